What follows belongs to an exercise in optimizing a design on an open flow for small area and a short achievable clock period; a production flow would make more cautious choices. RTL that was checked went through simulation tests only; none was proved equivalent to the original. Order is by start time. A run may have started before the one above it ended, and the first run may already hold edits. Not every run is shown, and edits may drop behaviour that the tests do not exercise. For runs 3 to 5, 7 and 8, only the layout was checked, not whether the RTL still works. No activity file was given, so power comes from the tool's default toggle rates.

==> design/flow/run.sh <==
#!/bin/bash
# synth_recipe.tcl (not shown) runs the flow's synth.tcl, then flattens the netlist and writes it again
# the make line also repeats each setting of config.mk as NAME=value (left out here)
make -C /OpenROAD-flow-scripts/flow DESIGN_CONFIG=/design/flow/config.mk WORK_HOME=/design/flow/orfs CLKGATE_MAP_FILE= SYNTH_SCRIPT=/design/flow/synth_recipe.tcl finish
==> design/flow/config.mk <==
export PLATFORM = sky130hd
export DESIGN_NAME = sata_link
export DESIGN_NICKNAME = sata_link
export VERILOG_FILES = /design/flow/design.v
export SDC_FILE = /design/flow/constraint.sdc
export NUM_CORES = 4
export LEC_CHECK = 0
export CAP_MARGIN = 20
export CORE_MARGIN = 2
export CORE_UTILIZATION = 45
export PLACE_DENSITY = 0.6
export SLEW_MARGIN = 20
==> design/flow/constraint.sdc <==
create_clock -name core_clock -period 6.5 [get_ports {phyclk}]
set_input_delay 1.3000 -clock core_clock [delete_from_list [all_inputs] [get_ports {phyclk}]]
set_output_delay 1.3000 -clock core_clock [all_outputs]
set_load 0.01 [all_outputs]
==> design/flow/design.v <==
localparam [31:0]
  P_ALIGN              = 32'h7B4A_4ABC, 
  P_CONT               = 32'h9999_AA7C,
  P_DMAT               = 32'h3636_B57C,
  P_EOF                = 32'hD5D5_B57C,
  P_HOLD               = 32'hD5D5_AA7C,
  P_HOLDA              = 32'h9595_AA7C,
  P_PMNAK              = 32'hF5F5_957C,
  P_PMREQ_P            = 32'h1717_B57C,
  P_PMREQ_S            = 32'h7575_957C,
  P_R_ERR              = 32'h5656_B57C,
  P_R_IP               = 32'h5555_B57C,
  P_R_OK               = 32'h3535_B57C,
  P_R_RDY              = 32'h4A4A_957C,
  P_SOF                = 32'h3737_B57C,
  P_SYNC               = 32'hB5B5_957C,
  P_WTRM               = 32'h5858_B57C,
  P_X_RDY              = 32'h5757_B57C;
localparam [3:0]
  C_R_OK  = 4'h1,
  C_R_ERR = 4'h2,
  C_SYNC  = 4'h3,
  C_GOOD  = 4'h4,
  C_BAD   = 4'h5,
  C_SRCV  = 4'h6;
function [4:0] encode_prim;
   input [31:0] prim;
   begin
      case (prim)
	P_ALIGN   : encode_prim = 5'h01;
	P_SYNC    : encode_prim = 5'h02;
	P_CONT    : encode_prim = 5'h03;
	P_SOF     : encode_prim = 5'h04;
	P_EOF     : encode_prim = 5'h05;
	P_HOLD    : encode_prim = 5'h06;
	P_WTRM    : encode_prim = 5'h07;
	P_HOLDA   : encode_prim = 5'h10;
	P_R_ERR   : encode_prim = 5'h11;
	P_R_IP    : encode_prim = 5'h12;
	P_R_OK    : encode_prim = 5'h13;
	P_R_RDY   : encode_prim = 5'h14;
	P_X_RDY   : encode_prim = 5'h15;
	P_DMAT    : encode_prim = 5'h1c;
	P_PMNAK   : encode_prim = 5'h1d;
	P_PMREQ_P : encode_prim = 5'h1e;
	P_PMREQ_S : encode_prim = 5'h1f;
	default   : encode_prim = 5'h00;
      endcase
   end
endfunction
function [64:0] prim2ascii;
   input [31:0] prim;
   begin
      case (prim)
	P_ALIGN   : prim2ascii = "ALIGN";
	P_SYNC    : prim2ascii = "SYNC";
	P_CONT    : prim2ascii = "CONT ";
	P_SOF     : prim2ascii = "SOF";
	P_EOF     : prim2ascii = "EOF  ";
	P_HOLD    : prim2ascii = "HOLD ";
	P_WTRM    : prim2ascii = "WTRM";
	P_HOLDA   : prim2ascii = "HOLDA";
	P_R_ERR   : prim2ascii = "R_ERR";
	P_R_IP    : prim2ascii = "R_IP";
	P_R_OK    : prim2ascii = "R_OK";
	P_R_RDY   : prim2ascii = "R_RDY";
	P_X_RDY   : prim2ascii = "X_RDY";
	P_DMAT    : prim2ascii = "DMAT ";
	P_PMNAK   : prim2ascii = "PMNAK";
	P_PMREQ_P : prim2ascii = "PMREQ_P";
	P_PMREQ_S : prim2ascii = "PMREQ_S";
	default   : prim2ascii = "       ";
      endcase
   end
endfunction 
function [7:0] Swap_inv;
   input [7:0] Byte;
   begin
      Swap_inv[7]  = ~Byte[0];
      Swap_inv[6]  = ~Byte[1];
      Swap_inv[5]  = ~Byte[2];
      Swap_inv[4]  = ~Byte[3];
      Swap_inv[3]  = ~Byte[4];
      Swap_inv[2]  = ~Byte[5];
      Swap_inv[1]  = ~Byte[6];
      Swap_inv[0]  = ~Byte[7];
   end
endfunction  
function [7:0] Swap;
   input [7:0] Byte;
   begin
      Swap[7]  = Byte[0];
      Swap[6]  = Byte[1];
      Swap[5]  = Byte[2];
      Swap[4]  = Byte[3];
      Swap[3]  = Byte[4];
      Swap[2]  = Byte[5];
      Swap[1]  = Byte[6];
      Swap[0]  = Byte[7];
   end
endfunction  
module crc ( 
   crc_out,
   clk_75m, crc_rst, data_in, data_valid
   );
   input clk_75m;
   input crc_rst;
   input [31:0] data_in;
   input data_valid;
   output [31:0] crc_out;
   reg 		crc_valid;
   wire [31:0] 	new_bit;
   wire [31:0] 	crc_bit;
   reg  [31:0]	crc_out;
   always @(posedge clk_75m)
     begin
	if(crc_rst) 
          crc_out <= 32'h52325032;
	else if(data_valid)
          begin
             crc_out <= new_bit;
          end
     end   
   assign crc_bit = data_in ^ crc_out ; 
   assign new_bit[31] = crc_bit[31] ^ crc_bit[30] ^ crc_bit[29] ^
			crc_bit[28] ^ crc_bit[27] ^ crc_bit[25] ^
			crc_bit[24] ^ crc_bit[23] ^ crc_bit[15] ^
			crc_bit[11] ^ crc_bit[9]  ^ crc_bit[8]  ^ crc_bit[5];
   assign new_bit[30] = crc_bit[30] ^ crc_bit[29] ^ crc_bit[28] ^
			crc_bit[27] ^ crc_bit[26] ^ crc_bit[24] ^
			crc_bit[23] ^ crc_bit[22] ^ crc_bit[14] ^
			crc_bit[10] ^ crc_bit[8]  ^ crc_bit[7]  ^ crc_bit[4];
   assign new_bit[29] = crc_bit[31] ^ crc_bit[29] ^ crc_bit[28] ^
			crc_bit[27] ^ crc_bit[26] ^ crc_bit[25] ^
			crc_bit[23] ^ crc_bit[22] ^ crc_bit[21] ^
			crc_bit[13] ^ crc_bit[9]  ^ crc_bit[7]  ^
			crc_bit[6]  ^ crc_bit[3];
   assign new_bit[28] = crc_bit[30] ^ crc_bit[28] ^ crc_bit[27] ^
			crc_bit[26] ^ crc_bit[25] ^ crc_bit[24] ^
			crc_bit[22] ^ crc_bit[21] ^ crc_bit[20] ^
			crc_bit[12] ^ crc_bit[8]  ^ crc_bit[6]  ^
			crc_bit[5]  ^ crc_bit[2];
   assign new_bit[27] = crc_bit[29] ^ crc_bit[27] ^ crc_bit[26] ^
			crc_bit[25] ^ crc_bit[24] ^ crc_bit[23] ^
			crc_bit[21] ^ crc_bit[20] ^ crc_bit[19] ^
			crc_bit[11] ^ crc_bit[7]  ^ crc_bit[5]  ^
			crc_bit[4]  ^ crc_bit[1];
   assign new_bit[26] = crc_bit[31] ^ crc_bit[28] ^ crc_bit[26] ^
			crc_bit[25] ^ crc_bit[24] ^ crc_bit[23] ^
			crc_bit[22] ^ crc_bit[20] ^ crc_bit[19] ^
			crc_bit[18] ^ crc_bit[10] ^ crc_bit[6]  ^
			crc_bit[4]  ^ crc_bit[3]  ^ crc_bit[0];
   assign new_bit[25] = crc_bit[31] ^ crc_bit[29] ^ crc_bit[28] ^
			crc_bit[22] ^ crc_bit[21] ^ crc_bit[19] ^
			crc_bit[18] ^ crc_bit[17] ^ crc_bit[15] ^
			crc_bit[11] ^ crc_bit[8]  ^ crc_bit[3]  ^ crc_bit[2];
   assign new_bit[24] = crc_bit[30] ^ crc_bit[28] ^ crc_bit[27] ^
			crc_bit[21] ^ crc_bit[20] ^ crc_bit[18] ^
			crc_bit[17] ^ crc_bit[16] ^ crc_bit[14] ^
			crc_bit[10] ^ crc_bit[7]  ^ crc_bit[2]  ^ crc_bit[1];
   assign new_bit[23] = crc_bit[31] ^ crc_bit[29] ^ crc_bit[27] ^
			crc_bit[26] ^ crc_bit[20] ^ crc_bit[19] ^
			crc_bit[17] ^ crc_bit[16] ^ crc_bit[15] ^
			crc_bit[13] ^ crc_bit[9]  ^ crc_bit[6]  ^
			crc_bit[1]  ^ crc_bit[0];
   assign new_bit[22] = crc_bit[31] ^ crc_bit[29] ^ crc_bit[27] ^
			crc_bit[26] ^ crc_bit[24] ^ crc_bit[23] ^
			crc_bit[19] ^ crc_bit[18] ^ crc_bit[16] ^
			crc_bit[14] ^ crc_bit[12] ^ crc_bit[11] ^
			crc_bit[9]  ^ crc_bit[0];
   assign new_bit[21] = crc_bit[31] ^ crc_bit[29] ^ crc_bit[27] ^
			crc_bit[26] ^ crc_bit[24] ^ crc_bit[22] ^
			crc_bit[18] ^ crc_bit[17] ^ crc_bit[13] ^
			crc_bit[10] ^ crc_bit[9]  ^ crc_bit[5];
   assign new_bit[20] = crc_bit[30] ^ crc_bit[28] ^ crc_bit[26] ^
			crc_bit[25] ^ crc_bit[23] ^ crc_bit[21] ^
			crc_bit[17] ^ crc_bit[16] ^ crc_bit[12] ^
			crc_bit[9]  ^ crc_bit[8]  ^ crc_bit[4];
   assign new_bit[19] = crc_bit[29] ^ crc_bit[27] ^ crc_bit[25] ^
			crc_bit[24] ^ crc_bit[22] ^ crc_bit[20] ^
			crc_bit[16] ^ crc_bit[15] ^ crc_bit[11] ^
			crc_bit[8]  ^ crc_bit[7]  ^ crc_bit[3];
   assign new_bit[18] = crc_bit[31] ^ crc_bit[28] ^ crc_bit[26] ^
			crc_bit[24] ^ crc_bit[23] ^ crc_bit[21] ^
			crc_bit[19] ^ crc_bit[15] ^ crc_bit[14] ^
			crc_bit[10] ^ crc_bit[7]  ^ crc_bit[6]  ^ crc_bit[2];
   assign new_bit[17] = crc_bit[31] ^ crc_bit[30] ^ crc_bit[27] ^
			crc_bit[25] ^ crc_bit[23] ^ crc_bit[22] ^
			crc_bit[20] ^ crc_bit[18] ^ crc_bit[14] ^
			crc_bit[13] ^ crc_bit[9]  ^ crc_bit[6]  ^
			crc_bit[5]  ^ crc_bit[1];
   assign new_bit[16] = crc_bit[30] ^ crc_bit[29] ^ crc_bit[26] ^
			crc_bit[24] ^ crc_bit[22] ^ crc_bit[21] ^
			crc_bit[19] ^ crc_bit[17] ^ crc_bit[13] ^
			crc_bit[12] ^ crc_bit[8]  ^ crc_bit[5]  ^
			crc_bit[4]  ^ crc_bit[0];
   assign new_bit[15] = crc_bit[30] ^ crc_bit[27] ^ crc_bit[24] ^
			crc_bit[21] ^ crc_bit[20] ^ crc_bit[18] ^
			crc_bit[16] ^ crc_bit[15] ^ crc_bit[12] ^
			crc_bit[9]  ^ crc_bit[8]  ^ crc_bit[7]  ^
			crc_bit[5]  ^ crc_bit[4]  ^ crc_bit[3];
   assign new_bit[14] = crc_bit[29] ^ crc_bit[26] ^ crc_bit[23] ^
			crc_bit[20] ^ crc_bit[19] ^ crc_bit[17] ^
			crc_bit[15] ^ crc_bit[14] ^ crc_bit[11] ^
			crc_bit[8]  ^ crc_bit[7]  ^ crc_bit[6]  ^
			crc_bit[4]  ^ crc_bit[3]  ^ crc_bit[2];
   assign new_bit[13] = crc_bit[31] ^ crc_bit[28] ^ crc_bit[25] ^
			crc_bit[22] ^ crc_bit[19] ^ crc_bit[18] ^
			crc_bit[16] ^ crc_bit[14] ^ crc_bit[13] ^
			crc_bit[10] ^ crc_bit[7]  ^ crc_bit[6]  ^
			crc_bit[5]  ^ crc_bit[3]  ^ crc_bit[2]  ^ crc_bit[1];
   assign new_bit[12] = crc_bit[31] ^ crc_bit[30] ^ crc_bit[27] ^
			crc_bit[24] ^ crc_bit[21] ^ crc_bit[18] ^
			crc_bit[17] ^ crc_bit[15] ^ crc_bit[13] ^
			crc_bit[12] ^ crc_bit[9]  ^ crc_bit[6]  ^
			crc_bit[5]  ^ crc_bit[4]  ^ crc_bit[2]  ^
			crc_bit[1]  ^ crc_bit[0];
   assign new_bit[11] = crc_bit[31] ^ crc_bit[28] ^ crc_bit[27] ^
			crc_bit[26] ^ crc_bit[25] ^ crc_bit[24] ^
			crc_bit[20] ^ crc_bit[17] ^ crc_bit[16] ^
			crc_bit[15] ^ crc_bit[14] ^ crc_bit[12] ^
			crc_bit[9]  ^ crc_bit[4]  ^ crc_bit[3]  ^
			crc_bit[1]  ^ crc_bit[0];
   assign new_bit[10] = crc_bit[31] ^ crc_bit[29] ^ crc_bit[28] ^
			crc_bit[26] ^ crc_bit[19] ^ crc_bit[16] ^
			crc_bit[14] ^ crc_bit[13] ^ crc_bit[9] ^
			crc_bit[5]  ^ crc_bit[3]  ^ crc_bit[2] ^ crc_bit[0];
   assign new_bit[9] = crc_bit[29] ^ crc_bit[24] ^ crc_bit[23] ^
		       crc_bit[18] ^ crc_bit[13] ^ crc_bit[12] ^
		       crc_bit[11] ^ crc_bit[9]  ^ crc_bit[5]  ^
		       crc_bit[4]  ^ crc_bit[2]  ^ crc_bit[1];
   assign new_bit[8] = crc_bit[31] ^ crc_bit[28] ^ crc_bit[23] ^
		       crc_bit[22] ^ crc_bit[17] ^ crc_bit[12] ^
		       crc_bit[11] ^ crc_bit[10] ^ crc_bit[8]  ^
		       crc_bit[4]  ^ crc_bit[3]  ^ crc_bit[1]  ^ crc_bit[0];
   assign new_bit[7] = crc_bit[29] ^ crc_bit[28] ^ crc_bit[25] ^
		       crc_bit[24] ^ crc_bit[23] ^ crc_bit[22] ^
		       crc_bit[21] ^ crc_bit[16] ^ crc_bit[15] ^
		       crc_bit[10] ^ crc_bit[8]  ^ crc_bit[7]  ^
		       crc_bit[5]  ^ crc_bit[3]  ^ crc_bit[2]  ^ crc_bit[0];
   assign new_bit[6] = crc_bit[30] ^ crc_bit[29] ^ crc_bit[25] ^
		       crc_bit[22] ^ crc_bit[21] ^ crc_bit[20] ^
		       crc_bit[14] ^ crc_bit[11] ^ crc_bit[8]  ^
		       crc_bit[7]  ^ crc_bit[6]  ^ crc_bit[5]  ^
		       crc_bit[4]  ^ crc_bit[2]  ^ crc_bit[1];
   assign new_bit[5] = crc_bit[29] ^ crc_bit[28] ^ crc_bit[24] ^
		       crc_bit[21] ^ crc_bit[20] ^ crc_bit[19] ^
		       crc_bit[13] ^ crc_bit[10] ^ crc_bit[7]  ^
		       crc_bit[6]  ^ crc_bit[5]  ^ crc_bit[4]  ^
		       crc_bit[3]  ^ crc_bit[1]  ^ crc_bit[0];
   assign new_bit[4] = crc_bit[31] ^ crc_bit[30] ^ crc_bit[29] ^
		       crc_bit[25] ^ crc_bit[24] ^ crc_bit[20] ^
		       crc_bit[19] ^ crc_bit[18] ^ crc_bit[15] ^
		       crc_bit[12] ^ crc_bit[11] ^ crc_bit[8]  ^
		       crc_bit[6]  ^ crc_bit[4]  ^ crc_bit[3]  ^
		       crc_bit[2]  ^ crc_bit[0];
   assign new_bit[3] = crc_bit[31] ^ crc_bit[27] ^ crc_bit[25] ^
		       crc_bit[19] ^ crc_bit[18] ^ crc_bit[17] ^
		       crc_bit[15] ^ crc_bit[14] ^ crc_bit[10] ^
		       crc_bit[9]  ^ crc_bit[8]  ^ crc_bit[7]  ^
		       crc_bit[3]  ^ crc_bit[2]  ^ crc_bit[1];
   assign new_bit[2] = crc_bit[31] ^ crc_bit[30] ^ crc_bit[26] ^
		       crc_bit[24] ^ crc_bit[18] ^ crc_bit[17] ^
		       crc_bit[16] ^ crc_bit[14] ^ crc_bit[13] ^
		       crc_bit[9]  ^ crc_bit[8]  ^ crc_bit[7]  ^
		       crc_bit[6]  ^ crc_bit[2]  ^ crc_bit[1]  ^ crc_bit[0];
   assign new_bit[1] = crc_bit[28] ^ crc_bit[27] ^ crc_bit[24] ^
		       crc_bit[17] ^ crc_bit[16] ^ crc_bit[13] ^
		       crc_bit[12] ^ crc_bit[11] ^ crc_bit[9]  ^
		       crc_bit[7]  ^ crc_bit[6]  ^ crc_bit[1]  ^ crc_bit[0];
   assign new_bit[0] = crc_bit[31] ^ crc_bit[30] ^ crc_bit[29] ^
		       crc_bit[28] ^ crc_bit[26] ^ crc_bit[25] ^
		       crc_bit[24] ^ crc_bit[16] ^ crc_bit[12] ^
		       crc_bit[10] ^ crc_bit[9]  ^ crc_bit[6]  ^ crc_bit[0];
endmodule
module scrambler( 
   scrambler,
   clk_75m, crc_rst, data_valid
   );
   input         clk_75m;
   input         crc_rst;
   input         data_valid;
   output [31:0] scrambler;
   reg [15:0]scr_context;
   wire scrambler_rst;
   assign scrambler_rst = crc_rst;
   always @(posedge clk_75m)
     if(scrambler_rst)
       scr_context <= 16'hF0F6;
     else if(data_valid)
       scr_context <= scrambler[31:16];
   wire [15:0] now;
   wire  [31:0] next;
   assign now = scr_context[15:0];
   assign scrambler = next[31:0];
   assign        next[31] = now[12] ^ now[10] ^ now[7] ^ now[3] ^ now[1] ^ now[0];
   assign        next[30] = now[15] ^ now[14] ^ now[12] ^ now[11] ^ now[9] ^ now[6]    ^  now[3]  ^ now[2]  ^ now[0];
   assign        next[29] = now[15] ^ now[13] ^ now[12] ^ now[11] ^ now[10] ^ now[8]   ^  now[5]  ^ now[3]  ^ now[2]  ^ now[1];
   assign        next[28] = now[14] ^ now[12] ^ now[11] ^ now[10] ^ now[9] ^ now[7]    ^  now[4]  ^ now[2]  ^ now[1]  ^ now[0];
   assign        next[27] = now[15] ^ now[14] ^ now[13] ^ now[12] ^ now[11] ^ now[10]  ^  now[9]  ^ now[8]  ^ now[6]  ^ now[1] ^ now[0];
   assign        next[26] = now[15] ^ now[13] ^ now[11] ^ now[10] ^ now[9] ^ now[8]    ^  now[7]  ^ now[5]  ^ now[3]  ^ now[0];
   assign        next[25] = now[15] ^ now[10] ^ now[9] ^ now[8] ^ now[7] ^ now[6]      ^  now[4]  ^ now[3]  ^ now[2];
   assign        next[24] = now[14] ^ now[9] ^ now[8] ^ now[7] ^ now[6] ^ now[5]       ^  now[3]  ^ now[2]  ^ now[1];
   assign        next[23] = now[13] ^ now[8] ^ now[7] ^ now[6] ^ now[5] ^ now[4]       ^  now[2]  ^ now[1]  ^ now[0];
   assign        next[22] = now[15] ^ now[14] ^ now[7] ^ now[6] ^ now[5] ^ now[4]      ^  now[1]  ^ now[0];
   assign        next[21] = now[15] ^ now[13] ^ now[12] ^ now[6] ^ now[5] ^ now[4]     ^  now[0];
   assign        next[20] = now[15] ^ now[11] ^ now[5] ^ now[4];
   assign        next[19] = now[14] ^ now[10] ^ now[4] ^ now[3];
   assign        next[18] = now[13] ^ now[9] ^ now[3] ^ now[2];
   assign        next[17] = now[12] ^ now[8] ^ now[2] ^ now[1];
   assign        next[16] = now[11] ^ now[7] ^ now[1] ^ now[0];
   assign        next[15] = now[15] ^ now[14] ^ now[12] ^ now[10] ^ now[6] ^ now[3]    ^ now[0];
   assign        next[14] = now[15] ^ now[13] ^ now[12] ^ now[11] ^ now[9] ^ now[5]    ^ now[3]   ^ now[2];
   assign        next[13] = now[14] ^ now[12] ^ now[11] ^ now[10] ^ now[8] ^ now[4]    ^ now[2]   ^ now[1];
   assign        next[12] = now[13] ^ now[11] ^ now[10] ^ now[9] ^ now[7] ^ now[3]     ^ now[1]   ^ now[0];
   assign        next[11] = now[15] ^ now[14] ^ now[10] ^ now[9] ^ now[8] ^ now[6]     ^ now[3]   ^ now[2]  ^ now[0];
   assign        next[10] = now[15] ^ now[13] ^ now[12] ^ now[9] ^ now[8] ^ now[7]     ^ now[5]   ^ now[3]  ^ now[2]  ^ now[1];
   assign        next[9] = now[14] ^ now[12] ^ now[11] ^ now[8] ^ now[7] ^ now[6]      ^ now[4]   ^ now[2]  ^ now[1]  ^ now[0];
   assign        next[8] = now[15] ^ now[14] ^ now[13] ^ now[12] ^ now[11] ^ now[10]   ^ now[7]   ^ now[6]  ^ now[5]  ^ now[1] ^ now[0];
   assign        next[7] = now[15] ^ now[13] ^ now[11] ^ now[10] ^ now[9] ^ now[6]     ^ now[5]   ^ now[4]  ^ now[3]  ^ now[0];
   assign        next[6] = now[15] ^ now[10] ^ now[9] ^ now[8] ^ now[5] ^ now[4]       ^ now[2];
   assign        next[5] = now[14] ^ now[9] ^ now[8] ^ now[7] ^ now[4] ^ now[3]        ^ now[1];
   assign        next[4] = now[13] ^ now[8] ^ now[7] ^ now[6] ^ now[3] ^ now[2]        ^ now[0];
   assign        next[3] = now[15] ^ now[14] ^ now[7] ^ now[6] ^ now[5] ^ now[3]       ^ now[2]   ^ now[1];
   assign        next[2] = now[14] ^ now[13] ^ now[6] ^ now[5] ^ now[4] ^ now[2]       ^ now[1]   ^ now[0];
   assign        next[1] = now[15] ^ now[14] ^ now[13] ^ now[5] ^ now[4] ^ now[1]      ^ now[0];
   assign        next[0] = now[15] ^ now[13] ^ now[4] ^ now[0];
endmodule  
module srl16e_fifo_protect
 #(parameter
    c_width  = 8,
    c_awidth = 4,
    c_depth  = 16
  )
  (
    input                Clk,        
    input                Rst,      
    input                WR_EN,      
    input                RD_EN,      
    input  [c_width-1:0] DIN,        
    output [c_width-1:0] DOUT,       
    output               ALMOST_FULL,
    output               FULL,       
    output               ALMOST_EMPTY,
    output               EMPTY       
  );
localparam [c_awidth-1:0] c_empty     = ~(0);
localparam [c_awidth-1:0] c_empty_pre =  (0);
localparam [c_awidth-1:0] c_empty_pre1=  (1);
localparam [c_awidth-1:0] c_full      = c_empty-1;
localparam [c_awidth-1:0] c_full_pre  = c_full-1;
localparam [c_awidth-1:0] c_full_pre1 = c_full-2;
reg  [c_width-1:0] memory [c_depth-1:0];
reg [c_awidth-1:0] cnt_read;
always @(posedge Clk) begin : blkSRL
integer i;
  if (WR_EN) begin
    for (i = 0; i < c_depth-1; i = i + 1) begin
      memory[i+1] <= memory[i];
    end
    memory[0] <= DIN;
  end
end
always @(posedge Clk) begin
  if (Rst) cnt_read <= c_empty;
  else if ( WR_EN & !RD_EN & !FULL)  cnt_read <= cnt_read + 1;
  else if (!WR_EN &  RD_EN & !EMPTY) cnt_read <= cnt_read - 1;
end
assign FULL  = (cnt_read == c_full);
assign EMPTY = (cnt_read == c_empty);
assign ALMOST_FULL  = (cnt_read == c_full_pre  || c_full_pre1  == cnt_read);
assign ALMOST_EMPTY = (cnt_read == c_empty_pre || c_empty_pre1 == cnt_read);
assign DOUT  = (c_depth == 1) ? memory[0] : memory[cnt_read];
endmodule  
module link_fsm( 
   link2cs_char, link2cs_chark, trn_tfifo_rst, ll2cs_sof, ll2cs_eof,
   ll2cs_datav, trn_csrc_rdy_n, trn_csrc_dsc_n, trn_cd, trn_csof_n,
   trn_ceof_n, trn_tdst_dsc_n, state_idle, lfsm_state, link_fsm2dbg,
   tx_sync,
   clk_75m, host_rst, link_up, rxdata, rxdatak, txdata, txdatak,
   txdatak_pop, cs2link_crc_ok, cs2link_crc_rdy, cs2link_char,
   cs2link_kchar, rd_sof, rd_eof, rd_empty, rd_almost_empty,
   trn_cdst_rdy_n, trn_cdst_dsc_n, trn_rsof_n, trn_reof_n, trn_rd,
   trn_rsrc_rdy_n, trn_rsrc_dsc_n, trn_rdst_rdy_n, trn_rdst_dsc_n,
   trn_tsof_n, trn_teof_n, trn_td, trn_tsrc_rdy_n, trn_tsrc_dsc_n,
   trn_tdst_rdy_n
   );
localparam [31:0]
  P_ALIGN              = 32'h7B4A_4ABC, 
  P_CONT               = 32'h9999_AA7C,
  P_DMAT               = 32'h3636_B57C,
  P_EOF                = 32'hD5D5_B57C,
  P_HOLD               = 32'hD5D5_AA7C,
  P_HOLDA              = 32'h9595_AA7C,
  P_PMNAK              = 32'hF5F5_957C,
  P_PMREQ_P            = 32'h1717_B57C,
  P_PMREQ_S            = 32'h7575_957C,
  P_R_ERR              = 32'h5656_B57C,
  P_R_IP               = 32'h5555_B57C,
  P_R_OK               = 32'h3535_B57C,
  P_R_RDY              = 32'h4A4A_957C,
  P_SOF                = 32'h3737_B57C,
  P_SYNC               = 32'hB5B5_957C,
  P_WTRM               = 32'h5858_B57C,
  P_X_RDY              = 32'h5757_B57C;
localparam [3:0]
  C_R_OK  = 4'h1,
  C_R_ERR = 4'h2,
  C_SYNC  = 4'h3,
  C_GOOD  = 4'h4,
  C_BAD   = 4'h5,
  C_SRCV  = 4'h6;
function [4:0] encode_prim;
   input [31:0] prim;
   begin
      case (prim)
	P_ALIGN   : encode_prim = 5'h01;
	P_SYNC    : encode_prim = 5'h02;
	P_CONT    : encode_prim = 5'h03;
	P_SOF     : encode_prim = 5'h04;
	P_EOF     : encode_prim = 5'h05;
	P_HOLD    : encode_prim = 5'h06;
	P_WTRM    : encode_prim = 5'h07;
	P_HOLDA   : encode_prim = 5'h10;
	P_R_ERR   : encode_prim = 5'h11;
	P_R_IP    : encode_prim = 5'h12;
	P_R_OK    : encode_prim = 5'h13;
	P_R_RDY   : encode_prim = 5'h14;
	P_X_RDY   : encode_prim = 5'h15;
	P_DMAT    : encode_prim = 5'h1c;
	P_PMNAK   : encode_prim = 5'h1d;
	P_PMREQ_P : encode_prim = 5'h1e;
	P_PMREQ_S : encode_prim = 5'h1f;
	default   : encode_prim = 5'h00;
      endcase
   end
endfunction
function [64:0] prim2ascii;
   input [31:0] prim;
   begin
      case (prim)
	P_ALIGN   : prim2ascii = "ALIGN";
	P_SYNC    : prim2ascii = "SYNC";
	P_CONT    : prim2ascii = "CONT ";
	P_SOF     : prim2ascii = "SOF";
	P_EOF     : prim2ascii = "EOF  ";
	P_HOLD    : prim2ascii = "HOLD ";
	P_WTRM    : prim2ascii = "WTRM";
	P_HOLDA   : prim2ascii = "HOLDA";
	P_R_ERR   : prim2ascii = "R_ERR";
	P_R_IP    : prim2ascii = "R_IP";
	P_R_OK    : prim2ascii = "R_OK";
	P_R_RDY   : prim2ascii = "R_RDY";
	P_X_RDY   : prim2ascii = "X_RDY";
	P_DMAT    : prim2ascii = "DMAT ";
	P_PMNAK   : prim2ascii = "PMNAK";
	P_PMREQ_P : prim2ascii = "PMREQ_P";
	P_PMREQ_S : prim2ascii = "PMREQ_S";
	default   : prim2ascii = "       ";
      endcase
   end
endfunction 
function [7:0] Swap_inv;
   input [7:0] Byte;
   begin
      Swap_inv[7]  = ~Byte[0];
      Swap_inv[6]  = ~Byte[1];
      Swap_inv[5]  = ~Byte[2];
      Swap_inv[4]  = ~Byte[3];
      Swap_inv[3]  = ~Byte[4];
      Swap_inv[2]  = ~Byte[5];
      Swap_inv[1]  = ~Byte[6];
      Swap_inv[0]  = ~Byte[7];
   end
endfunction  
function [7:0] Swap;
   input [7:0] Byte;
   begin
      Swap[7]  = Byte[0];
      Swap[6]  = Byte[1];
      Swap[5]  = Byte[2];
      Swap[4]  = Byte[3];
      Swap[3]  = Byte[4];
      Swap[2]  = Byte[5];
      Swap[1]  = Byte[6];
      Swap[0]  = Byte[7];
   end
endfunction  
   input         clk_75m;
   input         host_rst;
   input         link_up;
   input [31:0]  rxdata;
   input         rxdatak;
   input [31:0]  txdata;
   input         txdatak;
   input 	 txdatak_pop;
   input 	 cs2link_crc_ok;
   input 	 cs2link_crc_rdy;
   input [31:0]  cs2link_char;
   input         cs2link_kchar;
   output [31:0] link2cs_char;
   output        link2cs_chark;
   output        trn_tfifo_rst;
   wire          phy2link_rdy;
   assign        phy2link_rdy = 1'b1;  
   output 	 ll2cs_sof;
   output 	 ll2cs_eof;
   output 	 ll2cs_datav;
   input 	 rd_sof;
   input 	 rd_eof;
   input 	 rd_empty;
   input 	 rd_almost_empty;
   input         trn_cdst_rdy_n;
   input         trn_cdst_dsc_n;
   output        trn_csrc_rdy_n;
   output        trn_csrc_dsc_n;
   output [31:0] trn_cd;
   output        trn_csof_n;
   output        trn_ceof_n;
   input         trn_rsof_n;
   input         trn_reof_n;
   input [31:0]  trn_rd;
   input 	 trn_rsrc_rdy_n;
   input 	 trn_rsrc_dsc_n;
   input 	 trn_rdst_rdy_n;
   input 	 trn_rdst_dsc_n;
   input 	 trn_tsof_n;
   input 	 trn_teof_n;
   input [31:0]  trn_td;
   input 	 trn_tsrc_rdy_n;
   input 	 trn_tsrc_dsc_n;
   input 	 trn_tdst_rdy_n;   
   output 	 trn_tdst_dsc_n;   
   output        state_idle;
   output [7:0]  lfsm_state;
   output        tx_sync;
   reg [31:0]		link2cs_char;
   reg			link2cs_chark;
   reg [31:0]		trn_cd;
   reg			trn_ceof_n;
   reg			trn_csof_n;
   reg			trn_csrc_dsc_n;
   reg			trn_csrc_rdy_n;
   reg			trn_tdst_dsc_n;
   reg			trn_tfifo_rst;
   wire          trn_rd_rdy;
   wire          trn_rd_rdy1;
   wire          trn_rd_rdy2;
   assign        trn_rd_rdy1= (rd_empty | rd_almost_empty) && rd_eof;
   assign        trn_rd_rdy2= ~(rd_empty | rd_almost_empty) && ~rd_eof;
   assign        trn_rd_rdy = trn_rd_rdy1 || trn_rd_rdy2;
   localparam [4:0]        
     S_IDLE               = 5'h00,
     S_H_SENDCHKRDY       = 5'h01,
     S_L_SENDSOF          = 5'h02,
     S_L_SENDDATA         = 5'h03, 
     S_L_RCVRHOLD         = 5'h04, 
     S_L_SENDHOLD         = 5'h05,
     S_L_SENDCRC          = 5'h06,
     S_L_SENDEOF          = 5'h07,
     S_L_WAIT             = 5'h08,
     S_L_SYNCESCAPE       = 5'h09,
     S_L_RCVWAITFIFO      = 5'h0a,
     S_L_RCVCHKRDY        = 5'h0b,
     S_L_RCVDATA          = 5'h0c,
     S_L_HOLD             = 5'h0d,
     S_L_RCVHOLD          = 5'h0e,
     S_L_RCVEOF           = 5'h0f,
     S_L_GOODCRC          = 5'h10,
     S_L_GOODEND          = 5'h11,
     S_L_BADEND           = 5'h12,
     S_PM_DENY            = 5'h13,
     S_L_NoCommErr        = 5'h14,
     S_L_NoComm           = 5'h15,
     S_L_SendAlign        = 5'h16,
     S_L_SEND_RCV         = 5'h18,  
     S_L_SEND_SYNC        = 5'h19,  
     S_L_SEND_RERR        = 5'h1a,  
     S_L_SEND_ROK         = 5'h1b,  
     S_L_RCV_SYNC         = 5'h1c,  
     S_L_RCV_GOOD         = 5'h1d,  
     S_L_RCV_BAD          = 5'h1e,  
     S_L_RCV_ABORT        = 5'h1f;  
   reg [4:0]              
			 state, next_state;
   always @(posedge clk_75m)
     begin
	if (host_rst || ~link_up)
	  begin
	     state <= S_IDLE;
	  end
	else
	  begin
	     state <= next_state; 
	  end
     end
   always @(*)
     begin
	next_state  = state;
	case (state)
          S_IDLE: 
            begin
               if (rd_sof && ~rd_empty &&  
		   phy2link_rdy)
		 begin
                    next_state = S_H_SENDCHKRDY;
		 end
	       else if (cs2link_kchar && cs2link_char == P_X_RDY && 
			phy2link_rdy)
		 begin		 
		    next_state = S_L_RCVWAITFIFO;
		 end	
               else if ((cs2link_char == P_PMREQ_P && cs2link_kchar) |  
			(cs2link_char == P_PMREQ_S && cs2link_kchar))
		 begin
		    next_state = S_PM_DENY;
		 end
	       else if (~phy2link_rdy)  
		 begin
		    next_state = S_L_NoCommErr;
		 end
            end  
          S_L_SYNCESCAPE:
            begin
	       if (cs2link_kchar &&
		   (cs2link_char == P_SYNC |
		    cs2link_char == P_X_RDY))
		 begin		 
                    next_state = S_IDLE;
                 end
	       else if (~phy2link_rdy)
		 begin		 
		    next_state = S_L_NoCommErr;
		 end
	    end
	  S_L_NoCommErr:
	    begin
	       next_state = S_L_NoComm;
	    end
	  S_L_NoComm:
	    begin
	       if (~phy2link_rdy)
		 begin
		    next_state = S_L_NoComm;
		 end
	       else
		 begin
		    next_state = S_L_SendAlign;
		 end
	    end  
	  S_L_SendAlign:
	    begin
	       if (~phy2link_rdy)
		 begin
		    next_state = S_L_NoCommErr;
		 end
	       else
		 begin
		    next_state = S_IDLE;
		 end
	    end
          S_PM_DENY:
            begin
               if (cs2link_kchar && 
		   (cs2link_char != P_PMREQ_P ||
		    cs2link_char != P_PMREQ_S))
		 begin
                    next_state = S_IDLE;
		 end	
            end
          S_H_SENDCHKRDY:
            begin
               if (cs2link_kchar && cs2link_char == P_R_RDY &&
		   phy2link_rdy && 
		   ~rd_empty &&
	           rd_sof)
		 begin		 
                    next_state = S_L_SENDSOF;
		 end	
               else if (cs2link_kchar && cs2link_char == P_X_RDY &&
			phy2link_rdy)
		 begin		 
		    next_state = S_L_SEND_RCV;
		 end
	       else if (~phy2link_rdy)
		 begin		 
		    next_state = S_L_NoCommErr;
		 end
            end  
	  S_L_SEND_RCV:
	    begin
	       if (trn_cdst_rdy_n == 1'b0)
		 begin
	            next_state = S_L_RCVWAITFIFO;
		 end
	    end
          S_L_SENDSOF:
            begin
	       if (~phy2link_rdy)
		 begin		 
		    next_state = S_L_NoCommErr;
		 end
               else if (cs2link_kchar && cs2link_char == P_SYNC)
		 begin		 
                    next_state = S_L_SEND_SYNC;
                 end
	       else if (phy2link_rdy && 
			~rd_empty &&
			rd_sof &&
			txdatak_pop)
		 begin		 
		    next_state = S_L_SENDDATA;
		 end
	    end  
          S_L_SENDDATA:
            begin
               if (trn_rd_rdy2 &&
		   cs2link_kchar && cs2link_char == P_HOLD)
		 begin		 
                    next_state = S_L_RCVRHOLD;
                 end
	       else if ((rd_empty | rd_almost_empty) &&
		        ~rd_eof &&
			cs2link_kchar && cs2link_char != P_SYNC)
		 begin		 
		    next_state = S_L_SENDHOLD;
		 end
	       else if (~rd_empty &&
			rd_eof &&
			cs2link_kchar && cs2link_char != P_SYNC)
		 begin
		    next_state = S_L_SENDCRC;
		 end
               else if (cs2link_kchar && cs2link_char == P_SYNC)
		 begin		 
                    next_state = S_L_SEND_SYNC;
                 end
	       else if (~phy2link_rdy)
		 begin		 
		    next_state = S_L_NoCommErr;
		 end
               else if (trn_tsrc_dsc_n == 1'b0)
		 begin		 
                    next_state = S_L_SYNCESCAPE;
                 end
            end
          S_L_RCVRHOLD:
            begin
	       if (trn_rd_rdy &&
		   (cs2link_kchar &&
		    ~(cs2link_char == P_HOLD ||
		      cs2link_char == P_SYNC)) &&
		   phy2link_rdy)
		 begin		 
		    next_state = S_L_SENDDATA;
		 end
	       else if (~rd_empty &&
			cs2link_kchar && cs2link_char == P_HOLD)
		 begin		 
                    next_state = S_L_RCVRHOLD;
                 end
               else if (~rd_empty &&
			cs2link_kchar && cs2link_char == P_SYNC)
		 begin		 
                    next_state = S_L_SEND_SYNC;
                 end
	       else if (~phy2link_rdy)
		 begin		 
		    next_state = S_L_NoCommErr;
		 end
               else if (trn_tsrc_dsc_n == 1'b0)
		 begin		 
                    next_state = S_L_SYNCESCAPE;
                 end
	       else if (cs2link_kchar && cs2link_char == P_SYNC)
		 begin		 
		    next_state = S_L_SEND_SYNC;
		 end
            end  
	  S_L_SEND_SYNC:
	    begin
	       if (trn_cdst_rdy_n == 1'b0) 
		 begin
	            next_state = S_IDLE;
		 end
	    end
          S_L_SENDHOLD:
            begin
	       if (trn_rd_rdy &&
		   cs2link_kchar &&
		   ~(cs2link_char == P_HOLD ||
		     cs2link_char == P_SYNC) &&
		   txdatak_pop)
		 begin		 
		    next_state = S_L_SENDDATA;
		 end
               else if (~rd_empty &&
			cs2link_kchar && cs2link_char == P_HOLD)
		 begin		 
                    next_state = S_L_RCVRHOLD;
                 end
               else if (cs2link_kchar && cs2link_char == P_SYNC)
		 begin		 
                    next_state = S_L_SEND_SYNC;
                 end
	       else if (~phy2link_rdy)
		 begin		 
		    next_state = S_L_NoCommErr;
		 end
               else if (trn_tsrc_dsc_n == 1'b0)
		 begin		 
                    next_state = S_L_SYNCESCAPE;
                 end
            end
          S_L_SENDCRC:
            begin
               if (phy2link_rdy &&
		   cs2link_kchar && cs2link_char != P_SYNC &&
		   txdatak_pop)
		 begin		 
		    next_state = S_L_SENDEOF;
		 end
	       else if (~phy2link_rdy)
		 begin		 
		    next_state = S_L_NoCommErr;
		 end
	       else if (phy2link_rdy &&
			cs2link_kchar && cs2link_char == P_SYNC)
		 begin		 
                    next_state = S_L_SEND_SYNC;
                 end
            end
          S_L_SENDEOF:
            begin
	       if (phy2link_rdy &&
		   cs2link_kchar && cs2link_char != P_SYNC &&
		   txdatak_pop)
		 begin		 
		    next_state = S_L_WAIT;
		 end		
	       else if (~phy2link_rdy)
		 begin		 
		    next_state = S_L_NoCommErr;
		 end
	       else if (phy2link_rdy &&
			cs2link_kchar & cs2link_char == P_SYNC)
		 begin		 
                    next_state = S_L_SEND_SYNC;
                 end
            end
          S_L_WAIT:
            begin
               if (cs2link_kchar && cs2link_char == P_R_OK)
		 begin		 
                    next_state = S_L_SEND_ROK;
                 end
               else if (cs2link_kchar && cs2link_char == P_R_ERR)
		 begin		 
                    next_state = S_L_SEND_RERR;
                 end
               else if (cs2link_kchar && cs2link_char == P_SYNC)
		 begin		 
                    next_state = S_L_SEND_SYNC;
                 end
	       else if (~phy2link_rdy)
		 begin		 
		    next_state = S_L_NoCommErr;
		 end
            end  
	  S_L_SEND_RERR:
	    begin
	       if (trn_cdst_rdy_n == 1'b0)
		 begin
		    next_state = S_IDLE;
		 end
	    end
	  S_L_SEND_ROK:
	    begin
	       if (trn_cdst_rdy_n == 1'b0)
		 begin
		    next_state = S_IDLE;
		 end
	    end
          S_L_RCVWAITFIFO:
            begin
               if (cs2link_kchar && cs2link_char == P_X_RDY &&
		   trn_rdst_rdy_n == 1'b0)
		 begin		 
                    next_state = S_L_RCVCHKRDY;
                 end
	       else if (cs2link_kchar && cs2link_char == P_X_RDY &&
			trn_rdst_rdy_n == 1'b1)
		 begin		 
                    next_state = S_L_RCVWAITFIFO;
                 end
               else if (cs2link_kchar && cs2link_char != P_X_RDY)
		 begin		 
                    next_state = S_IDLE;
                 end
	       else if (~phy2link_rdy)
		 begin		 
		    next_state = S_L_NoCommErr;
		 end
            end
          S_L_RCVCHKRDY:
            begin
	       if (cs2link_char == P_X_RDY && cs2link_kchar) 
		 begin		 
                    next_state = S_L_RCVCHKRDY;
                 end
	       else if (cs2link_char == P_SOF && cs2link_kchar)
		 begin		 
		    next_state = S_L_RCVDATA;
		 end
	       else if (cs2link_kchar && 
			(cs2link_char != P_SOF ||
			 cs2link_char != P_X_RDY))
		 begin		 
                    next_state = S_IDLE;
                 end
	       else if (~phy2link_rdy)
		 begin		 
		    next_state = S_L_NoCommErr;
		 end
            end  
          S_L_RCVDATA:
            begin
	       if (cs2link_char == P_HOLDA && cs2link_kchar)
		 begin		 
		    next_state = S_L_RCVDATA;
		 end
               else if (cs2link_char == P_EOF && cs2link_kchar)
		 begin		 
                    next_state = S_L_RCVEOF;
                 end
               else if (trn_rdst_rdy_n == 1'b1)
		 begin		 
                    next_state = S_L_HOLD;
                 end
               else if (cs2link_char == P_HOLD && cs2link_kchar)
		 begin		 
                    next_state = S_L_RCVHOLD;
                 end
               else if (cs2link_char == P_WTRM && cs2link_kchar)
		 begin		 
                    next_state = S_L_BADEND;
                 end
               else if (cs2link_char == P_SYNC && cs2link_kchar)
		 begin		 
                    next_state = S_L_RCV_SYNC; 
                 end
	       else if (~phy2link_rdy)
		 begin		 
		    next_state = S_L_NoCommErr;
		 end
               else if (trn_rdst_dsc_n == 1'b0)
		 begin		 
                    next_state = S_L_RCV_ABORT;
                 end
            end  
          S_L_HOLD:
            begin
               if (trn_rdst_rdy_n == 1'b0 &&
		   cs2link_char == P_HOLD && cs2link_kchar)
		 begin		 
                    next_state = S_L_RCVHOLD;
                 end
	       else if (cs2link_char == P_EOF && cs2link_kchar)
		 begin		 
                    next_state = S_L_RCVEOF;
                 end
	       else if (~phy2link_rdy)
		 begin		 
		    next_state = S_L_NoCommErr;
		 end
               else if (cs2link_char == P_SYNC && cs2link_kchar)
		 begin		 
                    next_state = S_L_RCV_SYNC;
                 end
               else if (trn_rdst_dsc_n == 1'b0)
		 begin		 
                    next_state = S_L_RCV_ABORT;
                 end
               else if (trn_rdst_rdy_n == 1'b0)
		 begin		 
                    next_state = S_L_RCVDATA;
                 end
            end
          S_L_RCVHOLD:
            begin
	       if (cs2link_char == P_HOLD && cs2link_kchar)
		 begin		 
		    next_state = S_L_RCVHOLD;
		 end
	       else if (cs2link_char == P_EOF && cs2link_kchar)
		 begin		 
                    next_state = S_L_RCVEOF;
                 end
               else if (cs2link_char == P_SYNC && cs2link_kchar)
		 begin		 
                    next_state = S_L_RCV_SYNC;
                 end
	       else if (~phy2link_rdy)
		 begin		 
		    next_state = S_L_NoCommErr;
		 end
               else if (trn_rdst_dsc_n == 1'b0)
		 begin		 
                    next_state = S_IDLE;
                 end
	       else              
		 begin
		    next_state = S_L_RCVDATA;
		 end
            end  
          S_L_RCVEOF:
            begin
               if (cs2link_crc_ok && cs2link_crc_rdy)
		 begin
                    next_state = S_L_GOODCRC;
                 end
               else if (~cs2link_crc_ok && cs2link_crc_rdy)
		 begin
                    next_state = S_L_BADEND;
                 end
            end  
          S_L_GOODCRC:
            begin
	       begin		 
		  if (cs2link_char == P_SYNC && cs2link_kchar)
		    begin
		       next_state = S_L_RCV_SYNC;
		    end
		  else
		    begin
                       next_state = S_L_RCV_GOOD;
		    end
	       end
            end  
	  S_L_RCV_GOOD:
	    begin
	       if (cs2link_char == P_SYNC && cs2link_kchar)
		 begin
		    next_state = S_L_RCV_SYNC;
		 end
	       else if (trn_cdst_rdy_n == 1'b0 && trn_cdst_dsc_n == 1'b1)
		 begin
		    next_state = S_L_GOODEND;
		 end
	       else if (trn_cdst_rdy_n == 1'b0 && trn_cdst_dsc_n == 1'b0)
		 begin
		    next_state = S_L_RCV_ABORT;		    
		 end
	    end  
          S_L_GOODEND:
            begin
               if (cs2link_char == P_SYNC && cs2link_kchar)
		 begin		 
                    next_state = S_IDLE;
                 end
	       else if (~phy2link_rdy)
		 begin		 
		    next_state = S_L_NoCommErr;
		 end
            end
          S_L_BADEND:
            begin
	       if (cs2link_char == P_SYNC && cs2link_kchar)
		 begin		 
                    next_state = S_L_RCV_BAD;
                 end
	       else if (~phy2link_rdy)
		 begin		 
		    next_state = S_L_NoCommErr;
		 end
            end  
	  S_L_RCV_ABORT:
	    begin
	       if (trn_cdst_dsc_n == 1'b1)
		 begin
		    next_state = S_IDLE;
		 end
	    end
	  S_L_RCV_SYNC:
	    begin
	       if (trn_cdst_rdy_n == 1'b0)
		 begin
		    next_state = S_IDLE;
		 end
	    end
	  S_L_RCV_BAD:
	    begin
	       if (trn_cdst_rdy_n == 1'b0)
		 begin
		    next_state = S_IDLE;
		 end
	    end
        endcase
     end  
   always @(posedge clk_75m)
     begin
	if (state == S_L_SEND_RCV)
	  begin
	     trn_csrc_rdy_n <= 1'b0;
	     trn_csrc_dsc_n <= 1'b1;
	     trn_csof_n     <= 1'b0;
	     trn_ceof_n     <= 1'b0;
	     trn_cd         <= C_SRCV;	     
	     trn_tfifo_rst  <= 1'b1;
	  end
	else if (state == S_L_SEND_SYNC)
	  begin
	     trn_csrc_rdy_n <= 1'b0;
	     trn_csrc_dsc_n <= 1'b1;
	     trn_csof_n     <= 1'b0;
	     trn_ceof_n     <= 1'b0;
	     trn_cd         <= C_SYNC;
	     trn_tfifo_rst  <= 1'b1;
	  end
	else if (state == S_L_SEND_ROK)
	  begin
	     trn_csrc_rdy_n <= 1'b0;
	     trn_csrc_dsc_n <= 1'b1;
	     trn_csof_n     <= 1'b0;
	     trn_ceof_n     <= 1'b0;
	     trn_cd         <= C_R_OK;
	     trn_tfifo_rst  <= 1'b1;
	  end
	else if (state == S_L_SEND_RERR)
	  begin
	     trn_csrc_rdy_n <= 1'b0;
	     trn_csrc_dsc_n <= 1'b1;
	     trn_csof_n     <= 1'b0;
	     trn_ceof_n     <= 1'b0;
	     trn_cd         <= C_R_ERR;
	     trn_tfifo_rst  <= 1'b1;
	  end
	else if (state == S_L_RCV_SYNC)
	  begin
	     trn_csrc_rdy_n <= 1'b0;
	     trn_csrc_dsc_n <= 1'b1;
	     trn_csof_n     <= 1'b0;
	     trn_ceof_n     <= 1'b0;
	     trn_cd         <= C_SYNC;
	     trn_tfifo_rst  <= 1'b1;
	  end
	else if (state == S_L_RCV_GOOD)
	  begin
	     trn_csrc_rdy_n <= 1'b0;
	     trn_csrc_dsc_n <= 1'b1;	     
	     trn_csof_n     <= 1'b0;
	     trn_ceof_n     <= 1'b0;
	     trn_cd         <= C_GOOD;
	     trn_tfifo_rst  <= 1'b1;
	  end
	else if (state == S_L_RCV_BAD)
	  begin
	     trn_csrc_rdy_n <= 1'b0;
	     trn_csrc_dsc_n <= 1'b1;
	     trn_csof_n     <= 1'b0;
	     trn_ceof_n     <= 1'b0;
	     trn_cd         <= C_BAD;	     	     	     
	     trn_tfifo_rst  <= 1'b1;
	  end
	else
	  begin
	     trn_csrc_rdy_n <= 1'b1;
	     trn_csrc_dsc_n <= 1'b1;
	     trn_csof_n     <= 1'b1;
	     trn_ceof_n     <= 1'b1;
	     trn_cd         <= 8'h0;
	     trn_tfifo_rst  <= ~link_up;
	  end
     end  
   always @(posedge clk_75m)
     begin
	if (state == S_L_RCVWAITFIFO ||
	    state == S_L_RCVCHKRDY ||
	    state == S_L_RCVDATA ||
	    state == S_L_HOLD    ||
	    state == S_L_RCVHOLD ||
	    state == S_L_RCVEOF  ||
	    state == S_L_GOODCRC ||
	    state == S_L_GOODEND ||
	    state == S_L_BADEND  ||
	    state == S_L_RCV_ABORT ||
	    state == S_L_RCV_SYNC  ||
	    state == S_L_RCV_GOOD  ||
	    state == S_L_RCV_BAD)
	  begin
	     trn_tdst_dsc_n <= 1'b0;	     
	  end
	else
	  begin
	     trn_tdst_dsc_n <= 1'b1;	     
	  end
     end  
   always @(posedge clk_75m)
     begin
        case (next_state)
          S_IDLE: 
            begin
               link2cs_char      <= P_SYNC;
               link2cs_chark     <= 1'b1;
            end
          S_L_SYNCESCAPE:
            begin
               link2cs_char      <= P_SYNC;
               link2cs_chark     <= 1'b1;
            end 
	  S_L_NoCommErr:
            begin
            end 
	  S_L_NoComm, S_L_SendAlign:
            begin
               link2cs_char      <= P_ALIGN;
               link2cs_chark     <= 1'b1;
            end 
          S_PM_DENY:
            begin
               link2cs_char      <= P_PMNAK;
               link2cs_chark     <= 1'b1;
            end
          S_H_SENDCHKRDY:
            begin
               link2cs_char      <= P_X_RDY;
               link2cs_chark     <= 1'b1;
            end
	  S_L_SENDSOF:
	    begin
               link2cs_char      <= P_SOF;
               link2cs_chark     <= 1'b1;
	    end
	  S_L_SENDDATA:
	    begin
	       link2cs_char      <= 32'h0;
               link2cs_chark     <= 1'b0;	       	       	       
	    end
	  S_L_SENDCRC:
	    begin
	       link2cs_char      <= 32'h0;
               link2cs_chark     <= 1'b0;
	    end
	  S_L_SENDEOF:
	    begin
	       link2cs_char      <= P_EOF;
               link2cs_chark     <= 1'b1;
	    end
          S_L_RCVRHOLD:
            begin
               link2cs_char      <= P_HOLDA;
               link2cs_chark     <= 1'b1;                 
            end
          S_L_SENDHOLD:
            begin
               link2cs_char      <= P_HOLD;
               link2cs_chark     <= 1'b1;
            end           
          S_L_WAIT:
            begin
               link2cs_char      <= P_WTRM;
               link2cs_chark     <= 1'b1;  
            end
          S_L_RCVWAITFIFO:
            begin
               link2cs_char      <= P_SYNC;
               link2cs_chark     <= 1'b1;
            end
          S_L_RCVCHKRDY:
            begin
               link2cs_char      <= P_R_RDY;
               link2cs_chark     <= 1'b1;
            end
          S_L_RCVDATA:
            begin
               link2cs_char      <= P_R_IP;
               link2cs_chark     <= 1'b1;
            end
          S_L_HOLD:
            begin
               link2cs_char      <= P_HOLD;
               link2cs_chark     <= 1'b1;
            end        
          S_L_RCVHOLD:
            begin
               link2cs_char      <= P_HOLDA;
               link2cs_chark     <= 1'b1;
            end 
          S_L_RCVEOF:
            begin
               link2cs_char      <= P_R_IP;
               link2cs_chark     <= 1'b1;
            end          
          S_L_GOODCRC:
            begin
               link2cs_char      <= P_R_IP;
               link2cs_chark     <= 1'b1;
            end            
          S_L_GOODEND:
            begin
               link2cs_char      <= P_R_OK;
               link2cs_chark     <= 1'b1;
            end
          S_L_RCV_GOOD:
            begin
               link2cs_char      <= P_R_IP;
               link2cs_chark     <= 1'b1;
            end	  
          S_L_BADEND:
            begin
               link2cs_char      <= P_R_ERR;
               link2cs_chark     <= 1'b1;
            end
          S_L_SEND_RCV, S_L_SEND_SYNC, S_L_SEND_RERR, S_L_SEND_ROK:
	    begin
               link2cs_char      <= P_SYNC;
               link2cs_chark     <= 1'b1;	       
	    end
	  S_L_RCV_SYNC, S_L_RCV_BAD, S_L_RCV_ABORT:
	    begin
               link2cs_char      <= P_SYNC;
               link2cs_chark     <= 1'b1;	       	       
	    end
        endcase
     end  
   assign ll2cs_sof = state == S_L_RCVCHKRDY && 
		      cs2link_char == P_SOF && cs2link_kchar;
   assign ll2cs_eof = (state == S_L_RCVDATA  ||
		       state == S_L_HOLD     ||
		       state == S_L_RCVHOLD) && 
		      cs2link_char == P_EOF && cs2link_kchar;
   assign ll2cs_datav=(state == S_L_RCVDATA && ~cs2link_kchar) |
		      (state == S_L_RCVHOLD && ~cs2link_kchar) |
		      (state == S_L_HOLD    && ~cs2link_kchar);
   assign state_idle = state == S_IDLE;
   assign lfsm_state = state;
   wire dead_lock;
   reg [8:0] dead_cnt;
   always @(posedge clk_75m)
     begin
	if (state == S_L_RCVRHOLD ||
		 state == S_L_SENDHOLD ||
		 state == S_L_RCVRHOLD ||
		 state == S_L_HOLD ||
		 state == S_L_WAIT)
	  begin
	     dead_cnt <= dead_cnt + 1'b1;
	  end
	else
	  begin
	     dead_cnt <= 0;
	  end
     end  
   assign dead_lock = &dead_cnt;
   reg tx_sync;
   always @(posedge clk_75m)
     begin
        if (next_state == S_L_SEND_SYNC && state != S_L_SEND_SYNC)
	  tx_sync <= 1;
	else 
	  tx_sync <= 0;
     end
   output [127:0] link_fsm2dbg;
   assign link_fsm2dbg[7:0]  = state;
   assign link_fsm2dbg[15:8] = encode_prim(cs2link_char);
   assign link_fsm2dbg[23:16]= encode_prim(link2cs_char);
   assign link_fsm2dbg[24]   = cs2link_crc_ok;
   assign link_fsm2dbg[25]   = cs2link_crc_rdy;
   assign link_fsm2dbg[26]   = trn_rsof_n;
   assign link_fsm2dbg[27]   = trn_reof_n;
   assign link_fsm2dbg[28]   = trn_rsrc_rdy_n;
   assign link_fsm2dbg[29]   = trn_rdst_rdy_n;
   assign link_fsm2dbg[30]   = trn_rsrc_dsc_n;
   assign link_fsm2dbg[31]   = trn_rdst_dsc_n;
   assign link_fsm2dbg[63:32]= trn_rd;
   assign link_fsm2dbg[95:64]= trn_td;
   assign link_fsm2dbg[96]   = txdatak;
   assign link_fsm2dbg[97]   = trn_tsof_n;
   assign link_fsm2dbg[98]   = trn_teof_n;
   assign link_fsm2dbg[99]   = trn_tsrc_rdy_n;
   assign link_fsm2dbg[100]  = trn_tsrc_dsc_n;
   assign link_fsm2dbg[101]  = trn_tdst_rdy_n;
   assign link_fsm2dbg[102]  = trn_tdst_dsc_n;
   assign link_fsm2dbg[103]  = trn_cdst_rdy_n;
   assign link_fsm2dbg[104]  = trn_cdst_dsc_n;
   assign link_fsm2dbg[105]  = trn_csrc_rdy_n;
   assign link_fsm2dbg[106]  = dead_lock;
   assign link_fsm2dbg[107]  = trn_csof_n;
   assign link_fsm2dbg[108]  = trn_ceof_n;
   assign link_fsm2dbg[112:109]=trn_cd;
   assign link_fsm2dbg[113]  = 1'b0;
   reg [63:0] cs2link_char_ascii;
   reg [63:0] link2cs_char_ascii;
   always @(*)
     begin
	cs2link_char_ascii = prim2ascii(cs2link_char);
	link2cs_char_ascii = prim2ascii(link2cs_char);
     end
   reg [103:0]		state_ascii;		 
   always @(state) begin
      case ({state})
	S_IDLE:          state_ascii = "idle         ";
	S_H_SENDCHKRDY:  state_ascii = "h_sendchkrdy ";
	S_L_SENDSOF:     state_ascii = "l_sendsof    ";
	S_L_SENDDATA:    state_ascii = "l_senddata   ";
	S_L_RCVRHOLD:    state_ascii = "l_rcvrhold   ";
	S_L_SENDHOLD:    state_ascii = "l_sendhold   ";
	S_L_SENDCRC:     state_ascii = "l_sendcrc    ";
	S_L_SENDEOF:     state_ascii = "l_sendeof    ";
	S_L_WAIT:        state_ascii = "l_wait       ";
	S_L_SYNCESCAPE:  state_ascii = "l_syncescape ";
	S_L_RCVWAITFIFO: state_ascii = "l_rcvwaitfifo";
	S_L_RCVCHKRDY:   state_ascii = "l_rcvchkrdy  ";
	S_L_RCVDATA:     state_ascii = "l_rcvdata    ";
	S_L_HOLD:        state_ascii = "l_hold       ";
	S_L_RCVHOLD:     state_ascii = "l_rcvhold    ";
	S_L_RCVEOF:      state_ascii = "l_rcveof     ";
	S_L_GOODCRC:     state_ascii = "l_goodcrc    ";
	S_L_GOODEND:     state_ascii = "l_goodend    ";
	S_L_BADEND:      state_ascii = "l_badend     ";
	S_PM_DENY:       state_ascii = "pm_deny      ";
	S_L_NoCommErr:   state_ascii = "l_nocommerr  ";
	S_L_NoComm:      state_ascii = "l_nocomm     ";
	S_L_SendAlign:   state_ascii = "l_sendalign  ";
	S_L_SEND_RCV:    state_ascii = "l_send_rcv   ";
	S_L_SEND_SYNC:   state_ascii = "l_send_sync  ";
	S_L_SEND_RERR:   state_ascii = "l_send_rerr  ";
	S_L_SEND_ROK:    state_ascii = "l_send_rok   ";
	S_L_RCV_SYNC:    state_ascii = "l_rcv_sync   ";
	S_L_RCV_GOOD:    state_ascii = "l_rcv_good   ";
	S_L_RCV_BAD:     state_ascii = "l_rcv_bad    ";
	S_L_RCV_ABORT:   state_ascii = "l_rcv_abort  ";
	default:         state_ascii = "%Error       ";
      endcase
   end
endmodule
module rx_cs ( 
   cs2link_char, cs2link_kchar, cs2link_crc_ok, cs2link_crc_rdy,
   trn_rsof_n, trn_reof_n, trn_rd, trn_rsrc_rdy_n, trn_rsrc_dsc_n,
   cs2dcr_prim, cs2dcr_cnt, err_ack_dfis, err_ack_ndfis, rx_cs2dbg,
   clk_75m, host_rst, phy2cs_k, phy2cs_data, trn_rdst_rdy_n,
   trn_rdst_dsc_n, ll2cs_sof, ll2cs_eof, ll2cs_datav, dcr2cs_pop,
   dcr2cs_clk, txdatak, txdata, state_idle, lfsm_state, port_state,
   gtx_txdata, gtx_txdatak, gtx_rxdata, gtx_rxdatak, err_req
   );
   parameter C_LINKFSM_DEBUG = 0;
   parameter C_HW_CRC = 0;
   parameter C_HW_FAKE_ERROR = 0;
localparam [31:0]
  P_ALIGN              = 32'h7B4A_4ABC, 
  P_CONT               = 32'h9999_AA7C,
  P_DMAT               = 32'h3636_B57C,
  P_EOF                = 32'hD5D5_B57C,
  P_HOLD               = 32'hD5D5_AA7C,
  P_HOLDA              = 32'h9595_AA7C,
  P_PMNAK              = 32'hF5F5_957C,
  P_PMREQ_P            = 32'h1717_B57C,
  P_PMREQ_S            = 32'h7575_957C,
  P_R_ERR              = 32'h5656_B57C,
  P_R_IP               = 32'h5555_B57C,
  P_R_OK               = 32'h3535_B57C,
  P_R_RDY              = 32'h4A4A_957C,
  P_SOF                = 32'h3737_B57C,
  P_SYNC               = 32'hB5B5_957C,
  P_WTRM               = 32'h5858_B57C,
  P_X_RDY              = 32'h5757_B57C;
localparam [3:0]
  C_R_OK  = 4'h1,
  C_R_ERR = 4'h2,
  C_SYNC  = 4'h3,
  C_GOOD  = 4'h4,
  C_BAD   = 4'h5,
  C_SRCV  = 4'h6;
function [4:0] encode_prim;
   input [31:0] prim;
   begin
      case (prim)
	P_ALIGN   : encode_prim = 5'h01;
	P_SYNC    : encode_prim = 5'h02;
	P_CONT    : encode_prim = 5'h03;
	P_SOF     : encode_prim = 5'h04;
	P_EOF     : encode_prim = 5'h05;
	P_HOLD    : encode_prim = 5'h06;
	P_WTRM    : encode_prim = 5'h07;
	P_HOLDA   : encode_prim = 5'h10;
	P_R_ERR   : encode_prim = 5'h11;
	P_R_IP    : encode_prim = 5'h12;
	P_R_OK    : encode_prim = 5'h13;
	P_R_RDY   : encode_prim = 5'h14;
	P_X_RDY   : encode_prim = 5'h15;
	P_DMAT    : encode_prim = 5'h1c;
	P_PMNAK   : encode_prim = 5'h1d;
	P_PMREQ_P : encode_prim = 5'h1e;
	P_PMREQ_S : encode_prim = 5'h1f;
	default   : encode_prim = 5'h00;
      endcase
   end
endfunction
function [64:0] prim2ascii;
   input [31:0] prim;
   begin
      case (prim)
	P_ALIGN   : prim2ascii = "ALIGN";
	P_SYNC    : prim2ascii = "SYNC";
	P_CONT    : prim2ascii = "CONT ";
	P_SOF     : prim2ascii = "SOF";
	P_EOF     : prim2ascii = "EOF  ";
	P_HOLD    : prim2ascii = "HOLD ";
	P_WTRM    : prim2ascii = "WTRM";
	P_HOLDA   : prim2ascii = "HOLDA";
	P_R_ERR   : prim2ascii = "R_ERR";
	P_R_IP    : prim2ascii = "R_IP";
	P_R_OK    : prim2ascii = "R_OK";
	P_R_RDY   : prim2ascii = "R_RDY";
	P_X_RDY   : prim2ascii = "X_RDY";
	P_DMAT    : prim2ascii = "DMAT ";
	P_PMNAK   : prim2ascii = "PMNAK";
	P_PMREQ_P : prim2ascii = "PMREQ_P";
	P_PMREQ_S : prim2ascii = "PMREQ_S";
	default   : prim2ascii = "       ";
      endcase
   end
endfunction 
function [7:0] Swap_inv;
   input [7:0] Byte;
   begin
      Swap_inv[7]  = ~Byte[0];
      Swap_inv[6]  = ~Byte[1];
      Swap_inv[5]  = ~Byte[2];
      Swap_inv[4]  = ~Byte[3];
      Swap_inv[3]  = ~Byte[4];
      Swap_inv[2]  = ~Byte[5];
      Swap_inv[1]  = ~Byte[6];
      Swap_inv[0]  = ~Byte[7];
   end
endfunction  
function [7:0] Swap;
   input [7:0] Byte;
   begin
      Swap[7]  = Byte[0];
      Swap[6]  = Byte[1];
      Swap[5]  = Byte[2];
      Swap[4]  = Byte[3];
      Swap[3]  = Byte[4];
      Swap[2]  = Byte[5];
      Swap[1]  = Byte[6];
      Swap[0]  = Byte[7];
   end
endfunction  
   input clk_75m;
   input host_rst;
   input phy2cs_k;
   input [31:0] phy2cs_data;
   output [31:0] cs2link_char;
   output        cs2link_kchar;
   output 	 cs2link_crc_ok;
   output 	 cs2link_crc_rdy;
   output 	 trn_rsof_n;
   output 	 trn_reof_n;
   output [31:0] trn_rd;
   output 	 trn_rsrc_rdy_n;
   output        trn_rsrc_dsc_n;
   input 	 trn_rdst_rdy_n;
   input 	 trn_rdst_dsc_n;
   input         ll2cs_sof;
   input         ll2cs_eof;
   input         ll2cs_datav;
   output [35:0] cs2dcr_prim;
   output [8:0]  cs2dcr_cnt;
   input         dcr2cs_pop;
   input         dcr2cs_clk;
   input 	 txdatak;
   input [31:0]  txdata;
   input 	 state_idle;
   input [7:0]   lfsm_state;
   input [7:0]   port_state;
   input [31:0]  gtx_txdata;
   input [3:0] 	 gtx_txdatak;
   input [31:0]  gtx_rxdata;
   input [3:0] 	 gtx_rxdatak;
   input [7:0] 	 err_req;
   output 	 err_ack_dfis;
   output 	 err_ack_ndfis;
   reg			cs2link_crc_ok;
   reg			cs2link_crc_rdy;
   reg			err_ack_dfis;
   reg			err_ack_ndfis;
   reg [31:0]		trn_rd;
   reg			trn_reof_n;
   reg			trn_rsof_n;
   reg			trn_rsrc_dsc_n;
   reg			trn_rsrc_rdy_n;
   wire cs_sof;
   wire cs_eof;
   wire cs_datav;
   assign cs_sof = ll2cs_sof;
   assign cs_eof = ll2cs_eof;
   assign cs_datav=ll2cs_datav;
   reg  cs_kvalid;
   reg  cs_kvalid1;
   reg  cs_kvalid2;
   reg 	cs_kchar;
   reg [31:0] cs_char;
   reg 	cs_kchar_d1;
   reg [31:0] cs_char_d1;
   reg 	      cs_cont_mask;
   always @(posedge clk_75m)
     begin
	if (host_rst)
	  begin
	     cs_cont_mask<= 1'b0;
	     cs_kchar    <= 1'b0;
	     cs_kvalid   <= 1'b0;
	  end
	else if (phy2cs_k && phy2cs_data == P_CONT)
	  begin
	     cs_cont_mask<= 1'b1;
	     cs_kvalid   <= 1'b1;
	  end
	else if (phy2cs_k && phy2cs_data == P_ALIGN)
	  begin  
	     cs_kvalid   <= 1'b0;
	  end
	else if ((phy2cs_k && phy2cs_data != P_CONT) ||
		 (~cs_cont_mask))
	  begin
	     cs_cont_mask<= 1'b0;
	     cs_kvalid   <= 1'b1;
	     cs_kchar    <= phy2cs_k;
	     cs_kchar_d1 <= cs_kchar;
	     cs_char     <= phy2cs_data;
	     cs_char_d1  <= cs_char;
	  end
     end  
   assign cs2link_char = cs_char;
   assign cs2link_kchar= cs_kchar;
   wire [31:0] scrambler_out;
   wire [31:0] crc_out;
   wire        crc_rdy;
   scrambler
     rx_scrambler (.scrambler(scrambler_out),
		   .clk_75m(clk_75m),
		   .crc_rst(cs_sof),
		   .data_valid(cs_datav && cs_kvalid));
   wire [31:0] rd_do;
   wire        rd_sof;
   wire        rd_eof;
   wire        rd_en;
   wire        rd_empty;
   reg [31:0]  wr_di;
   reg 	       wr_sof;
   reg 	       wr_eof;
   reg 	       wr_en;
   wire        wr_almost_full;
   srl16e_fifo_protect
     rx_fifo (
	      .DOUT			({rd_sof, rd_eof, rd_do}),
	      .ALMOST_FULL		(wr_almost_full),
	      .FULL			(),
	      .ALMOST_EMPTY		(),
	      .EMPTY			(rd_empty),
	      .Clk			(clk_75m),
	      .Rst			(host_rst),
	      .WR_EN			(wr_en),
	      .RD_EN			(rd_en),
	      .DIN			({wr_sof, wr_eof, wr_di}));
   defparam rx_fifo.c_width = 34;
   defparam rx_fifo.c_depth = 16;
   defparam rx_fifo.c_awidth= 4;
   always @(posedge clk_75m)
     begin
	if (cs_sof)
	  begin
	     wr_en  <= 1'b1;
	     wr_sof <= 1'b1;
	     wr_eof <= 1'b0;
	     wr_di  <= 32'h0;
	  end
	else if (cs_datav && cs_kvalid)
	  begin
	     wr_en  <= 1'b1;
	     wr_sof <= 1'b0;
	     wr_eof <= 1'b0;
	     wr_di  <= scrambler_out ^ cs_char;
	  end
	else if (cs_eof)
	  begin
	     wr_en  <= 1'b1;
	     wr_sof <= 1'b0;
	     wr_eof <= 1'b1;
	  end
	else
	  begin
	     wr_en  <= 1'b0;	     
	  end
     end  
   assign rd_en = wr_almost_full | (wr_eof && ~rd_empty);
   reg rd_sof1;
   reg rd_sof2;
   reg rd_sof3;   
   reg rd_eof1;
   reg rd_eof2;
   reg rd_eof3;
   reg [31:0] rd_do1;
   reg [31:0] rd_do2;
   reg [31:0] rd_do3;
   reg 	      rd_rdy1;
   reg 	      rd_rdy2;
   reg 	      rd_rdy3;
   always @(posedge clk_75m)
     begin
	rd_sof1 <= rd_sof;
	rd_eof1 <= rd_eof;
	rd_do1  <= rd_do;
	rd_rdy1 <= rd_en;
	rd_sof2 <= rd_sof1;
	rd_eof2 <= rd_eof1;
	rd_do2  <= rd_do1;
	rd_rdy2 <= rd_rdy1;
	rd_sof3 <= rd_sof2;
	rd_eof3 <= rd_eof2;
	rd_do3  <= rd_do2;
	rd_rdy3 <= rd_rdy2;
     end  
   reg eof_sent;
   wire rdy_case;
   wire eof_case;
   assign rdy_case = rd_rdy3 && ~eof_sent;
   assign eof_case = rd_eof;
   always @(posedge clk_75m)
     begin
	if (cs_sof)
	  begin
	     eof_sent <= 1'b0;
	  end
	else if (rdy_case && eof_case)
	  begin
	     eof_sent <= 1'b1;
	  end
     end  
   always @(posedge clk_75m)
     begin
	trn_rd         <= rd_do2;
	trn_rsrc_rdy_n <= ~rdy_case;
	trn_rsof_n     <= ~(rdy_case && rd_sof3);
	trn_reof_n     <= ~(rdy_case && eof_case);
     end
   wire crc_valid;
   assign crc_valid = wr_en && wr_sof == 1'b0 && wr_eof == 1'b0;
   wire [31:0] crc_out_hw;
   wire [31:0] crc_out_lut;
   reg [31:0]  crc_out_inv;
   reg [31:0]  wr_di_swap;
generate if (C_HW_CRC == 0)
begin
   crc
     rx_crc (.crc_out(crc_out_lut),
	     .clk_75m(clk_75m),
	     .crc_rst(cs_sof),
	     .data_in(wr_di),
	     .data_valid(crc_valid));
   assign crc_out = crc_out_lut;
   assign crc_rdy = cs_eof;
end
endgenerate
   reg fake_crc_err_dfis;
   reg fake_crc_err_ndfis;
generate if (C_HW_FAKE_ERROR == 1)
  begin
   always @(posedge clk_75m)
     begin
	if (host_rst || crc_rdy)
	  begin
	     fake_crc_err_dfis  <= 1'b0;
	     fake_crc_err_ndfis <= 1'b0;
	  end
	else if (trn_rsof_n == 1'b0)
	  begin
	     fake_crc_err_dfis  <= err_req[0] && trn_rd[7:0] == 8'h46;
	     fake_crc_err_ndfis <= err_req[1] && trn_rd[7:0] != 8'h46;
	  end
     end  
  end  
endgenerate
generate if (C_HW_FAKE_ERROR == 0)
  begin
     always @(posedge clk_75m)
     begin
	fake_crc_err_dfis  <= 1'b0;	
	fake_crc_err_ndfis <= 1'b0;
     end
  end
endgenerate   
   reg fake_crc_err_dfis_d0;
   reg fake_crc_err_ndfis_d0;
   always @(posedge clk_75m)
     begin
	fake_crc_err_dfis_d0  <= fake_crc_err_dfis;
	fake_crc_err_ndfis_d0 <= fake_crc_err_ndfis;
	err_ack_dfis  <= fake_crc_err_dfis_d0 ^ fake_crc_err_dfis;
	err_ack_ndfis <= fake_crc_err_ndfis_d0 ^ fake_crc_err_ndfis;
     end
   always @(posedge clk_75m)
     begin
	if (crc_rdy)
	  begin
	     cs2link_crc_ok <= crc_out == wr_di && ~(fake_crc_err_dfis | fake_crc_err_ndfis);
	     cs2link_crc_rdy<= 1'b1;
	  end
	else if (cs_sof)
	  begin
	     cs2link_crc_rdy<= 1'b0;
	     cs2link_crc_ok <= 1'b0;
	  end
     end  
   reg [7:0]  rx_wi;
   reg 	      rx_we;
   reg [7:0]  tx_wi;
   reg 	      tx_we;
   reg [31:0] phy2cs_data_d1;
   reg [31:0] txdata_d1;
   always @(posedge clk_75m)
     begin
	if (state_idle)
	  begin
	     txdata_d1 <= 32'h0;
	  end
	else if (txdatak)
	  begin
	     txdata_d1 <= txdata;
	  end
     end
   always @(posedge clk_75m)
     begin
	if (state_idle)
	  begin
	     phy2cs_data_d1<= 32'h0;
	  end
	else if (phy2cs_k && phy2cs_data != P_CONT)
	  begin
	     phy2cs_data_d1 <= phy2cs_data;
	  end
     end  
   always @(posedge clk_75m)
     begin
	if (phy2cs_k &&
	    phy2cs_data_d1 != phy2cs_data &&
	    phy2cs_data != P_ALIGN &&
            ~state_idle)
	  begin
	     rx_wi[6:0] <= encode_prim(phy2cs_data);
	     rx_wi[7]   <= 1'b1;
	     rx_we      <= 1'b1;
	  end
	else
	  begin
	     rx_wi[6:0] <= encode_prim(phy2cs_data);
	     rx_wi[7]   <= 1'b0;
	     rx_we      <= 1'b0;
	  end
     end  
   always @(posedge clk_75m)
     begin
	if (txdatak &&
	    txdata_d1 != txdata &&
	    ~state_idle)
	  begin
	     tx_wi[6:0] <= encode_prim(txdata);
	     tx_wi[7]   <= 1'b1;
	     tx_we      <= 1'b1;
	  end
	else
	  begin
	     tx_wi[6:0] <= encode_prim(txdata);
	     tx_wi[7]   <= 1'b0;
	     tx_we      <= 1'b0;
	  end
     end  
   wire cs2dcr_we;
   wire [35:0] cs2dcr_wi;
   assign cs2dcr_wi[7:0] = rx_wi;
   assign cs2dcr_wi[15:8]= tx_wi;
   assign cs2dcr_wi[23:16]=lfsm_state;
   assign cs2dcr_wi[31:24]=port_state;
   assign cs2dcr_wi[35:32]=4'h0;
   assign cs2dcr_we = rx_we | tx_we;
   wire [8:0]		cs2dcr_cnt;
   wire [35:0]		cs2dcr_prim;
   assign cs2dcr_prim = 36'h0;
   assign cs2dcr_cnt = 9'h0;
   reg [63:0] phy2cs_ascii;
   always @(*)
   begin
	phy2cs_ascii = prim2ascii(phy2cs_data);
   end
   output [127:0] rx_cs2dbg;
   assign rx_cs2dbg[31:0] = phy2cs_data;
   assign rx_cs2dbg[32]   = phy2cs_k;
   assign rx_cs2dbg[64:33]= trn_rd;
   assign rx_cs2dbg[65]   = trn_rsrc_rdy_n;
   assign rx_cs2dbg[66]   = trn_rdst_rdy_n;
   assign rx_cs2dbg[67]   = trn_rdst_dsc_n;
   assign rx_cs2dbg[68]   = trn_rsof_n;
   assign rx_cs2dbg[69]   = trn_reof_n;
endmodule  
module tx_cs ( 
   trn_tdst_rdy_n, txdata, txdatak, rd_sof, rd_eof, rd_empty,
   rd_almost_empty, tx_cs2dbg, err_ack_dfis_tx, err_ack_ndfis_tx,
   clk_75m, host_rst, link2cs_char, link2cs_chark, trn_tsof_n,
   trn_teof_n, trn_td, trn_tsrc_rdy_n, trn_tsrc_dsc_n, trn_tdst_dsc_n,
   trn_tfifo_rst, txdatak_pop, gtx_tune, err_req, link_up, tx_sync
   );
   parameter C_HW_CRC = 0;
   parameter C_HW_FAKE_ERROR = 1;
localparam [31:0]
  P_ALIGN              = 32'h7B4A_4ABC, 
  P_CONT               = 32'h9999_AA7C,
  P_DMAT               = 32'h3636_B57C,
  P_EOF                = 32'hD5D5_B57C,
  P_HOLD               = 32'hD5D5_AA7C,
  P_HOLDA              = 32'h9595_AA7C,
  P_PMNAK              = 32'hF5F5_957C,
  P_PMREQ_P            = 32'h1717_B57C,
  P_PMREQ_S            = 32'h7575_957C,
  P_R_ERR              = 32'h5656_B57C,
  P_R_IP               = 32'h5555_B57C,
  P_R_OK               = 32'h3535_B57C,
  P_R_RDY              = 32'h4A4A_957C,
  P_SOF                = 32'h3737_B57C,
  P_SYNC               = 32'hB5B5_957C,
  P_WTRM               = 32'h5858_B57C,
  P_X_RDY              = 32'h5757_B57C;
localparam [3:0]
  C_R_OK  = 4'h1,
  C_R_ERR = 4'h2,
  C_SYNC  = 4'h3,
  C_GOOD  = 4'h4,
  C_BAD   = 4'h5,
  C_SRCV  = 4'h6;
function [4:0] encode_prim;
   input [31:0] prim;
   begin
      case (prim)
	P_ALIGN   : encode_prim = 5'h01;
	P_SYNC    : encode_prim = 5'h02;
	P_CONT    : encode_prim = 5'h03;
	P_SOF     : encode_prim = 5'h04;
	P_EOF     : encode_prim = 5'h05;
	P_HOLD    : encode_prim = 5'h06;
	P_WTRM    : encode_prim = 5'h07;
	P_HOLDA   : encode_prim = 5'h10;
	P_R_ERR   : encode_prim = 5'h11;
	P_R_IP    : encode_prim = 5'h12;
	P_R_OK    : encode_prim = 5'h13;
	P_R_RDY   : encode_prim = 5'h14;
	P_X_RDY   : encode_prim = 5'h15;
	P_DMAT    : encode_prim = 5'h1c;
	P_PMNAK   : encode_prim = 5'h1d;
	P_PMREQ_P : encode_prim = 5'h1e;
	P_PMREQ_S : encode_prim = 5'h1f;
	default   : encode_prim = 5'h00;
      endcase
   end
endfunction
function [64:0] prim2ascii;
   input [31:0] prim;
   begin
      case (prim)
	P_ALIGN   : prim2ascii = "ALIGN";
	P_SYNC    : prim2ascii = "SYNC";
	P_CONT    : prim2ascii = "CONT ";
	P_SOF     : prim2ascii = "SOF";
	P_EOF     : prim2ascii = "EOF  ";
	P_HOLD    : prim2ascii = "HOLD ";
	P_WTRM    : prim2ascii = "WTRM";
	P_HOLDA   : prim2ascii = "HOLDA";
	P_R_ERR   : prim2ascii = "R_ERR";
	P_R_IP    : prim2ascii = "R_IP";
	P_R_OK    : prim2ascii = "R_OK";
	P_R_RDY   : prim2ascii = "R_RDY";
	P_X_RDY   : prim2ascii = "X_RDY";
	P_DMAT    : prim2ascii = "DMAT ";
	P_PMNAK   : prim2ascii = "PMNAK";
	P_PMREQ_P : prim2ascii = "PMREQ_P";
	P_PMREQ_S : prim2ascii = "PMREQ_S";
	default   : prim2ascii = "       ";
      endcase
   end
endfunction 
function [7:0] Swap_inv;
   input [7:0] Byte;
   begin
      Swap_inv[7]  = ~Byte[0];
      Swap_inv[6]  = ~Byte[1];
      Swap_inv[5]  = ~Byte[2];
      Swap_inv[4]  = ~Byte[3];
      Swap_inv[3]  = ~Byte[4];
      Swap_inv[2]  = ~Byte[5];
      Swap_inv[1]  = ~Byte[6];
      Swap_inv[0]  = ~Byte[7];
   end
endfunction  
function [7:0] Swap;
   input [7:0] Byte;
   begin
      Swap[7]  = Byte[0];
      Swap[6]  = Byte[1];
      Swap[5]  = Byte[2];
      Swap[4]  = Byte[3];
      Swap[3]  = Byte[4];
      Swap[2]  = Byte[5];
      Swap[1]  = Byte[6];
      Swap[0]  = Byte[7];
   end
endfunction  
   input clk_75m;
   input host_rst;
   input link_up;
   input tx_sync;
   input [31:0] link2cs_char;
   input 	link2cs_chark;
   input        trn_tsof_n;
   input        trn_teof_n;
   input [31:0] trn_td;
   input        trn_tsrc_rdy_n;
   output 	trn_tdst_rdy_n;
   input 	trn_tsrc_dsc_n;
   input 	trn_tdst_dsc_n;
   input        trn_tfifo_rst;
   output [31:0] txdata;
   output 	 txdatak;
   input 	 txdatak_pop;
   output 	 rd_sof;
   output 	 rd_eof;
   output 	 rd_empty;
   output 	 rd_almost_empty;
   input [31:0]  gtx_tune;
   input [7:0] 	 err_req;
   output 	 err_ack_dfis_tx;
   output 	 err_ack_ndfis_tx;
   reg  	 err_ack_dfis_tx;
   reg  	 err_ack_ndfis_tx;
   reg           txcs_rst;
   wire [31:0] rd_do;
   wire        rd_sof;
   wire        rd_eof;
   wire        rd_en;
   wire        rd_empty;
   wire        rd_almost_empty;
   wire        wr_almost_full;
   wire        wr_full;
   wire        align_send;
   reg [31:0]  wr_di;
   reg 	       wr_sof;
   reg 	       wr_eof;
   reg 	       wr_en;
   reg [31:0] link2cs_char_d;
   reg        prim_insert;
   srl16e_fifo_protect
     cs_fifo (
	      .DOUT			({rd_eof, rd_sof, rd_do}),
	      .ALMOST_FULL		(wr_almost_full),
	      .FULL			(wr_full),
	      .ALMOST_EMPTY		(rd_almost_empty),
	      .EMPTY			(rd_empty),
	      .Clk			(clk_75m),
	      .Rst			(host_rst | trn_tfifo_rst),
	      .WR_EN			(wr_en),
	      .RD_EN			(rd_en),
	      .DIN			({wr_eof, wr_sof, wr_di}));
   defparam cs_fifo.c_width = 34;
   defparam cs_fifo.c_awidth= 4;
   defparam cs_fifo.c_depth = 16;
   assign trn_tdst_rdy_n = ~(~(wr_almost_full|wr_full) && trn_tsrc_rdy_n == 1'b0);
   wire [31:0] trn_scrambler;
   wire [31:0] trn_crc_lut;
   wire [31:0] trn_crc_int;
   wire        trn_rst;
   wire        trn_xfer;
   assign trn_rst  = trn_tsrc_rdy_n == 1'b1 && trn_tsof_n == 1'b0;
   assign trn_xfer = trn_tdst_rdy_n == 1'b0 && trn_tsrc_rdy_n == 1'b0;
   scrambler
     cs_scrambler (.scrambler (trn_scrambler),
		   .clk_75m   (clk_75m),
		   .crc_rst   (txcs_rst || tx_sync),
		   .data_valid(trn_xfer));
   reg [31:0]  trn_td_swap;
   wire [31:0] trn_crc_hw;
   reg [31:0]  trn_crc_inv;
generate if (C_HW_CRC == 0)
begin
   crc
     cs_crc       (.crc_out   (trn_crc_lut),
		   .clk_75m   (clk_75m),
		   .crc_rst   (txcs_rst || tx_sync),
		   .data_valid(trn_xfer),
		   .data_in   (trn_td));
   assign trn_crc_int = trn_crc_lut;
end
endgenerate
   reg 	       eof_reg, eof_reg_d;
   always @(posedge clk_75m)
     begin
	eof_reg <= trn_xfer && trn_teof_n == 1'b0;
	eof_reg_d <= eof_reg;
     end
   reg fake_crc_err_dfis_tx;
   reg fake_crc_err_ndfis_tx;
   wire fake_crc_en;
   wire [31:0] crc_xor;
   assign fake_crc_en = fake_crc_err_dfis_tx | fake_crc_err_ndfis_tx;
   assign crc_xor = trn_scrambler ^ trn_crc_int;
   always @(posedge clk_75m)
     begin
        if (host_rst)
          begin
             wr_en <= 1'b0;
             txcs_rst <= 1'b1;
          end
        else if (trn_xfer)
          begin
             wr_en  <= 1'b1;
             wr_di  <= trn_scrambler ^ trn_td;
             wr_sof <= ~trn_tsof_n;
             wr_eof <= ~trn_teof_n;
             txcs_rst <= 1'b0;
          end
        else if (eof_reg_d)
          begin
             wr_di  <= fake_crc_en ? ~crc_xor : crc_xor;
             wr_en  <= 1'b1;
             txcs_rst <= 1'b1;
          end
        else
          begin
             wr_en <= 1'b0;
             txcs_rst <= 1'b0;
          end
     end  
   reg trn_eof_reg;
   always @(posedge clk_75m)
     begin
	if (rd_eof && rd_en)
	  begin
	     trn_eof_reg <= 1'b1;
	  end
	else if (rd_sof)
	  begin
	     trn_eof_reg <= 1'b0;
	  end
     end  
   reg link2cs_chark_d1, link2cs_chark_d2;
   wire data_insert0;
   wire data_insert1;
   assign rd_en  =(~link2cs_chark && ~align_send && ~prim_insert) | data_insert0 | data_insert1 ;
   assign txdatak= (link2cs_chark | align_send | prim_insert) && ~data_insert0 && ~data_insert1; 
   assign txdata = align_send ? P_ALIGN : 
		   (~align_send && ~data_insert0 && ~data_insert1 && prim_insert)? link2cs_char_d :
		   ((data_insert0|data_insert1) && ~trn_eof_reg) ? rd_do :
		   ((data_insert0|data_insert1) && trn_eof_reg) ? wr_di :
		   link2cs_chark ? link2cs_char :
		   trn_eof_reg? wr_di  :  rd_do;
generate if (C_HW_FAKE_ERROR == 1)
  begin
   always @(posedge clk_75m)
     begin
	if (host_rst || trn_eof_reg)
	  begin
	     fake_crc_err_dfis_tx  <= 1'b0;
	     fake_crc_err_ndfis_tx <= 1'b0;
	  end
	else if (trn_xfer && (trn_tsof_n == 1'b0))
	  begin
	     fake_crc_err_dfis_tx  <= err_req[4] && trn_td[7:0] == 8'h46;
	     fake_crc_err_ndfis_tx <= err_req[5] && trn_td[7:0] != 8'h46;
	  end
     end  
  end  
endgenerate
generate if (C_HW_FAKE_ERROR == 0)
  begin
     always @(posedge clk_75m)
     begin
	fake_crc_err_dfis_tx  <= 1'b0;	
	fake_crc_err_ndfis_tx <= 1'b0;
     end
  end
endgenerate   
   reg fake_crc_err_dfis_d1;
   reg fake_crc_err_ndfis_d1;
   always @(posedge clk_75m)
     begin
	fake_crc_err_dfis_d1  <= fake_crc_err_dfis_tx;
	fake_crc_err_ndfis_d1 <= fake_crc_err_ndfis_tx;
	err_ack_dfis_tx  <= fake_crc_err_dfis_d1 ^ fake_crc_err_dfis_tx;
	err_ack_ndfis_tx <= fake_crc_err_ndfis_d1 ^ fake_crc_err_ndfis_tx;
     end
   always @(posedge clk_75m)
     begin
	link2cs_chark_d1 <= link2cs_chark;
        link2cs_chark_d2 <= link2cs_chark_d1;
     end
   always @(posedge clk_75m)
     begin
	if ((align_send | data_insert0 | data_insert1) && link2cs_chark && (link2cs_char == P_SOF | 
		link2cs_char == P_EOF))
	   begin
	     link2cs_char_d <= link2cs_char;
	     prim_insert <= 1;
	   end
	else if (~align_send && (data_insert0|data_insert1) && prim_insert)
	   begin
	     prim_insert <= 1;
           end
	else if (~align_send | host_rst)
	   begin
	     prim_insert <= 0;
	   end
     end
   reg [7:0] align_cnt;
   assign data_insert0 = align_cnt == 1 && ~link2cs_chark_d2;
   assign data_insert1 = align_cnt == 2 && ~link2cs_chark_d2;
   assign align_send = align_cnt == 0 | &align_cnt;
   always @(posedge clk_75m)
     begin
	if (host_rst | ~link_up)
	   begin
	     align_cnt <= 1;
	   end 
	else
	   begin
	     align_cnt <= align_cnt + 1;
	   end
     end
   output [127:0] tx_cs2dbg;
endmodule
module sata_link( 
   trn_rsof_n, trn_reof_n, trn_rd, trn_rsrc_rdy_n,
   trn_tdst_rdy_n, trn_tdst_dsc_n, trn_csof_n, trn_ceof_n, trn_cd,
   trn_csrc_rdy_n, trn_csrc_dsc_n, txdata, txdatak,
   phyclk, host_rst, trn_rdst_rdy_n, trn_rdst_dsc_n, trn_tsof_n,
   trn_teof_n, trn_td, trn_tsrc_rdy_n, trn_tsrc_dsc_n, trn_cdst_rdy_n,
   trn_cdst_dsc_n, txdatak_pop, rxdata, rxdatak, linkup
   );
   parameter C_LINKFSM_DEBUG = 0;
   parameter C_HW_CRC = 0;
   parameter C_HW_FAKE_ERROR = 0;
localparam [31:0]
  P_ALIGN              = 32'h7B4A_4ABC, 
  P_CONT               = 32'h9999_AA7C,
  P_DMAT               = 32'h3636_B57C,
  P_EOF                = 32'hD5D5_B57C,
  P_HOLD               = 32'hD5D5_AA7C,
  P_HOLDA              = 32'h9595_AA7C,
  P_PMNAK              = 32'hF5F5_957C,
  P_PMREQ_P            = 32'h1717_B57C,
  P_PMREQ_S            = 32'h7575_957C,
  P_R_ERR              = 32'h5656_B57C,
  P_R_IP               = 32'h5555_B57C,
  P_R_OK               = 32'h3535_B57C,
  P_R_RDY              = 32'h4A4A_957C,
  P_SOF                = 32'h3737_B57C,
  P_SYNC               = 32'hB5B5_957C,
  P_WTRM               = 32'h5858_B57C,
  P_X_RDY              = 32'h5757_B57C;
localparam [3:0]
  C_R_OK  = 4'h1,
  C_R_ERR = 4'h2,
  C_SYNC  = 4'h3,
  C_GOOD  = 4'h4,
  C_BAD   = 4'h5,
  C_SRCV  = 4'h6;
function [4:0] encode_prim;
   input [31:0] prim;
   begin
      case (prim)
	P_ALIGN   : encode_prim = 5'h01;
	P_SYNC    : encode_prim = 5'h02;
	P_CONT    : encode_prim = 5'h03;
	P_SOF     : encode_prim = 5'h04;
	P_EOF     : encode_prim = 5'h05;
	P_HOLD    : encode_prim = 5'h06;
	P_WTRM    : encode_prim = 5'h07;
	P_HOLDA   : encode_prim = 5'h10;
	P_R_ERR   : encode_prim = 5'h11;
	P_R_IP    : encode_prim = 5'h12;
	P_R_OK    : encode_prim = 5'h13;
	P_R_RDY   : encode_prim = 5'h14;
	P_X_RDY   : encode_prim = 5'h15;
	P_DMAT    : encode_prim = 5'h1c;
	P_PMNAK   : encode_prim = 5'h1d;
	P_PMREQ_P : encode_prim = 5'h1e;
	P_PMREQ_S : encode_prim = 5'h1f;
	default   : encode_prim = 5'h00;
      endcase
   end
endfunction
function [64:0] prim2ascii;
   input [31:0] prim;
   begin
      case (prim)
	P_ALIGN   : prim2ascii = "ALIGN";
	P_SYNC    : prim2ascii = "SYNC";
	P_CONT    : prim2ascii = "CONT ";
	P_SOF     : prim2ascii = "SOF";
	P_EOF     : prim2ascii = "EOF  ";
	P_HOLD    : prim2ascii = "HOLD ";
	P_WTRM    : prim2ascii = "WTRM";
	P_HOLDA   : prim2ascii = "HOLDA";
	P_R_ERR   : prim2ascii = "R_ERR";
	P_R_IP    : prim2ascii = "R_IP";
	P_R_OK    : prim2ascii = "R_OK";
	P_R_RDY   : prim2ascii = "R_RDY";
	P_X_RDY   : prim2ascii = "X_RDY";
	P_DMAT    : prim2ascii = "DMAT ";
	P_PMNAK   : prim2ascii = "PMNAK";
	P_PMREQ_P : prim2ascii = "PMREQ_P";
	P_PMREQ_S : prim2ascii = "PMREQ_S";
	default   : prim2ascii = "       ";
      endcase
   end
endfunction 
function [7:0] Swap_inv;
   input [7:0] Byte;
   begin
      Swap_inv[7]  = ~Byte[0];
      Swap_inv[6]  = ~Byte[1];
      Swap_inv[5]  = ~Byte[2];
      Swap_inv[4]  = ~Byte[3];
      Swap_inv[3]  = ~Byte[4];
      Swap_inv[2]  = ~Byte[5];
      Swap_inv[1]  = ~Byte[6];
      Swap_inv[0]  = ~Byte[7];
   end
endfunction  
function [7:0] Swap;
   input [7:0] Byte;
   begin
      Swap[7]  = Byte[0];
      Swap[6]  = Byte[1];
      Swap[5]  = Byte[2];
      Swap[4]  = Byte[3];
      Swap[3]  = Byte[4];
      Swap[2]  = Byte[5];
      Swap[1]  = Byte[6];
      Swap[0]  = Byte[7];
   end
endfunction  
   input         phyclk;
   input         host_rst;
   output 	 trn_rsof_n;
   output 	 trn_reof_n;
   output [31:0] trn_rd;
   output 	 trn_rsrc_rdy_n;
   input 	 trn_rdst_rdy_n;
   input 	 trn_rdst_dsc_n;
   input 	 trn_tsof_n;
   input 	 trn_teof_n;
   input [31:0]  trn_td;
   input 	 trn_tsrc_rdy_n;
   output 	 trn_tdst_rdy_n;
   input 	 trn_tsrc_dsc_n;
   output 	 trn_tdst_dsc_n;
   output 	 trn_csof_n;
   output 	 trn_ceof_n;
   output [31:0] trn_cd;
   output 	 trn_csrc_rdy_n;
   input 	 trn_cdst_rdy_n;
   output	 trn_csrc_dsc_n;
   input 	 trn_cdst_dsc_n;
   output [31:0] txdata;
   output        txdatak;
   input         txdatak_pop;
   input [31:0]  rxdata;
   input    	 rxdatak;
   input 	 linkup;
   wire           plllock = 1'b1;
   wire [127:0]   rx_cs2dbg;
   wire [127:0]   tx_cs2dbg;
   wire [127:0]   link_fsm2dbg;
   wire [35:0]    cs2dcr_prim;
   wire [8:0]     cs2dcr_cnt;
   wire           dcr2cs_pop = 1'b0;
   wire           dcr2cs_clk = 1'b0;
   wire [7:0]     port_state = 8'h0;
   wire [31:0]    gtx_txdata = 32'h0;
   wire [3:0]     gtx_txdatak = 4'h0;
   wire [31:0]    gtx_rxdata = 32'h0;
   wire [3:0]     gtx_rxdatak = 4'h0;
   wire [31:0]    gtx_tune = 32'h0;
   wire [7:0]     err_req = 8'h0;
   wire [7:0]     err_ack;
   wire           trn_rsrc_dsc_n;
   wire           link_up;
   wire [31:0]		cs2link_char;		 
   wire			cs2link_crc_ok;		 
   wire			cs2link_crc_rdy;	 
   wire			cs2link_kchar;		 
   wire			err_ack_dfis;		 
   wire			err_ack_ndfis;		 
   wire			err_ack_dfis_tx;	 
   wire			err_ack_ndfis_tx;	 
   wire [7:0]		lfsm_state;		 
   wire [31:0]		link2cs_char;		 
   wire			link2cs_chark;		 
   wire			ll2cs_datav;		 
   wire			ll2cs_eof;		 
   wire			ll2cs_sof;		 
   wire			rd_almost_empty;	 
   wire			rd_empty;		 
   wire			rd_eof;			 
   wire			rd_sof;			 
   wire			state_idle;		 
   wire			trn_tfifo_rst;		 
   wire [31:0] 	  phy2cs_data;
   wire           tx_sync;		
   assign               phy2cs_data 	   = rxdata;
   assign               phy2cs_k    	   = rxdatak;
   assign               link_up     	   = linkup;
   assign err_ack[0]   = err_ack_dfis;
   assign err_ack[1]   = err_ack_ndfis;
   assign err_ack[4]   = err_ack_dfis_tx;
   assign err_ack[5]   = err_ack_ndfis_tx;
   assign err_ack[3:2] = 0;
   assign err_ack[7:6] = 0;
   link_fsm 
     link_fsm(.clk_75m(phyclk),
	      .link2cs_char		(link2cs_char[31:0]),
	      .link2cs_chark		(link2cs_chark),
	      .trn_tfifo_rst		(trn_tfifo_rst),
	      .ll2cs_sof		(ll2cs_sof),
	      .ll2cs_eof		(ll2cs_eof),
	      .ll2cs_datav		(ll2cs_datav),
	      .trn_csrc_rdy_n		(trn_csrc_rdy_n),
	      .trn_csrc_dsc_n		(trn_csrc_dsc_n),
	      .trn_cd			(trn_cd[31:0]),
	      .trn_csof_n		(trn_csof_n),
	      .trn_ceof_n		(trn_ceof_n),
	      .trn_tdst_dsc_n		(trn_tdst_dsc_n),
	      .state_idle		(state_idle),
	      .lfsm_state		(lfsm_state[7:0]),
	      .link_fsm2dbg		(link_fsm2dbg[127:0]),
	      .tx_sync                  (tx_sync),
	      .host_rst			(host_rst),
	      .link_up			(link_up),
	      .rxdata			(rxdata[31:0]),
	      .rxdatak			(rxdatak),
	      .txdata			(txdata[31:0]),
	      .txdatak			(txdatak),
	      .txdatak_pop		(txdatak_pop),
	      .cs2link_crc_ok		(cs2link_crc_ok),
	      .cs2link_crc_rdy		(cs2link_crc_rdy),
	      .cs2link_char		(cs2link_char[31:0]),
	      .cs2link_kchar		(cs2link_kchar),
	      .rd_sof			(rd_sof),
	      .rd_eof			(rd_eof),
	      .rd_empty			(rd_empty),
	      .rd_almost_empty		(rd_almost_empty),
	      .trn_cdst_rdy_n		(trn_cdst_rdy_n),
	      .trn_cdst_dsc_n		(trn_cdst_dsc_n),
	      .trn_rsof_n		(trn_rsof_n),
	      .trn_reof_n		(trn_reof_n),
	      .trn_rd			(trn_rd[31:0]),
	      .trn_rsrc_rdy_n		(trn_rsrc_rdy_n),
	      .trn_rsrc_dsc_n		(trn_rsrc_dsc_n),
	      .trn_rdst_rdy_n		(trn_rdst_rdy_n),
	      .trn_rdst_dsc_n		(trn_rdst_dsc_n),
	      .trn_tsof_n		(trn_tsof_n),
	      .trn_teof_n		(trn_teof_n),
	      .trn_td			(trn_td[31:0]),
	      .trn_tsrc_rdy_n		(trn_tsrc_rdy_n),
	      .trn_tsrc_dsc_n		(trn_tsrc_dsc_n),
	      .trn_tdst_rdy_n		(trn_tdst_rdy_n));
   rx_cs #( 
	   .C_LINKFSM_DEBUG		(C_LINKFSM_DEBUG),
	   .C_HW_CRC			(C_HW_CRC),
	   .C_HW_FAKE_ERROR		(C_HW_FAKE_ERROR))
   rx_cs (
	  .clk_75m			(phyclk),
	  .cs2link_char			(cs2link_char[31:0]),
	  .cs2link_kchar		(cs2link_kchar),
	  .cs2link_crc_ok		(cs2link_crc_ok),
	  .cs2link_crc_rdy		(cs2link_crc_rdy),
	  .trn_rsof_n			(trn_rsof_n),
	  .trn_reof_n			(trn_reof_n),
	  .trn_rd			(trn_rd[31:0]),
	  .trn_rsrc_rdy_n		(trn_rsrc_rdy_n),
	  .trn_rsrc_dsc_n		(trn_rsrc_dsc_n),
	  .cs2dcr_prim			(cs2dcr_prim[35:0]),
	  .cs2dcr_cnt			(cs2dcr_cnt[8:0]),
	  .err_ack_dfis			(err_ack_dfis),
	  .err_ack_ndfis		(err_ack_ndfis),
	  .rx_cs2dbg			(rx_cs2dbg[127:0]),
	  .host_rst			(host_rst),
	  .phy2cs_k			(phy2cs_k),
	  .phy2cs_data			(phy2cs_data[31:0]),
	  .trn_rdst_rdy_n		(trn_rdst_rdy_n),
	  .trn_rdst_dsc_n		(trn_rdst_dsc_n),
	  .ll2cs_sof			(ll2cs_sof),
	  .ll2cs_eof			(ll2cs_eof),
	  .ll2cs_datav			(ll2cs_datav),
	  .dcr2cs_pop			(dcr2cs_pop),
	  .dcr2cs_clk			(dcr2cs_clk),
	  .txdatak			(txdatak),
	  .txdata			(txdata[31:0]),
	  .state_idle			(state_idle),
	  .lfsm_state			(lfsm_state[7:0]),
	  .port_state			(port_state[7:0]),
	  .gtx_txdata			(gtx_txdata[31:0]),
	  .gtx_txdatak			(gtx_txdatak[3:0]),
	  .gtx_rxdata			(gtx_rxdata[31:0]),
	  .gtx_rxdatak			(gtx_rxdatak[3:0]),
	  .err_req			(err_req[7:0]));
   tx_cs #( 
	   .C_HW_CRC			(C_HW_CRC),
	   .C_HW_FAKE_ERROR		(C_HW_FAKE_ERROR))
   tx_cs (
	  .clk_75m			(phyclk),
	  .trn_tdst_rdy_n		(trn_tdst_rdy_n),
	  .txdata			(txdata[31:0]),
	  .txdatak			(txdatak),
	  .rd_sof			(rd_sof),
	  .rd_eof			(rd_eof),
	  .rd_empty			(rd_empty),
	  .rd_almost_empty		(rd_almost_empty),
	  .err_ack_dfis_tx		(err_ack_dfis_tx),
	  .err_ack_ndfis_tx		(err_ack_ndfis_tx),
	  .tx_cs2dbg			(tx_cs2dbg[127:0]),
	  .host_rst			(host_rst),
	  .link_up			(link_up),
	  .link2cs_char			(link2cs_char[31:0]),
	  .link2cs_chark		(link2cs_chark),
	  .tx_sync                      (tx_sync),
	  .trn_tsof_n			(trn_tsof_n),
	  .trn_teof_n			(trn_teof_n),
	  .trn_td			(trn_td[31:0]),
	  .trn_tsrc_rdy_n		(trn_tsrc_rdy_n),
	  .trn_tsrc_dsc_n		(trn_tsrc_dsc_n),
	  .trn_tdst_dsc_n		(trn_tdst_dsc_n),
	  .trn_tfifo_rst		(trn_tfifo_rst),
	  .txdatak_pop			(txdatak_pop),
	  .gtx_tune			(gtx_tune[31:0]),
          .err_req			(err_req[7:0]));
endmodule
==> results.yml, run 1 <==
detailed_routing:
  postRouteWirelength_um: 165000
  via_per_inst: 5.90
  firstDrtPassIters: 6
  num_vias: 38000
  antenna_left: 0
  drc: 0
  routedWlPerCell_um: 25.6
  drtIter0Drc: 4970
placement:
  place_hpwl_um: 106000
  gp_congestion: 0.903
  dp.cells: 6167
  postPlaceCellArea_um2: 64700
  portBuffers: 152
die:
  die_x_um: 373
  dieArea_um2: 139000
  coreArea_um2: 135000
  rows: 135
  ios: 183
  start_util: 0.453
  die_h_um: 373
clock_network:
  cts_buffers: 152
  ctsResizeCount: 0
  cts_setup_buffers: 0
  h-tree-depth: 4
  cts.clk_slew.worst_paths_ps: 60
  hold_buffers: 0
  cts_tree: "done"
  cts_root_buffer: "clkbuf_16"
  cts_sinks: 1467
  clk_latency_ps: 800
  clk_path_buf_depth: 3
setup_path:
  r2r_slack_ps: 1130
  crit_chain: "or4_1 -> nor3_1 -> nor3b_1 -> nand2b_1 -> buf_4 -> o221ai_1 -> nor2b_1 -> o21ai_0 -> buf_4 -> clkdlybuf4s50_1"
  cp.required_ps: 5200
  crit_path_top_delay_cell: "nor3b_1"
  cpMostUsedCell: "buf_4"
  worst-endpoint-arrival_ps: 5020
  crit_fanout: 12
  crit_path_end_kind: "output port"
  slowest_delay_ps: 710
  criticalPathCategory: "register to output port"
  worst_setup_path_start_kind: "register"
layout:
  area_delta_synth_final_pct: 13.4
  final_core_util: 0.514
  stdcell_area_um2: 69600
  drive_gt1_frac: 0.0803
  finalNonFillerCells: 6452
  largestRegisters: "rx_cs.rx_fifo.memory x544, tx_cs.cs_fifo.memory x544"
  regArea_um2: 41300
  multi_input_area_um2: 18900
  finalNetCount: 4636
  fillers: 11500
sta:
  finClkSkew_ps: 34.1
  report.final.setup_viol: 0
  fin_crit_ps: 6320
  hold_viol_final: 0
  max-slew-margin-rel: 0.214
  maxSlewViolCount: 0
  tightest_slew_ps: 1170
  fin_tns_setup_ps: 0
  fin_crit_sh: 0.972
  clock.fmax_mhz: 158
  rsz0062_at_grt: "false"
synth:
  syn_area_um2: 61400
  ys_async_sr_fraction: 0
  yosys.area.top_type_share: 0.582
  ys_types: 100
  synth_common_cells: "edfxtp_1 (1190), xnor2_1 (632), dfxtp_1 (277)"
  yosysSeqAreaShare: 0.673
  synthCells: 4413
  synth_top_flop_cell: "edfxtp_1"
  yosys.cell_count.top_type: "edfxtp_1"
  synth.top_cells.by_area: "edfxtp_1 (58%), dfxtp_1 (9.0%), xnor2_1 (9.0%)"
  yosys_warnings: 8
  synth_top_area_cell: "edfxtp_1"
  synth-edff-count: 1190
  postSynthAreaPerCell_um2: 13.9
  ys_ff_latch: 1467
global_routing:
  grt_pass1_vias: 37100
  grt_pass1_wl_um: 245000
  grt_max_degree: 215
  grt_overflow_total: 0
  gr-usage-all-layers: 0.232
  antenna_found_initial: 2
pwr:
  power_mw: 26.7
  powerDensity_nw_per_um2: 384
  power_leakage_nw: 23.0
  peakVddDrop_mv: 0.429
outcome:
  status: "finished clean"
flow_run:
  drv_cap: 0
hold_path:
  min_path_type: "register to register"
[layer usage]
layer	global-route usage	share of wire	up-vias
met4	0.0589	0.020	0
met5	0	0	-
met1	0.346	0.45	19100
met3	0.0454	0.082	218
li1	-	-	16900
met2	0.349	0.44	1794
[worst max-delay path: cells and delay by family (launching register included)]
kind,cells,cell delay [ps]
flip-flops,1,350
buffers and inverters,3,1060
AO/OA/AOI/OAI,2,480
AND/OR/NAND/NOR,5,2340
[report_power, final]
part | internal, mW | total [mW] | switching, mW
Clock | 4.70 | 8.44 | 3.74
Sequential | 10.9 | 11.5 | 0.553
Combinational | 3.06 | 6.78 | 3.72
[placed cells by master (no fill, tap or decap), drive strengths merged, types with 89 or more instances in the layout]
cell type / count
edfxtp: 1190
xnor2: 632
dfxtp: 277
nand2: 273
a22oi: 219
clkbuf: 206
nor2: 196
xor2: 174
clkdlybuf4s50: 152
a21oi: 137
a221oi: 100
nand3: 99
a22o: 97
o21ai: 89
[final timing paths]
kind                             startpoint                        end  cells after the start
setup / recovery         tx_cs.align_cnt[3]                  txdata[3]                     10
hold / removal             rx_cs.rd_do1[12]           rx_cs.rd_do2[12]                      0
setup reg to reg  tx_cs.cs_fifo.cnt_read[2]  link_fsm.link2cs_char[24]                     13
hold reg to reg            rx_cs.rd_do1[12]           rx_cs.rd_do2[12]                      0
[area by class of cell]
class	instances	area share
flip-flops and latches	1467	0.593
multi-input cells	2650	0.271
clock buffers	206	0.0596
well taps	1781	0.0320
repair buffers	233	0.0316
clock inverters	77	0.0100
inverters	37	0.00200
diodes	1	0.0000360
[metrics by stage]
stage                     setup WS (ps)  hold WS, ps
after detailed placement           1130          312
final                               182          318
after floorplan                    1030          310
after global placement             1190          311
after CTS                           237          325
after global routing               8.06          331
[logic make-up after synthesis]
kind of cell    Yosys count  share of synthesized area
compound gates          888                      0.108
buf+inv                 324                     0.0227
other cells               2                   0.000122
fa+ha+maj                18                    0.00367
xor+xnor                807                      0.115
flops                  1467                      0.673
simple gates            869                     0.0706
mux                      38                    0.00667
==> run 2: changes to the inputs <==
==> design/flow/design.v (replaced) <==
localparam [31:0]
  P_ALIGN              = 32'h7B4A_4ABC,
  P_CONT               = 32'h9999_AA7C,
  P_DMAT               = 32'h3636_B57C,
  P_EOF                = 32'hD5D5_B57C,
  P_HOLD               = 32'hD5D5_AA7C,
  P_HOLDA              = 32'h9595_AA7C,
  P_PMNAK              = 32'hF5F5_957C,
  P_PMREQ_P            = 32'h1717_B57C,
  P_PMREQ_S            = 32'h7575_957C,
  P_R_ERR              = 32'h5656_B57C,
  P_R_IP               = 32'h5555_B57C,
  P_R_OK               = 32'h3535_B57C,
  P_R_RDY              = 32'h4A4A_957C,
  P_SOF                = 32'h3737_B57C,
  P_SYNC               = 32'hB5B5_957C,
  P_WTRM               = 32'h5858_B57C,
  P_X_RDY              = 32'h5757_B57C;
localparam [3:0]
  C_R_OK  = 4'h1,
  C_R_ERR = 4'h2,
  C_SYNC  = 4'h3,
  C_GOOD  = 4'h4,
  C_BAD   = 4'h5,
  C_SRCV  = 4'h6;
localparam [3:0]
  K_OTHER   = 4'd0,
  K_X_RDY   = 4'd1,
  K_PMREQ_P = 4'd2,
  K_PMREQ_S = 4'd3,
  K_SYNC    = 4'd4,
  K_R_RDY   = 4'd5,
  K_HOLD    = 4'd6,
  K_R_OK    = 4'd7,
  K_R_ERR   = 4'd8,
  K_SOF     = 4'd9,
  K_HOLDA   = 4'd10,
  K_EOF     = 4'd11,
  K_WTRM    = 4'd12;
module crc_next (
   input  [31:0] crc,
   input  [31:0] data_in,
   output [31:0] new_bit
   );
   wire [31:0] crc_bit = data_in ^ crc;
   assign new_bit[31] = crc_bit[31] ^ crc_bit[30] ^ crc_bit[29] ^
			crc_bit[28] ^ crc_bit[27] ^ crc_bit[25] ^
			crc_bit[24] ^ crc_bit[23] ^ crc_bit[15] ^
			crc_bit[11] ^ crc_bit[9]  ^ crc_bit[8]  ^ crc_bit[5];
   assign new_bit[30] = crc_bit[30] ^ crc_bit[29] ^ crc_bit[28] ^
			crc_bit[27] ^ crc_bit[26] ^ crc_bit[24] ^
			crc_bit[23] ^ crc_bit[22] ^ crc_bit[14] ^
			crc_bit[10] ^ crc_bit[8]  ^ crc_bit[7]  ^ crc_bit[4];
   assign new_bit[29] = crc_bit[31] ^ crc_bit[29] ^ crc_bit[28] ^
			crc_bit[27] ^ crc_bit[26] ^ crc_bit[25] ^
			crc_bit[23] ^ crc_bit[22] ^ crc_bit[21] ^
			crc_bit[13] ^ crc_bit[9]  ^ crc_bit[7]  ^
			crc_bit[6]  ^ crc_bit[3];
   assign new_bit[28] = crc_bit[30] ^ crc_bit[28] ^ crc_bit[27] ^
			crc_bit[26] ^ crc_bit[25] ^ crc_bit[24] ^
			crc_bit[22] ^ crc_bit[21] ^ crc_bit[20] ^
			crc_bit[12] ^ crc_bit[8]  ^ crc_bit[6]  ^
			crc_bit[5]  ^ crc_bit[2];
   assign new_bit[27] = crc_bit[29] ^ crc_bit[27] ^ crc_bit[26] ^
			crc_bit[25] ^ crc_bit[24] ^ crc_bit[23] ^
			crc_bit[21] ^ crc_bit[20] ^ crc_bit[19] ^
			crc_bit[11] ^ crc_bit[7]  ^ crc_bit[5]  ^
			crc_bit[4]  ^ crc_bit[1];
   assign new_bit[26] = crc_bit[31] ^ crc_bit[28] ^ crc_bit[26] ^
			crc_bit[25] ^ crc_bit[24] ^ crc_bit[23] ^
			crc_bit[22] ^ crc_bit[20] ^ crc_bit[19] ^
			crc_bit[18] ^ crc_bit[10] ^ crc_bit[6]  ^
			crc_bit[4]  ^ crc_bit[3]  ^ crc_bit[0];
   assign new_bit[25] = crc_bit[31] ^ crc_bit[29] ^ crc_bit[28] ^
			crc_bit[22] ^ crc_bit[21] ^ crc_bit[19] ^
			crc_bit[18] ^ crc_bit[17] ^ crc_bit[15] ^
			crc_bit[11] ^ crc_bit[8]  ^ crc_bit[3]  ^ crc_bit[2];
   assign new_bit[24] = crc_bit[30] ^ crc_bit[28] ^ crc_bit[27] ^
			crc_bit[21] ^ crc_bit[20] ^ crc_bit[18] ^
			crc_bit[17] ^ crc_bit[16] ^ crc_bit[14] ^
			crc_bit[10] ^ crc_bit[7]  ^ crc_bit[2]  ^ crc_bit[1];
   assign new_bit[23] = crc_bit[31] ^ crc_bit[29] ^ crc_bit[27] ^
			crc_bit[26] ^ crc_bit[20] ^ crc_bit[19] ^
			crc_bit[17] ^ crc_bit[16] ^ crc_bit[15] ^
			crc_bit[13] ^ crc_bit[9]  ^ crc_bit[6]  ^
			crc_bit[1]  ^ crc_bit[0];
   assign new_bit[22] = crc_bit[31] ^ crc_bit[29] ^ crc_bit[27] ^
			crc_bit[26] ^ crc_bit[24] ^ crc_bit[23] ^
			crc_bit[19] ^ crc_bit[18] ^ crc_bit[16] ^
			crc_bit[14] ^ crc_bit[12] ^ crc_bit[11] ^
			crc_bit[9]  ^ crc_bit[0];
   assign new_bit[21] = crc_bit[31] ^ crc_bit[29] ^ crc_bit[27] ^
			crc_bit[26] ^ crc_bit[24] ^ crc_bit[22] ^
			crc_bit[18] ^ crc_bit[17] ^ crc_bit[13] ^
			crc_bit[10] ^ crc_bit[9]  ^ crc_bit[5];
   assign new_bit[20] = crc_bit[30] ^ crc_bit[28] ^ crc_bit[26] ^
			crc_bit[25] ^ crc_bit[23] ^ crc_bit[21] ^
			crc_bit[17] ^ crc_bit[16] ^ crc_bit[12] ^
			crc_bit[9]  ^ crc_bit[8]  ^ crc_bit[4];
   assign new_bit[19] = crc_bit[29] ^ crc_bit[27] ^ crc_bit[25] ^
			crc_bit[24] ^ crc_bit[22] ^ crc_bit[20] ^
			crc_bit[16] ^ crc_bit[15] ^ crc_bit[11] ^
			crc_bit[8]  ^ crc_bit[7]  ^ crc_bit[3];
   assign new_bit[18] = crc_bit[31] ^ crc_bit[28] ^ crc_bit[26] ^
			crc_bit[24] ^ crc_bit[23] ^ crc_bit[21] ^
			crc_bit[19] ^ crc_bit[15] ^ crc_bit[14] ^
			crc_bit[10] ^ crc_bit[7]  ^ crc_bit[6]  ^ crc_bit[2];
   assign new_bit[17] = crc_bit[31] ^ crc_bit[30] ^ crc_bit[27] ^
			crc_bit[25] ^ crc_bit[23] ^ crc_bit[22] ^
			crc_bit[20] ^ crc_bit[18] ^ crc_bit[14] ^
			crc_bit[13] ^ crc_bit[9]  ^ crc_bit[6]  ^
			crc_bit[5]  ^ crc_bit[1];
   assign new_bit[16] = crc_bit[30] ^ crc_bit[29] ^ crc_bit[26] ^
			crc_bit[24] ^ crc_bit[22] ^ crc_bit[21] ^
			crc_bit[19] ^ crc_bit[17] ^ crc_bit[13] ^
			crc_bit[12] ^ crc_bit[8]  ^ crc_bit[5]  ^
			crc_bit[4]  ^ crc_bit[0];
   assign new_bit[15] = crc_bit[30] ^ crc_bit[27] ^ crc_bit[24] ^
			crc_bit[21] ^ crc_bit[20] ^ crc_bit[18] ^
			crc_bit[16] ^ crc_bit[15] ^ crc_bit[12] ^
			crc_bit[9]  ^ crc_bit[8]  ^ crc_bit[7]  ^
			crc_bit[5]  ^ crc_bit[4]  ^ crc_bit[3];
   assign new_bit[14] = crc_bit[29] ^ crc_bit[26] ^ crc_bit[23] ^
			crc_bit[20] ^ crc_bit[19] ^ crc_bit[17] ^
			crc_bit[15] ^ crc_bit[14] ^ crc_bit[11] ^
			crc_bit[8]  ^ crc_bit[7]  ^ crc_bit[6]  ^
			crc_bit[4]  ^ crc_bit[3]  ^ crc_bit[2];
   assign new_bit[13] = crc_bit[31] ^ crc_bit[28] ^ crc_bit[25] ^
			crc_bit[22] ^ crc_bit[19] ^ crc_bit[18] ^
			crc_bit[16] ^ crc_bit[14] ^ crc_bit[13] ^
			crc_bit[10] ^ crc_bit[7]  ^ crc_bit[6]  ^
			crc_bit[5]  ^ crc_bit[3]  ^ crc_bit[2]  ^ crc_bit[1];
   assign new_bit[12] = crc_bit[31] ^ crc_bit[30] ^ crc_bit[27] ^
			crc_bit[24] ^ crc_bit[21] ^ crc_bit[18] ^
			crc_bit[17] ^ crc_bit[15] ^ crc_bit[13] ^
			crc_bit[12] ^ crc_bit[9]  ^ crc_bit[6]  ^
			crc_bit[5]  ^ crc_bit[4]  ^ crc_bit[2]  ^
			crc_bit[1]  ^ crc_bit[0];
   assign new_bit[11] = crc_bit[31] ^ crc_bit[28] ^ crc_bit[27] ^
			crc_bit[26] ^ crc_bit[25] ^ crc_bit[24] ^
			crc_bit[20] ^ crc_bit[17] ^ crc_bit[16] ^
			crc_bit[15] ^ crc_bit[14] ^ crc_bit[12] ^
			crc_bit[9]  ^ crc_bit[4]  ^ crc_bit[3]  ^
			crc_bit[1]  ^ crc_bit[0];
   assign new_bit[10] = crc_bit[31] ^ crc_bit[29] ^ crc_bit[28] ^
			crc_bit[26] ^ crc_bit[19] ^ crc_bit[16] ^
			crc_bit[14] ^ crc_bit[13] ^ crc_bit[9] ^
			crc_bit[5]  ^ crc_bit[3]  ^ crc_bit[2] ^ crc_bit[0];
   assign new_bit[9] = crc_bit[29] ^ crc_bit[24] ^ crc_bit[23] ^
		       crc_bit[18] ^ crc_bit[13] ^ crc_bit[12] ^
		       crc_bit[11] ^ crc_bit[9]  ^ crc_bit[5]  ^
		       crc_bit[4]  ^ crc_bit[2]  ^ crc_bit[1];
   assign new_bit[8] = crc_bit[31] ^ crc_bit[28] ^ crc_bit[23] ^
		       crc_bit[22] ^ crc_bit[17] ^ crc_bit[12] ^
		       crc_bit[11] ^ crc_bit[10] ^ crc_bit[8]  ^
		       crc_bit[4]  ^ crc_bit[3]  ^ crc_bit[1]  ^ crc_bit[0];
   assign new_bit[7] = crc_bit[29] ^ crc_bit[28] ^ crc_bit[25] ^
		       crc_bit[24] ^ crc_bit[23] ^ crc_bit[22] ^
		       crc_bit[21] ^ crc_bit[16] ^ crc_bit[15] ^
		       crc_bit[10] ^ crc_bit[8]  ^ crc_bit[7]  ^
		       crc_bit[5]  ^ crc_bit[3]  ^ crc_bit[2]  ^ crc_bit[0];
   assign new_bit[6] = crc_bit[30] ^ crc_bit[29] ^ crc_bit[25] ^
		       crc_bit[22] ^ crc_bit[21] ^ crc_bit[20] ^
		       crc_bit[14] ^ crc_bit[11] ^ crc_bit[8]  ^
		       crc_bit[7]  ^ crc_bit[6]  ^ crc_bit[5]  ^
		       crc_bit[4]  ^ crc_bit[2]  ^ crc_bit[1];
   assign new_bit[5] = crc_bit[29] ^ crc_bit[28] ^ crc_bit[24] ^
		       crc_bit[21] ^ crc_bit[20] ^ crc_bit[19] ^
		       crc_bit[13] ^ crc_bit[10] ^ crc_bit[7]  ^
		       crc_bit[6]  ^ crc_bit[5]  ^ crc_bit[4]  ^
		       crc_bit[3]  ^ crc_bit[1]  ^ crc_bit[0];
   assign new_bit[4] = crc_bit[31] ^ crc_bit[30] ^ crc_bit[29] ^
		       crc_bit[25] ^ crc_bit[24] ^ crc_bit[20] ^
		       crc_bit[19] ^ crc_bit[18] ^ crc_bit[15] ^
		       crc_bit[12] ^ crc_bit[11] ^ crc_bit[8]  ^
		       crc_bit[6]  ^ crc_bit[4]  ^ crc_bit[3]  ^
		       crc_bit[2]  ^ crc_bit[0];
   assign new_bit[3] = crc_bit[31] ^ crc_bit[27] ^ crc_bit[25] ^
		       crc_bit[19] ^ crc_bit[18] ^ crc_bit[17] ^
		       crc_bit[15] ^ crc_bit[14] ^ crc_bit[10] ^
		       crc_bit[9]  ^ crc_bit[8]  ^ crc_bit[7]  ^
		       crc_bit[3]  ^ crc_bit[2]  ^ crc_bit[1];
   assign new_bit[2] = crc_bit[31] ^ crc_bit[30] ^ crc_bit[26] ^
		       crc_bit[24] ^ crc_bit[18] ^ crc_bit[17] ^
		       crc_bit[16] ^ crc_bit[14] ^ crc_bit[13] ^
		       crc_bit[9]  ^ crc_bit[8]  ^ crc_bit[7]  ^
		       crc_bit[6]  ^ crc_bit[2]  ^ crc_bit[1]  ^ crc_bit[0];
   assign new_bit[1] = crc_bit[28] ^ crc_bit[27] ^ crc_bit[24] ^
		       crc_bit[17] ^ crc_bit[16] ^ crc_bit[13] ^
		       crc_bit[12] ^ crc_bit[11] ^ crc_bit[9]  ^
		       crc_bit[7]  ^ crc_bit[6]  ^ crc_bit[1]  ^ crc_bit[0];
   assign new_bit[0] = crc_bit[31] ^ crc_bit[30] ^ crc_bit[29] ^
		       crc_bit[28] ^ crc_bit[26] ^ crc_bit[25] ^
		       crc_bit[24] ^ crc_bit[16] ^ crc_bit[12] ^
		       crc_bit[10] ^ crc_bit[9]  ^ crc_bit[6]  ^ crc_bit[0];
endmodule
module scrambler_next (
   input  [15:0] now,
   output [31:0] next
   );
   assign        next[31] = now[12] ^ now[10] ^ now[7] ^ now[3] ^ now[1] ^ now[0];
   assign        next[30] = now[15] ^ now[14] ^ now[12] ^ now[11] ^ now[9] ^ now[6]    ^  now[3]  ^ now[2]  ^ now[0];
   assign        next[29] = now[15] ^ now[13] ^ now[12] ^ now[11] ^ now[10] ^ now[8]   ^  now[5]  ^ now[3]  ^ now[2]  ^ now[1];
   assign        next[28] = now[14] ^ now[12] ^ now[11] ^ now[10] ^ now[9] ^ now[7]    ^  now[4]  ^ now[2]  ^ now[1]  ^ now[0];
   assign        next[27] = now[15] ^ now[14] ^ now[13] ^ now[12] ^ now[11] ^ now[10]  ^  now[9]  ^ now[8]  ^ now[6]  ^ now[1] ^ now[0];
   assign        next[26] = now[15] ^ now[13] ^ now[11] ^ now[10] ^ now[9] ^ now[8]    ^  now[7]  ^ now[5]  ^ now[3]  ^ now[0];
   assign        next[25] = now[15] ^ now[10] ^ now[9] ^ now[8] ^ now[7] ^ now[6]      ^  now[4]  ^ now[3]  ^ now[2];
   assign        next[24] = now[14] ^ now[9] ^ now[8] ^ now[7] ^ now[6] ^ now[5]       ^  now[3]  ^ now[2]  ^ now[1];
   assign        next[23] = now[13] ^ now[8] ^ now[7] ^ now[6] ^ now[5] ^ now[4]       ^  now[2]  ^ now[1]  ^ now[0];
   assign        next[22] = now[15] ^ now[14] ^ now[7] ^ now[6] ^ now[5] ^ now[4]      ^  now[1]  ^ now[0];
   assign        next[21] = now[15] ^ now[13] ^ now[12] ^ now[6] ^ now[5] ^ now[4]     ^  now[0];
   assign        next[20] = now[15] ^ now[11] ^ now[5] ^ now[4];
   assign        next[19] = now[14] ^ now[10] ^ now[4] ^ now[3];
   assign        next[18] = now[13] ^ now[9] ^ now[3] ^ now[2];
   assign        next[17] = now[12] ^ now[8] ^ now[2] ^ now[1];
   assign        next[16] = now[11] ^ now[7] ^ now[1] ^ now[0];
   assign        next[15] = now[15] ^ now[14] ^ now[12] ^ now[10] ^ now[6] ^ now[3]    ^ now[0];
   assign        next[14] = now[15] ^ now[13] ^ now[12] ^ now[11] ^ now[9] ^ now[5]    ^ now[3]   ^ now[2];
   assign        next[13] = now[14] ^ now[12] ^ now[11] ^ now[10] ^ now[8] ^ now[4]    ^ now[2]   ^ now[1];
   assign        next[12] = now[13] ^ now[11] ^ now[10] ^ now[9] ^ now[7] ^ now[3]     ^ now[1]   ^ now[0];
   assign        next[11] = now[15] ^ now[14] ^ now[10] ^ now[9] ^ now[8] ^ now[6]     ^ now[3]   ^ now[2]  ^ now[0];
   assign        next[10] = now[15] ^ now[13] ^ now[12] ^ now[9] ^ now[8] ^ now[7]     ^ now[5]   ^ now[3]  ^ now[2]  ^ now[1];
   assign        next[9] = now[14] ^ now[12] ^ now[11] ^ now[8] ^ now[7] ^ now[6]      ^ now[4]   ^ now[2]  ^ now[1]  ^ now[0];
   assign        next[8] = now[15] ^ now[14] ^ now[13] ^ now[12] ^ now[11] ^ now[10]   ^ now[7]   ^ now[6]  ^ now[5]  ^ now[1] ^ now[0];
   assign        next[7] = now[15] ^ now[13] ^ now[11] ^ now[10] ^ now[9] ^ now[6]     ^ now[5]   ^ now[4]  ^ now[3]  ^ now[0];
   assign        next[6] = now[15] ^ now[10] ^ now[9] ^ now[8] ^ now[5] ^ now[4]       ^ now[2];
   assign        next[5] = now[14] ^ now[9] ^ now[8] ^ now[7] ^ now[4] ^ now[3]        ^ now[1];
   assign        next[4] = now[13] ^ now[8] ^ now[7] ^ now[6] ^ now[3] ^ now[2]        ^ now[0];
   assign        next[3] = now[15] ^ now[14] ^ now[7] ^ now[6] ^ now[5] ^ now[3]       ^ now[2]   ^ now[1];
   assign        next[2] = now[14] ^ now[13] ^ now[6] ^ now[5] ^ now[4] ^ now[2]       ^ now[1]   ^ now[0];
   assign        next[1] = now[15] ^ now[14] ^ now[13] ^ now[5] ^ now[4] ^ now[1]      ^ now[0];
   assign        next[0] = now[15] ^ now[13] ^ now[4] ^ now[0];
endmodule
module sata_link(
   trn_rsof_n, trn_reof_n, trn_rd, trn_rsrc_rdy_n,
   trn_tdst_rdy_n, trn_tdst_dsc_n, trn_csof_n, trn_ceof_n, trn_cd,
   trn_csrc_rdy_n, trn_csrc_dsc_n, txdata, txdatak,
   phyclk, host_rst, trn_rdst_rdy_n, trn_rdst_dsc_n, trn_tsof_n,
   trn_teof_n, trn_td, trn_tsrc_rdy_n, trn_tsrc_dsc_n, trn_cdst_rdy_n,
   trn_cdst_dsc_n, txdatak_pop, rxdata, rxdatak, linkup
   );
localparam [31:0]
  P_ALIGN              = 32'h7B4A_4ABC,
  P_CONT               = 32'h9999_AA7C,
  P_DMAT               = 32'h3636_B57C,
  P_EOF                = 32'hD5D5_B57C,
  P_HOLD               = 32'hD5D5_AA7C,
  P_HOLDA              = 32'h9595_AA7C,
  P_PMNAK              = 32'hF5F5_957C,
  P_PMREQ_P            = 32'h1717_B57C,
  P_PMREQ_S            = 32'h7575_957C,
  P_R_ERR              = 32'h5656_B57C,
  P_R_IP               = 32'h5555_B57C,
  P_R_OK               = 32'h3535_B57C,
  P_R_RDY              = 32'h4A4A_957C,
  P_SOF                = 32'h3737_B57C,
  P_SYNC               = 32'hB5B5_957C,
  P_WTRM               = 32'h5858_B57C,
  P_X_RDY              = 32'h5757_B57C;
localparam [3:0]
  C_R_OK  = 4'h1,
  C_R_ERR = 4'h2,
  C_SYNC  = 4'h3,
  C_GOOD  = 4'h4,
  C_BAD   = 4'h5,
  C_SRCV  = 4'h6;
localparam [3:0]
  K_OTHER   = 4'd0,
  K_X_RDY   = 4'd1,
  K_PMREQ_P = 4'd2,
  K_PMREQ_S = 4'd3,
  K_SYNC    = 4'd4,
  K_R_RDY   = 4'd5,
  K_HOLD    = 4'd6,
  K_R_OK    = 4'd7,
  K_R_ERR   = 4'd8,
  K_SOF     = 4'd9,
  K_HOLDA   = 4'd10,
  K_EOF     = 4'd11,
  K_WTRM    = 4'd12;
   input         phyclk;
   input         host_rst;
   output        trn_rsof_n;
   output        trn_reof_n;
   output [31:0] trn_rd;
   output        trn_rsrc_rdy_n;
   input         trn_rdst_rdy_n;
   input         trn_rdst_dsc_n;
   input         trn_tsof_n;
   input         trn_teof_n;
   input [31:0]  trn_td;
   input         trn_tsrc_rdy_n;
   output        trn_tdst_rdy_n;
   input         trn_tsrc_dsc_n;
   output        trn_tdst_dsc_n;
   output        trn_csof_n;
   output        trn_ceof_n;
   output [31:0] trn_cd;
   output        trn_csrc_rdy_n;
   input         trn_cdst_rdy_n;
   output        trn_csrc_dsc_n;
   input         trn_cdst_dsc_n;
   output [31:0] txdata;
   output        txdatak;
   input         txdatak_pop;
   input [31:0]  rxdata;
   input         rxdatak;
   input         linkup;
   localparam [4:0]
     S_IDLE               = 5'h00,
     S_H_SENDCHKRDY       = 5'h01,
     S_L_SENDSOF          = 5'h02,
     S_L_SENDDATA         = 5'h03,
     S_L_RCVRHOLD         = 5'h04,
     S_L_SENDHOLD         = 5'h05,
     S_L_SENDCRC          = 5'h06,
     S_L_SENDEOF          = 5'h07,
     S_L_WAIT             = 5'h08,
     S_L_SYNCESCAPE       = 5'h09,
     S_L_RCVWAITFIFO      = 5'h0a,
     S_L_RCVCHKRDY        = 5'h0b,
     S_L_RCVDATA          = 5'h0c,
     S_L_HOLD             = 5'h0d,
     S_L_RCVHOLD          = 5'h0e,
     S_L_RCVEOF           = 5'h0f,
     S_L_GOODCRC          = 5'h10,
     S_L_GOODEND          = 5'h11,
     S_L_BADEND           = 5'h12,
     S_PM_DENY            = 5'h13,
     S_L_SEND_RCV         = 5'h18,
     S_L_SEND_SYNC        = 5'h19,
     S_L_SEND_RERR        = 5'h1a,
     S_L_SEND_ROK         = 5'h1b,
     S_L_RCV_SYNC         = 5'h1c,
     S_L_RCV_GOOD         = 5'h1d,
     S_L_RCV_BAD          = 5'h1e,
     S_L_RCV_ABORT        = 5'h1f;
   reg        cs_kvalid;
   reg        cs_kchar;
   reg [31:0] cs_char;
   reg [3:0]  cs_code;
   reg        cs_cont_mask;
   reg [3:0]  rx_code;
   always @(*)
     case (rxdata)
       P_X_RDY:   rx_code = K_X_RDY;
       P_PMREQ_P: rx_code = K_PMREQ_P;
       P_PMREQ_S: rx_code = K_PMREQ_S;
       P_SYNC:    rx_code = K_SYNC;
       P_R_RDY:   rx_code = K_R_RDY;
       P_HOLD:    rx_code = K_HOLD;
       P_R_OK:    rx_code = K_R_OK;
       P_R_ERR:   rx_code = K_R_ERR;
       P_SOF:     rx_code = K_SOF;
       P_HOLDA:   rx_code = K_HOLDA;
       P_EOF:     rx_code = K_EOF;
       P_WTRM:    rx_code = K_WTRM;
       default:   rx_code = K_OTHER;
     endcase
   always @(posedge phyclk)
     begin
        if (host_rst)
          begin
             cs_cont_mask <= 1'b0;
             cs_kchar     <= 1'b0;
             cs_kvalid    <= 1'b0;
          end
        else if (rxdatak && rxdata == P_CONT)
          begin
             cs_cont_mask <= 1'b1;
             cs_kvalid    <= 1'b1;
          end
        else if (rxdatak && rxdata == P_ALIGN)
          begin
             cs_kvalid    <= 1'b0;
          end
        else if (rxdatak || ~cs_cont_mask)
          begin
             cs_cont_mask <= 1'b0;
             cs_kvalid    <= 1'b1;
             cs_kchar     <= rxdatak;
             cs_char      <= rxdata;
             cs_code      <= rx_code;
          end
     end
   wire k       = cs_kchar;
   wire k_xrdy  = k && cs_code == K_X_RDY;
   wire k_pmreq = k && (cs_code == K_PMREQ_P || cs_code == K_PMREQ_S);
   wire k_sync  = k && cs_code == K_SYNC;
   wire k_rrdy  = k && cs_code == K_R_RDY;
   wire k_hold  = k && cs_code == K_HOLD;
   wire k_rok   = k && cs_code == K_R_OK;
   wire k_rerr  = k && cs_code == K_R_ERR;
   wire k_sof   = k && cs_code == K_SOF;
   wire k_holda = k && cs_code == K_HOLDA;
   wire k_eof   = k && cs_code == K_EOF;
   wire k_wtrm  = k && cs_code == K_WTRM;
   reg [33:0] tmem [0:15];      
   reg [3:0]  tcnt;
   reg        t_empty;          
   reg        t_low;            
   reg        t_full;           
   reg        rd_sof, rd_eof;   
   reg [4:0] state, next_state;
   wire rdy_low = t_low;
   wire trn_rd_rdy1 = rdy_low && rd_eof;
   wire trn_rd_rdy2 = ~rdy_low && ~rd_eof;
   wire trn_rd_rdy  = trn_rd_rdy1 || trn_rd_rdy2;
   always @(*)
     begin
        next_state = state;
        case (state)
          S_IDLE:
            if (rd_sof && ~t_empty)                    next_state = S_H_SENDCHKRDY;
            else if (k_xrdy)                           next_state = S_L_RCVWAITFIFO;
            else if (k_pmreq)                          next_state = S_PM_DENY;
          S_L_SYNCESCAPE:
            if (k_sync || k_xrdy)                      next_state = S_IDLE;
          S_PM_DENY:
            if (k)                                     next_state = S_IDLE;
          S_H_SENDCHKRDY:
            if (k_rrdy && ~t_empty && rd_sof)          next_state = S_L_SENDSOF;
            else if (k_xrdy)                           next_state = S_L_SEND_RCV;
          S_L_SEND_RCV:
            if (~trn_cdst_rdy_n)                       next_state = S_L_RCVWAITFIFO;
          S_L_SENDSOF:
            if (k_sync)                                next_state = S_L_SEND_SYNC;
            else if (~t_empty && rd_sof && txdatak_pop) next_state = S_L_SENDDATA;
          S_L_SENDDATA:
            if (trn_rd_rdy2 && k_hold)                 next_state = S_L_RCVRHOLD;
            else if (rdy_low && ~rd_eof && k && ~k_sync) next_state = S_L_SENDHOLD;
            else if (~t_empty && rd_eof && k && ~k_sync) next_state = S_L_SENDCRC;
            else if (k_sync)                           next_state = S_L_SEND_SYNC;
            else if (~trn_tsrc_dsc_n)                  next_state = S_L_SYNCESCAPE;
          S_L_RCVRHOLD:
            if (trn_rd_rdy && k && ~k_hold && ~k_sync) next_state = S_L_SENDDATA;
            else if (~t_empty && k_hold)               next_state = S_L_RCVRHOLD;
            else if (~t_empty && k_sync)               next_state = S_L_SEND_SYNC;
            else if (~trn_tsrc_dsc_n)                  next_state = S_L_SYNCESCAPE;
            else if (k_sync)                           next_state = S_L_SEND_SYNC;
          S_L_SEND_SYNC:
            if (~trn_cdst_rdy_n)                       next_state = S_IDLE;
          S_L_SENDHOLD:
            if (trn_rd_rdy && k && ~k_hold && ~k_sync && txdatak_pop) next_state = S_L_SENDDATA;
            else if (~t_empty && k_hold)               next_state = S_L_RCVRHOLD;
            else if (k_sync)                           next_state = S_L_SEND_SYNC;
            else if (~trn_tsrc_dsc_n)                  next_state = S_L_SYNCESCAPE;
          S_L_SENDCRC:
            if (k && ~k_sync && txdatak_pop)           next_state = S_L_SENDEOF;
            else if (k_sync)                           next_state = S_L_SEND_SYNC;
          S_L_SENDEOF:
            if (k && ~k_sync && txdatak_pop)           next_state = S_L_WAIT;
            else if (k_sync)                           next_state = S_L_SEND_SYNC;
          S_L_WAIT:
            if (k_rok)                                 next_state = S_L_SEND_ROK;
            else if (k_rerr)                           next_state = S_L_SEND_RERR;
            else if (k_sync)                           next_state = S_L_SEND_SYNC;
          S_L_SEND_RERR:
            if (~trn_cdst_rdy_n)                       next_state = S_IDLE;
          S_L_SEND_ROK:
            if (~trn_cdst_rdy_n)                       next_state = S_IDLE;
          S_L_RCVWAITFIFO:
            if (k_xrdy && ~trn_rdst_rdy_n)             next_state = S_L_RCVCHKRDY;
            else if (k && ~k_xrdy)                     next_state = S_IDLE;
          S_L_RCVCHKRDY:
            if (k_xrdy)                                next_state = S_L_RCVCHKRDY;
            else if (k_sof)                            next_state = S_L_RCVDATA;
            else if (k)                                next_state = S_IDLE;
          S_L_RCVDATA:
            if (k_holda)                               next_state = S_L_RCVDATA;
            else if (k_eof)                            next_state = S_L_RCVEOF;
            else if (trn_rdst_rdy_n)                   next_state = S_L_HOLD;
            else if (k_hold)                           next_state = S_L_RCVHOLD;
            else if (k_wtrm)                           next_state = S_L_BADEND;
            else if (k_sync)                           next_state = S_L_RCV_SYNC;
            else if (~trn_rdst_dsc_n)                  next_state = S_L_RCV_ABORT;
          S_L_HOLD:
            if (~trn_rdst_rdy_n && k_hold)             next_state = S_L_RCVHOLD;
            else if (k_eof)                            next_state = S_L_RCVEOF;
            else if (k_sync)                           next_state = S_L_RCV_SYNC;
            else if (~trn_rdst_dsc_n)                  next_state = S_L_RCV_ABORT;
            else if (~trn_rdst_rdy_n)                  next_state = S_L_RCVDATA;
          S_L_RCVHOLD:
            if (k_hold)                                next_state = S_L_RCVHOLD;
            else if (k_eof)                            next_state = S_L_RCVEOF;
            else if (k_sync)                           next_state = S_L_RCV_SYNC;
            else if (~trn_rdst_dsc_n)                  next_state = S_IDLE;
            else                                       next_state = S_L_RCVDATA;
          S_L_RCVEOF:
            if (cs2link_crc_rdy && cs2link_crc_ok)     next_state = S_L_GOODCRC;
            else if (cs2link_crc_rdy)                  next_state = S_L_BADEND;
          S_L_GOODCRC:
            if (k_sync)                                next_state = S_L_RCV_SYNC;
            else                                       next_state = S_L_RCV_GOOD;
          S_L_RCV_GOOD:
            if (k_sync)                                next_state = S_L_RCV_SYNC;
            else if (~trn_cdst_rdy_n && trn_cdst_dsc_n)  next_state = S_L_GOODEND;
            else if (~trn_cdst_rdy_n && ~trn_cdst_dsc_n) next_state = S_L_RCV_ABORT;
          S_L_GOODEND:
            if (k_sync)                                next_state = S_IDLE;
          S_L_BADEND:
            if (k_sync)                                next_state = S_L_RCV_BAD;
          S_L_RCV_ABORT:
            if (trn_cdst_dsc_n)                        next_state = S_IDLE;
          S_L_RCV_SYNC:
            if (~trn_cdst_rdy_n)                       next_state = S_IDLE;
          S_L_RCV_BAD:
            if (~trn_cdst_rdy_n)                       next_state = S_IDLE;
          default: ;
        endcase
     end
   always @(posedge phyclk)
     if (host_rst || ~linkup)
       state <= S_IDLE;
     else
       state <= next_state;
   reg        c_n;              
   reg [2:0]  cd;
   reg        trn_tfifo_rst;
   reg        tdst_dsc_n;
   always @(posedge phyclk)
     begin
        c_n           <= 1'b0;
        trn_tfifo_rst <= 1'b1;
        case (state)
          S_L_SEND_RCV:  cd <= C_SRCV;
          S_L_SEND_SYNC: cd <= C_SYNC;
          S_L_SEND_ROK:  cd <= C_R_OK;
          S_L_SEND_RERR: cd <= C_R_ERR;
          S_L_RCV_SYNC:  cd <= C_SYNC;
          S_L_RCV_GOOD:  cd <= C_GOOD;
          S_L_RCV_BAD:   cd <= C_BAD;
          default:
            begin
               c_n           <= 1'b1;
               cd            <= 3'h0;
               trn_tfifo_rst <= ~linkup;
            end
        endcase
        tdst_dsc_n <= ~(state == S_L_RCVWAITFIFO || state == S_L_RCVCHKRDY ||
                        state == S_L_RCVDATA     || state == S_L_HOLD      ||
                        state == S_L_RCVHOLD     || state == S_L_RCVEOF    ||
                        state == S_L_GOODCRC     || state == S_L_GOODEND   ||
                        state == S_L_BADEND      || state == S_L_RCV_ABORT ||
                        state == S_L_RCV_SYNC    || state == S_L_RCV_GOOD  ||
                        state == S_L_RCV_BAD);
     end
   assign trn_csrc_rdy_n = c_n;
   assign trn_csof_n     = c_n;
   assign trn_ceof_n     = c_n;
   assign trn_csrc_dsc_n = 1'b1;
   assign trn_cd         = {29'h0, cd};
   assign trn_tdst_dsc_n = tdst_dsc_n;
   reg        ns_k;
   reg [31:0] ns_char;
   always @(*)
     begin
        ns_k    = 1'b1;
        ns_char = P_SYNC;
        case (next_state)
          S_PM_DENY:       ns_char = P_PMNAK;
          S_H_SENDCHKRDY:  ns_char = P_X_RDY;
          S_L_SENDSOF:     ns_char = P_SOF;
          S_L_SENDDATA,
          S_L_SENDCRC:     begin ns_char = 32'h0; ns_k = 1'b0; end
          S_L_SENDEOF:     ns_char = P_EOF;
          S_L_RCVRHOLD:    ns_char = P_HOLDA;
          S_L_SENDHOLD:    ns_char = P_HOLD;
          S_L_WAIT:        ns_char = P_WTRM;
          S_L_RCVCHKRDY:   ns_char = P_R_RDY;
          S_L_RCVDATA:     ns_char = P_R_IP;
          S_L_HOLD:        ns_char = P_HOLD;
          S_L_RCVHOLD:     ns_char = P_HOLDA;
          S_L_RCVEOF:      ns_char = P_R_IP;
          S_L_GOODCRC:     ns_char = P_R_IP;
          S_L_GOODEND:     ns_char = P_R_OK;
          S_L_RCV_GOOD:    ns_char = P_R_IP;
          S_L_BADEND:      ns_char = P_R_ERR;
          default:         ns_char = P_SYNC;
        endcase
     end
   wire ns_sof = next_state == S_L_SENDSOF;
   wire ns_eof = next_state == S_L_SENDEOF;
   reg  lk;                      
   reg  lk_sof, lk_eof;          
   reg  tx_sync;
   always @(posedge phyclk)
     begin
        lk      <= ns_k;
        lk_sof  <= ns_sof;
        lk_eof  <= ns_eof;
        tx_sync <= next_state == S_L_SEND_SYNC && state != S_L_SEND_SYNC;
     end
   wire cs_sof   = state == S_L_RCVCHKRDY && k_sof;
   wire rcv_st   = state == S_L_RCVDATA || state == S_L_HOLD || state == S_L_RCVHOLD;
   wire cs_eof   = rcv_st && k_eof;
   wire cs_datav = rcv_st && ~k;
   reg  [15:0] rscr;
   wire [31:0] rscr_out;
   scrambler_next rx_scr (.now(rscr), .next(rscr_out));
   always @(posedge phyclk)
     if (cs_sof)
       rscr <= 16'hF0F6;
     else if (cs_datav && cs_kvalid)
       rscr <= rscr_out[31:16];
   reg [31:0] r_wr_di;
   reg        r_wr_sof, r_wr_eof, r_wr_en;
   always @(posedge phyclk)
     begin
        if (cs_sof)
          begin
             r_wr_en  <= 1'b1;
             r_wr_sof <= 1'b1;
             r_wr_eof <= 1'b0;
             r_wr_di  <= 32'h0;
          end
        else if (cs_datav && cs_kvalid)
          begin
             r_wr_en  <= 1'b1;
             r_wr_sof <= 1'b0;
             r_wr_eof <= 1'b0;
             r_wr_di  <= rscr_out ^ cs_char;
          end
        else if (cs_eof)
          begin
             r_wr_en  <= 1'b1;
             r_wr_sof <= 1'b0;
             r_wr_eof <= 1'b1;
          end
        else
          r_wr_en <= 1'b0;
     end
   reg [33:0] rmem [0:15];      
   reg [3:0]  rcnt;
   wire r_empty = rcnt == 4'hf;
   wire r_afull = rcnt == 4'hc || rcnt == 4'hd;
   wire r_full  = rcnt == 4'he;
   wire r_rd_en = r_afull | (r_wr_eof && ~r_empty);
   wire [33:0] r_dout = rmem[rcnt];
   always @(posedge phyclk)
     if (r_wr_en)
       begin : rshift
          integer i;
          for (i = 15; i > 0; i = i - 1)
            rmem[i] <= rmem[i-1];
          rmem[0] <= {r_wr_sof, r_wr_eof, r_wr_di};
       end
   always @(posedge phyclk)
     if (host_rst)
       rcnt <= 4'hf;
     else if (r_wr_en && ~r_rd_en && ~r_full)
       rcnt <= rcnt + 1'b1;
     else if (~r_wr_en && r_rd_en && ~r_empty)
       rcnt <= rcnt - 1'b1;
   reg        rd_sof1, rd_sof2, rd_sof3;
   reg [31:0] rd_do1, rd_do2;
   reg        rd_rdy1, rd_rdy2, rd_rdy3;
   reg [31:0] trn_rd_q;
   reg        rsrc_rdy_n, rsof_n, reof_n;
   reg        eof_sent;
   wire       r_rd_eof = r_dout[32];
   wire       rdy_case = rd_rdy3 && ~eof_sent;
   always @(posedge phyclk)
     begin
        rd_sof1 <= r_dout[33];
        rd_do1  <= r_dout[31:0];
        rd_rdy1 <= r_rd_en;
        rd_sof2 <= rd_sof1;
        rd_do2  <= rd_do1;
        rd_rdy2 <= rd_rdy1;
        rd_sof3 <= rd_sof2;
        rd_rdy3 <= rd_rdy2;
        if (cs_sof)
          eof_sent <= 1'b0;
        else if (rdy_case && r_rd_eof)
          eof_sent <= 1'b1;
        trn_rd_q   <= rd_do2;
        rsrc_rdy_n <= ~rdy_case;
        rsof_n     <= ~(rdy_case && rd_sof3);
        reof_n     <= ~(rdy_case && r_rd_eof);
     end
   assign trn_rd         = trn_rd_q;
   assign trn_rsrc_rdy_n = rsrc_rdy_n;
   assign trn_rsof_n     = rsof_n;
   assign trn_reof_n     = reof_n;
   reg  [31:0] rcrc;
   wire [31:0] rcrc_next;
   crc_next rx_crc (.crc(rcrc), .data_in(r_wr_di), .new_bit(rcrc_next));
   always @(posedge phyclk)
     if (cs_sof)
       rcrc <= 32'h52325032;
     else if (r_wr_en && ~r_wr_sof && ~r_wr_eof)
       rcrc <= rcrc_next;
   reg cs2link_crc_ok, cs2link_crc_rdy;
   always @(posedge phyclk)
     if (cs_eof)
       begin
          cs2link_crc_ok  <= rcrc == r_wr_di;
          cs2link_crc_rdy <= 1'b1;
       end
     else if (cs_sof)
       begin
          cs2link_crc_ok  <= 1'b0;
          cs2link_crc_rdy <= 1'b0;
       end
   reg  afull_q;                        
   assign trn_tdst_rdy_n = trn_tsrc_rdy_n | afull_q;
   wire trn_xfer = ~trn_tsrc_rdy_n & ~afull_q;
   reg         txcs_rst;
   wire        tx_rst = txcs_rst || tx_sync;
   reg  [15:0] tscr;
   wire [31:0] tscr_out;
   scrambler_next tx_scr (.now(tscr), .next(tscr_out));
   always @(posedge phyclk)
     if (tx_rst)
       tscr <= 16'hF0F6;
     else if (trn_xfer)
       tscr <= tscr_out[31:16];
   reg  [31:0] tcrc;
   wire [31:0] tcrc_next;
   crc_next tx_crc (.crc(tcrc), .data_in(trn_td), .new_bit(tcrc_next));
   always @(posedge phyclk)
     if (tx_rst)
       tcrc <= 32'h52325032;
     else if (trn_xfer)
       tcrc <= tcrc_next;
   reg eof_reg, eof_reg_d;
   always @(posedge phyclk)
     begin
        eof_reg   <= trn_xfer && ~trn_teof_n;
        eof_reg_d <= eof_reg;
     end
   reg [31:0] wr_di;
   reg        wr_sof, wr_eof, wr_en;
   reg [31:0] wr_di_n;
   reg        wr_sof_n, wr_eof_n, wr_en_n, txcs_rst_n;
   always @(*)
     begin
        wr_di_n    = wr_di;
        wr_sof_n   = wr_sof;
        wr_eof_n   = wr_eof;
        wr_en_n    = 1'b0;
        txcs_rst_n = 1'b0;
        if (host_rst)
          txcs_rst_n = 1'b1;
        else if (trn_xfer)
          begin
             wr_en_n  = 1'b1;
             wr_di_n  = tscr_out ^ trn_td;
             wr_sof_n = ~trn_tsof_n;
             wr_eof_n = ~trn_teof_n;
          end
        else if (eof_reg_d)
          begin
             wr_en_n    = 1'b1;
             wr_di_n    = tscr_out ^ tcrc;
             txcs_rst_n = 1'b1;
          end
     end
   always @(posedge phyclk)
     begin
        wr_di    <= wr_di_n;
        wr_sof   <= wr_sof_n;
        wr_eof   <= wr_eof_n;
        wr_en    <= wr_en_n;
        txcs_rst <= txcs_rst_n;
     end
   reg [7:0] align_cnt;
   reg       as_q;               
   reg       c12_q;              
   reg       lk_d1, lk_d2;
   reg       prim_insert;
   reg       char_d_eof;         
   reg       trn_eof_reg;
   wire di      = c12_q & ~lk_d2;             
   wire rd_en   = (~lk & ~as_q & ~prim_insert) | di;
   wire align_rst = host_rst | ~linkup;
   wire [7:0] align_cnt_n = align_rst ? 8'd1 : align_cnt + 8'd1;
   wire as_n  = align_cnt_n == 8'd0 || align_cnt_n == 8'hff;
   wire c12_n = align_cnt_n == 8'd1 || align_cnt_n == 8'd2;
   wire di_n  = c12_n & ~lk_d1;
   reg pi_n, cde_n;
   always @(*)
     begin
        pi_n  = prim_insert;
        cde_n = char_d_eof;
        if ((as_q | di) && (lk_sof | lk_eof))
          begin
             cde_n = lk_eof;
             pi_n  = 1'b1;
          end
        else if (~as_q && di && prim_insert)
          pi_n = 1'b1;
        else if (~as_q | host_rst)
          pi_n = 1'b0;
     end
   wire eofr_n = (rd_eof && rd_en) ? 1'b1 : rd_sof ? 1'b0 : trn_eof_reg;
   wire t_rst = host_rst | trn_tfifo_rst;
   wire t_inc = wr_en & ~rd_en & ~t_full;
   wire t_dec = ~wr_en & rd_en & ~t_empty;
   wire [3:0] tcnt_a = t_inc ? tcnt + 4'd1 : t_dec ? tcnt - 4'd1 : tcnt;
   wire [3:0] tcnt_n = t_rst ? 4'hf : tcnt_a;
   wire [3:0] hidx_a = wr_en ? tcnt_a - 4'd1 : tcnt_a;
   wire       hwr_a  = wr_en && tcnt_a == 4'd0;
   wire [33:0] head_a = hwr_a ? {wr_eof, wr_sof, wr_di} : tmem[hidx_a];
   wire [33:0] head_r = wr_en ? tmem[14] : tmem[15];
   wire [33:0] head_n = t_rst ? head_r : head_a;
   always @(posedge phyclk)
     if (wr_en)
       begin : tshift
          integer i;
          for (i = 15; i > 0; i = i - 1)
            tmem[i] <= tmem[i-1];
          tmem[0] <= {wr_eof, wr_sof, wr_di};
       end
   always @(posedge phyclk)
     begin
        tcnt    <= tcnt_n;
        t_empty <= tcnt_n == 4'hf;
        t_low   <= tcnt_n == 4'hf || tcnt_n == 4'h0 || tcnt_n == 4'h1;
        t_full  <= tcnt_n == 4'he;
        afull_q <= tcnt_n == 4'hc || tcnt_n == 4'hd || tcnt_n == 4'he;
        rd_sof  <= head_n[32];
        rd_eof  <= head_n[33];
     end
   wire [31:0] dat_n = eofr_n ? wr_di_n : head_n[31:0];
   reg  [31:0] txdata_n;
   reg         txdatak_n;
   always @(*)
     begin
        txdatak_n = (ns_k | as_n | pi_n) && ~di_n;
        if (as_n)
          txdata_n = P_ALIGN;
        else if (pi_n && ~di_n)
          txdata_n = cde_n ? P_EOF : P_SOF;
        else if (di_n || ~ns_k)
          txdata_n = dat_n;
        else
          txdata_n = ns_char;
     end
   reg [31:0] txdata_q;
   reg        txdatak_q;
   always @(posedge phyclk)
     begin
        align_cnt   <= align_cnt_n;
        as_q        <= as_n;
        c12_q       <= c12_n;
        lk_d1       <= lk;
        lk_d2       <= lk_d1;
        prim_insert <= pi_n;
        char_d_eof  <= cde_n;
        trn_eof_reg <= eofr_n;
        txdata_q    <= txdata_n;
        txdatak_q   <= txdatak_n;
     end
   assign txdata  = txdata_q;
   assign txdatak = txdatak_q;
endmodule
==> results.yml, run 2 <==
sta:
  fin_crit_sh: 0.802
  report.final.setup_viol: 0
  max-slew-margin-rel: 0.224
  worst_hold_slack_ps: 315
  finClkSkew_ps: 52.2
  tightest_slew_ps: 1160
  hold_viol_final: 0
  fin_crit_ps: 5220
  rsz0062_at_grt: "false"
  maxSlewViolCount: 0
  setup_ws_ps: 1280
  clock.fmax_mhz: 192
setup_path:
  r2r_slack_ps: 1280
  r2r_cells: 14
  worst_setup_path_start_kind: "register"
  timing.rr.start: "as_q"
  criticalPathCategory: "register to register"
  cp.required_ps: 7160
  crit_fanout: 21
  crit_chain: "or3_1 -> a211oi_2 -> a311o_1 -> inv_2 -> ha_4 -> inv_2 -> a221o_2 -> nand2_2 -> nor4_1 -> buf_4 -> a221o_1 -> a2111oi_0 -> o21a_1 -> o21ai_1"
  crit_buf_inv: 3
  crit_path_top_delay_cell: "a2111oi_0"
  crit_path_end_kind: "register"
  cp.depth: 14
  cpMostUsedCell: "inv_2"
  worst-endpoint-arrival_ps: 5880
  slowest_delay_ps: 820
  reg2reg_to: "txdata_q[30]"
  crit_family: "compound AO/OA/AOI/OAI gates"
clock_network:
  ctsResizeCount: 0
  clk_path_buf_depth: 3
  cts_buffers: 158
  hold_buffers: 0
  cts_sinks: 1481
  cts_root_buffer: "clkbuf_16"
  h-tree-depth: 4
  cts_tree: "done"
  cts.clk_slew.worst_paths_ps: 60
  cts_setup_buffers: 0
  clk_latency_ps: 820
synth:
  yosys.cell_count.top_type: "edfxtp_1"
  synth_top_flop_cell: "edfxtp_1"
  postSynthAreaPerCell_um2: 12.9
  synthCells: 4963
  synth_common_cells: "edfxtp_1 (1093), xnor2_1 (677), dfxtp_1 (388)"
  ys_types: 105
  syn_area_um2: 63800
  synth.top_cells.by_area: "edfxtp_1 (51%), dfxtp_1 (12%), xnor2_1 (9.3%)"
  yosys_warnings: 3
  synth-edff-count: 1093
  yosys.area.top_type_share: 0.514
  ys_ff_latch: 1481
  yosysSeqAreaShare: 0.636
  synth_top_area_cell: "edfxtp_1"
  ys_async_sr_fraction: 0
flow_run:
  drv_cap: 0
placement:
  dp.cells: 6839
  place_hpwl_um: 127000
  gp_congestion: 0.935
  portBuffers: 152
  post-place-ws_ps: 1300
die:
  dieArea_um2: 145000
  ios: 183
  die_h_um: 381
  coreArea_um2: 141000
  rows: 138
  die_x_um: 381
  start_util: 0.452
pwr:
  combPwrFrac: 0.298
  internal-power_mw: 19.7
  power_leakage_nw: 24.4
  power_mw: 29.2
  pwr-share-clk: 0.313
  p_sw_frac: 0.324
  peakVddDrop_mv: 0.589
  p_switching_mw: 9.46
  seqPwrFrac: 0.389
  powerDensity_nw_per_um2: 399
outcome:
  status: "finished clean"
global_routing:
  gr-usage-all-layers: 0.259
  antenna_found_initial: 9
  grt_max_degree: 201
  grt_pass1_vias: 41000
  grt_pass1_wl_um: 280000
  grt_overflow_total: 0
layout:
  drive_gt1_frac: 0.101
  largestRegisters: "rmem x544, tmem x544"
  finalNonFillerCells: 7135
  finalNetCount: 5205
  area_delta_synth_final_pct: 14.6
  final_core_util: 0.518
  final_cell_mix: "edfxtp_1 (1093), xnor2_1 (675), dfxtp_1 (386)"
  final_common_cell: "edfxtp_1"
  fillers: 12200
hold_path:
  hold_depth: 0
  hold_end: "trn_rd_q[11]"
  worstHoldStart: "rd_do2[11]"
  min_path_type: "register to register"
detailed_routing:
  wl_met1_um: 83300
  topRoutingLayerUsed: "met5"
  num_vias: 42800
  antenna_left: 0
  via_per_inst: 6.00
  postRouteWirelength_um: 192000
  drc: 0
  met2WireLength_um: 82200
  dr_wl_met3_um: 20500
  routedWlPerCell_um: 26.8
  firstDrtPassIters: 6
  drtIter0Drc: 5442
## run 2: how the worst max path moves through the flow
stage / from / endpoint / slack, ps
2_1_floorplan: wr_en / txdata_q[21] / -740
3_3_place_gp: trn_cdst_dsc_n / txdata_q[21] / 1400
3_5_place_dp: trn_cdst_dsc_n / txdata_q[21] / 1300
4_1_cts: as_q / txdata_q[30] / 1320
5_1_grt: as_q / txdata_q[30] / 1030
6_report: as_q / txdata_q[30] / 1280
## run 2: final cells by class
cell class,instances,area (um^2),share of cell area
diodes,1,2.50,0.0000342
multi-input cells,3130,22000,0.301
clock inverters,71,876,0.0120
repair buffers,289,2650,0.0362
inverters,49,184,0.00252
clock buffers,224,4450,0.0608
well taps,1890,2360,0.0323
flip-flops and latches,1481,40600,0.555
## run 2: layer usage
layer  up-vias  track usage
met2      2278        0.376
met5         -            0
met3       314       0.0685
li1      18900            -
met1     21300        0.378
met4         4       0.0761
## run 2: power groups by stage
stage / logic (mW) / registers [mW] / clock network [mW]
2_1_floorplan: 6.43 / 11.3 / 0
3_3_place_gp: 8.60 / 11.5 / 0
6_report: 8.70 / 11.4 / 9.15
3_5_place_dp: 8.61 / 11.5 / 0
5_1_grt: 9.30 / 11.4 / 9.67
4_1_cts: 8.65 / 11.3 / 9.32
## run 2: worst register-to-register path: cells and delay by family, from the launching register on
kind / cells / cell delay (ps)
AOI/OAI and AO/OA: 7 / 2850
adders and majority gates: 1 / 300
buffers and inverters: 3 / 410
DFF: 1 / 350
and+or+nand+nor: 3 / 1180
## run 2: stage by stage
step / setup TNS [ps] / area [um^2]
CTS: 0 / 73100
global route: 0 / 73100
global placement: 0 / 67800
detailed placement: 0 / 67800
floorplan: -18350 / 64300
finish: 0 / 73100
## run 2: cell families after synthesis
group	synth area share
mux	0.0155
fa+ha+maj	0.00372
other cells	0.000118
xor+xnor	0.115
flops	0.636
buf+inv	0.0255
compound gates	0.121
simple gates	0.0826
==> run 3: changes to the inputs <==
--- a/design/flow/design.v
+++ b/design/flow/design.v
@@ -772,8 +772,8 @@
    reg       prim_insert;
    reg       char_d_eof;         
    reg       trn_eof_reg;
+   reg       rd_en;              
    wire di      = c12_q & ~lk_d2;             
-   wire rd_en   = (~lk & ~as_q & ~prim_insert) | di;
    wire align_rst = host_rst | ~linkup;
    wire [7:0] align_cnt_n = align_rst ? 8'd1 : align_cnt + 8'd1;
    wire as_n  = align_cnt_n == 8'd0 || align_cnt_n == 8'hff;
@@ -800,11 +800,17 @@
    wire t_dec = ~wr_en & rd_en & ~t_empty;
    wire [3:0] tcnt_a = t_inc ? tcnt + 4'd1 : t_dec ? tcnt - 4'd1 : tcnt;
    wire [3:0] tcnt_n = t_rst ? 4'hf : tcnt_a;
-   wire [3:0] hidx_a = wr_en ? tcnt_a - 4'd1 : tcnt_a;
-   wire       hwr_a  = wr_en && tcnt_a == 4'd0;
-   wire [33:0] head_a = hwr_a ? {wr_eof, wr_sof, wr_di} : tmem[hidx_a];
+   reg  [3:0]  hidx;
+   reg         hwr;
+   wire [33:0] head_a = hwr ? {wr_eof, wr_sof, wr_di} : tmem[hidx];
    wire [33:0] head_r = wr_en ? tmem[14] : tmem[15];
    wire [33:0] head_n = t_rst ? head_r : head_a;
+   wire rd_en_n = (~ns_k & ~as_n & ~pi_n) | di_n;
+   wire full_n  = tcnt_n == 4'he;
+   wire empty_n = tcnt_n == 4'hf;
+   wire hdec_n  = wr_en_n ? (rd_en_n | full_n) : (rd_en_n & ~empty_n);
+   wire [3:0] hidx_n = hdec_n ? tcnt_n - 4'd1 : tcnt_n;
+   wire hwr_n   = wr_en_n & (rd_en_n ? tcnt_n == 4'h0 : empty_n);
    always @(posedge phyclk)
      if (wr_en)
        begin : tshift
@@ -816,6 +822,9 @@
    always @(posedge phyclk)
      begin
         tcnt    <= tcnt_n;
+        rd_en   <= rd_en_n;
+        hidx    <= hidx_n;
+        hwr     <= hwr_n;
         t_empty <= tcnt_n == 4'hf;
         t_low   <= tcnt_n == 4'hf || tcnt_n == 4'h0 || tcnt_n == 4'h1;
         t_full  <= tcnt_n == 4'he;
--- a/design/flow/config.mk
+++ b/design/flow/config.mk
@@ -9,4 +9,6 @@
 export CORE_MARGIN = 2
 export CORE_UTILIZATION = 45
 export PLACE_DENSITY = 0.6
+export SETUP_SLACK_MARGIN = 3.2
 export SLEW_MARGIN = 20
+export TNS_END_PERCENT = 10
==> results.yml, run 3 <==
setup_path:
  crit_fanout: 8
  reg2reg_to: "hidx[1]"
  r2r_cells: 16
  cp.required_ps: 7180
  crit_family: "simple AND/OR/NAND/NOR gates"
  timing.rr.start: "cs_code[0]"
  criticalPathCategory: "register to register"
  crit_path_end_kind: "register"
  worst-endpoint-arrival_ps: 4180
  r2r_slack_ps: 3000
  cpMostUsedCell: "buf_6"
  crit_chain: "buf_6 -> buf_6 -> or4_4 -> a31oi_1 -> and3_1 -> nand4_1 -> nor2_4 -> buf_6 -> ha_4 -> inv_2 -> a31oi_4 -> o2111ai_2 -> buf_4 -> a21oi_2 -> o22a_1 -> mux2_4"
  slowest_delay_ps: 530
  crit_path_top_delay_cell: "or4_4"
  worst_setup_path_start_kind: "register"
  crit_buf_inv: 5
hold_path:
  hold_end: "trn_rd_q[20]"
  hold_depth: 0
  min_path_type: "register to register"
  worstHoldStart: "rd_do2[20]"
sta:
  fin_crit_ps: 3500
  maxSlewViolCount: 0
  worst_hold_slack_ps: 310
  clock.fmax_mhz: 286
  finClkSkew_ps: 27.7
  report.final.setup_viol: 0
  fin_tns_setup_ps: 0
  rsz0062_at_grt: "true"
  max-slew-margin-rel: 0.264
  hold_viol_final: 0
  fin_crit_sh: 0.538
  setup_ws_ps: 3000
  tightest_slew_ps: 1100
detailed_routing:
  met2WireLength_um: 77800
  via_per_inst: 6.01
  drtIter0Drc: 5173
  routedWlPerCell_um: 26.5
  dr_wl_met3_um: 17600
  firstDrtPassIters: 8
  num_vias: 40600
  drc: 0
  wl_met1_um: 80300
  antenna_left: 0
  postRouteWirelength_um: 179000
  topRoutingLayerUsed: "met5"
outcome:
  status: "finished clean"
synth:
  synth_top_flop_cell: "edfxtp_1"
  ys_types: 95
  postSynthAreaPerCell_um2: 13.4
  yosys.area.top_type_share: 0.525
  ys_async_sr_fraction: 0
  synthCells: 4657
  yosys.cell_count.top_type: "edfxtp_1"
  synth.top_cells.by_area: "edfxtp_1 (52%), dfxtp_1 (13%), xnor2_1 (9.3%)"
  syn_area_um2: 62500
  yosysSeqAreaShare: 0.651
  synth-edff-count: 1093
  yosys_warnings: 3
  synth_top_area_cell: "edfxtp_1"
  synth_common_cells: "edfxtp_1 (1093), xnor2_1 (661), dfxtp_1 (394)"
  ys_ff_latch: 1487
placement:
  dp.cells: 6408
  place_hpwl_um: 115000
  gp_congestion: 0.914
  postPlaceCellArea_um2: 66100
  portBuffers: 152
  post-place-ws_ps: 1130
clock_network:
  cts_tree: "done"
  clk_latency_ps: 810
  clk_path_buf_depth: 3
  h-tree-depth: 4
  cts_root_buffer: "clkbuf_16"
  cts.clk_slew.worst_paths_ps: 60
  cts_sinks: 1487
  cts_buffers: 155
die:
  ios: 183
  start_util: 0.454
  coreArea_um2: 138000
  die_h_um: 377
  rows: 136
  die_x_um: 377
  dieArea_um2: 142000
layout:
  finalNonFillerCells: 6764
  area_delta_synth_final_pct: 15.9
  largestRegisters: "rmem x544, tmem x544"
  drive_gt1_frac: 0.123
  finalNetCount: 4937
  stdcell_area_um2: 72500
  diodes: 0
  final_cell_mix: "edfxtp_1 (1093), xnor2_1 (660), dfxtp_1 (383)"
  final_common_cell: "edfxtp_1"
  final_core_util: 0.527
global_routing:
  grt_max_degree: 137
  grt_overflow_total: 0
  antenna_found_initial: 8
  grt_pass1_vias: 39300
  grt_pass1_wl_um: 263000
  gr-usage-all-layers: 0.249
pwr:
  power_leakage_nw: 24.7
  peakVddDrop_mv: 0.432
  powerDensity_nw_per_um2: 407
  power_mw: 29.5
flow_run:
  drv_cap: 0
run 3: kinds of logic (layout without fill, tap and decap cells):
kind of cell	count (synthesis)	after routing	share of synthesized area
mux	50	50	0.00882
simple gates	863	864	0.0688
flops	1487	1487	0.651
compound gates	1026	1026	0.124
fa+ha+maj	22	22	0.00440
buf+inv	369	653	0.0248
xor+xnor	838	838	0.118
other cells	2	30	0.000120
run 3: worst max path at each step:
stage	start	end	slack [ps]	cells after the start
floorplan	wr_en	hidx[1]	630	10
global placement	trn_rdst_dsc_n	hidx[1]	1100	14
detailed placement	trn_rdst_dsc_n	hidx[1]	1130	14
CTS	hidx[1]	txdata_q[20]	3000	10
global route	cs_code[0]	hidx[1]	2880	16
finish	cs_code[0]	hidx[1]	3000	16
run 3: layout make-up:
| class | count | area [um^2] |
|---|---|---|
| Multi-Input combinational cell | 2830 | 21100 |
| Inverter | 46 | 180 |
| Timing Repair Buffer | 318 | 2900 |
| Tap cell | 1794 | 2240 |
| Sequential cell | 1487 | 40700 |
| Clock buffer | 223 | 4380 |
| Fill cell | 11600 | 65200 |
| Clock inverter | 66 | 931 |
run 3: timing repair:
action / in CTS / in global routing
hold endpoints to repair: 0 / 0
hold buffers: 0 / 0
pin swaps: 32 / 12
buffers inserted: 57 / 8
gates resized for setup: 134 / 37
gates cloned: 1 / 1
endpoints found under the setup margin: 66 / 71
run 3: power breakdown:
| group | switching, mW | leakage [nW] | internal (mW) | total (mW) |
|---|---|---|---|---|
| clock | 3.83 | 2.57 | 5.36 | 9.19 |
| sequential | 0.701 | 13.4 | 10.8 | 11.5 |
| combinational | 5.00 | 8.68 | 3.75 | 8.76 |
| total | 9.54 | 24.7 | 20.0 | 29.5 |
run 3: worst reg2reg max path, delay by kind of cell (launching register included):
family / cells / cell delay [ps]
AND/OR/NAND/NOR: 4 / 1120
buffers and inverters: 5 / 670
AO/OA/AOI/OAI: 5 / 750
flip-flops: 1 / 440
adder cells (fa/ha/maj): 1 / 120
multiplexers: 1 / 300
run 3: routing by layer:
layer / GRT usage / up-vias
met5: 0 / -
met1: 0.371 / 20400
li1: - / 18000
met4: 0.0651 / 8
met2: 0.362 / 2007
met3: 0.0603 / 255
==> run 4: changes to the inputs <==
--- a/design/flow/design.v
+++ b/design/flow/design.v
@@ -338,25 +338,9 @@
    reg        cs_kvalid;
    reg        cs_kchar;
    reg [31:0] cs_char;
-   reg [3:0]  cs_code;
    reg        cs_cont_mask;
-   reg [3:0]  rx_code;
-   always @(*)
-     case (rxdata)
-       P_X_RDY:   rx_code = K_X_RDY;
-       P_PMREQ_P: rx_code = K_PMREQ_P;
-       P_PMREQ_S: rx_code = K_PMREQ_S;
-       P_SYNC:    rx_code = K_SYNC;
-       P_R_RDY:   rx_code = K_R_RDY;
-       P_HOLD:    rx_code = K_HOLD;
-       P_R_OK:    rx_code = K_R_OK;
-       P_R_ERR:   rx_code = K_R_ERR;
-       P_SOF:     rx_code = K_SOF;
-       P_HOLDA:   rx_code = K_HOLDA;
-       P_EOF:     rx_code = K_EOF;
-       P_WTRM:    rx_code = K_WTRM;
-       default:   rx_code = K_OTHER;
-     endcase
+   reg k_xrdy, k_pmreq, k_sync, k_rrdy, k_hold, k_rok, k_rerr, k_sof,
+       k_holda, k_eof, k_wtrm;
    always @(posedge phyclk)
      begin
         if (host_rst)
@@ -364,6 +348,9 @@
              cs_cont_mask <= 1'b0;
              cs_kchar     <= 1'b0;
              cs_kvalid    <= 1'b0;
+             k_xrdy  <= 1'b0; k_pmreq <= 1'b0; k_sync  <= 1'b0; k_rrdy  <= 1'b0;
+             k_hold  <= 1'b0; k_rok   <= 1'b0; k_rerr  <= 1'b0; k_sof   <= 1'b0;
+             k_holda <= 1'b0; k_eof   <= 1'b0; k_wtrm  <= 1'b0;
           end
         else if (rxdatak && rxdata == P_CONT)
           begin
@@ -380,21 +367,20 @@
              cs_kvalid    <= 1'b1;
              cs_kchar     <= rxdatak;
              cs_char      <= rxdata;
-             cs_code      <= rx_code;
+             k_xrdy  <= rxdatak && rxdata == P_X_RDY;
+             k_pmreq <= rxdatak && (rxdata == P_PMREQ_P || rxdata == P_PMREQ_S);
+             k_sync  <= rxdatak && rxdata == P_SYNC;
+             k_rrdy  <= rxdatak && rxdata == P_R_RDY;
+             k_hold  <= rxdatak && rxdata == P_HOLD;
+             k_rok   <= rxdatak && rxdata == P_R_OK;
+             k_rerr  <= rxdatak && rxdata == P_R_ERR;
+             k_sof   <= rxdatak && rxdata == P_SOF;
+             k_holda <= rxdatak && rxdata == P_HOLDA;
+             k_eof   <= rxdatak && rxdata == P_EOF;
+             k_wtrm  <= rxdatak && rxdata == P_WTRM;
           end
      end
-   wire k       = cs_kchar;
-   wire k_xrdy  = k && cs_code == K_X_RDY;
-   wire k_pmreq = k && (cs_code == K_PMREQ_P || cs_code == K_PMREQ_S);
-   wire k_sync  = k && cs_code == K_SYNC;
-   wire k_rrdy  = k && cs_code == K_R_RDY;
-   wire k_hold  = k && cs_code == K_HOLD;
-   wire k_rok   = k && cs_code == K_R_OK;
-   wire k_rerr  = k && cs_code == K_R_ERR;
-   wire k_sof   = k && cs_code == K_SOF;
-   wire k_holda = k && cs_code == K_HOLDA;
-   wire k_eof   = k && cs_code == K_EOF;
-   wire k_wtrm  = k && cs_code == K_WTRM;
+   wire k = cs_kchar;
    reg [33:0] tmem [0:15];      
    reg [3:0]  tcnt;
    reg        t_empty;          
@@ -800,17 +786,14 @@
    wire t_dec = ~wr_en & rd_en & ~t_empty;
    wire [3:0] tcnt_a = t_inc ? tcnt + 4'd1 : t_dec ? tcnt - 4'd1 : tcnt;
    wire [3:0] tcnt_n = t_rst ? 4'hf : tcnt_a;
-   reg  [3:0]  hidx;
-   reg         hwr;
+   reg  [3:0]  tcnt_m1;         
+   wire hdec = wr_en ? (rd_en | t_full) : (rd_en & ~t_empty);
+   wire hwr  = wr_en & (rd_en ? tcnt == 4'h0 : t_empty);
+   wire [3:0]  hidx = hdec ? tcnt_m1 : tcnt;
    wire [33:0] head_a = hwr ? {wr_eof, wr_sof, wr_di} : tmem[hidx];
    wire [33:0] head_r = wr_en ? tmem[14] : tmem[15];
    wire [33:0] head_n = t_rst ? head_r : head_a;
    wire rd_en_n = (~ns_k & ~as_n & ~pi_n) | di_n;
-   wire full_n  = tcnt_n == 4'he;
-   wire empty_n = tcnt_n == 4'hf;
-   wire hdec_n  = wr_en_n ? (rd_en_n | full_n) : (rd_en_n & ~empty_n);
-   wire [3:0] hidx_n = hdec_n ? tcnt_n - 4'd1 : tcnt_n;
-   wire hwr_n   = wr_en_n & (rd_en_n ? tcnt_n == 4'h0 : empty_n);
    always @(posedge phyclk)
      if (wr_en)
        begin : tshift
@@ -823,8 +806,7 @@
      begin
         tcnt    <= tcnt_n;
         rd_en   <= rd_en_n;
-        hidx    <= hidx_n;
-        hwr     <= hwr_n;
+        tcnt_m1 <= tcnt_n - 4'd1;
         t_empty <= tcnt_n == 4'hf;
         t_low   <= tcnt_n == 4'hf || tcnt_n == 4'h0 || tcnt_n == 4'h1;
         t_full  <= tcnt_n == 4'he;
--- a/design/flow/config.mk
+++ b/design/flow/config.mk
@@ -8,6 +8,8 @@
 export CAP_MARGIN = 20
 export CORE_MARGIN = 2
 export CORE_UTILIZATION = 45
+export CTS_CLUSTER_DIAMETER = 100
+export CTS_CLUSTER_SIZE = 25
 export PLACE_DENSITY = 0.6
 export SETUP_SLACK_MARGIN = 3.2
 export SLEW_MARGIN = 20
==> results.yml, run 4 <==
global_routing:
  met2_usage: 0.382
  grt_pass1_vias: 39000
  gr-usage-all-layers: 0.260
  grt_overflow_total: 0
  grt-busiest-layer: "met1"
  grt_pass1_wl_um: 273000
  gr-usage-met3: 0.0494
  grt_max_degree: 158
  met1_usage: 0.391
  antenna_found_initial: 9
detailed_routing:
  num_vias: 41000
  postRouteWirelength_um: 189000
  drtIter0Drc: 5483
  via_per_inst: 5.97
  firstDrtPassIters: 6
  antenna_left: 0
  routedWlPerCell_um: 27.6
  drc: 0
synth:
  synth-edff-count: 1089
  synth_common_cells: "edfxtp_1 (1089), xnor2_1 (670), dfxtp_1 (404)"
  yosysSeqAreaShare: 0.647
  syn_area_um2: 63000
  ys_types: 103
  synth_top_flop_cell: "edfxtp_1"
  yosys.area.top_type_share: 0.519
  postSynthAreaPerCell_um2: 13.2
  yosys_warnings: 3
  synth.top_cells.by_area: "edfxtp_1 (52%), dfxtp_1 (13%), xnor2_1 (9.3%)"
  ys_ff_latch: 1493
  synth_top_area_cell: "edfxtp_1"
  synthCells: 4765
  ys_async_sr_fraction: 0
  yosys.cell_count.top_type: "edfxtp_1"
pwr:
  combPwrFrac: 0.345
  powerDensity_nw_per_um2: 363
  pwr-share-clk: 0.209
  p_switching_mw: 8.92
  internal-power_mw: 16.8
  seqPwrFrac: 0.446
  p_sw_frac: 0.347
  peakVddDrop_mv: 0.569
  power_leakage_nw: 23.3
  power_mw: 25.7
layout:
  final_common_cell: "edfxtp_1"
  largestRegisters: "rmem x544, tmem x544"
  finalNetCount: 5026
  diodes: 0
  area_delta_synth_final_pct: 12.5
  final_cell_mix: "edfxtp_1 (1089), xnor2_1 (660), dfxtp_1 (391)"
  final_core_util: 0.509
  stdcell_area_um2: 70900
  finalNonFillerCells: 6859
  fillers: 12100
  drive_gt1_frac: 0.114
setup_path:
  crit_path_top_delay_cell: "xnor2_1"
  criticalPathCategory: "input port to register"
  slowest_delay_ps: 890
  cpMostUsedCell: "xnor2_1"
  worst_setup_path_start_kind: "input port"
  worst-endpoint-arrival_ps: 4060
  cp.required_ps: 7060
  crit_chain: "clkdlybuf4s50_1 -> xnor2_1 -> xnor2_1 -> xnor2_1 -> xnor2_1 -> xnor2_1 -> o211ai_1"
  crit_fanout: 5
  crit_path_end_kind: "register"
die:
  start_util: 0.453
  die_x_um: 378
  die_h_um: 378
  ios: 183
  coreArea_um2: 139000
  dieArea_um2: 143000
  rows: 137
placement:
  gp_congestion: 0.907
  place_hpwl_um: 125000
  postPlaceCellArea_um2: 66900
  dp.cells: 6629
  portBuffers: 152
  post-place-ws_ps: 892
sta:
  worst_hold_slack_ps: 321
  fin_crit_sh: 0.539
  max-slew-margin-rel: 0.256
  hold_viol_final: 0
  clock.fmax_mhz: 286
  report.final.setup_viol: 0
  maxSlewViolCount: 0
  finClkSkew_ps: 31.2
  tightest_slew_ps: 1110
  fin_crit_ps: 3500
  setup_ws_ps: 3000
  rsz0062_at_grt: "true"
  fin_tns_setup_ps: 0
flow_run:
  drv_cap: 0
clock_network:
  cts_sinks: 1493
  cts_tree: "done"
  cts_root_buffer: "clkbuf_16"
  h-tree-depth: 3
  clk_path_buf_depth: 3
  cts_buffers: 73
  cts.clk_slew.worst_paths_ps: 100
  clk_latency_ps: 720
  hold_buffers: 0
outcome:
  status: "finished clean"
hold_path:
  min_path_type: "register to register"
-- run 4: worst paths after layout --
path	start	slack [ps]	depth (start not counted)	end
setup / recovery	trn_td[13]	3000	7	tcrc[21]
hold / removal	rd_do2[24]	320	0	trn_rd_q[24]
setup reg to reg	state[0]	3070	14	txdata_q[29]
hold reg to reg	rd_do2[24]	320	0	trn_rd_q[24]
-- run 4: area by class of cell --
| type | count | area [um^2] | share of cell area |
|---|---|---|---|
| Multi-Input combinational cell | 2950 | 21800 | 0.308 |
| Timing Repair Buffer | 363 | 3450 | 0.0487 |
| Tap cell | 1876 | 2350 | 0.0331 |
| Sequential cell | 1493 | 40800 | 0.576 |
| Inverter | 45 | 191 | 0.00270 |
| Clock inverter | 16 | 253 | 0.00357 |
| Clock buffer | 116 | 2010 | 0.0283 |
-- run 4: layer usage --
layer,wire length (um),share of wire
met1,83600,0.44
met2,82500,0.44
met3,18800,0.099
met4,4480,0.024
met5,13,0.000069
-- run 4: power groups by stage --
| stage | logic, mW | registers (mW) | clock network, mW |
|---|---|---|---|
| detailed placement | 8.58 | 11.6 | 0 |
| finish | 8.87 | 11.5 | 5.38 |
| floorplan | 6.37 | 11.4 | 0 |
| global route | 9.41 | 11.5 | 5.80 |
| CTS | 8.75 | 11.4 | 5.50 |
| global placement | 8.57 | 11.6 | 0 |
-- run 4: critical path: cells and delay by family --
kind            cells  cell delay, ps
compound gates      1             130
buf+inv             1             540
xor+xnor            5            2090
-- run 4: what timing repair did --
action / in CTS / in global routing
hold endpoints to repair: 0 / 0
gates resized for setup: 167 / 59
buffers inserted: 68 / 26
setup endpoints to repair: 120 / 117
cloned: 4 / 0
pin swaps: 39 / 29
-- run 4: cell families after synthesis --
group,after synthesis,share of synthesized area
AND/OR/NAND/NOR,951,0.0742
XOR/XNOR,850,0.118
AO/OA/AOI/OAI,1031,0.119
other,2,0.000119
flip-flops,1493,0.647
multiplexers,62,0.0106
buffers and inverters,352,0.0250
adder cells (fa/ha/maj),24,0.00473
==> run 5: changes to the inputs <==
--- a/design/flow/design.v
+++ b/design/flow/design.v
@@ -306,35 +306,37 @@
    input [31:0]  rxdata;
    input         rxdatak;
    input         linkup;
-   localparam [4:0]
-     S_IDLE               = 5'h00,
-     S_H_SENDCHKRDY       = 5'h01,
-     S_L_SENDSOF          = 5'h02,
-     S_L_SENDDATA         = 5'h03,
-     S_L_RCVRHOLD         = 5'h04,
-     S_L_SENDHOLD         = 5'h05,
-     S_L_SENDCRC          = 5'h06,
-     S_L_SENDEOF          = 5'h07,
-     S_L_WAIT             = 5'h08,
-     S_L_SYNCESCAPE       = 5'h09,
-     S_L_RCVWAITFIFO      = 5'h0a,
-     S_L_RCVCHKRDY        = 5'h0b,
-     S_L_RCVDATA          = 5'h0c,
-     S_L_HOLD             = 5'h0d,
-     S_L_RCVHOLD          = 5'h0e,
-     S_L_RCVEOF           = 5'h0f,
-     S_L_GOODCRC          = 5'h10,
-     S_L_GOODEND          = 5'h11,
-     S_L_BADEND           = 5'h12,
-     S_PM_DENY            = 5'h13,
-     S_L_SEND_RCV         = 5'h18,
-     S_L_SEND_SYNC        = 5'h19,
-     S_L_SEND_RERR        = 5'h1a,
-     S_L_SEND_ROK         = 5'h1b,
-     S_L_RCV_SYNC         = 5'h1c,
-     S_L_RCV_GOOD         = 5'h1d,
-     S_L_RCV_BAD          = 5'h1e,
-     S_L_RCV_ABORT        = 5'h1f;
+   localparam integer NS = 28;
+   localparam [NS-1:0] ONE = 1;
+   localparam integer
+     S_IDLE               = 0,
+     S_H_SENDCHKRDY       = 1,
+     S_L_SENDSOF          = 2,
+     S_L_SENDDATA         = 3,
+     S_L_RCVRHOLD         = 4,
+     S_L_SENDHOLD         = 5,
+     S_L_SENDCRC          = 6,
+     S_L_SENDEOF          = 7,
+     S_L_WAIT             = 8,
+     S_L_SYNCESCAPE       = 9,
+     S_L_RCVWAITFIFO      = 10,
+     S_L_RCVCHKRDY        = 11,
+     S_L_RCVDATA          = 12,
+     S_L_HOLD             = 13,
+     S_L_RCVHOLD          = 14,
+     S_L_RCVEOF           = 15,
+     S_L_GOODCRC          = 16,
+     S_L_GOODEND          = 17,
+     S_L_BADEND           = 18,
+     S_PM_DENY            = 19,
+     S_L_SEND_RCV         = 20,
+     S_L_SEND_SYNC        = 21,
+     S_L_SEND_RERR        = 22,
+     S_L_SEND_ROK         = 23,
+     S_L_RCV_SYNC         = 24,
+     S_L_RCV_GOOD         = 25,
+     S_L_RCV_BAD          = 26,
+     S_L_RCV_ABORT        = 27;
    reg        cs_kvalid;
    reg        cs_kchar;
    reg [31:0] cs_char;
@@ -387,149 +389,217 @@
    reg        t_low;            
    reg        t_full;           
    reg        rd_sof, rd_eof;   
-   reg [4:0] state, next_state;
+   reg [NS-1:0] st, ns;
    wire rdy_low = t_low;
    wire trn_rd_rdy1 = rdy_low && rd_eof;
    wire trn_rd_rdy2 = ~rdy_low && ~rd_eof;
    wire trn_rd_rdy  = trn_rd_rdy1 || trn_rd_rdy2;
    always @(*)
      begin
-        next_state = state;
-        case (state)
-          S_IDLE:
-            if (rd_sof && ~t_empty)                    next_state = S_H_SENDCHKRDY;
-            else if (k_xrdy)                           next_state = S_L_RCVWAITFIFO;
-            else if (k_pmreq)                          next_state = S_PM_DENY;
-          S_L_SYNCESCAPE:
-            if (k_sync || k_xrdy)                      next_state = S_IDLE;
-          S_PM_DENY:
-            if (k)                                     next_state = S_IDLE;
-          S_H_SENDCHKRDY:
-            if (k_rrdy && ~t_empty && rd_sof)          next_state = S_L_SENDSOF;
-            else if (k_xrdy)                           next_state = S_L_SEND_RCV;
-          S_L_SEND_RCV:
-            if (~trn_cdst_rdy_n)                       next_state = S_L_RCVWAITFIFO;
-          S_L_SENDSOF:
-            if (k_sync)                                next_state = S_L_SEND_SYNC;
-            else if (~t_empty && rd_sof && txdatak_pop) next_state = S_L_SENDDATA;
-          S_L_SENDDATA:
-            if (trn_rd_rdy2 && k_hold)                 next_state = S_L_RCVRHOLD;
-            else if (rdy_low && ~rd_eof && k && ~k_sync) next_state = S_L_SENDHOLD;
-            else if (~t_empty && rd_eof && k && ~k_sync) next_state = S_L_SENDCRC;
-            else if (k_sync)                           next_state = S_L_SEND_SYNC;
-            else if (~trn_tsrc_dsc_n)                  next_state = S_L_SYNCESCAPE;
-          S_L_RCVRHOLD:
-            if (trn_rd_rdy && k && ~k_hold && ~k_sync) next_state = S_L_SENDDATA;
-            else if (~t_empty && k_hold)               next_state = S_L_RCVRHOLD;
-            else if (~t_empty && k_sync)               next_state = S_L_SEND_SYNC;
-            else if (~trn_tsrc_dsc_n)                  next_state = S_L_SYNCESCAPE;
-            else if (k_sync)                           next_state = S_L_SEND_SYNC;
-          S_L_SEND_SYNC:
-            if (~trn_cdst_rdy_n)                       next_state = S_IDLE;
-          S_L_SENDHOLD:
-            if (trn_rd_rdy && k && ~k_hold && ~k_sync && txdatak_pop) next_state = S_L_SENDDATA;
-            else if (~t_empty && k_hold)               next_state = S_L_RCVRHOLD;
-            else if (k_sync)                           next_state = S_L_SEND_SYNC;
-            else if (~trn_tsrc_dsc_n)                  next_state = S_L_SYNCESCAPE;
-          S_L_SENDCRC:
-            if (k && ~k_sync && txdatak_pop)           next_state = S_L_SENDEOF;
-            else if (k_sync)                           next_state = S_L_SEND_SYNC;
-          S_L_SENDEOF:
-            if (k && ~k_sync && txdatak_pop)           next_state = S_L_WAIT;
-            else if (k_sync)                           next_state = S_L_SEND_SYNC;
-          S_L_WAIT:
-            if (k_rok)                                 next_state = S_L_SEND_ROK;
-            else if (k_rerr)                           next_state = S_L_SEND_RERR;
-            else if (k_sync)                           next_state = S_L_SEND_SYNC;
-          S_L_SEND_RERR:
-            if (~trn_cdst_rdy_n)                       next_state = S_IDLE;
-          S_L_SEND_ROK:
-            if (~trn_cdst_rdy_n)                       next_state = S_IDLE;
-          S_L_RCVWAITFIFO:
-            if (k_xrdy && ~trn_rdst_rdy_n)             next_state = S_L_RCVCHKRDY;
-            else if (k && ~k_xrdy)                     next_state = S_IDLE;
-          S_L_RCVCHKRDY:
-            if (k_xrdy)                                next_state = S_L_RCVCHKRDY;
-            else if (k_sof)                            next_state = S_L_RCVDATA;
-            else if (k)                                next_state = S_IDLE;
-          S_L_RCVDATA:
-            if (k_holda)                               next_state = S_L_RCVDATA;
-            else if (k_eof)                            next_state = S_L_RCVEOF;
-            else if (trn_rdst_rdy_n)                   next_state = S_L_HOLD;
-            else if (k_hold)                           next_state = S_L_RCVHOLD;
-            else if (k_wtrm)                           next_state = S_L_BADEND;
-            else if (k_sync)                           next_state = S_L_RCV_SYNC;
-            else if (~trn_rdst_dsc_n)                  next_state = S_L_RCV_ABORT;
-          S_L_HOLD:
-            if (~trn_rdst_rdy_n && k_hold)             next_state = S_L_RCVHOLD;
-            else if (k_eof)                            next_state = S_L_RCVEOF;
-            else if (k_sync)                           next_state = S_L_RCV_SYNC;
-            else if (~trn_rdst_dsc_n)                  next_state = S_L_RCV_ABORT;
-            else if (~trn_rdst_rdy_n)                  next_state = S_L_RCVDATA;
-          S_L_RCVHOLD:
-            if (k_hold)                                next_state = S_L_RCVHOLD;
-            else if (k_eof)                            next_state = S_L_RCVEOF;
-            else if (k_sync)                           next_state = S_L_RCV_SYNC;
-            else if (~trn_rdst_dsc_n)                  next_state = S_IDLE;
-            else                                       next_state = S_L_RCVDATA;
-          S_L_RCVEOF:
-            if (cs2link_crc_rdy && cs2link_crc_ok)     next_state = S_L_GOODCRC;
-            else if (cs2link_crc_rdy)                  next_state = S_L_BADEND;
-          S_L_GOODCRC:
-            if (k_sync)                                next_state = S_L_RCV_SYNC;
-            else                                       next_state = S_L_RCV_GOOD;
-          S_L_RCV_GOOD:
-            if (k_sync)                                next_state = S_L_RCV_SYNC;
-            else if (~trn_cdst_rdy_n && trn_cdst_dsc_n)  next_state = S_L_GOODEND;
-            else if (~trn_cdst_rdy_n && ~trn_cdst_dsc_n) next_state = S_L_RCV_ABORT;
-          S_L_GOODEND:
-            if (k_sync)                                next_state = S_IDLE;
-          S_L_BADEND:
-            if (k_sync)                                next_state = S_L_RCV_BAD;
-          S_L_RCV_ABORT:
-            if (trn_cdst_dsc_n)                        next_state = S_IDLE;
-          S_L_RCV_SYNC:
-            if (~trn_cdst_rdy_n)                       next_state = S_IDLE;
-          S_L_RCV_BAD:
-            if (~trn_cdst_rdy_n)                       next_state = S_IDLE;
-          default: ;
-        endcase
+        ns = {NS{1'b0}};
+        if (st[S_IDLE])
+          begin
+             if (rd_sof && ~t_empty) ns[S_H_SENDCHKRDY] = 1'b1;
+             else if (k_xrdy) ns[S_L_RCVWAITFIFO] = 1'b1;
+             else if (k_pmreq) ns[S_PM_DENY] = 1'b1;
+             else ns[S_IDLE] = 1'b1;
+          end
+        if (st[S_L_SYNCESCAPE])
+          begin
+             if (k_sync || k_xrdy) ns[S_IDLE] = 1'b1;
+             else ns[S_L_SYNCESCAPE] = 1'b1;
+          end
+        if (st[S_PM_DENY])
+          begin
+             if (k) ns[S_IDLE] = 1'b1;
+             else ns[S_PM_DENY] = 1'b1;
+          end
+        if (st[S_H_SENDCHKRDY])
+          begin
+             if (k_rrdy && ~t_empty && rd_sof) ns[S_L_SENDSOF] = 1'b1;
+             else if (k_xrdy) ns[S_L_SEND_RCV] = 1'b1;
+             else ns[S_H_SENDCHKRDY] = 1'b1;
+          end
+        if (st[S_L_SEND_RCV])
+          begin
+             if (~trn_cdst_rdy_n) ns[S_L_RCVWAITFIFO] = 1'b1;
+             else ns[S_L_SEND_RCV] = 1'b1;
+          end
+        if (st[S_L_SENDSOF])
+          begin
+             if (k_sync) ns[S_L_SEND_SYNC] = 1'b1;
+             else if (~t_empty && rd_sof && txdatak_pop) ns[S_L_SENDDATA] = 1'b1;
+             else ns[S_L_SENDSOF] = 1'b1;
+          end
+        if (st[S_L_SENDDATA])
+          begin
+             if (trn_rd_rdy2 && k_hold) ns[S_L_RCVRHOLD] = 1'b1;
+             else if (rdy_low && ~rd_eof && k && ~k_sync) ns[S_L_SENDHOLD] = 1'b1;
+             else if (~t_empty && rd_eof && k && ~k_sync) ns[S_L_SENDCRC] = 1'b1;
+             else if (k_sync) ns[S_L_SEND_SYNC] = 1'b1;
+             else if (~trn_tsrc_dsc_n) ns[S_L_SYNCESCAPE] = 1'b1;
+             else ns[S_L_SENDDATA] = 1'b1;
+          end
+        if (st[S_L_RCVRHOLD])
+          begin
+             if (trn_rd_rdy && k && ~k_hold && ~k_sync) ns[S_L_SENDDATA] = 1'b1;
+             else if (~t_empty && k_hold) ns[S_L_RCVRHOLD] = 1'b1;
+             else if (~t_empty && k_sync) ns[S_L_SEND_SYNC] = 1'b1;
+             else if (~trn_tsrc_dsc_n) ns[S_L_SYNCESCAPE] = 1'b1;
+             else if (k_sync) ns[S_L_SEND_SYNC] = 1'b1;
+             else ns[S_L_RCVRHOLD] = 1'b1;
+          end
+        if (st[S_L_SEND_SYNC])
+          begin
+             if (~trn_cdst_rdy_n) ns[S_IDLE] = 1'b1;
+             else ns[S_L_SEND_SYNC] = 1'b1;
+          end
+        if (st[S_L_SENDHOLD])
+          begin
+             if (trn_rd_rdy && k && ~k_hold && ~k_sync && txdatak_pop) ns[S_L_SENDDATA] = 1'b1;
+             else if (~t_empty && k_hold) ns[S_L_RCVRHOLD] = 1'b1;
+             else if (k_sync) ns[S_L_SEND_SYNC] = 1'b1;
+             else if (~trn_tsrc_dsc_n) ns[S_L_SYNCESCAPE] = 1'b1;
+             else ns[S_L_SENDHOLD] = 1'b1;
+          end
+        if (st[S_L_SENDCRC])
+          begin
+             if (k && ~k_sync && txdatak_pop) ns[S_L_SENDEOF] = 1'b1;
+             else if (k_sync) ns[S_L_SEND_SYNC] = 1'b1;
+             else ns[S_L_SENDCRC] = 1'b1;
+          end
+        if (st[S_L_SENDEOF])
+          begin
+             if (k && ~k_sync && txdatak_pop) ns[S_L_WAIT] = 1'b1;
+             else if (k_sync) ns[S_L_SEND_SYNC] = 1'b1;
+             else ns[S_L_SENDEOF] = 1'b1;
+          end
+        if (st[S_L_WAIT])
+          begin
+             if (k_rok) ns[S_L_SEND_ROK] = 1'b1;
+             else if (k_rerr) ns[S_L_SEND_RERR] = 1'b1;
+             else if (k_sync) ns[S_L_SEND_SYNC] = 1'b1;
+             else ns[S_L_WAIT] = 1'b1;
+          end
+        if (st[S_L_SEND_RERR])
+          begin
+             if (~trn_cdst_rdy_n) ns[S_IDLE] = 1'b1;
+             else ns[S_L_SEND_RERR] = 1'b1;
+          end
+        if (st[S_L_SEND_ROK])
+          begin
+             if (~trn_cdst_rdy_n) ns[S_IDLE] = 1'b1;
+             else ns[S_L_SEND_ROK] = 1'b1;
+          end
+        if (st[S_L_RCVWAITFIFO])
+          begin
+             if (k_xrdy && ~trn_rdst_rdy_n) ns[S_L_RCVCHKRDY] = 1'b1;
+             else if (k && ~k_xrdy) ns[S_IDLE] = 1'b1;
+             else ns[S_L_RCVWAITFIFO] = 1'b1;
+          end
+        if (st[S_L_RCVCHKRDY])
+          begin
+             if (k_xrdy) ns[S_L_RCVCHKRDY] = 1'b1;
+             else if (k_sof) ns[S_L_RCVDATA] = 1'b1;
+             else if (k) ns[S_IDLE] = 1'b1;
+             else ns[S_L_RCVCHKRDY] = 1'b1;
+          end
+        if (st[S_L_RCVDATA])
+          begin
+             if (k_holda) ns[S_L_RCVDATA] = 1'b1;
+             else if (k_eof) ns[S_L_RCVEOF] = 1'b1;
+             else if (trn_rdst_rdy_n) ns[S_L_HOLD] = 1'b1;
+             else if (k_hold) ns[S_L_RCVHOLD] = 1'b1;
+             else if (k_wtrm) ns[S_L_BADEND] = 1'b1;
+             else if (k_sync) ns[S_L_RCV_SYNC] = 1'b1;
+             else if (~trn_rdst_dsc_n) ns[S_L_RCV_ABORT] = 1'b1;
+             else ns[S_L_RCVDATA] = 1'b1;
+          end
+        if (st[S_L_HOLD])
+          begin
+             if (~trn_rdst_rdy_n && k_hold) ns[S_L_RCVHOLD] = 1'b1;
+             else if (k_eof) ns[S_L_RCVEOF] = 1'b1;
+             else if (k_sync) ns[S_L_RCV_SYNC] = 1'b1;
+             else if (~trn_rdst_dsc_n) ns[S_L_RCV_ABORT] = 1'b1;
+             else if (~trn_rdst_rdy_n) ns[S_L_RCVDATA] = 1'b1;
+             else ns[S_L_HOLD] = 1'b1;
+          end
+        if (st[S_L_RCVHOLD])
+          begin
+             if (k_hold) ns[S_L_RCVHOLD] = 1'b1;
+             else if (k_eof) ns[S_L_RCVEOF] = 1'b1;
+             else if (k_sync) ns[S_L_RCV_SYNC] = 1'b1;
+             else if (~trn_rdst_dsc_n) ns[S_IDLE] = 1'b1;
+             else ns[S_L_RCVDATA] = 1'b1;
+          end
+        if (st[S_L_RCVEOF])
+          begin
+             if (cs2link_crc_rdy && cs2link_crc_ok) ns[S_L_GOODCRC] = 1'b1;
+             else if (cs2link_crc_rdy) ns[S_L_BADEND] = 1'b1;
+             else ns[S_L_RCVEOF] = 1'b1;
+          end
+        if (st[S_L_GOODCRC])
+          begin
+             if (k_sync) ns[S_L_RCV_SYNC] = 1'b1;
+             else ns[S_L_RCV_GOOD] = 1'b1;
+          end
+        if (st[S_L_RCV_GOOD])
+          begin
+             if (k_sync) ns[S_L_RCV_SYNC] = 1'b1;
+             else if (~trn_cdst_rdy_n && trn_cdst_dsc_n) ns[S_L_GOODEND] = 1'b1;
+             else if (~trn_cdst_rdy_n && ~trn_cdst_dsc_n) ns[S_L_RCV_ABORT] = 1'b1;
+             else ns[S_L_RCV_GOOD] = 1'b1;
+          end
+        if (st[S_L_GOODEND])
+          begin
+             if (k_sync) ns[S_IDLE] = 1'b1;
+             else ns[S_L_GOODEND] = 1'b1;
+          end
+        if (st[S_L_BADEND])
+          begin
+             if (k_sync) ns[S_L_RCV_BAD] = 1'b1;
+             else ns[S_L_BADEND] = 1'b1;
+          end
+        if (st[S_L_RCV_ABORT])
+          begin
+             if (trn_cdst_dsc_n) ns[S_IDLE] = 1'b1;
+             else ns[S_L_RCV_ABORT] = 1'b1;
+          end
+        if (st[S_L_RCV_SYNC])
+          begin
+             if (~trn_cdst_rdy_n) ns[S_IDLE] = 1'b1;
+             else ns[S_L_RCV_SYNC] = 1'b1;
+          end
+        if (st[S_L_RCV_BAD])
+          begin
+             if (~trn_cdst_rdy_n) ns[S_IDLE] = 1'b1;
+             else ns[S_L_RCV_BAD] = 1'b1;
+          end
      end
    always @(posedge phyclk)
      if (host_rst || ~linkup)
-       state <= S_IDLE;
+       st <= ONE << S_IDLE;
      else
-       state <= next_state;
+       st <= ns;
+   wire st_stat = st[S_L_SEND_RCV] | st[S_L_SEND_SYNC] | st[S_L_SEND_ROK] |
+                  st[S_L_SEND_RERR] | st[S_L_RCV_SYNC] | st[S_L_RCV_GOOD] |
+                  st[S_L_RCV_BAD];
    reg        c_n;              
    reg [2:0]  cd;
    reg        trn_tfifo_rst;
    reg        tdst_dsc_n;
    always @(posedge phyclk)
      begin
-        c_n           <= 1'b0;
-        trn_tfifo_rst <= 1'b1;
-        case (state)
-          S_L_SEND_RCV:  cd <= C_SRCV;
-          S_L_SEND_SYNC: cd <= C_SYNC;
-          S_L_SEND_ROK:  cd <= C_R_OK;
-          S_L_SEND_RERR: cd <= C_R_ERR;
-          S_L_RCV_SYNC:  cd <= C_SYNC;
-          S_L_RCV_GOOD:  cd <= C_GOOD;
-          S_L_RCV_BAD:   cd <= C_BAD;
-          default:
-            begin
-               c_n           <= 1'b1;
-               cd            <= 3'h0;
-               trn_tfifo_rst <= ~linkup;
-            end
-        endcase
-        tdst_dsc_n <= ~(state == S_L_RCVWAITFIFO || state == S_L_RCVCHKRDY ||
-                        state == S_L_RCVDATA     || state == S_L_HOLD      ||
-                        state == S_L_RCVHOLD     || state == S_L_RCVEOF    ||
-                        state == S_L_GOODCRC     || state == S_L_GOODEND   ||
-                        state == S_L_BADEND      || state == S_L_RCV_ABORT ||
-                        state == S_L_RCV_SYNC    || state == S_L_RCV_GOOD  ||
-                        state == S_L_RCV_BAD);
+        c_n           <= ~st_stat;
+        trn_tfifo_rst <= st_stat | ~linkup;
+        cd[0] <= st[S_L_SEND_ROK] | st[S_L_SEND_SYNC] | st[S_L_RCV_SYNC] | st[S_L_RCV_BAD];
+        cd[1] <= st[S_L_SEND_RERR] | st[S_L_SEND_SYNC] | st[S_L_RCV_SYNC] | st[S_L_SEND_RCV];
+        cd[2] <= st[S_L_RCV_GOOD] | st[S_L_RCV_BAD] | st[S_L_SEND_RCV];
+        tdst_dsc_n <= ~(st[S_L_RCVWAITFIFO] | st[S_L_RCVCHKRDY] | st[S_L_RCVDATA] |
+                        st[S_L_HOLD]        | st[S_L_RCVHOLD]   | st[S_L_RCVEOF]  |
+                        st[S_L_GOODCRC]     | st[S_L_GOODEND]   | st[S_L_BADEND]  |
+                        st[S_L_RCV_ABORT]   | st[S_L_RCV_SYNC]  | st[S_L_RCV_GOOD] |
+                        st[S_L_RCV_BAD]);
      end
    assign trn_csrc_rdy_n = c_n;
    assign trn_csof_n     = c_n;
@@ -537,36 +607,26 @@
    assign trn_csrc_dsc_n = 1'b1;
    assign trn_cd         = {29'h0, cd};
    assign trn_tdst_dsc_n = tdst_dsc_n;
-   reg        ns_k;
+   wire ns_k = ~(ns[S_L_SENDDATA] | ns[S_L_SENDCRC]);
    reg [31:0] ns_char;
    always @(*)
-     begin
-        ns_k    = 1'b1;
-        ns_char = P_SYNC;
-        case (next_state)
-          S_PM_DENY:       ns_char = P_PMNAK;
-          S_H_SENDCHKRDY:  ns_char = P_X_RDY;
-          S_L_SENDSOF:     ns_char = P_SOF;
-          S_L_SENDDATA,
-          S_L_SENDCRC:     begin ns_char = 32'h0; ns_k = 1'b0; end
-          S_L_SENDEOF:     ns_char = P_EOF;
-          S_L_RCVRHOLD:    ns_char = P_HOLDA;
-          S_L_SENDHOLD:    ns_char = P_HOLD;
-          S_L_WAIT:        ns_char = P_WTRM;
-          S_L_RCVCHKRDY:   ns_char = P_R_RDY;
-          S_L_RCVDATA:     ns_char = P_R_IP;
-          S_L_HOLD:        ns_char = P_HOLD;
-          S_L_RCVHOLD:     ns_char = P_HOLDA;
-          S_L_RCVEOF:      ns_char = P_R_IP;
-          S_L_GOODCRC:     ns_char = P_R_IP;
-          S_L_GOODEND:     ns_char = P_R_OK;
-          S_L_RCV_GOOD:    ns_char = P_R_IP;
-          S_L_BADEND:      ns_char = P_R_ERR;
-          default:         ns_char = P_SYNC;
-        endcase
-     end
-   wire ns_sof = next_state == S_L_SENDSOF;
-   wire ns_eof = next_state == S_L_SENDEOF;
+     ns_char = ({32{ns[S_PM_DENY]}}      & P_PMNAK) |
+               ({32{ns[S_H_SENDCHKRDY]}} & P_X_RDY) |
+               ({32{ns[S_L_SENDSOF]}}    & P_SOF)   |
+               ({32{ns[S_L_SENDEOF]}}    & P_EOF)   |
+               ({32{ns[S_L_RCVRHOLD] | ns[S_L_RCVHOLD]}} & P_HOLDA) |
+               ({32{ns[S_L_SENDHOLD] | ns[S_L_HOLD]}}    & P_HOLD)  |
+               ({32{ns[S_L_WAIT]}}       & P_WTRM)  |
+               ({32{ns[S_L_RCVCHKRDY]}}  & P_R_RDY) |
+               ({32{ns[S_L_RCVDATA] | ns[S_L_RCVEOF] | ns[S_L_GOODCRC] | ns[S_L_RCV_GOOD]}} & P_R_IP) |
+               ({32{ns[S_L_GOODEND]}}    & P_R_OK)  |
+               ({32{ns[S_L_BADEND]}}     & P_R_ERR) |
+               ({32{ns[S_IDLE] | ns[S_L_SYNCESCAPE] | ns[S_L_RCVWAITFIFO] |
+                    ns[S_L_SEND_RCV] | ns[S_L_SEND_SYNC] | ns[S_L_SEND_RERR] |
+                    ns[S_L_SEND_ROK] | ns[S_L_RCV_SYNC] | ns[S_L_RCV_BAD] |
+                    ns[S_L_RCV_ABORT]}} & P_SYNC);
+   wire ns_sof = ns[S_L_SENDSOF];
+   wire ns_eof = ns[S_L_SENDEOF];
    reg  lk;                      
    reg  lk_sof, lk_eof;          
    reg  tx_sync;
@@ -575,10 +635,10 @@
         lk      <= ns_k;
         lk_sof  <= ns_sof;
         lk_eof  <= ns_eof;
-        tx_sync <= next_state == S_L_SEND_SYNC && state != S_L_SEND_SYNC;
+        tx_sync <= ns[S_L_SEND_SYNC] & ~st[S_L_SEND_SYNC];
      end
-   wire cs_sof   = state == S_L_RCVCHKRDY && k_sof;
-   wire rcv_st   = state == S_L_RCVDATA || state == S_L_HOLD || state == S_L_RCVHOLD;
+   wire cs_sof   = st[S_L_RCVCHKRDY] && k_sof;
+   wire rcv_st   = st[S_L_RCVDATA] | st[S_L_HOLD] | st[S_L_RCVHOLD];
    wire cs_eof   = rcv_st && k_eof;
    wire cs_datav = rcv_st && ~k;
    reg  [15:0] rscr;
@@ -719,6 +779,7 @@
    reg [31:0] wr_di;
    reg        wr_sof, wr_eof, wr_en;
    reg [31:0] wr_di_n;
+   wire [31:0] wr_src = trn_xfer ? trn_td : tcrc;
    reg        wr_sof_n, wr_eof_n, wr_en_n, txcs_rst_n;
    always @(*)
      begin
@@ -732,14 +793,14 @@
         else if (trn_xfer)
           begin
              wr_en_n  = 1'b1;
-             wr_di_n  = tscr_out ^ trn_td;
+             wr_di_n  = tscr_out ^ wr_src;
              wr_sof_n = ~trn_tsof_n;
              wr_eof_n = ~trn_teof_n;
           end
         else if (eof_reg_d)
           begin
              wr_en_n    = 1'b1;
-             wr_di_n    = tscr_out ^ tcrc;
+             wr_di_n    = tscr_out ^ wr_src;
              txcs_rst_n = 1'b1;
           end
      end
==> design/flow/flow/run.sh (new file) <==
#!/bin/bash
# Layout flow: the standard ORFS flow (standard.sh, unchanged synthesis,
# floorplan, power grid, placement, CTS and routing) with two extra ORFS
# settings:
#  - port buffers are sky130_fd_sc_hd__buf_2 instead of the delay cell
#    buffer_ports picks by default (BUFFER_PORTS_ARGS);
#  - the resizer may change a cell's footprint (MATCH_CELL_FOOTPRINT=0), so
#    port buffers and gates on critical paths can be sized freely.
# The full output of the run goes to standard.log in the work folder.
set -euo pipefail
bash standard.sh \
  "BUFFER_PORTS_ARGS=-buffer_cell sky130_fd_sc_hd__buf_2" \
  MATCH_CELL_FOOTPRINT=0 \
  finish > standard.log 2>&1
==> design/flow/standard.sh (new file) <==
#!/bin/bash
# synth_recipe.tcl (not shown) runs the flow's synth.tcl, then flattens the netlist and writes it again
# the make line also repeats each setting of config.mk as NAME=value (left out here)
make -C /OpenROAD-flow-scripts/flow DESIGN_CONFIG=/design/flow/config.mk WORK_HOME=/design/flow/orfs CLKGATE_MAP_FILE= SYNTH_SCRIPT=/design/flow/synth_recipe.tcl "${@:-finish}"
--- a/design/flow/config.mk
+++ b/design/flow/config.mk
@@ -7,10 +7,10 @@
 export LEC_CHECK = 0
 export CAP_MARGIN = 20
 export CORE_MARGIN = 2
-export CORE_UTILIZATION = 45
+export CORE_UTILIZATION = 55
 export CTS_CLUSTER_DIAMETER = 100
 export CTS_CLUSTER_SIZE = 25
-export PLACE_DENSITY = 0.6
-export SETUP_SLACK_MARGIN = 3.2
+export PLACE_DENSITY = 0.65
+export SETUP_SLACK_MARGIN = 3.4
 export SLEW_MARGIN = 20
 export TNS_END_PERCENT = 10
removed: design/flow/run.sh
==> results.yml, run 5 <==
outcome:
  status: "finished clean"
sta:
  max-slew-margin-rel: 0.241
  finClkSkew_ps: 23.8
  maxSlewViolCount: 0
  report.final.setup_viol: 0
  worst_hold_slack_ps: 329
  tightest_slew_ps: 1130
  fin_tns_setup_ps: 0
  rsz0062_at_grt: "true"
  fin_crit_sh: 0.504
  setup_ws_ps: 3220
  hold_viol_final: 0
  clock.fmax_mhz: 305
  fin_crit_ps: 3280
global_routing:
  antenna_found_initial: 1
  grt_pass1_vias: 39400
  gr-usage-all-layers: 0.308
  grt_max_degree: 196
  grt_pass1_wl_um: 266000
  grt_overflow_total: 0
synth:
  synth_top_area_cell: "edfxtp_1"
  synthCells: 4723
  synth_top_flop_cell: "edfxtp_1"
  ys_async_sr_fraction: 0
  yosys_warnings: 3
  synth.top_cells.by_area: "edfxtp_1 (52%), dfxtp_1 (14%), xnor2_1 (8.8%)"
  ys_types: 105
  ys_ff_latch: 1516
  synth_common_cells: "edfxtp_1 (1089), xnor2_1 (633), dfxtp_1 (427)"
  yosysSeqAreaShare: 0.654
  syn_area_um2: 63100
  yosys.cell_count.top_type: "edfxtp_1"
  yosys.area.top_type_share: 0.518
  synth-edff-count: 1089
  postSynthAreaPerCell_um2: 13.4
placement:
  post-place-ws_ps: 1850
  place_hpwl_um: 120000
  gp_congestion: 0.947
  dp.cells: 6222
  portBuffers: 152
hold_path:
  worstHoldStart: "rd_do1[12]"
  hold_end: "rd_do2[12]"
  min_path_type: "register to register"
  hold_depth: 0
detailed_routing:
  via_per_inst: 6.45
  drc: 0
  postRouteWirelength_um: 185000
  routedWlPerCell_um: 28.8
  antenna_left: 0
  num_vias: 41500
  drtIter0Drc: 5703
  firstDrtPassIters: 8
setup_path:
  worst_setup_path_start_kind: "input port"
  r2r_cells: 11
  slowest_delay_ps: 150
  crit_fanout: 3
  crit_chain: "buf_6 -> nor2_4 -> buf_12 -> clkinvlp_4 -> buf_12 -> buf_6"
  r2r_slack_ps: 3280
  timing.rr.start: "rd_en"
  crit_path_end_kind: "output port"
  reg2reg_to: "txdata_q[22]"
  crit_path_top_delay_cell: "buf_12"
  cp.required_ps: 5200
  criticalPathCategory: "input port to output port"
  worst-endpoint-arrival_ps: 1980
layout:
  multi_input_area_um2: 21300
  regArea_um2: 41300
  finalNonFillerCells: 6439
  area_delta_synth_final_pct: 9.71
  fillers: 9007
  final_cell_mix: "edfxtp_1 (1089), xnor2_1 (630), dfxtp_1 (419)"
  drive_gt1_frac: 0.129
  final_common_cell: "edfxtp_1"
  finalNetCount: 4961
  largestRegisters: "rmem x544, tmem x544"
clock_network:
  hold_buffers: 0
  cts_sinks: 1516
  clk_latency_ps: 690
  cts.clk_slew.worst_paths_ps: 100
  cts_root_buffer: "clkbuf_16"
  cts_buffers: 73
  h-tree-depth: 3
  cts_tree: "done"
  clk_path_buf_depth: 3
die:
  ios: 183
  die_h_um: 343
  die_x_um: 343
  dieArea_um2: 117000
  start_util: 0.553
  rows: 124
  coreArea_um2: 114000
pwr:
  peakVddDrop_mv: 0.504
  power_leakage_nw: 23.7
  powerDensity_nw_per_um2: 353
flow_run:
  drv_cap: 0
[run 5: metrics by stage]
stage	util	instance area (um^2)	power, mW
4_1_cts	0.601	68600	24.4
5_1_grt	0.607	69200	25.4
2_1_floorplan	-	63600	17.1
6_report	0.607	69200	24.4
3_3_place_gp	0.575	65600	19.0
3_5_place_dp	0.575	65600	19.0
[run 5: worst max-delay path: cells and delay by family]
kind                   cells  cell delay, ps
buffers and inverters      5             560
AND/OR/NAND/NOR            1             100
[run 5: kinds of logic (layout without fill, tap and decap cells)]
family | after synthesis | after routing | synth area share
AO/OA/AOI/OAI | 1028 | 1028 | 0.120
buffers and inverters | 332 | 501 | 0.0237
flip-flops | 1516 | 1516 | 0.654
AND/OR/NAND/NOR | 943 | 947 | 0.0731
XOR/XNOR | 804 | 804 | 0.113
other | 2 | 33 | 0.000119
multiplexers | 81 | 81 | 0.0138
adder cells (fa/ha/maj) | 17 | 17 | 0.00337
[run 5: layer usage]
layer | vias to the layer above | track usage | wire (um)
li1 | 17900 | - | -
met1 | 20600 | 0.419 | 72700
met5 | - | 0 | 0
met3 | 514 | 0.0428 | 15900
met4 | 0 | 0.165 | 12000
met2 | 2460 | 0.482 | 84800
[run 5: layout make-up]
type,instances,share of cell area
timing repair buffer,330,0.0356
sequential,1516,0.596
clock inverter,14,0.00253
multi-input combinational,2907,0.307
clock buffer,118,0.0288
inverter,39,0.00221
tap,1512,0.0273
antenna,3,0.000108
[run 5: worst max path at each step]
stage,start,to,cells after the start
finish,trn_tsrc_rdy_n,trn_tdst_rdy_n,6
global route,trn_tsrc_rdy_n,trn_tdst_rdy_n,6
CTS,trn_tsrc_rdy_n,trn_tdst_rdy_n,6
detailed placement,host_rst,txdata_q[23],10
global placement,host_rst,txdata_q[23],10
floorplan,wr_en,txdata_q[28],12
[run 5: power breakdown]
part / switching, mW / total (mW) / internal, mW / leakage, nW
registers: 0.628 / 11.6 / 11.0 / 14.1
clock network: 3.11 / 5.30 / 2.19 / 1.04
logic: 4.22 / 7.53 / 3.31 / 8.56
[run 5: timing repair]
item	in CTS	in global routing
endpoints found under the setup margin	42	72
resized for setup	72	76
pin swaps	22	15
setup buffers	48	26
gates cloned	5	3
==> run 6: changes to the inputs <==
--- a/design/flow/design.v
+++ b/design/flow/design.v
@@ -779,7 +779,6 @@
    reg [31:0] wr_di;
    reg        wr_sof, wr_eof, wr_en;
    reg [31:0] wr_di_n;
-   wire [31:0] wr_src = trn_xfer ? trn_td : tcrc;
    reg        wr_sof_n, wr_eof_n, wr_en_n, txcs_rst_n;
    always @(*)
      begin
@@ -793,14 +792,14 @@
         else if (trn_xfer)
           begin
              wr_en_n  = 1'b1;
-             wr_di_n  = tscr_out ^ wr_src;
+             wr_di_n  = tscr_out ^ trn_td;
              wr_sof_n = ~trn_tsof_n;
              wr_eof_n = ~trn_teof_n;
           end
         else if (eof_reg_d)
           begin
              wr_en_n    = 1'b1;
-             wr_di_n    = tscr_out ^ wr_src;
+             wr_di_n    = tscr_out ^ tcrc;
              txcs_rst_n = 1'b1;
           end
      end
--- a/design/flow/config.mk
+++ b/design/flow/config.mk
@@ -7,10 +7,10 @@
 export LEC_CHECK = 0
 export CAP_MARGIN = 20
 export CORE_MARGIN = 2
-export CORE_UTILIZATION = 55
+export CORE_UTILIZATION = 45
 export CTS_CLUSTER_DIAMETER = 100
 export CTS_CLUSTER_SIZE = 25
-export PLACE_DENSITY = 0.65
+export PLACE_DENSITY = 0.6
 export SETUP_SLACK_MARGIN = 3.4
 export SLEW_MARGIN = 20
 export TNS_END_PERCENT = 10
==> results.yml, run 6 <==
sta:
  max-slew-margin-rel: 0.227
  rsz0062_at_grt: "true"
  setup_ws_ps: 3290
  hold_viol_final: 0
  finClkSkew_ps: 64.1
  tightest_slew_ps: 1150
  report.final.setup_viol: 0
  fin_tns_setup_ps: 0
  clock.fmax_mhz: 312
  fin_crit_sh: 0.493
  fin_crit_ps: 3210
  maxSlewViolCount: 0
global_routing:
  gr-usage-all-layers: 0.262
  grt_pass1_wl_um: 275000
  grt_pass1_vias: 39100
  grt_max_degree: 199
  grt_overflow_total: 0
  antenna_found_initial: 9
setup_path:
  worst_setup_path_start_kind: "input port"
  cp-startpoint: "host_rst"
  cp.required_ps: 7110
  crit_fanout: 21
  criticalPathCategory: "input port to register"
  worst-endpoint-arrival_ps: 3820
  timing.rr.start: "t_empty"
  crit_path_end_kind: "register"
  r2r_cells: 12
pwr:
  powerDensity_nw_per_um2: 387
  power_leakage_nw: 23.1
  peakVddDrop_mv: 0.527
die:
  coreArea_um2: 139000
  ios: 183
  rows: 137
  start_util: 0.452
  die_x_um: 378
  die_h_um: 378
  dieArea_um2: 143000
placement:
  portBuffers: 152
  dp.cells: 6568
  postPlaceCellArea_um2: 65800
  post-place-ws_ps: 1890
  gp_congestion: 0.966
  place_hpwl_um: 127000
synth:
  synthCells: 4691
  synth_top_flop_cell: "edfxtp_1"
  syn_area_um2: 62800
  ys_async_sr_fraction: 0
  synth-edff-count: 1089
  postSynthAreaPerCell_um2: 13.4
  synth_top_area_cell: "edfxtp_1"
  yosys.cell_count.top_type: "edfxtp_1"
  yosys_warnings: 3
  synth_common_cells: "edfxtp_1 (1089), xnor2_1 (641), dfxtp_1 (427)"
  synth.top_cells.by_area: "edfxtp_1 (52%), dfxtp_1 (14%), xnor2_1 (8.9%)"
  yosys.area.top_type_share: 0.521
  yosysSeqAreaShare: 0.657
  ys_ff_latch: 1516
  ys_types: 96
hold_path:
  worstHoldStart: "rd_do1[6]"
  min_path_type: "register to register"
  hold_depth: 0
clock_network:
  h-tree-depth: 3
  cts_sinks: 1516
  clk_latency_ps: 750
  cts_tree: "done"
  clk_path_buf_depth: 3
  cts.clk_slew.worst_paths_ps: 110
  cts_buffers: 73
  hold_buffers: 0
  cts_root_buffer: "clkbuf_16"
layout:
  final_cell_mix: "edfxtp_1 (1089), xnor2_1 (636), dfxtp_1 (416)"
  area_delta_synth_final_pct: 10.6
  finalNonFillerCells: 6771
  final_core_util: 0.500
  drive_gt1_frac: 0.129
  largestRegisters: "rmem x544, tmem x544"
  final_common_cell: "edfxtp_1"
  finalNetCount: 4926
  stdcell_area_um2: 69400
detailed_routing:
  routedWlPerCell_um: 28.2
  drtIter0Drc: 5866
  antenna_left: 0
  drc: 0
  firstDrtPassIters: 9
  num_vias: 41200
  via_per_inst: 6.08
  postRouteWirelength_um: 191000
flow_run:
  drv_cap: 0
outcome:
  status: "finished clean"
[run 6: cell types whose count changed in the layout (fill, tap and decap cells not counted), sizes merged, moves of 13 or more]
cell and delta:
nand3 +13, a22oi +45, buf -16, mux2i -14, xor2 +15, nand2 -13
[run 6: worst max-delay path, cell delays in order]
cell and delay [ps]:
buf_2 140, nor2_4 550, buf_4 420, o21ai_2 330, a21oi_1 250, nand3_1 90, or4_1 460, a22oi_1 170
o21ai_1 80
[run 6: layer usage]
metal  up-vias  share of wire  GRT usage  routed length, um
li1      17800              -          -                  -
met1     20700           0.41      0.370              78900
met2      2289           0.45      0.402              86600
met3       420          0.091     0.0439              17400
met4         8          0.042      0.104               8090
met5         -        0.00021          0                 40
[run 6: what timing repair did]
| item | CTS | global route |
|---|---|---|
| setup endpoints to repair | 161 | 78 |
| resized for setup | 116 | 59 |
| endpoints found under the hold margin | 0 | 0 |
| buffers inserted | 41 | 14 |
| pin swaps | 22 | 18 |
| cloned | 9 | 1 |
[run 6: cell families (layout without fill, tap and decap cells)]
kind of cell             Yosys count  count (layout)  synth area share
flip-flops                      1516            1516             0.657
AO/OA/AOI/OAI                   1010            1010             0.117
AND/OR/NAND/NOR                  925             932            0.0719
XOR/XNOR                         829             829             0.117
buffers and inverters            327             493            0.0231
multiplexers                      65              65            0.0113
adder cells (fa/ha/maj)           17              17           0.00339
other                              2              33          0.000120
[run 6: worst paths after layout]
check	end	slack (ps)
worst max register to register	txdata_q[11]	3330
worst min register to register	rd_do2[6]	330
worst max-delay path	txdata_q[29]	3290
worst min-delay path	rd_do2[6]	330
[run 6: report_power, final]
| part | switching (mW) | total (mW) | leakage [nW] | internal (mW) |
|---|---|---|---|---|
| clock | 3.17 | 5.46 | 1.09 | 2.29 |
| combinational | 5.57 | 9.67 | 8.39 | 4.11 |
| sequential | 0.728 | 11.7 | 13.6 | 11.0 |
[run 6: stage by stage]
step | hold slack [ps] | total power, mW
finish | 325 | 26.8
global route | 327 | 27.9
CTS | 323 | 26.8
detailed placement | 312 | 21.3
global placement | 311 | 21.3
floorplan | 310 | 18.5
[run 6: area by class of cell]
type | instances | area [um^2]
Fill cell | 12000 | 69600
Sequential cell | 1516 | 41300
Multi-Input combinational cell | 2883 | 21000
Tap cell | 1876 | 2350
Timing Repair Buffer | 312 | 2330
Clock buffer | 124 | 2090
Clock inverter | 11 | 209
Inverter | 46 | 185
Antenna cell | 3 | 7.51
==> run 7: changes to the inputs <==
--- a/design/flow/design.v
+++ b/design/flow/design.v
@@ -194,6 +194,113 @@
 		       crc_bit[24] ^ crc_bit[16] ^ crc_bit[12] ^
 		       crc_bit[10] ^ crc_bit[9]  ^ crc_bit[6]  ^ crc_bit[0];
 endmodule
+module crc_next_shared (
+   input  [31:0] crc,
+   input  [31:0] data_in,
+   output [31:0] new_bit
+   );
+   wire [31:0] b = data_in ^ crc;
+   wire t32 = b[9] ^ b[31];
+   wire t33 = b[24] ^ b[29];
+   wire t34 = b[10] ^ b[28];
+   wire t35 = b[27] ^ t32;
+   wire t36 = b[8] ^ b[30];
+   wire t37 = b[6] ^ b[7];
+   wire t38 = b[22] ^ b[25];
+   wire t39 = b[2] ^ b[14];
+   wire t40 = b[5] ^ b[21];
+   wire t41 = b[4] ^ b[20];
+   wire t42 = b[19] ^ b[26];
+   wire t43 = b[1] ^ b[17];
+   wire t44 = b[0] ^ b[16];
+   wire t45 = b[3] ^ b[15];
+   wire t46 = b[13] ^ b[18];
+   wire t47 = b[11] ^ t33;
+   wire t48 = b[12] ^ t36;
+   wire t49 = t37 ^ t39;
+   wire t50 = b[23] ^ t42;
+   wire t51 = b[7] ^ b[27];
+   wire t52 = b[8] ^ t45;
+   wire t53 = b[12] ^ t44;
+   wire t54 = b[31] ^ t34;
+   wire t55 = t33 ^ t34;
+   wire t56 = t40 ^ t41;
+   wire t57 = b[5] ^ t46;
+   wire t58 = b[4] ^ b[23];
+   wire t59 = b[24] ^ t43;
+   wire t60 = b[26] ^ b[28];
+   wire t61 = b[3] ^ t54;
+   wire t62 = b[3] ^ b[13];
+   wire t63 = b[1] ^ t56;
+   wire t64 = b[16] ^ t51;
+   wire t65 = b[2] ^ t40;
+   wire t66 = b[18] ^ b[19];
+   wire t67 = b[23] ^ t38;
+   wire t68 = b[6] ^ b[30];
+   wire t69 = b[17] ^ b[22];
+   wire t70 = b[14] ^ t35;
+   wire t71 = b[15] ^ t35;
+   wire t72 = b[1] ^ t57;
+   wire t73 = b[25] ^ t47;
+   wire t74 = b[11] ^ b[29];
+   wire t75 = b[26] ^ t55;
+   wire t76 = b[20] ^ t64;
+   wire t77 = b[24] ^ t38;
+   wire t78 = b[6] ^ t48;
+   wire t79 = b[7] ^ t52;
+   wire t80 = b[0] ^ t41;
+   wire t81 = t38 ^ t49;
+   wire t82 = t53 ^ t59;
+   wire t83 = t37 ^ t62;
+   wire t84 = t52 ^ t74;
+   wire t85 = t46 ^ t59;
+   wire t86 = t32 ^ t44;
+   wire t87 = b[2] ^ t66;
+   wire t88 = b[5] ^ b[28];
+   wire t89 = b[10] ^ t35;
+   wire t90 = b[0] ^ b[12];
+   wire t91 = b[9] ^ t58;
+   wire t92 = b[29] ^ t42;
+   wire t93 = b[18] ^ t50;
+   wire t94 = b[21] ^ t60;
+   wire t95 = t39 ^ t43;
+   wire t96 = t33 ^ t69;
+   wire t97 = b[31] ^ t87;
+   wire t98 = b[22] ^ t58;
+   wire t99 = t49 ^ t50;
+   assign new_bit[0] = (t75 ^ (t53 ^ (t68 ^ (b[25] ^ t32))));
+   assign new_bit[1] = ((((b[27] ^ b[28]) ^ t37) ^ (b[9] ^ (b[11] ^ b[13]))) ^ t82);
+   assign new_bit[2] = (t85 ^ (t86 ^ ((b[26] ^ t36) ^ t49)));
+   assign new_bit[3] = (t89 ^ (((b[25] ^ t66) ^ t95) ^ t79));
+   assign new_bit[4] = (((t45 ^ t80) ^ t73) ^ (t78 ^ t97));
+   assign new_bit[5] = (t63 ^ (t83 ^ ((b[0] ^ b[19]) ^ t55)));
+   assign new_bit[6] = (t81 ^ ((t36 ^ t74) ^ t63));
+   assign new_bit[7] = (t79 ^ ((t44 ^ t55) ^ (t65 ^ t67)));
+   assign new_bit[8] = (t61 ^ (t98 ^ (t90 ^ ((b[11] ^ b[8]) ^ t43))));
+   assign new_bit[9] = (t72 ^ (t91 ^ ((b[12] ^ b[2]) ^ t47)));
+   assign new_bit[10] = ((t86 ^ t92) ^ (t88 ^ (t39 ^ t62)));
+   assign new_bit[11] = (t82 ^ (((b[25] ^ t41) ^ (t45 ^ t60)) ^ t70));
+   assign new_bit[12] = ((t65 ^ (t90 ^ (b[4] ^ t68))) ^ (t71 ^ t85));
+   assign new_bit[13] = (((b[16] ^ b[19]) ^ t61) ^ (t72 ^ t81));
+   assign new_bit[14] = (t99 ^ ((b[17] ^ t41) ^ t84));
+   assign new_bit[15] = ((t48 ^ t56) ^ (t64 ^ (t45 ^ (b[9] ^ (b[18] ^ b[24])))));
+   assign new_bit[16] = (((b[4] ^ (b[0] ^ b[13])) ^ (t40 ^ t42)) ^ (t48 ^ t96));
+   assign new_bit[17] = (t72 ^ (((b[20] ^ t68) ^ t67) ^ t70));
+   assign new_bit[18] = (((b[24] ^ (b[15] ^ b[21])) ^ t54) ^ t99);
+   assign new_bit[19] = (t76 ^ (t52 ^ (t38 ^ t47)));
+   assign new_bit[20] = (((b[25] ^ (b[16] ^ b[17])) ^ t48) ^ (t91 ^ t94));
+   assign new_bit[21] = (t89 ^ (t96 ^ (b[26] ^ t57)));
+   assign new_bit[22] = (t93 ^ ((t47 ^ t53) ^ t70));
+   assign new_bit[23] = (t71 ^ (t92 ^ ((b[6] ^ (b[13] ^ b[20])) ^ (t43 ^ t44))));
+   assign new_bit[24] = (t76 ^ (t95 ^ (t34 ^ (b[30] ^ (b[18] ^ b[21])))));
+   assign new_bit[25] = (t97 ^ (((b[21] ^ b[28]) ^ t69) ^ t84));
+   assign new_bit[26] = ((t61 ^ t93) ^ (t80 ^ (b[6] ^ t77)));
+   assign new_bit[27] = (t73 ^ ((t51 ^ t50) ^ t63));
+   assign new_bit[28] = (t78 ^ (t77 ^ (((b[20] ^ b[27]) ^ t60) ^ t65)));
+   assign new_bit[29] = ((t67 ^ t83) ^ (t94 ^ (b[29] ^ t35)));
+   assign new_bit[30] = (t75 ^ (t98 ^ (t51 ^ (b[14] ^ t36))));
+   assign new_bit[31] = (t73 ^ ((t88 ^ (b[23] ^ t36)) ^ t71));
+endmodule
 module scrambler_next (
    input  [15:0] now,
    output [31:0] next
@@ -731,7 +838,7 @@
    assign trn_reof_n     = reof_n;
    reg  [31:0] rcrc;
    wire [31:0] rcrc_next;
-   crc_next rx_crc (.crc(rcrc), .data_in(r_wr_di), .new_bit(rcrc_next));
+   crc_next_shared rx_crc (.crc(rcrc), .data_in(r_wr_di), .new_bit(rcrc_next));
    always @(posedge phyclk)
      if (cs_sof)
        rcrc <= 32'h52325032;
@@ -779,6 +886,7 @@
    reg [31:0] wr_di;
    reg        wr_sof, wr_eof, wr_en;
    reg [31:0] wr_di_n;
+   wire [31:0] wr_src = trn_xfer ? trn_td : tcrc;
    reg        wr_sof_n, wr_eof_n, wr_en_n, txcs_rst_n;
    always @(*)
      begin
@@ -792,14 +900,14 @@
         else if (trn_xfer)
           begin
              wr_en_n  = 1'b1;
-             wr_di_n  = tscr_out ^ trn_td;
+             wr_di_n  = tscr_out ^ wr_src;
              wr_sof_n = ~trn_tsof_n;
              wr_eof_n = ~trn_teof_n;
           end
         else if (eof_reg_d)
           begin
              wr_en_n    = 1'b1;
-             wr_di_n    = tscr_out ^ tcrc;
+             wr_di_n    = tscr_out ^ wr_src;
              txcs_rst_n = 1'b1;
           end
      end
==> design/flow/flow/run.sh (replaced) <==
#!/bin/bash
# Layout flow: the standard ORFS flow (standard.sh: unchanged synthesis,
# floorplan, power grid, placement, CTS and routing) with three extra ORFS
# settings:
#  - port buffers are sky130_fd_sc_hd__buf_2 instead of the delay cell
#    buffer_ports picks by default (BUFFER_PORTS_ARGS);
#  - the resizer may change a cell's footprint (MATCH_CELL_FOOTPRINT=0), so
#    port buffers and gates on critical paths can be sized freely;
#  - CTS clusters up to 25 sinks within 100 um and adds no dummy loads
#    (CTS_ARGS; the other arguments are the ones cts.tcl uses by default).
# The full output of the run goes to standard.log in the work folder.
set -euo pipefail
bash standard.sh \
  "BUFFER_PORTS_ARGS=-buffer_cell sky130_fd_sc_hd__buf_2" \
  MATCH_CELL_FOOTPRINT=0 \
  "CTS_ARGS=-sink_clustering_enable -repair_clock_nets -sink_clustering_size 25 -sink_clustering_max_diameter 100 -dont_use_dummy_load" \
  finish > standard.log 2>&1
--- a/design/flow/config.mk
+++ b/design/flow/config.mk
@@ -7,10 +7,10 @@
 export LEC_CHECK = 0
 export CAP_MARGIN = 20
 export CORE_MARGIN = 2
-export CORE_UTILIZATION = 45
+export CORE_UTILIZATION = 55
 export CTS_CLUSTER_DIAMETER = 100
 export CTS_CLUSTER_SIZE = 25
-export PLACE_DENSITY = 0.6
+export PLACE_DENSITY = 0.65
 export SETUP_SLACK_MARGIN = 3.4
 export SLEW_MARGIN = 20
 export TNS_END_PERCENT = 10
==> results.yml, run 7 <==
die:
  die_h_um: 343
  coreArea_um2: 114000
  dieArea_um2: 117000
  ios: 183
  start_util: 0.553
  rows: 124
  die_x_um: 343
setup_path:
  cp.required_ps: 7100
  worst-endpoint-arrival_ps: 3900
  crit_fanout: 12
  crit_path_end_kind: "register"
  crit_buf_inv: 1
  r2r_cells: 10
  slowest_delay_ps: 730
  crit_chain: "o21a_1 -> nor3_1 -> nor2_4 -> buf_4 -> nor2_1 -> a21boi_0 -> nand4bb_1 -> o221ai_1 -> a21oi_1 -> o21a_1"
  reg2reg_to: "txdata_q[13]"
  r2r_slack_ps: 3200
  worst_setup_path_start_kind: "register"
  crit_path_top_delay_cell: "nor2_1"
  crit_family: "simple AND/OR/NAND/NOR gates"
  timing.rr.start: "rd_en"
  cpMostUsedCell: "o21a_1"
  criticalPathCategory: "register to register"
layout:
  drive_gt1_frac: 0.123
  fillers: 8963
  finalNonFillerCells: 6371
  largestRegisters: "rmem x544, tmem x544"
  final_common_cell: "edfxtp_1"
  finalNetCount: 4954
  final_core_util: 0.601
  final_cell_mix: "edfxtp_1 (1089), xnor2_1 (609), dfxtp_1 (420)"
  stdcell_area_um2: 68500
  area_delta_synth_final_pct: 8.60
pwr:
  power_mw: 24.1
  powerDensity_nw_per_um2: 352
  power_leakage_nw: 22.8
  peakVddDrop_mv: 0.502
synth:
  synth_common_cells: "edfxtp_1 (1089), xnor2_1 (609), dfxtp_1 (427)"
  synth.top_cells.by_area: "edfxtp_1 (52%), dfxtp_1 (14%), xnor2_1 (8.5%)"
  yosys.area.top_type_share: 0.519
  synthCells: 4749
  yosys.cell_count.top_type: "edfxtp_1"
  ys_ff_latch: 1516
  synth-edff-count: 1089
  ys_async_sr_fraction: 0
  syn_area_um2: 63100
  ys_types: 92
  synth_top_area_cell: "edfxtp_1"
  postSynthAreaPerCell_um2: 13.3
  synth_top_flop_cell: "edfxtp_1"
  yosys_warnings: 3
  yosysSeqAreaShare: 0.654
global_routing:
  gr-usage-all-layers: 0.311
  grt_pass1_vias: 39300
  grt_pass1_wl_um: 268000
  grt_overflow_total: 0
  grt_max_degree: 132
  antenna_found_initial: 7
sta:
  hold_viol_final: 0
  fin_tns_setup_ps: 0
  maxSlewViolCount: 0
  report.final.setup_viol: 0
  tightest_slew_ps: 1060
  finClkSkew_ps: 73.3
  max-slew-margin-rel: 0.289
  fin_crit_sh: 0.507
  clock.fmax_mhz: 303
  fin_crit_ps: 3300
  rsz0062_at_grt: "true"
clock_network:
  hold_buffers: 0
  h-tree-depth: 3
  clk_path_buf_depth: 3
  cts.clk_slew.worst_paths_ps: 100
  cts_sinks: 1516
  cts_root_buffer: "clkbuf_16"
  cts_buffers: 72
  clk_latency_ps: 720
  cts_tree: "done"
hold_path:
  min_path_type: "register to register"
  worstHoldStart: "eof_reg"
  hold_end: "eof_reg_d"
  hold_depth: 0
detailed_routing:
  postRouteWirelength_um: 185000
  drtIter0Drc: 5600
  drc: 0
  antenna_left: 0
  firstDrtPassIters: 7
  num_vias: 41100
  routedWlPerCell_um: 29.1
  via_per_inst: 6.45
placement:
  dp.cells: 6245
  gp_congestion: 0.963
  portBuffers: 152
  postPlaceCellArea_um2: 65600
  place_hpwl_um: 121000
outcome:
  status: "finished clean"
flow_run:
  drv_cap: 0
[run 7: where the power goes]
group	switching (mW)	internal (mW)	total [mW]
combinational	4.33	3.31	7.64
clock	2.91	1.99	4.90
sequential	0.591	11.0	11.6
total	7.83	16.3	24.1
[run 7: worst max path at each step]
stage                   startpoint        endpoint  slack (ps)  depth (start not counted)
floorplan                    wr_en    txdata_q[26]         130                         10
global placement          host_rst    txdata_q[28]        2220                          8
detailed placement      rxdata[10]     cs_char[19]        2110                          9
CTS                 trn_tsrc_rdy_n  trn_tdst_rdy_n        3340                          5
global route          align_cnt[0]     txdata_q[6]        3160                         10
finish                       rd_en    txdata_q[13]        3200                         10
[run 7: cells by family after synthesis]
family / count (synthesis) / share of synthesized area
and+or+nand+nor: 982 / 0.0747
muxes: 91 / 0.0155
adders and majority gates: 18 / 0.00357
xor gates and xnor gates: 779 / 0.109
buffers and inverters: 344 / 0.0250
DFF: 1516 / 0.654
other: 2 / 0.000119
AOI/OAI and AO/OA: 1017 / 0.118
[run 7: stage by stage]
step           hold WS (ps)  setup WS (ps)
5_1_grt                 336           3160
2_1_floorplan           310            133
3_5_place_dp            312           2110
3_3_place_gp            311           2220
4_1_cts                 323           3340
6_report                326           3200
[run 7: repair_timing]
| action | CTS | global route |
|---|---|---|
| endpoints found under the setup margin | 82 | 83 |
| cloned | 10 | 0 |
| resized for setup | 111 | 24 |
| buffers inserted | 34 | 8 |
| pin swaps | 17 | 7 |
[run 7: cell type report]
| class | count | area [um^2] | share of cell area |
|---|---|---|---|
| Sequential cell | 1516 | 41300 | 0.603 |
| Multi-Input combinational cell | 2925 | 21200 | 0.309 |
| Antenna cell | 2 | 5.00 | 0.0000731 |
| Timing Repair Buffer | 296 | 2140 | 0.0313 |
| Inverter | 48 | 183 | 0.00267 |
| Clock buffer | 72 | 1800 | 0.0263 |
| Tap cell | 1512 | 1890 | 0.0276 |
[run 7: layer usage]
metal	vias to the layer above	wire [um]	global-route usage
met2	2358	85100	0.489
met5	-	30	0
li1	17900	-	-
met4	4	10600	0.152
met1	20500	73200	0.423
met3	425	16400	0.0497
==> run 8: changes to the inputs <==
--- a/design/flow/design.v
+++ b/design/flow/design.v
@@ -857,7 +857,8 @@
           cs2link_crc_rdy <= 1'b0;
        end
    reg  afull_q;                        
-   assign trn_tdst_rdy_n = trn_tsrc_rdy_n | afull_q;
+   reg  afull_nq;                       
+   assign trn_tdst_rdy_n = trn_tsrc_rdy_n | ~afull_nq;
    wire trn_xfer = ~trn_tsrc_rdy_n & ~afull_q;
    reg         txcs_rst;
    wire        tx_rst = txcs_rst || tx_sync;
@@ -955,13 +956,17 @@
    wire [3:0] tcnt_a = t_inc ? tcnt + 4'd1 : t_dec ? tcnt - 4'd1 : tcnt;
    wire [3:0] tcnt_n = t_rst ? 4'hf : tcnt_a;
    reg  [3:0]  tcnt_m1;         
-   wire hdec = wr_en ? (rd_en | t_full) : (rd_en & ~t_empty);
-   wire hwr  = wr_en & (rd_en ? tcnt == 4'h0 : t_empty);
+   reg         hdec;            
+   reg         hwr;             
    wire [3:0]  hidx = hdec ? tcnt_m1 : tcnt;
    wire [33:0] head_a = hwr ? {wr_eof, wr_sof, wr_di} : tmem[hidx];
    wire [33:0] head_r = wr_en ? tmem[14] : tmem[15];
    wire [33:0] head_n = t_rst ? head_r : head_a;
    wire rd_en_n = (~ns_k & ~as_n & ~pi_n) | di_n;
+   wire full_n  = tcnt_n == 4'he;
+   wire empty_n = tcnt_n == 4'hf;
+   wire hdec_n  = wr_en_n ? (rd_en_n | full_n) : (rd_en_n & ~empty_n);
+   wire hwr_n   = wr_en_n & (rd_en_n ? tcnt_n == 4'h0 : empty_n);
    always @(posedge phyclk)
      if (wr_en)
        begin : tshift
@@ -975,10 +980,13 @@
         tcnt    <= tcnt_n;
         rd_en   <= rd_en_n;
         tcnt_m1 <= tcnt_n - 4'd1;
+        hdec    <= hdec_n;
+        hwr     <= hwr_n;
         t_empty <= tcnt_n == 4'hf;
         t_low   <= tcnt_n == 4'hf || tcnt_n == 4'h0 || tcnt_n == 4'h1;
         t_full  <= tcnt_n == 4'he;
         afull_q <= tcnt_n == 4'hc || tcnt_n == 4'hd || tcnt_n == 4'he;
+        afull_nq <= ~(tcnt_n == 4'hc || tcnt_n == 4'hd || tcnt_n == 4'he);
         rd_sof  <= head_n[32];
         rd_eof  <= head_n[33];
      end
--- a/design/flow/config.mk
+++ b/design/flow/config.mk
@@ -11,6 +11,6 @@
 export CTS_CLUSTER_DIAMETER = 100
 export CTS_CLUSTER_SIZE = 25
 export PLACE_DENSITY = 0.65
-export SETUP_SLACK_MARGIN = 3.4
+export SETUP_SLACK_MARGIN = 3.6
 export SLEW_MARGIN = 20
 export TNS_END_PERCENT = 10
==> results.yml, run 8 <==
detailed_routing:
  antenna_left: 0
  firstDrtPassIters: 6
  via_per_inst: 6.56
  drtIter0Drc: 6510
  routedWlPerCell_um: 29.4
  postRouteWirelength_um: 187000
  drc: 0
  num_vias: 41800
synth:
  synth_compound_area_frac: 0.118
  synthMuxAreaShare: 0.0158
  yosys.area.top_type_share: 0.513
  postSynthAreaPerCell_um2: 13.4
  synth-edff-count: 1089
  synth-simple-area-share: 0.0768
  synth_top_flop_cell: "edfxtp_1"
  synth_common_cells: "edfxtp_1 (1089), xnor2_1 (552), dfxtp_1 (430)"
  yosysSeqAreaShare: 0.648
  yosys.cell_count.top_type: "edfxtp_1"
  ys_async_sr_fraction: 0
  synth.top_cells.by_area: "edfxtp_1 (51%), dfxtp_1 (14%), xnor2_1 (7.6%)"
  synth_fa_ha_area_frac: 0.00334
  ys_ff_latch: 1519
  synth_top_area_cell: "edfxtp_1"
  synth_xor_area_frac: 0.112
  ys_types: 104
  syn_area_um2: 63800
  synth_top_family_by_area: "compound AO/OA/AOI/OAI gates"
  synthCells: 4766
  yosys_warnings: 3
sta:
  setup_ws_ps: 3410
  tightest_slew_ps: 1040
  max-slew-margin-rel: 0.300
  fin_tns_setup_ps: 0
  fin_crit_sh: 0.476
  worst_hold_slack_ps: 300
  report.final.setup_viol: 0
  rsz0062_at_grt: "true"
  fin_crit_ps: 3090
  clock.fmax_mhz: 323
  maxSlewViolCount: 0
  finClkSkew_ps: 50.6
  hold_viol_final: 0
clock_network:
  hold_buffers: 0
  h-tree-depth: 3
  cts_buffers: 72
  clk_path_buf_depth: 3
  cts_tree: "done"
  clk_latency_ps: 690
  cts.clk_slew.worst_paths_ps: 100
  cts_sinks: 1519
  cts_root_buffer: "clkbuf_16"
setup_path:
  worst-endpoint-arrival_ps: 3650
  criticalPathCategory: "input port to register"
  crit_fanout: 38
  cp.required_ps: 7060
  worst_setup_path_start_kind: "input port"
  crit_path_end_kind: "register"
global_routing:
  antenna_found_initial: 11
  grt_max_degree: 181
  grt_pass1_wl_um: 268000
  grt_pass1_vias: 38700
  grt_overflow_total: 0
  gr-usage-all-layers: 0.308
layout:
  final_cell_mix: "edfxtp_1 (1089), xnor2_1 (541), dfxtp_1 (420)"
  area_delta_synth_final_pct: 8.83
  final_common_cell: "edfxtp_1"
  drive_gt1_frac: 0.131
  finalNonFillerCells: 6366
  largestRegisters: "rmem x544, tmem x544"
  finalNetCount: 4947
  stdcell_area_um2: 69400
  final_core_util: 0.605
  fillers: 8988
die:
  coreArea_um2: 115000
  die_h_um: 344
  dieArea_um2: 119000
  rows: 124
  start_util: 0.556
  ios: 183
  die_x_um: 344
pwr:
  power_mw: 24.2
  seqPwrFrac: 0.483
  internal-power_mw: 16.3
  combPwrFrac: 0.314
  power_leakage_nw: 21.7
  p_switching_mw: 7.90
  p_sw_frac: 0.327
  pwr-share-clk: 0.203
  peakVddDrop_mv: 0.461
  powerDensity_nw_per_um2: 348
placement:
  portBuffers: 152
  postPlaceCellArea_um2: 66300
  dp.cells: 6244
  post-place-ws_ps: 1870
  gp_congestion: 0.965
  place_hpwl_um: 124000
hold_path:
  min_path_type: "register to register"
outcome:
  status: "finished clean"
flow_run:
  drv_cap: 0
==> run 8: changes by cell type after synthesis, moves of 15 or more <==
cell	previous run	this run
nand2_1	292	233
xnor2_1	609	552
a22oi_1	212	255
nor2_1	273	231
a211oi_1	70	40
a22o_1	82	59
o21ai_0	111	134
buf_2	40	62
xnor2_2	1	21
xnor3_1	1	20
o22ai_1	9	26
or3_1	14	31
a221oi_1	74	59
nand3b_1	4	19
==> run 8: final timing paths <==
kind	startpoint	to	slack [ps]	cells after the start
worst min register to register	rd_do1[0]	rd_do2[0]	300	0
worst min-delay path	rd_do1[0]	rd_do2[0]	300	0
worst max-delay path	trn_tsrc_rdy_n	txdata_q[21]	3410	9
worst max register to register	tscr[14]	txdata_q[28]	3480	7
==> run 8: power by group through the flow <==
stage,clock network (mW),registers (mW),logic (mW)
after floorplan,0,11.6,5.41
after global placement,0,11.8,7.26
after detailed placement,0,11.8,7.26
after CTS,5.00,11.6,7.36
after global routing,5.28,11.7,7.96
final,4.90,11.7,7.58
==> run 8: what timing repair did <==
action                     CTS  global route
gates cloned                 1             2
pin swaps                   19            15
setup buffers               30            14
resized for setup           90           101
setup endpoints to repair  109           442
==> run 8: logic make-up (layout without fill, tap and decap cells) <==
kind of cell | count (synthesis) | count (layout)
AO/OA/AOI/OAI | 1038 | 1038
XOR/XNOR | 762 | 762
adder cells (fa/ha/maj) | 17 | 17
buffers and inverters | 365 | 421
flip-flops | 1519 | 1519
multiplexers | 94 | 94
other | 2 | 33
AND/OR/NAND/NOR | 969 | 970
==> run 8: cell type report <==
class	instances	area, um^2	area share
Tap cell	1512	1890	0.0273
Antenna cell	3	7.51	0.000108
Sequential cell	1519	41300	0.596
Inverter	57	214	0.00308
Timing Repair Buffer	292	2180	0.0314
Clock buffer	72	1800	0.0260
Multi-Input combinational cell	2911	22000	0.316
==> run 8: layer usage <==
layer  track usage  wire, um  part of all wire  vias up
met2         0.435     79500              0.42     2556
met3        0.0697     22600              0.12      341
met5             0        50           0.00027        -
li1              -         -                 -    18000
met4        0.0864      5350             0.029       10
met1         0.476     79700              0.43    20900
==> run 8: worst max-delay path, stage by stage <==
cell and delay, ps:
clkbuf_4 170, or2_2 350, buf_4 290, nand2_1 140, a21boi_0 300, xor2_1 410, o21ai_0 180, a211o_1 360
o311a_1 140
==> run 9: changes to the inputs <==
--- a/design/flow/design.v
+++ b/design/flow/design.v
@@ -956,17 +956,13 @@
    wire [3:0] tcnt_a = t_inc ? tcnt + 4'd1 : t_dec ? tcnt - 4'd1 : tcnt;
    wire [3:0] tcnt_n = t_rst ? 4'hf : tcnt_a;
    reg  [3:0]  tcnt_m1;         
-   reg         hdec;            
-   reg         hwr;             
+   wire hdec = wr_en ? (rd_en | t_full) : (rd_en & ~t_empty);
+   wire hwr  = wr_en & (rd_en ? tcnt == 4'h0 : t_empty);
    wire [3:0]  hidx = hdec ? tcnt_m1 : tcnt;
    wire [33:0] head_a = hwr ? {wr_eof, wr_sof, wr_di} : tmem[hidx];
    wire [33:0] head_r = wr_en ? tmem[14] : tmem[15];
    wire [33:0] head_n = t_rst ? head_r : head_a;
    wire rd_en_n = (~ns_k & ~as_n & ~pi_n) | di_n;
-   wire full_n  = tcnt_n == 4'he;
-   wire empty_n = tcnt_n == 4'hf;
-   wire hdec_n  = wr_en_n ? (rd_en_n | full_n) : (rd_en_n & ~empty_n);
-   wire hwr_n   = wr_en_n & (rd_en_n ? tcnt_n == 4'h0 : empty_n);
    always @(posedge phyclk)
      if (wr_en)
        begin : tshift
@@ -980,8 +976,6 @@
         tcnt    <= tcnt_n;
         rd_en   <= rd_en_n;
         tcnt_m1 <= tcnt_n - 4'd1;
-        hdec    <= hdec_n;
-        hwr     <= hwr_n;
         t_empty <= tcnt_n == 4'hf;
         t_low   <= tcnt_n == 4'hf || tcnt_n == 4'h0 || tcnt_n == 4'h1;
         t_full  <= tcnt_n == 4'he;
==> results.yml, run 9 <==
die:
  rows: 123
  die_h_um: 341
  start_util: 0.554
  ios: 183
  coreArea_um2: 112000
  die_x_um: 341
  dieArea_um2: 116000
setup_path:
  cpMostUsedCell: "xnor2_1"
  crit_fanout: 50
  crit_family: "XOR/XNOR gates"
  crit_buf_inv: 2
  cp-startpoint: "trn_tsrc_rdy_n"
  crit_chain: "buf_2 -> nor2_4 -> buf_4 -> mux2i_1 -> xnor2_1 -> xnor2_1 -> o21ai_0 -> o2111ai_1 -> nand2_1"
  timing.rr.start: "rd_eof"
  slowest_delay_ps: 630
  crit_path_end_kind: "register"
  cp.required_ps: 7070
  criticalPathCategory: "input port to register"
  crit_path_top_delay_cell: "mux2i_1"
  worst-endpoint-arrival_ps: 3800
  worst_setup_path_start_kind: "input port"
sta:
  fin_crit_sh: 0.496
  max-slew-margin-rel: 0.276
  fin_tns_setup_ps: 0
  maxSlewViolCount: 0
  hold_viol_final: 0
  clock.fmax_mhz: 310
  finClkSkew_ps: 83.3
  fin_crit_ps: 3220
  worst_hold_slack_ps: 326
  rsz0062_at_grt: "true"
  tightest_slew_ps: 1080
  setup_ws_ps: 3280
  report.final.setup_viol: 0
synth:
  synthCells: 4634
  synth_top_flop_cell: "edfxtp_1"
  synth_common_cells: "edfxtp_1 (1089), xnor2_1 (621), dfxtp_1 (428)"
  yosysSeqAreaShare: 0.662
  synth_top_area_cell: "edfxtp_1"
  synth.top_cells.by_area: "edfxtp_1 (52%), dfxtp_1 (14%), xnor2_1 (8.7%)"
  synth-edff-count: 1089
  postSynthAreaPerCell_um2: 13.4
  ys_types: 96
  yosys.cell_count.top_type: "edfxtp_1"
  yosys.area.top_type_share: 0.525
  ys_async_sr_fraction: 0
  syn_area_um2: 62300
  yosys_warnings: 3
  ys_ff_latch: 1517
global_routing:
  grt_pass1_vias: 38700
  grt_max_degree: 184
  gr-usage-all-layers: 0.307
  grt_pass1_wl_um: 263000
  grt_overflow_total: 0
  antenna_found_initial: 9
layout:
  final_cell_mix: "edfxtp_1 (1089), xnor2_1 (609), dfxtp_1 (421)"
  area_delta_synth_final_pct: 9.57
  finalNetCount: 4886
  drive_gt1_frac: 0.130
  largestRegisters: "rmem x544, tmem x544"
  final_common_cell: "edfxtp_1"
placement:
  portBuffers: 152
  gp_congestion: 0.934
  place_hpwl_um: 116000
  post-place-ws_ps: 2010
pwr:
  powerDensity_nw_per_um2: 360
  peakVddDrop_mv: 0.607
  power_leakage_nw: 23.4
clock_network:
  h-tree-depth: 3
  clk_path_buf_depth: 3
  cts.clk_slew.worst_paths_ps: 100
  cts_sinks: 1517
  cts_tree: "done"
  clk_latency_ps: 690
  cts_root_buffer: "clkbuf_16"
  cts_buffers: 72
detailed_routing:
  via_per_inst: 6.42
  routedWlPerCell_um: 28.8
  antenna_left: 0
  drtIter0Drc: 6041
  postRouteWirelength_um: 181000
  drc: 0
  num_vias: 40400
  firstDrtPassIters: 6
outcome:
  status: "finished clean"
hold_path:
  worstHoldStart: "rd_do1[9]"
  min_path_type: "register to register"
flow_run:
  drv_cap: 0
run 9: changes by cell type after synthesis, sizes merged, moves of 19 or more:
cell    before  now
xnor2      573  626
nand2      233  278
nor3        65   44
xnor3       20    0
a211oi      40   59
o22ai       29   10
run 9: logic make-up after synthesis:
logic type / synth area share
xor+xnor: 0.111
flops: 0.662
compound gates: 0.115
fa+ha+maj: 0.00361
mux: 0.0115
other cells: 0.000121
buf+inv: 0.0238
simple gates: 0.0734
run 9: routing by layer:
metal / GRT usage / share of wire / vias up
met2: 0.467 / 0.45 / 2408
met5: 0 / 0.0010 / -
met4: 0.104 / 0.038 / 14
met3: 0.0601 / 0.11 / 402
li1: - / - / 17500
met1: 0.443 / 0.41 / 20000
run 9: path summary, 6_finish.rpt:
check | end | slack, ps | cells after the start
worst max register to register | txdata_q[23] | 3360 | 12
worst max-delay path | txdata_q[6] | 3280 | 9
worst min register to register | rd_do2[9] | 330 | 0
worst min-delay path | rd_do2[9] | 330 | 0
run 9: what timing repair did:
item	CTS	global route
setup buffers	81	1
setup endpoints to repair	165	121
resized for setup	159	15
gates cloned	12	0
pin swaps	48	1
hold buffers	0	0
run 9: layout make-up:
type	count	area [um^2]
fillers	8691	44200
repair buffers	338	2610
well taps	1500	1880
multi-input cells	2822	20500
flip-flops and latches	1517	41300
clock buffers	72	1800
inverters	40	156
diodes	2	5.00
run 9: where the power goes:
group / switching (mW) / internal, mW / leakage (nW)
registers: 0.550 / 11.0 / 14.1
logic: 4.81 / 3.34 / 8.36
clock network: 2.89 / 1.99 / 0.887
run 9: per-stage QoR:
stage / cell area, um^2 / std cells / total power, mW / util
6_report: 68300 / 6291 / 24.5 / 0.607
5_1_grt: 68300 / 6289 / 25.4 / 0.607
4_1_cts: 68100 / 6288 / 24.5 / 0.606
3_5_place_dp: 64800 / 6123 / 19.6 / 0.576
3_3_place_gp: 64800 / 6122 / 19.6 / 0.576
2_1_floorplan: 62800 / 4662 / 17.0 / -
==> run 10: changes to the inputs <==
--- a/design/flow/design.v
+++ b/design/flow/design.v
@@ -956,13 +956,17 @@
    wire [3:0] tcnt_a = t_inc ? tcnt + 4'd1 : t_dec ? tcnt - 4'd1 : tcnt;
    wire [3:0] tcnt_n = t_rst ? 4'hf : tcnt_a;
    reg  [3:0]  tcnt_m1;         
-   wire hdec = wr_en ? (rd_en | t_full) : (rd_en & ~t_empty);
-   wire hwr  = wr_en & (rd_en ? tcnt == 4'h0 : t_empty);
+   reg         hdec;            
+   reg         hwr;             
    wire [3:0]  hidx = hdec ? tcnt_m1 : tcnt;
    wire [33:0] head_a = hwr ? {wr_eof, wr_sof, wr_di} : tmem[hidx];
    wire [33:0] head_r = wr_en ? tmem[14] : tmem[15];
    wire [33:0] head_n = t_rst ? head_r : head_a;
    wire rd_en_n = (~ns_k & ~as_n & ~pi_n) | di_n;
+   wire full_n  = tcnt_n == 4'he;
+   wire empty_n = tcnt_n == 4'hf;
+   wire hdec_n  = wr_en_n ? (rd_en_n | full_n) : (rd_en_n & ~empty_n);
+   wire hwr_n   = wr_en_n & (rd_en_n ? tcnt_n == 4'h0 : empty_n);
    always @(posedge phyclk)
      if (wr_en)
        begin : tshift
@@ -976,6 +980,8 @@
         tcnt    <= tcnt_n;
         rd_en   <= rd_en_n;
         tcnt_m1 <= tcnt_n - 4'd1;
+        hdec    <= hdec_n;
+        hwr     <= hwr_n;
         t_empty <= tcnt_n == 4'hf;
         t_low   <= tcnt_n == 4'hf || tcnt_n == 4'h0 || tcnt_n == 4'h1;
         t_full  <= tcnt_n == 4'he;
@@ -985,20 +991,11 @@
         rd_eof  <= head_n[33];
      end
    wire [31:0] dat_n = eofr_n ? wr_di_n : head_n[31:0];
-   reg  [31:0] txdata_n;
-   reg         txdatak_n;
-   always @(*)
-     begin
-        txdatak_n = (ns_k | as_n | pi_n) && ~di_n;
-        if (as_n)
-          txdata_n = P_ALIGN;
-        else if (pi_n && ~di_n)
-          txdata_n = cde_n ? P_EOF : P_SOF;
-        else if (di_n || ~ns_k)
-          txdata_n = dat_n;
-        else
-          txdata_n = ns_char;
-     end
+   wire        sel_ch = ~as_n & ~pi_n & ~di_n;          
+   wire [31:0] tx_y   = as_n ? P_ALIGN :
+                        (pi_n & ~di_n) ? (cde_n ? P_EOF : P_SOF) : dat_n;
+   wire [31:0] txdata_n  = (sel_ch & ns_k) ? ns_char : tx_y;
+   wire        txdatak_n = (ns_k | as_n | pi_n) && ~di_n;
    reg [31:0] txdata_q;
    reg        txdatak_q;
    always @(posedge phyclk)
==> results.yml, run 10 <==
outcome:
  status: "finished clean"
die:
  rows: 123
  die_h_um: 341
  die_x_um: 341
  coreArea_um2: 112000
  start_util: 0.554
  dieArea_um2: 116000
  ios: 183
setup_path:
  criticalPathCategory: "input port to register"
  crit_family: "simple AND/OR/NAND/NOR gates"
  r2r_cells: 10
  crit_fanout: 6
  r2r_slack_ps: 3460
  worst_setup_path_start_kind: "input port"
  worst-endpoint-arrival_ps: 3570
  slowest_delay_ps: 430
  crit_chain: "buf_2 -> inv_1 -> a21o_1 -> a222oi_1 -> nand3_1 -> or2_2 -> nor2b_2 -> and4b_2 -> a21oi_1"
  crit_buf_inv: 2
  crit_path_end_kind: "register"
  cp.required_ps: 7030
  cp.depth: 9
  crit_path_top_delay_cell: "a222oi_1"
placement:
  place_hpwl_um: 115000
  portBuffers: 152
  gp_congestion: 0.959
  post-place-ws_ps: 2180
hold_path:
  min_path_type: "register to register"
  hold_depth: 0
clock_network:
  clk_path_buf_depth: 3
  cts_buffers: 73
  cts.clk_slew.worst_paths_ps: 90
  cts_tree: "done"
  clk_latency_ps: 670
  cts_sinks: 1519
  h-tree-depth: 3
  cts_root_buffer: "clkbuf_16"
sta:
  setup_ws_ps: 3450
  maxSlewViolCount: 0
  fin_crit_ps: 3050
  fin_crit_sh: 0.469
  finClkSkew_ps: 61.2
  clock.fmax_mhz: 328
  tightest_slew_ps: 1020
  rsz0062_at_grt: "true"
  max-slew-margin-rel: 0.314
  report.final.setup_viol: 0
  hold_viol_final: 0
  fin_tns_setup_ps: 0
synth:
  yosys_warnings: 3
  ys_async_sr_fraction: 0
  synth_top_flop_cell: "edfxtp_1"
  yosysSeqAreaShare: 0.663
  syn_area_um2: 62300
  yosys.cell_count.top_type: "edfxtp_1"
  ys_ff_latch: 1519
  yosys.area.top_type_share: 0.525
  ys_types: 94
  synth.top_cells.by_area: "edfxtp_1 (52%), dfxtp_1 (14%), xnor2_1 (8.4%)"
  postSynthAreaPerCell_um2: 13.6
  synthCells: 4589
  synth_top_area_cell: "edfxtp_1"
  synth_common_cells: "edfxtp_1 (1089), xnor2_1 (596), dfxtp_1 (430)"
  synth-edff-count: 1089
layout:
  final_common_cell: "edfxtp_1"
  drive_gt1_frac: 0.129
  area_delta_synth_final_pct: 8.81
  multi_input_area_um2: 20500
  largestRegisters: "rmem x544, tmem x544"
  fillers: 8889
  final_cell_mix: "edfxtp_1 (1089), xnor2_1 (585), dfxtp_1 (413)"
  regArea_um2: 41300
  finalNetCount: 4797
detailed_routing:
  routedWlPerCell_um: 28.1
  antenna_left: 0
  via_per_inst: 6.37
  num_vias: 39500
  firstDrtPassIters: 6
  drtIter0Drc: 5210
  drc: 0
  postRouteWirelength_um: 174000
global_routing:
  grt_pass1_vias: 38300
  gr-usage-all-layers: 0.294
  grt_max_degree: 217
  grt_overflow_total: 0
  grt_pass1_wl_um: 255000
  antenna_found_initial: 5
pwr:
  powerDensity_nw_per_um2: 356
  power_leakage_nw: 22.5
  peakVddDrop_mv: 0.609
  power_mw: 24.1
flow_run:
  drv_cap: 0
## run 10: worst register-to-register path: cells and delay by family, from the launching register on
family	cells	cell delay [ps]
AND/OR/NAND/NOR	5	1820
buffers and inverters	1	50
adder cells (fa/ha/maj)	1	220
flip-flops	1	360
AO/OA/AOI/OAI	3	490
## run 10: area by class of cell
| cell class | instances | area share |
|---|---|---|
| Antenna cell | 3 | 0.000111 |
| Clock buffer | 73 | 0.0270 |
| Inverter | 49 | 0.00282 |
| Multi-Input combinational cell | 2763 | 0.303 |
| Sequential cell | 1519 | 0.610 |
| Tap cell | 1500 | 0.0277 |
| Timing Repair Buffer | 296 | 0.0292 |
| Timing Repair inverter | 1 | 0.000111 |
## run 10: what timing repair did
item | in CTS | in global routing
pin swaps | 22 | 12
gates cloned | 1 | 0
buffers inserted | 27 | 23
setup endpoints to repair | 98 | 117
gates resized for setup | 86 | 62
hold buffers | 0 | 0
## run 10: cell families (layout without fill, tap and decap cells)
logic type | count (synthesis) | in the layout | synth area share
xor+xnor | 782 | 782 | 0.112
buf+inv | 335 | 419 | 0.0228
compound gates | 998 | 998 | 0.118
mux | 74 | 74 | 0.0127
fa+ha+maj | 17 | 17 | 0.00341
other cells | 2 | 33 | 0.000121
simple gates | 862 | 862 | 0.0685
flops | 1519 | 1519 | 0.663
## run 10: metal layers
metal  GRT usage  wire [um]  vias up
met4       0.103       6650        8
li1            -          -    17400
met5           0         55        -
met2       0.460      80500     2062
met1       0.421      72500    19800
met3      0.0438      14700      294
## run 10: per-stage QoR
step                hold WS [ps]  instance area (um^2)   util  cells
floorplan                    310                 62500      -   4617
global placement             311                 64900  0.577   6076
detailed placement           312                 64900  0.577   6076
CTS                          321                 67200  0.599   6177
global route                 322                 67800  0.603   6201
finish                       314                 67800  0.603   6204
## run 10: final timing paths
check	startpoint	to
max	trn_rdst_rdy_n	txdata_q[3]
min	rd_do1[28]	rd_do2[28]
max reg2reg	t_low	txdata_q[26]
min reg2reg	rd_do1[28]	rd_do2[28]
## run 10: where the power goes
group / leakage [nW] / switching [mW] / internal, mW
Clock: 0.900 / 2.89 / 2.02
Sequential: 13.6 / 0.661 / 11.0
Combinational: 8.01 / 4.26 / 3.29
Total: 22.5 / 7.82 / 16.3
==> run 11: changes to the inputs <==
--- a/design/flow/config.mk
+++ b/design/flow/config.mk
@@ -7,10 +7,10 @@
 export LEC_CHECK = 0
 export CAP_MARGIN = 20
 export CORE_MARGIN = 2
-export CORE_UTILIZATION = 55
+export CORE_UTILIZATION = 65
 export CTS_CLUSTER_DIAMETER = 100
 export CTS_CLUSTER_SIZE = 25
-export PLACE_DENSITY = 0.65
+export PLACE_DENSITY = 0.75
 export SETUP_SLACK_MARGIN = 3.6
 export SLEW_MARGIN = 20
 export TNS_END_PERCENT = 10
==> results.yml, run 11 <==
pwr:
  power_leakage_nw: 22.3
  pwr-share-clk: 0.202
  peakVddDrop_mv: 0.573
  combPwrFrac: 0.309
  power_mw: 23.9
  powerDensity_nw_per_um2: 355
  seqPwrFrac: 0.489
  internal-power_mw: 16.2
  p_sw_frac: 0.321
  p_switching_mw: 7.65
sta:
  rsz0062_at_grt: "true"
  fin_crit_sh: 0.472
  finClkSkew_ps: 75.9
  tightest_slew_ps: 1110
  maxSlewViolCount: 0
  report.final.setup_viol: 0
  clock.fmax_mhz: 326
  max-slew-margin-rel: 0.257
  hold_viol_final: 0
  fin_tns_setup_ps: 0
  fin_crit_ps: 3070
die:
  coreArea_um2: 95000
  die_h_um: 314
  die_x_um: 314
  dieArea_um2: 98300
  ios: 183
  start_util: 0.656
  rows: 113
placement:
  postPlaceCellArea_um2: 64500
  portBuffers: 152
  place_hpwl_um: 113000
  gp_congestion: 0.965
detailed_routing:
  num_vias: 40300
  drc: 0
  postRouteWirelength_um: 170000
  firstDrtPassIters: 9
  via_per_inst: 6.79
  met2WireLength_um: 73100
  wl_met1_um: 68500
  antenna_left: 0
  topRoutingLayerUsed: "met5"
  dr_wl_met3_um: 23300
  routedWlPerCell_um: 28.6
  drtIter0Drc: 6529
layout:
  final_common_cell: "edfxtp_1"
  final_cell_mix: "edfxtp_1 (1089), xnor2_1 (589), dfxtp_1 (411)"
  drive_gt1_frac: 0.122
  area_delta_synth_final_pct: 7.88
  finalNetCount: 4768
  stdcell_area_um2: 67200
  largestRegisters: "rmem x544, tmem x544"
setup_path:
  worst_setup_path_start_kind: "input port"
  cp.required_ps: 7030
  crit_buf_inv: 1
  crit_chain: "buf_2 -> xnor2_1 -> xnor2_1 -> xnor2_1 -> xnor2_1 -> xnor2_1 -> xnor2_1 -> a21oi_1"
  cpMostUsedCell: "xnor2_1"
  crit_path_top_delay_cell: "xnor2_1"
  crit_path_end_kind: "register"
  worst-endpoint-arrival_ps: 3600
  crit_family: "XOR/XNOR gates"
  slowest_delay_ps: 780
  crit_fanout: 5
  criticalPathCategory: "input port to register"
synth:
  synth_top_area_cell: "edfxtp_1"
  ys_ff_latch: 1519
  synth-edff-count: 1089
  yosys.area.top_type_share: 0.525
  ys_types: 94
  synthCells: 4589
  yosys_warnings: 3
  yosys.cell_count.top_type: "edfxtp_1"
  postSynthAreaPerCell_um2: 13.6
  synth.top_cells.by_area: "edfxtp_1 (52%), dfxtp_1 (14%), xnor2_1 (8.4%)"
  yosysSeqAreaShare: 0.663
  syn_area_um2: 62300
  ys_async_sr_fraction: 0
  synth_common_cells: "edfxtp_1 (1089), xnor2_1 (596), dfxtp_1 (430)"
  synth_top_flop_cell: "edfxtp_1"
hold_path:
  min_path_type: "register to register"
clock_network:
  cts_root_buffer: "clkbuf_16"
  cts.clk_slew.worst_paths_ps: 90
  clk_latency_ps: 700
  cts_tree: "done"
  cts_sinks: 1519
  h-tree-depth: 3
  cts_buffers: 71
  clk_path_buf_depth: 3
global_routing:
  antenna_found_initial: 13
  grt_pass1_vias: 38100
  grt_max_degree: 183
  grt_overflow_total: 0
  grt_pass1_wl_um: 247000
  gr-usage-all-layers: 0.337
flow_run:
  drv_cap: 0
outcome:
  status: "finished clean"
==> run 11: changes by cell type in the layout (fill, tap and decap cells not counted), moves of 3 or more <==
cell        delta
buf_6          +4
xnor2_1        +4
xnor2_2        -3
buf_4         -30
clkinvlp_4     -3
mux2i_2        -3
mux2i_1        +3
nor3_2         -4
==> run 11: kinds of logic after synthesis <==
family	count (synthesis)	synth area share
buffers and inverters	335	0.0228
AO/OA/AOI/OAI	998	0.118
adder cells (fa/ha/maj)	17	0.00341
multiplexers	74	0.0127
XOR/XNOR	782	0.112
other	2	0.000121
AND/OR/NAND/NOR	862	0.0685
flip-flops	1519	0.663
==> run 11: power groups by stage <==
stage | clock network [mW] | registers, mW | logic (mW)
global route | 5.16 | 11.7 | 7.82
global placement | 0 | 11.8 | 7.07
CTS | 4.87 | 11.6 | 7.19
detailed placement | 0 | 11.8 | 7.10
floorplan | 0 | 11.6 | 5.51
finish | 4.82 | 11.7 | 7.37
==> run 11: layer usage <==
layer	vias up	GRT usage
li1	17300	-
met5	-	0.0102
met1	19900	0.506
met4	10	0.0898
met2	2819	0.483
met3	329	0.0959
==> run 11: layout make-up <==
| type | count | area (um^2) |
|---|---|---|
| multi-input combinational | 2765 | 20500 |
| inverter | 49 | 186 |
| clock buffer | 71 | 1780 |
| fill | 6443 | 27800 |
| tap | 1265 | 1580 |
| timing repair buffer | 268 | 1760 |
| sequential | 1519 | 41300 |
| antenna | 1 | 2.50 |
==> run 11: final timing paths <==
kind	from	to	slack [ps]	depth (start not counted)
worst max-delay path	trn_td[5]	tcrc[12]	3430	8
worst min-delay path	rd_do2[29]	trn_rd_q[29]	270	0
worst min register to register	rd_do2[29]	trn_rd_q[29]	270	0
worst max register to register	rd_eof	txdata_q[26]	3500	10
==> run 11: stage by stage <==
stage          hold WS (ps)  instances  setup slack [ps]   util
2_1_floorplan           310       4617              1030      -
3_3_place_gp            310       5830              1810  0.679
3_5_place_dp            312       5830              1760  0.679
4_1_cts                 283       5923              3460  0.703
5_1_grt                 285       5937              3400  0.707
6_report                274       5938              3430  0.707
==> run 11: timing repair <==
item,CTS,global route
gates cloned,0,2
setup buffers,22,12
pin swaps,26,16
setup endpoints to repair,100,121
gates resized for setup,88,62
hold buffers,0,0
==> run 12: changes to the inputs <==
--- a/design/flow/config.mk
+++ b/design/flow/config.mk
@@ -7,10 +7,10 @@
 export LEC_CHECK = 0
 export CAP_MARGIN = 20
 export CORE_MARGIN = 2
-export CORE_UTILIZATION = 65
+export CORE_UTILIZATION = 55
 export CTS_CLUSTER_DIAMETER = 100
 export CTS_CLUSTER_SIZE = 25
-export PLACE_DENSITY = 0.75
+export PLACE_DENSITY = 0.65
 export SETUP_SLACK_MARGIN = 3.6
 export SLEW_MARGIN = 20
-export TNS_END_PERCENT = 10
+export TNS_END_PERCENT = 30
==> results.yml, run 12 <==
placement:
  gp_congestion: 0.959
  place_hpwl_um: 115000
  portBuffers: 152
  dp.cells: 6076
  post-place-ws_ps: 2180
synth:
  synth.top_cells.by_area: "edfxtp_1 (52%), dfxtp_1 (14%), xnor2_1 (8.4%)"
  postSynthAreaPerCell_um2: 13.6
  yosysSeqAreaShare: 0.663
  yosys_warnings: 3
  synthCells: 4589
  yosys.area.top_type_share: 0.525
  synth_top_area_cell: "edfxtp_1"
  synth-edff-count: 1089
  syn_area_um2: 62300
  synth_top_flop_cell: "edfxtp_1"
  yosys.cell_count.top_type: "edfxtp_1"
  ys_async_sr_fraction: 0
  synth_common_cells: "edfxtp_1 (1089), xnor2_1 (596), dfxtp_1 (430)"
  ys_types: 94
  ys_ff_latch: 1519
layout:
  diodes: 0
  multi_input_area_um2: 20500
  finalNetCount: 4795
  drive_gt1_frac: 0.129
  regArea_um2: 41300
  fillers: 8889
  final_core_util: 0.603
  largestRegisters: "rmem x544, tmem x544"
  area_delta_synth_final_pct: 8.82
  final_common_cell: "edfxtp_1"
  final_cell_mix: "edfxtp_1 (1089), xnor2_1 (582), dfxtp_1 (413)"
  finalNonFillerCells: 6199
detailed_routing:
  drtIter0Drc: 5314
  antenna_left: 0
  drc: 0
  firstDrtPassIters: 8
  via_per_inst: 6.39
  postRouteWirelength_um: 175000
  num_vias: 39600
  routedWlPerCell_um: 28.2
setup_path:
  criticalPathCategory: "input port to register"
  r2r_slack_ps: 3500
  cp-startpoint: "trn_td[24]"
  cp.required_ps: 7040
  timing.rr.start: "rd_eof"
  r2r_cells: 10
  cp-endpoint: "tcrc[30]"
  worst_setup_path_start_kind: "input port"
  crit_path_end_kind: "register"
  reg2reg_to: "txdata_q[3]"
  crit_fanout: 4
  worst-endpoint-arrival_ps: 3540
hold_path:
  min_path_type: "register to register"
  hold_depth: 0
outcome:
  status: "finished clean"
sta:
  fin_crit_ps: 3010
  finClkSkew_ps: 65.0
  fin_crit_sh: 0.462
  setup_ws_ps: 3490
  rsz0062_at_grt: "true"
  report.final.setup_viol: 0
  max-slew-margin-rel: 0.312
  fin_tns_setup_ps: 0
  hold_viol_final: 0
  tightest_slew_ps: 1020
  maxSlewViolCount: 0
  clock.fmax_mhz: 333
global_routing:
  grt_pass1_vias: 38300
  grt_pass1_wl_um: 256000
  antenna_found_initial: 4
  grt_max_degree: 217
  gr-usage-all-layers: 0.295
  grt_overflow_total: 0
clock_network:
  h-tree-depth: 3
  clk_path_buf_depth: 3
  cts_sinks: 1519
  cts.clk_slew.worst_paths_ps: 110
  clk_latency_ps: 680
  hold_buffers: 0
  cts_tree: "done"
  cts_root_buffer: "clkbuf_16"
  cts_buffers: 73
die:
  die_x_um: 341
  rows: 123
  coreArea_um2: 112000
  ios: 183
  die_h_um: 341
  dieArea_um2: 116000
  start_util: 0.554
pwr:
  powerDensity_nw_per_um2: 356
  power_mw: 24.2
  peakVddDrop_mv: 0.613
  power_leakage_nw: 22.5
flow_run:
  drv_cap: 0
==> run 12: metrics by stage <==
| stage | area [um^2] | hold slack, ps |
|---|---|---|
| 2_1_floorplan | 62500 | 310 |
| 3_3_place_gp | 64900 | 311 |
| 3_5_place_dp | 64900 | 312 |
| 4_1_cts | 67400 | 321 |
| 5_1_grt | 67800 | 322 |
| 6_report | 67800 | 315 |
==> run 12: cells by family (layout without fill, tap and decap cells) <==
logic type               Yosys count  in the layout  synth area share
AO/OA/AOI/OAI                    998            998             0.118
XOR/XNOR                         782            782             0.112
adder cells (fa/ha/maj)           17             17           0.00341
buffers and inverters            335            416            0.0228
flip-flops                      1519           1519             0.663
multiplexers                      74             74            0.0127
other                              2             30          0.000121
AND/OR/NAND/NOR                  862            863            0.0685
==> run 12: worst min path at each step <==
| stage | slack, ps | endpoint | startpoint |
|---|---|---|---|
| 3_5_place_dp | 310 | rd_do2[10] | rd_do1[10] |
| 6_report | 310 | rd_do2[28] | rd_do1[28] |
| 4_1_cts | 320 | rd_do2[28] | rd_do1[28] |
| 5_1_grt | 320 | trn_rd_q[19] | rd_do2[19] |
| 3_3_place_gp | 310 | rd_rdy3 | rd_rdy2 |
| 2_1_floorplan | 310 | eof_reg_d | eof_reg |
==> run 12: power by group <==
group / internal (mW) / switching [mW] / total, mW
Clock: 2.02 / 2.89 / 4.91
Combinational: 3.31 / 4.28 / 7.59
Sequential: 11.0 / 0.660 / 11.7
==> run 12: routing by layer <==
layer | part of all wire | up-vias | GRT usage | wire (um)
met2 | 0.46 | 2121 | 0.463 | 80600
met5 | 0.00022 | - | 0 | 39
met4 | 0.037 | 6 | 0.0986 | 6490
met1 | 0.41 | 19800 | 0.423 | 72400
li1 | - | 17400 | - | -
met3 | 0.087 | 312 | 0.0439 | 15100
==> run 12: worst max-delay path, stage by stage <==
cell and delay [ps]:
buf_2 120, xnor2_1 630, xnor2_1 380, xnor2_1 510, xnor2_1 180, xnor2_1 290
o211ai_1 120
==> run 12: final cells by class <==
type                            instances  share of cell area
Sequential cell                      1519               0.610
Timing Repair Buffer                  293              0.0293
Inverter                               49             0.00282
Tap cell                             1500              0.0277
Timing Repair inverter                  1            0.000111
Multi-Input combinational cell       2764               0.303
Clock buffer                           73              0.0270
==> run 12: repair_timing <==
item / 4_1_cts / 5_1_grt
endpoints found under the setup margin: 98 / 116
resized for setup: 117 / 41
setup buffers: 29 / 18
cloned: 2 / 0
hold endpoints to repair: 0 / 0
pin swaps: 25 / 14
==> run 13: changes to the inputs <==
--- a/design/flow/config.mk
+++ b/design/flow/config.mk
@@ -11,6 +11,6 @@
 export CTS_CLUSTER_DIAMETER = 100
 export CTS_CLUSTER_SIZE = 25
 export PLACE_DENSITY = 0.65
-export SETUP_SLACK_MARGIN = 3.6
+export SETUP_SLACK_MARGIN = 3.8
 export SLEW_MARGIN = 20
 export TNS_END_PERCENT = 30
==> results.yml, run 13 <==
pwr:
  peakVddDrop_mv: 0.611
  powerDensity_nw_per_um2: 354
  power_leakage_nw: 23.0
die:
  coreArea_um2: 112000
  die_h_um: 341
  ios: 183
  rows: 123
  die_x_um: 341
  dieArea_um2: 116000
  start_util: 0.554
detailed_routing:
  num_vias: 39800
  drtIter0Drc: 5511
  routedWlPerCell_um: 28.2
  drc: 0
  via_per_inst: 6.39
  postRouteWirelength_um: 176000
  antenna_left: 0
  firstDrtPassIters: 6
layout:
  fillers: 8786
  largestRegisters: "rmem x544, tmem x544"
  stdcell_area_um2: 68800
  final_common_cell: "edfxtp_1"
  finalNetCount: 4828
  multi_input_area_um2: 21200
  drive_gt1_frac: 0.151
  final_core_util: 0.613
  area_delta_synth_final_pct: 10.5
  final_cell_mix: "edfxtp_1 (1089), xnor2_1 (539), dfxtp_1 (410)"
  regArea_um2: 41400
sta:
  fin_crit_ps: 3050
  report.final.setup_viol: 0
  hold_viol_final: 0
  worst_hold_slack_ps: 314
  maxSlewViolCount: 0
  setup_ws_ps: 3450
  fin_tns_setup_ps: 0
  rsz0062_at_grt: "true"
  tightest_slew_ps: 1070
  max-slew-margin-rel: 0.283
  finClkSkew_ps: 58.4
  fin_crit_sh: 0.469
  clock.fmax_mhz: 328
synth:
  synth_top_family_by_area: "compound AO/OA/AOI/OAI gates"
  yosysSeqAreaShare: 0.663
  postSynthAreaPerCell_um2: 13.6
  yosys_warnings: 3
  synth_common_cells: "edfxtp_1 (1089), xnor2_1 (596), dfxtp_1 (430)"
  yosys.area.top_type_share: 0.525
  ys_async_sr_fraction: 0
  synth-edff-count: 1089
  syn_area_um2: 62300
  synth_xor_area_frac: 0.112
  synthMuxAreaShare: 0.0127
  synth_compound_area_frac: 0.118
  synth-simple-area-share: 0.0685
  synth_top_area_cell: "edfxtp_1"
  ys_types: 94
  synth_fa_ha_area_frac: 0.00341
  yosys.cell_count.top_type: "edfxtp_1"
  ys_ff_latch: 1519
  synth_top_flop_cell: "edfxtp_1"
  synthCells: 4589
  synth.top_cells.by_area: "edfxtp_1 (52%), dfxtp_1 (14%), xnor2_1 (8.4%)"
clock_network:
  h-tree-depth: 3
  clk_latency_ps: 670
  cts_tree: "done"
  cts_buffers: 73
  clk_path_buf_depth: 3
  cts.clk_slew.worst_paths_ps: 110
  cts_root_buffer: "clkbuf_16"
  cts_sinks: 1519
  hold_buffers: 0
setup_path:
  worst-endpoint-arrival_ps: 3580
  worst_setup_path_start_kind: "register"
  cp.required_ps: 7030
  criticalPathCategory: "register to register"
  crit_fanout: 4
  crit_path_end_kind: "register"
placement:
  postPlaceCellArea_um2: 64900
  place_hpwl_um: 115000
  portBuffers: 152
  post-place-ws_ps: 2180
  gp_congestion: 0.959
global_routing:
  gr-usage-all-layers: 0.296
  antenna_found_initial: 4
  grt_pass1_wl_um: 257000
  grt_max_degree: 217
  grt_pass1_vias: 38600
  grt_overflow_total: 0
flow_run:
  drv_cap: 0
outcome:
  status: "finished clean"
hold_path:
  min_path_type: "register to register"
-- run 13: metal layers --
layer	GRT usage	wire, um	share of wire	up-vias
met4	0.104	6490	0.037	6
met5	0	39	0.00022	-
met2	0.465	81200	0.46	2056
met1	0.422	72500	0.41	20000
li1	-	-	-	17400
met3	0.0481	15500	0.088	310
-- run 13: worst max-delay path: stages (launching register included) --
cell and delay (ps):
dfxtp_2 370, inv_2 60, ha_4 200, or4b_4 530
and2_4 180, a221oi_2 230, o21ai_1 140, or4b_4 620
nor2_4 170, and4b_2 370, a21oi_2 40
-- run 13: logic make-up after synthesis --
group,after synthesis
AND/OR/NAND/NOR,862
flip-flops,1519
adder cells (fa/ha/maj),17
XOR/XNOR,782
multiplexers,74
buffers and inverters,335
AO/OA/AOI/OAI,998
other,2
-- run 13: where the power goes --
| part | internal (mW) | leakage [nW] | switching (mW) |
|---|---|---|---|
| Sequential | 11.0 | 13.6 | 0.684 |
| Clock | 2.02 | 0.900 | 2.89 |
| Combinational | 3.43 | 8.55 | 4.35 |
-- run 13: timing repair --
action | 4_1_cts | 5_1_grt
gates cloned | 2 | 0
pin swaps | 36 | 19
buffers inserted | 63 | 17
resized for setup | 159 | 113
setup endpoints to repair | 155 | 150
-- run 13: final timing paths --
| check | cells past startpoint | slack [ps] | from | endpoint |
|---|---|---|---|---|
| max | 10 | 3450 | rd_eof | txdata_q[3] |
| min reg2reg | 0 | 310 | rd_do1[28] | rd_do2[28] |
| max reg2reg | 10 | 3450 | rd_eof | txdata_q[3] |
| min | 0 | 310 | rd_do1[28] | rd_do2[28] |
-- run 13: area by class of cell --
cell class / count / area share
multi-input cells: 2764 / 0.309
flip-flops and latches: 1519 / 0.601
repair buffers: 326 / 0.0335
inverters: 49 / 0.00278
well taps: 1500 / 0.0273
repair inverters: 1 / 0.000109
diodes: 4 / 0.000145
clock buffers: 73 / 0.0265
-- run 13: stage by stage --
step | total power [mW] | cells
final | 24.4 | 6236
after global routing | 25.3 | 6232
after CTS | 24.2 | 6214
after detailed placement | 19.2 | 6076
after global placement | 19.2 | 6076
after floorplan | 17.1 | 4617

==> what the ideal ports hide <==
Ports are ideal in the flow. The routed layouts listed here were re-timed in OpenROAD. Step 1 (the two cells are an assumption about what drives the block):
set clk [get_ports {phyclk}]
set_driving_cell -lib_cell sky130_fd_sc_hd__clkbuf_16 $clk
set_driving_cell -lib_cell sky130_fd_sc_hd__buf_2 [delete_from_list [all_inputs] $clk]
Step 2 adds t to the input delays and takes it off the output delays; t is the mean of the earliest and latest rising clock arrival at the registers after step 1. Input paths then give back, and output paths get back, about the clock's delay inside the block. Three values: ideal ports, drivers, drivers and shift; two values: the first two.
run | shift t [ns] | setup slack, ns | worst setup path at the end
run 1 | 0.863 | 0.182 / 0.104 / 0.967 | register to output
run 2 | 0.871 | 1.285 / 1.285 / 1.174 | input to register
run 3 | 0.868 | 3.005 / 3.005 / 2.192 | input to register
run 4 | 0.792 | 2.999 / 3.058 / 2.266 | input to register
run 5 | 0.760 | 3.225 / 3.192 / 2.670 | input to register
run 6 | 0.789 | 3.294 / 3.253 / 2.537 | input to register
run 7 | 0.743 | 3.201 / 3.201 / 2.590 | input to register
run 8 | 0.745 | 3.408 / 3.423 / 2.723 | input to register
run 9 | 0.726 | 3.276 / 3.336 / 2.610 | input to register
run 10 | 0.732 | 3.453 / 3.437 / 2.706 | input to register
run 11 | 0.730 | 3.430 / 3.455 / 2.725 | input to register
run 12 | 0.732 | 3.494 / 3.486 / 2.758 | input to register
run 13 | 0.736 | 3.450 / 3.450 / 2.825 | input to register
After both steps every run listed still meets setup and hold. The setup slack of run 3, which loses most, moves by 0.000 ns with the drivers and by -0.813 ns with both steps.
